What follows belongs to an exercise in optimizing a design on an open flow for small area; a production flow would make more cautious choices. Only simulation tests tie the RTL to the original design; equivalence was not proved. Runs are listed by start time; runs that overlapped did not see each other's results, and the first one shown may already differ from the original design. The series may have gaps, and a smaller design here may also do less where the tests do not look.

==> flow/design.v <==
`timescale 1ns / 1ps
module thermo2binary_core #(
    parameter SERIAL_INPUT_LENGTH = 33,   
	parameter T2B_OUT_WIDTH = 6			 
)(
    input wire clk,           
    input wire reset,            
	input wire clear_data,     
	input wire capture_sign,   
    input wire add_enable,    	   
	input wire latch_data,     
    input wire serial_in,             
	output reg signed [T2B_OUT_WIDTH - 1:0] signed_result_out  
);
	localparam SUM_WIDTH = T2B_OUT_WIDTH - 1;   
    reg [SUM_WIDTH-1:0] sum_magnitude;  
	reg sign_bit_reg;
	always @(posedge clk) begin
        if (reset) begin
            sum_magnitude <= 0;
			sign_bit_reg <= 0;
			signed_result_out <= 0;		
        end 
		else if (clear_data) begin 
				sum_magnitude <= 0;
				sign_bit_reg <= 0;
        end else begin 
			if (capture_sign) begin
				sign_bit_reg <= !serial_in;  
			end
			if (add_enable) begin
				sum_magnitude <= sum_magnitude + serial_in;   
			end		
			if (latch_data) begin
				signed_result_out <= {sign_bit_reg, sum_magnitude};  
			end	
		end 
    end
endmodule
`timescale 1ns / 1ps
module thermo2binary_array_wrapper #(
    parameter SERIAL_INPUT_LENGTH = 33,
	parameter T2B_OUT_WIDTH = 6,
	parameter NUM_COLUMNS = 8
)(
    input wire clk,           
    input wire reset,         
    input wire start,		  
    input wire [NUM_COLUMNS-1:0] serial_in_array, 	
    output wire signed [NUM_COLUMNS-1:0][T2B_OUT_WIDTH - 1:0] signed_result_out_array,	
	output wire valid_out   
);
	reg valid_out_reg;  
	assign valid_out = valid_out_reg;    
    localparam IDLE = 2'b00;
    localparam START = 2'b01;   
    localparam ADDING = 2'b10;
    localparam DONE = 2'b11;
	localparam COUNT_WIDTH = $clog2(SERIAL_INPUT_LENGTH);	
	localparam LAST_BIT_COUNT = SERIAL_INPUT_LENGTH - 1;   
    reg [1:0] state, next_state;   
    reg [COUNT_WIDTH:0] bit_counter;   
	reg clear_data;
	reg capture_sign;
    reg add_enable; 
    reg latch_data;
    wire processing_complete;
    assign processing_complete = (bit_counter == LAST_BIT_COUNT);
	genvar i;
	generate 
		for (i = 0; i < NUM_COLUMNS; i = i + 1) begin : gen_thermo2binary_core_inst
			thermo2binary_core #(
				.SERIAL_INPUT_LENGTH(SERIAL_INPUT_LENGTH),
				.T2B_OUT_WIDTH(T2B_OUT_WIDTH)
			) t2b_dut (
				.clk(clk),
				.reset(reset),		
				.clear_data(clear_data),
				.capture_sign(capture_sign),
				.add_enable(add_enable),
				.latch_data(latch_data),		
				.serial_in(serial_in_array[i]),
				.signed_result_out(signed_result_out_array[i])		
			);
		end
	endgenerate
    always @(posedge clk) begin
        if (reset) begin
            state <= IDLE;
            bit_counter <= 0;
			valid_out_reg <= 0;
        end else begin
            state <= next_state;
            case (state)
                IDLE: begin
                    bit_counter <= 0;  
					valid_out_reg <= 0;
                end
                START: begin
                    bit_counter <= 1;  
					valid_out_reg <= 0;
                end
                ADDING: begin
                    bit_counter <= bit_counter + 1;  
					valid_out_reg <= 0;
                end
                DONE: begin
					valid_out_reg <= 1;
                end
                default: begin
                    bit_counter <= 0;
					valid_out_reg <= 0;
                end
            endcase
        end
    end
    always @(*) begin
        next_state = state;
        case (state)
            IDLE    : next_state = start ? START : IDLE;
            START   : next_state = ADDING;
            ADDING  : next_state = processing_complete ? DONE : ADDING;
            DONE    : next_state = IDLE;
            default : next_state = IDLE;   
        endcase
    end
    always @(*) begin
        clear_data = 0;
        capture_sign = 0;		
        add_enable = 0;
        latch_data = 0;
        case (state)
            IDLE: begin
				if (start) begin 
					clear_data = 1;  
				end 
            end
            START: begin
                capture_sign = 1;  
            end
            ADDING: begin
                add_enable = 1;  
            end
            DONE: begin
                latch_data = 1;  
            end
        endcase
    end
endmodule
`timescale 1ns / 1ps
module column_adder #(
    parameter INPUT_WIDTH = 6,
    parameter NUM_SEQ_INPUTS = 8,
	parameter COLUMN_SUM_WIDTH = 15
)(
    input clk,
    input clear,
    input signed [INPUT_WIDTH-1:0] sequential_sum_in,     
	input load_input,
    input enable_accumulation,
    output reg signed [COLUMN_SUM_WIDTH - 1:0] column_sum    
);
    localparam SUM_WIDTH = INPUT_WIDTH + 1 + NUM_SEQ_INPUTS;   
    localparam EXT_IN_WIDTH = INPUT_WIDTH + 1;   
	reg signed [INPUT_WIDTH-1:0] input_reg;   
    wire signed [EXT_IN_WIDTH-1:0] extended_input;
	wire signed [EXT_IN_WIDTH-1:0] sum_higher_bits;   
	wire signed [SUM_WIDTH-EXT_IN_WIDTH-1:0] sum_lower_bits;   
	wire signed [EXT_IN_WIDTH-1:0] updated_sum_higher_bits;   
	wire signed [SUM_WIDTH-1:0] updated_sum;   
	wire signed [SUM_WIDTH-1:0] shifted_sum;   
	assign extended_input = {input_reg[INPUT_WIDTH-1], input_reg};  	 
	assign sum_higher_bits = column_sum[SUM_WIDTH-1 -: EXT_IN_WIDTH];   
	assign sum_lower_bits = column_sum[SUM_WIDTH-EXT_IN_WIDTH-1:0];	    
	assign updated_sum_higher_bits = sum_higher_bits + extended_input;
	assign updated_sum = {updated_sum_higher_bits, sum_lower_bits}; 	 
	assign shifted_sum = updated_sum >>> 1; 							 
	always @(posedge clk) begin
		if (clear) begin  
			input_reg <= 0;
			column_sum <= 0;			
		end 
		else begin 
			if (load_input) begin 
				input_reg <= sequential_sum_in;
			end 
			if (enable_accumulation) begin 
				column_sum <= shifted_sum;   
			end 
		end 		
	end 
endmodule 
`timescale 1ns / 1ps
module column_adder_array #(
    parameter INPUT_WIDTH = 6,
    parameter NUM_SEQ_INPUTS = 8,
    parameter NUM_COLUMNS = 8,
	parameter COLUMN_SUM_WIDTH = 15,
	parameter FINAL_VECTOR_SUM_WIDTH = 24
)(
    input wire clk,
    input wire clear,
    input wire input_valid,
    input wire signed [NUM_COLUMNS-1:0][INPUT_WIDTH-1:0] data_in,
    output wire signed [NUM_COLUMNS-1:0][COLUMN_SUM_WIDTH - 1:0] column_sum,
    output wire out_column_sum_ready,   
	output wire signed [FINAL_VECTOR_SUM_WIDTH - 1:0] Final_Vector_Sum,
    output reg array_processing_complete	
);
	localparam IDLE  		= 2'b00,
			   ADD   		= 2'b01,
			   DONE 		= 2'b10,
			   HOLD 		= 2'b11;
    reg [1:0] state, next_state;
	localparam COUNTER_WIDTH = $clog2(NUM_SEQ_INPUTS+1);
	reg [COUNTER_WIDTH-1:0] iteration_count;   
	reg column_sum_ready;
	assign out_column_sum_ready = column_sum_ready;
	reg load_input;
	reg enable_accumulation; 
	reg first_accumulation; 
	wire w_load_input;
	assign w_load_input = ((state == IDLE || state == ADD)  && input_valid);	
	wire w_last_iteration;
	assign w_last_iteration = (state == ADD && (iteration_count == NUM_SEQ_INPUTS)); 
    genvar i;
    generate
        for (i = 0; i < NUM_COLUMNS; i = i + 1) begin : gen_column_adders
            column_adder #(
                .INPUT_WIDTH(INPUT_WIDTH),
                .NUM_SEQ_INPUTS(NUM_SEQ_INPUTS),
				.COLUMN_SUM_WIDTH(COLUMN_SUM_WIDTH)
            ) column_adder_inst (
                .clk(clk),
                .clear(clear),
                .sequential_sum_in(data_in[i]),
				.load_input(load_input),
                .enable_accumulation(enable_accumulation),
                .column_sum(column_sum[i])
            );
        end
    endgenerate
	always @(posedge clk) begin 
		if (clear) begin  
			state <= IDLE; 
			iteration_count <= 0;
			column_sum_ready <= 0;	
			array_processing_complete <= 0;
			enable_accumulation <= 0;
			first_accumulation <= 0;
		end else begin 
			state <= next_state;  
			case (state) 
				IDLE: begin 
					column_sum_ready <= 0;
					iteration_count <= 0;
					enable_accumulation <= 0;
					first_accumulation <= 0;
				end
				ADD: begin 
					if (load_input) begin  
						iteration_count <= iteration_count + 1;
						enable_accumulation <= 1;
					end else begin 
						enable_accumulation <= 0;
					end 
					if (!first_accumulation && (iteration_count == 0)) begin 
						enable_accumulation <= 1;
						first_accumulation <= 1;
						iteration_count <= iteration_count + 1;
					end else begin 
						first_accumulation <= 0;
					end 
					column_sum_ready <= 0;
				end 
				DONE: begin
					if (!column_sum_ready) begin 					
						column_sum_ready <= 1;	
						array_processing_complete <= 1;
					end
				end 
				HOLD: begin 
					column_sum_ready <= 1;
					array_processing_complete <= 1;
				end 
				default: begin 
					column_sum_ready <= 0;
					iteration_count <= 0;
					array_processing_complete <= 0;
					enable_accumulation <= 0;
				end 
			endcase 
		end 
	end 
	always @(*) begin 
		next_state = state; 
		case (state) 
			IDLE: begin 
				next_state = (input_valid) ? ADD : IDLE;
				if (input_valid) begin
					load_input = 1;
				end else begin 
					load_input = 0;
				end 
			end 
			ADD: begin 
				next_state = (w_last_iteration) ? DONE : ADD;
				if (input_valid) begin
					load_input = 1;
				end else begin 
					load_input = 0;
				end 
			end 
			DONE: begin 
				next_state = (column_sum_ready)? HOLD : DONE;  
				load_input = 0;
			end 
			HOLD: begin 
				next_state = HOLD;   
				load_input = 0;
			end 
			default: begin 
				next_state = IDLE;
				load_input = 0;
			end 
		endcase 
	end 
    localparam SUM_WIDTH = INPUT_WIDTH + 1 + NUM_SEQ_INPUTS;	
	localparam SIGN_EXT_SHIFTED_SUM_WIDTH = SUM_WIDTH + 1 + NUM_COLUMNS;   
	wire signed [NUM_COLUMNS-1:0][SIGN_EXT_SHIFTED_SUM_WIDTH - 1:0] Sign_Ext_and_Shifted_Col_Sum;   
	genvar j;
	generate
		for (j = 0; j < NUM_COLUMNS; j = j + 1) begin : gen_sign_ext_shift
			if (j == 0) begin
				assign Sign_Ext_and_Shifted_Col_Sum[0] = {
					{(NUM_COLUMNS + 1){column_sum[0][SUM_WIDTH-1]}},   
					column_sum[0]                                      
				};
			end else begin 
				assign Sign_Ext_and_Shifted_Col_Sum[j] = {
					{(NUM_COLUMNS + 1 - j){column_sum[j][SUM_WIDTH-1]}},   
					column_sum[j],                                          
					{j{1'b0}}                                              
				};
			end 
		end
	endgenerate
	wire signed [FINAL_VECTOR_SUM_WIDTH - 1:0] w_partial_sum [NUM_COLUMNS-1:0];
	genvar k, l, m;
	generate
		for (k = 0; k < NUM_COLUMNS/2; k = k + 1) begin : gen_accumulate_stage1
			assign w_partial_sum[k] = Sign_Ext_and_Shifted_Col_Sum[2*k] + Sign_Ext_and_Shifted_Col_Sum[2*k + 1];
		end 
		for (l = NUM_COLUMNS/2; l < NUM_COLUMNS - 1; l = l + 1) begin : gen_accumulate_stage2 
			assign w_partial_sum[l] = w_partial_sum[2*(l - NUM_COLUMNS/2)] + w_partial_sum[2*(l - NUM_COLUMNS/2) + 1];
		end 
		assign Final_Vector_Sum = w_partial_sum[NUM_COLUMNS - 2];   
	endgenerate
    generate
        if ((NUM_COLUMNS <= 0) || ((NUM_COLUMNS & (NUM_COLUMNS - 1)) != 0)) begin : gen_invalid_columns
			initial begin
                $fatal(1, "NUM_COLUMNS = %0d must be a positive power of 2. Valid values: 1, 2, 4, 8, 16, 32, ...", NUM_COLUMNS);
				$finish;
			end 
		end else begin : gen_valid_columns
		end
	endgenerate
endmodule
`timescale 1ns / 1ps
module column_processing_unit_top #(
	parameter NUM_UNITS = 16,
    parameter SERIAL_INPUT_LENGTH = 33,
    parameter T2B_OUT_WIDTH = 6,
    parameter NUM_COLUMNS = 8,
    parameter NUM_SEQ_INPUTS = 8,
	parameter COLUMN_SUM_WIDTH = 15,   
    parameter FINAL_VECTOR_SUM_WIDTH = 24
)(
    input wire clk,
    input wire reset,
    input wire clear,
	input wire global_accumulation_enable,   
	input wire start_conversion,  
    input wire [NUM_UNITS-1: 0][NUM_COLUMNS-1:0] serial_thermo_in,
    output wire signed [NUM_UNITS-1: 0][NUM_COLUMNS-1:0][COLUMN_SUM_WIDTH - 1:0] column_sum,
    output wire signed [NUM_UNITS-1: 0][FINAL_VECTOR_SUM_WIDTH - 1:0] final_vector_sum,
    output wire [NUM_UNITS-1: 0] conversion_valid,   
    output wire [NUM_UNITS-1: 0] column_sum_ready,
    output wire [NUM_UNITS-1: 0] processing_complete
); 
	wire w_start_conversion_top;  
	assign w_start_conversion_top = global_accumulation_enable && start_conversion;   
	genvar i; 
	generate 
		for (i = 0; i < NUM_UNITS; i = i + 1) begin: gen_col_proc_units 
			column_processing_unit #(
				.SERIAL_INPUT_LENGTH(SERIAL_INPUT_LENGTH),
				.T2B_OUT_WIDTH(T2B_OUT_WIDTH),
				.NUM_COLUMNS(NUM_COLUMNS),
				.NUM_SEQ_INPUTS(NUM_SEQ_INPUTS),
				.COLUMN_SUM_WIDTH(COLUMN_SUM_WIDTH),
				.FINAL_VECTOR_SUM_WIDTH(FINAL_VECTOR_SUM_WIDTH)
			) column_processing_unit_inst (
				.clk(clk),
				.reset(reset),
				.clear(clear),
				.start_conversion(w_start_conversion_top),   
				.serial_thermo_in(serial_thermo_in[i]),
				.column_sum(column_sum[i]),
				.final_vector_sum(final_vector_sum[i]),
				.conversion_valid(conversion_valid[i]),
				.column_sum_ready(column_sum_ready[i]),
				.processing_complete(processing_complete[i])
			);
		end 
	endgenerate 
endmodule
module column_processing_unit #(
    parameter SERIAL_INPUT_LENGTH = 33,
    parameter T2B_OUT_WIDTH = 6,
    parameter NUM_COLUMNS = 8,
    parameter NUM_SEQ_INPUTS = 8,
	parameter COLUMN_SUM_WIDTH = 15,
    parameter FINAL_VECTOR_SUM_WIDTH = 24
)(
    input wire clk,
    input wire reset,
    input wire clear,
	input wire start_conversion,  
    input wire [NUM_COLUMNS-1:0] serial_thermo_in,
    output wire signed [NUM_COLUMNS-1:0][COLUMN_SUM_WIDTH - 1:0] column_sum,
    output wire signed [FINAL_VECTOR_SUM_WIDTH - 1:0] final_vector_sum,
    output wire conversion_valid,   
    output wire column_sum_ready,
    output wire processing_complete
); 
    wire signed [NUM_COLUMNS-1:0][T2B_OUT_WIDTH - 1:0] t2b_results;
    wire t2b_valid;
    assign conversion_valid = t2b_valid;
    thermo2binary_array_wrapper #(
        .SERIAL_INPUT_LENGTH(SERIAL_INPUT_LENGTH),
        .T2B_OUT_WIDTH(T2B_OUT_WIDTH),
        .NUM_COLUMNS(NUM_COLUMNS)
    ) thermo2binary_wrapper_inst (
        .clk(clk),
        .reset(reset),
        .start(start_conversion),
        .serial_in_array(serial_thermo_in),
        .signed_result_out_array(t2b_results),
        .valid_out(t2b_valid)
    );
    column_adder_array #(
        .INPUT_WIDTH(T2B_OUT_WIDTH),
        .NUM_SEQ_INPUTS(NUM_SEQ_INPUTS),
        .NUM_COLUMNS(NUM_COLUMNS),
		.COLUMN_SUM_WIDTH(COLUMN_SUM_WIDTH),
        .FINAL_VECTOR_SUM_WIDTH(FINAL_VECTOR_SUM_WIDTH)
    ) column_adder_array_inst (
        .clk(clk),
        .clear(clear),
        .input_valid(t2b_valid),
        .data_in(t2b_results),
        .column_sum(column_sum),
        .out_column_sum_ready(column_sum_ready),
        .Final_Vector_Sum(final_vector_sum),
        .array_processing_complete(processing_complete)
    );
endmodule
==> flow/run.sh <==
#!/bin/bash
# synth_recipe.tcl (not shown) runs the flow's synth.tcl, then flattens the netlist and writes it again
# the make line also repeats each setting of config.mk as NAME=value (left out here)
make -C /OpenROAD-flow-scripts/flow DESIGN_CONFIG=/design/flow/config.mk WORK_HOME=/design/flow/orfs CLKGATE_MAP_FILE= SYNTH_SCRIPT=/design/flow/synth_recipe.tcl finish
==> flow/config.mk <==
export PLATFORM = sky130hd
export DESIGN_NAME = column_processing_unit_top
export DESIGN_NICKNAME = column_processing_unit_top
export VERILOG_FILES = /design/flow/design.v
export SDC_FILE = /design/flow/constraint.sdc
export NUM_CORES = 4
export LEC_CHECK = 0
export CAP_MARGIN = 20
export CORE_AREA = 10 10 890 890
export DIE_AREA = 0 0 900 900
export SLEW_MARGIN = 20
==> flow/constraint.sdc <==
create_clock -name core_clock -period 10.0 [get_ports {clk}]
set_input_delay 2.0000 -clock core_clock [delete_from_list [all_inputs] [get_ports {clk}]]
set_output_delay 2.0000 -clock core_clock [all_outputs]
set_load 0.01 [all_outputs]
==> summary.txt, run 1 <==
register area=88460 µm²; HP Class=reg2reg; Synth Flop Type=dfxtp_1; Seq/Total Area, Yosys=0.3571; Critical Path AT=7.53 ns; WL final=917500 µm; share of post-route cells with drive strength above 1=0.04233; Synthesized Nets=29870; CTS clk-pin slew, worst paths=0.06 ns; Root Buffer=clkbuf_16; hold_ws=0.3986 ns; Design Area, Final=293100 µm²; fin nets=30840; setup repair bufs after CTS=0; # DRC=0; CTS tree=built; WL/cell=24.00 µm; post-route setup slack=0.4735 ns; final setup fails=0; chip height=900 µm; Initial Utilization=0.3204; Final Hold Fails=0; Required @ worst endpoint=8.00 ns; I/O pin cnt=2485; status=complete, no violations; Max Clock Skew=0.09039 ns; number of DRC markers in iteration 0=11850; CTS Buf Count=532; vias in the first global route=181200; Placement Cell Area=274700 µm²; hold_buf cts=0; xor and xnor area share after synthesis=0.04192; Post-Synth Simple-Gate Area=0.1147; syn avg cell area=9.330 µm²; Worst-Margin Slew=1.326 ns; Relative slew margins=0.1098; commonest cells after routing, fill and taps aside=dfxtp_1, nor2_1, inv_1; overall routing resource usage=0.2182; ANT nets after route=0; largest net degree at the start of global routing=201; Die Area=810000 µm²; Mapped Area=247600 µm²; Final period util=0.9526; first-pass GRT wire length=1312000 µm; CTS max path bufs=4; Compound-Gate Fraction of Synth Area=0.07508; Crit Path Class=reg2out; worst-path maximum fanout=4; adder-cell area share of the yosys netlist=0.2093; Clock Sinks=4416; Core Area=772700 µm²; Hold Path Cell Cnt=2; multiplexer area fraction after synthesis=0.1042; combinational family with the most area after synthesis=adder cells; CP Launch Type=flop; R2R depth=4; Post-synth EDFFs=0; IO buf count=2484; Max Fclk=0.1050 GHz; Final Critical Period=9.526 ns; #FFs+latches synth=4416; area of the multi-input gates=135400 µm²; Post-Synthesis Cells=26530; most common cell after layout, fill and taps aside=dfxtp_1; Layout area overhead=18.39%; # resized after CTS=0; die width=900 µm; post-place setup slack=1.639 ns; max-slew violation count=0; hpwl dp=740400 µm; routed vias/inst=4.767; distinct cell type count after synthesis=73; crit end category=primary output; Pre-antenna DRT Iters=6; fillers=77060; routability cong.=0.9486; unrepaired setup endpoints after global routing=no; asr flop ratio synth=0; Ys Warns=4; initial antenna violation count=122; setup TNS=0 ns; CTS HTree Levels=6; worst skew pair latency=1.11 ns; Rows=323; aggregate global routing overflow=0; vias=182200; MaxCap Viol Count=0
worst max-delay path, cell delays in order, from the launching register on:
cell	delay [ns]
dfxtp_1	0.38
inv_1	0.11
fa_1	0.51
inv_1	0.09
fa_1	0.52
fa_1	0.54
inv_1	0.05
fa_1	0.53
inv_1	0.04
ha_1	0.33
o21ai_0	0.12
nand2b_1	0.08
a21oi_1	0.09
o31ai_1	0.61
nor3b_1	0.43
nor4_1	0.10
nor3_1	0.33
xor2_2	0.84
clkdlybuf4s50_1	0.72
logic make-up after synthesis:
logic type,count (synthesis)
adders and majority gates,3200
muxes,2578
AOI/OAI and AO/OA,2993
DFF,4416
xor gates and xnor gates,1185
buffers and inverters,5352
and+or+nand+nor,6810
per-layer routing:
| metal | wire length (µm) | track usage | up-vias |
|---|---|---|---|
| li1 | - | - | 86670 |
| met1 | 368200 | 0.2599 | 89940 |
| met2 | 428000 | 0.3644 | 4284 |
| met3 | 58800 | 0.04878 | 1287 |
| met4 | 62100 | 0.1192 | 54 |
| met5 | 374 | 0 | - |
path summary, 6_finish.rpt:
kind,start,to,slack (ns)
setup / recovery,flop,final_vector_sum[212],0.47
hold / removal,flop,flop,0.40
setup reg to reg,flop,flop,7.16
hold reg to reg,flop,flop,0.40
synth_stat cells (all sizes together), types with 24 or more instances:
master | number | area [µm²]
mux2i | 2576 | 25780
a211oi | 363 | 2730
o21bai | 61 | 457.9
nor2 | 3785 | 14210
a2111oi | 87 | 762.0
nand2 | 1868 | 7012
o21a | 28 | 210.2
nand3 | 96 | 480.5
a21oi | 1375 | 6885
xor2 | 737 | 6455
inv | 3134 | 11760
nand2b | 256 | 1602
clkbuf | 990 | 3716
a21o | 545 | 4091
dfxtp | 4416 | 88400
fa | 1568 | 31390
nor3b | 24 | 180.2
ha | 1632 | 20420
or2 | 24 | 150.1
buf | 1228 | 8706
nor3 | 81 | 405.4
a311oi | 49 | 429.2
nand4 | 303 | 1896
xnor2 | 448 | 3924
nor2b | 264 | 1652
a31oi | 42 | 262.8
and3 | 24 | 150.1
o21ai | 286 | 1431
area by class of cell:
cell class                      instances  share of cell area
Timing Repair Buffer                 2656             0.08978
Multi-Input combinational cell      16770              0.4618
Antenna cell                           69           0.0005891
Inverter                             3134             0.04014
Sequential cell                      4416              0.3018
Tap cell                            10240             0.04370
Clock inverter                        212             0.01044
Clock buffer                          739             0.05171
stage by stage:
stage | util | instances
2_1_floorplan | - | 26530
3_3_place_gp | 0.3554 | 37210
3_5_place_dp | 0.3554 | 37210
4_1_cts | 0.3790 | 38160
5_1_grt | 0.3792 | 38200
6_report | 0.3793 | 38230
Power of run 1 is not shown: the default activity estimate is doubtful for this run.
==> run 2: changes to the inputs <==
==> flow/design.v (replaced) <==
`timescale 1ns / 1ps
module thermo2binary_core (
    input  wire       clk,
    input  wire       ph_sign,
    input  wire       serial_in,
    output reg  [4:0] count,
    output reg        sign
);
    wire [4:0] c;
    wire [4:0] inc;
    assign c[0] = serial_in;
    genvar i;
    generate
        for (i = 0; i < 5; i = i + 1) begin : gen_inc
            assign inc[i] = count[i] ^ c[i];
            if (i < 4) begin : gen_c
                assign c[i+1] = count[i] & c[i];
            end
        end
    endgenerate
    always @(posedge clk) begin
        count <= ph_sign ? 5'd0 : inc;
        if (ph_sign) sign <= !serial_in;   
    end
endmodule
`timescale 1ns / 1ps
module thermo2binary_array_wrapper (
    input  wire clk,
    input  wire reset,
    input  wire clear,
    input  wire start,
    output wire ph_sign,
    output wire xfer,
    output wire first,
    output reg  valid,
    output reg  ready
);
    reg [5:0] ph;
    wire last = (ph == 6'd34);
    assign ph_sign = (ph == 6'd1);
    always @(posedge clk) begin
        if (reset)
            ph <= 6'd0;
        else if (ph == 6'd0)
            ph <= start ? 6'd1 : 6'd0;
        else if (last)
            ph <= 6'd0;
        else
            ph <= ph + 6'd1;
        valid <= !reset && last;
    end
    reg [3:0] cnt;
    reg       full_d;
    wire      full = cnt[3];
    always @(posedge clk) begin
        if (clear)
            cnt <= 4'd0;
        else if (valid && !full)
            cnt <= cnt + 4'd1;
        full_d <= !clear && full;
        ready  <= !clear && full_d;
    end
    assign first = clear || (cnt == 4'd0);
    assign xfer  = last && !reset && (clear || !full);
endmodule
`timescale 1ns / 1ps
module column_adder (
    input  wire        clk,
    input  wire        xfer,
    input  wire        first,
    input  wire [4:0]  count,
    input  wire        sign,
    output wire [14:0] column_sum
);
    reg  [13:0] A;
    wire [5:0]  a = first ? 6'd0 : A[13:8];    
    wire [6:0] h;
    wire [6:0] b = {sign, sign, count};
    wire [6:0] aa = {a[5], a};
    wire [7:0] cy;
    assign cy[0] = 1'b0;
    genvar i;
    generate
        for (i = 0; i < 7; i = i + 1) begin : gen_add
            assign h[i] = aa[i] ^ b[i] ^ cy[i];
            assign cy[i+1] = (aa[i] & b[i]) | (cy[i] & (aa[i] ^ b[i]));
        end
    endgenerate
    always @(posedge clk) begin
        if (xfer) A <= {h, A[7:1]};
    end
    assign column_sum = {A[13], A};
endmodule
`timescale 1ns / 1ps
module column_adder_array (
    input  wire                clk,
    input  wire                ph_sign,     
    input  wire                xfer,        
    input  wire                first,       
    input  wire [7:0]          serial_in,
    output wire [7:0][14:0]    column_sum,
    output wire [23:0]         final_vector_sum
);
    wire [4:0] n0, n1, n2, n3, n4, n5, n6, n7;
    wire [7:0] s;
    wire [7:0][4:0] n;
    assign {n7, n6, n5, n4, n3, n2, n1, n0} = n;
    genvar c;
    generate
        for (c = 0; c < 8; c = c + 1) begin : gen_lane
            thermo2binary_core conv (
                .clk(clk), .ph_sign(ph_sign), .serial_in(serial_in[c]),
                .count(n[c]), .sign(s[c])
            );
            column_adder acc (
                .clk(clk), .xfer(xfer), .first(first),
                .count(n[c]), .sign(s[c]), .column_sum(column_sum[c])
            );
        end
    endgenerate
    reg  [21:0] F;
    wire [13:0] ft = first ? 14'd0 : F[21:8];
    wire [14:0] hF;
  wire ts1;
  wire tc2;
  assign ts1 = ft[1] ^ n0[1] ^ n1[0];
  assign tc2 = (ft[1] & n0[1]) | (ft[1] & n1[0]) | (n0[1] & n1[0]);
  wire ts3;
  wire tc4;
  assign ts3 = ft[2] ^ n0[2] ^ n1[1];
  assign tc4 = (ft[2] & n0[2]) | (ft[2] & n1[1]) | (n0[2] & n1[1]);
  wire ts5;
  wire tc6;
  assign ts5 = ft[3] ^ n0[3] ^ n1[2];
  assign tc6 = (ft[3] & n0[3]) | (ft[3] & n1[2]) | (n0[3] & n1[2]);
  wire ts7;
  wire tc8;
  assign ts7 = ft[4] ^ n0[4] ^ n1[3];
  assign tc8 = (ft[4] & n0[4]) | (ft[4] & n1[3]) | (n0[4] & n1[3]);
  wire ts9;
  wire tc10;
  assign ts9 = n2[2] ^ n3[1] ^ n4[0];
  assign tc10 = (n2[2] & n3[1]) | (n2[2] & n4[0]) | (n3[1] & n4[0]);
  wire ts11;
  wire tc12;
  assign ts11 = ft[5] ^ ~s[0] ^ n1[4];
  assign tc12 = (ft[5] & ~s[0]) | (ft[5] & n1[4]) | (~s[0] & n1[4]);
  wire ts13;
  wire tc14;
  assign ts13 = n2[3] ^ n3[2] ^ n4[1];
  assign tc14 = (n2[3] & n3[2]) | (n2[3] & n4[1]) | (n3[2] & n4[1]);
  wire ts15;
  wire tc16;
  assign ts15 = ft[6] ^ ~s[1] ^ n2[4];
  assign tc16 = (ft[6] & ~s[1]) | (ft[6] & n2[4]) | (~s[1] & n2[4]);
  wire ts17;
  wire tc18;
  assign ts17 = n3[3] ^ n4[2] ^ n5[1];
  assign tc18 = (n3[3] & n4[2]) | (n3[3] & n5[1]) | (n4[2] & n5[1]);
  wire ts19;
  wire tc20;
  assign ts19 = ft[7] ^ ~s[2] ^ n3[4];
  assign tc20 = (ft[7] & ~s[2]) | (ft[7] & n3[4]) | (~s[2] & n3[4]);
  wire ts21;
  wire tc22;
  assign ts21 = n4[3] ^ n5[2] ^ n6[1];
  assign tc22 = (n4[3] & n5[2]) | (n4[3] & n6[1]) | (n5[2] & n6[1]);
  wire ts23;
  wire tc24;
  assign ts23 = ft[8] ^ ~s[3] ^ n4[4];
  assign tc24 = (ft[8] & ~s[3]) | (ft[8] & n4[4]) | (~s[3] & n4[4]);
  wire ts25;
  wire tc26;
  assign ts25 = n5[3] ^ n6[2] ^ n7[1];
  assign tc26 = (n5[3] & n6[2]) | (n5[3] & n7[1]) | (n6[2] & n7[1]);
  wire ts27;
  wire tc28;
  assign ts27 = ft[9] ^ ~s[4] ^ n5[4];
  assign tc28 = (ft[9] & ~s[4]) | (ft[9] & n5[4]) | (~s[4] & n5[4]);
  wire ts29;
  wire tc30;
  assign ts29 = ft[10] ^ ~s[5] ^ n6[4];
  assign tc30 = (ft[10] & ~s[5]) | (ft[10] & n6[4]) | (~s[5] & n6[4]);
  wire ts31;
  wire tc32;
  assign ts31 = ft[11] ^ ~s[6] ^ n7[4];
  assign tc32 = (ft[11] & ~s[6]) | (ft[11] & n7[4]) | (~s[6] & n7[4]);
  wire ts33;
  wire tc34;
  assign ts33 = tc2 ^ ts3 ^ n2[0];
  assign tc34 = (tc2 & ts3) | (tc2 & n2[0]) | (ts3 & n2[0]);
  wire ts35;
  wire tc36;
  assign ts35 = tc4 ^ ts5 ^ n2[1];
  assign tc36 = (tc4 & ts5) | (tc4 & n2[1]) | (ts5 & n2[1]);
  wire ts37;
  wire tc38;
  assign ts37 = tc6 ^ ts7 ^ ts9;
  assign tc38 = (tc6 & ts7) | (tc6 & ts9) | (ts7 & ts9);
  wire ts39;
  wire tc40;
  assign ts39 = tc8 ^ tc10 ^ ts11;
  assign tc40 = (tc8 & tc10) | (tc8 & ts11) | (tc10 & ts11);
  wire ts41;
  wire tc42;
  assign ts41 = ts13 ^ n5[0] ^ 1'b1;
  assign tc42 = (ts13 & n5[0]) | (ts13 & 1'b1) | (n5[0] & 1'b1);
  wire ts43;
  wire tc44;
  assign ts43 = tc12 ^ tc14 ^ ts15;
  assign tc44 = (tc12 & tc14) | (tc12 & ts15) | (tc14 & ts15);
  wire ts45;
  wire tc46;
  assign ts45 = tc16 ^ tc18 ^ ts19;
  assign tc46 = (tc16 & tc18) | (tc16 & ts19) | (tc18 & ts19);
  wire ts47;
  wire tc48;
  assign ts47 = tc20 ^ tc22 ^ ts23;
  assign tc48 = (tc20 & tc22) | (tc20 & ts23) | (tc22 & ts23);
  wire ts49;
  wire tc50;
  assign ts49 = tc24 ^ tc26 ^ ts27;
  assign tc50 = (tc24 & tc26) | (tc24 & ts27) | (tc26 & ts27);
  wire ts51;
  wire tc52;
  assign ts51 = tc28 ^ ts29 ^ n7[3];
  assign tc52 = (tc28 & ts29) | (tc28 & n7[3]) | (ts29 & n7[3]);
  wire ts53;
  wire tc54;
  assign ts53 = tc32 ^ ft[12] ^ ~s[7];
  assign tc54 = (tc32 & ft[12]) | (tc32 & ~s[7]) | (ft[12] & ~s[7]);
  wire ts55;
  wire tc56;
  assign ts55 = tc34 ^ ts35 ^ n3[0];
  assign tc56 = (tc34 & ts35) | (tc34 & n3[0]) | (ts35 & n3[0]);
  wire ts57;
  wire tc58;
  assign ts57 = tc38 ^ ts39 ^ ts41;
  assign tc58 = (tc38 & ts39) | (tc38 & ts41) | (ts39 & ts41);
  wire ts59;
  wire tc60;
  assign ts59 = tc40 ^ tc42 ^ ts43;
  assign tc60 = (tc40 & tc42) | (tc40 & ts43) | (tc42 & ts43);
  wire ts61;
  wire tc62;
  assign ts61 = tc44 ^ ts45 ^ ts21;
  assign tc62 = (tc44 & ts45) | (tc44 & ts21) | (ts45 & ts21);
  wire ts63;
  wire tc64;
  assign ts63 = tc46 ^ ts47 ^ ts25;
  assign tc64 = (tc46 & ts47) | (tc46 & ts25) | (ts47 & ts25);
  wire ts65;
  wire tc66;
  assign ts65 = tc48 ^ ts49 ^ n6[3];
  assign tc66 = (tc48 & ts49) | (tc48 & n6[3]) | (ts49 & n6[3]);
  wire ts67;
  wire tc68;
  assign ts67 = tc52 ^ tc30 ^ ts31;
  assign tc68 = (tc52 & tc30) | (tc52 & ts31) | (tc30 & ts31);
  wire ts69;
  wire tc70;
  assign ts69 = tc56 ^ tc36 ^ ts37;
  assign tc70 = (tc56 & tc36) | (tc56 & ts37) | (tc36 & ts37);
  wire ts71;
  wire tc72;
  assign ts71 = tc58 ^ ts59 ^ ts17;
  assign tc72 = (tc58 & ts59) | (tc58 & ts17) | (ts59 & ts17);
  wire ts73;
  wire tc74;
  assign ts73 = tc60 ^ ts61 ^ n7[0];
  assign tc74 = (tc60 & ts61) | (tc60 & n7[0]) | (ts61 & n7[0]);
  wire ts75;
  wire tc76;
  assign ts75 = tc64 ^ ts65 ^ n7[2];
  assign tc76 = (tc64 & ts65) | (tc64 & n7[2]) | (ts65 & n7[2]);
  wire ts77;
  wire tc78;
  assign ts77 = tc66 ^ tc50 ^ ts51;
  assign tc78 = (tc66 & tc50) | (tc66 & ts51) | (tc50 & ts51);
  wire ts79;
  wire tc80;
  assign ts79 = tc74 ^ tc62 ^ ts63;
  assign tc80 = (tc74 & tc62) | (tc74 & ts63) | (tc62 & ts63);
  wire ts81;
  wire tc82;
  assign ts81 = ft[0] ^ n0[0];
  assign tc82 = ft[0] & n0[0];
  wire ts83;
  wire tc84;
  assign ts83 = ts1 ^ tc82;
  assign tc84 = ts1 & tc82;
  wire ts85;
  wire tc86;
  assign ts85 = ts33 ^ tc84;
  assign tc86 = ts33 & tc84;
  wire ts87;
  wire tc88;
  assign ts87 = ts55 ^ tc86;
  assign tc88 = ts55 & tc86;
  wire ts89;
  wire tc90;
  assign ts89 = ts69 ^ tc88;
  assign tc90 = ts69 & tc88;
  wire ts91;
  wire tc92;
  assign ts91 = tc70 ^ ts57 ^ tc90;
  assign tc92 = (tc70 & ts57) | (tc70 & tc90) | (ts57 & tc90);
  wire ts93;
  wire tc94;
  assign ts93 = ts71 ^ n6[0] ^ tc92;
  assign tc94 = (ts71 & n6[0]) | (ts71 & tc92) | (n6[0] & tc92);
  wire ts95;
  wire tc96;
  assign ts95 = tc72 ^ ts73 ^ tc94;
  assign tc96 = (tc72 & ts73) | (tc72 & tc94) | (ts73 & tc94);
  wire ts97;
  wire tc98;
  assign ts97 = ts79 ^ tc96;
  assign tc98 = ts79 & tc96;
  wire ts99;
  wire tc100;
  assign ts99 = tc80 ^ ts75 ^ tc98;
  assign tc100 = (tc80 & ts75) | (tc80 & tc98) | (ts75 & tc98);
  wire ts101;
  wire tc102;
  assign ts101 = tc76 ^ ts77 ^ tc100;
  assign tc102 = (tc76 & ts77) | (tc76 & tc100) | (ts77 & tc100);
  wire ts103;
  wire tc104;
  assign ts103 = tc78 ^ ts67 ^ tc102;
  assign tc104 = (tc78 & ts67) | (tc78 & tc102) | (ts67 & tc102);
  wire ts105;
  wire tc106;
  assign ts105 = tc68 ^ ts53 ^ tc104;
  assign tc106 = (tc68 & ts53) | (tc68 & tc104) | (ts53 & tc104);
  wire ts107;
  wire tc108;
  assign ts107 = tc54 ^ ~ft[13] ^ tc106;
  assign tc108 = (tc54 & ~ft[13]) | (tc54 & tc106) | (~ft[13] & tc106);
  wire ts109;
  assign ts109 = 1'b1 ^ tc108;
  assign hF[0] = ts81;
  assign hF[1] = ts83;
  assign hF[2] = ts85;
  assign hF[3] = ts87;
  assign hF[4] = ts89;
  assign hF[5] = ts91;
  assign hF[6] = ts93;
  assign hF[7] = ts95;
  assign hF[8] = ts97;
  assign hF[9] = ts99;
  assign hF[10] = ts101;
  assign hF[11] = ts103;
  assign hF[12] = ts105;
  assign hF[13] = ts107;
  assign hF[14] = ts109;
    always @(posedge clk) begin
        if (xfer) F <= {hF, F[7:1]};
    end
    assign final_vector_sum = {F[21], F[21], F};
endmodule
`timescale 1ns / 1ps
module column_processing_unit_top #(
    parameter NUM_UNITS = 16,
    parameter NUM_COLUMNS = 8,
    parameter COLUMN_SUM_WIDTH = 15,
    parameter FINAL_VECTOR_SUM_WIDTH = 24
)(
    input  wire clk,
    input  wire reset,
    input  wire clear,
    input  wire global_accumulation_enable,
    input  wire start_conversion,
    input  wire [NUM_UNITS-1:0][NUM_COLUMNS-1:0] serial_thermo_in,
    output wire signed [NUM_UNITS-1:0][NUM_COLUMNS-1:0][COLUMN_SUM_WIDTH-1:0] column_sum,
    output wire signed [NUM_UNITS-1:0][FINAL_VECTOR_SUM_WIDTH-1:0] final_vector_sum,
    output wire [NUM_UNITS-1:0] conversion_valid,
    output wire [NUM_UNITS-1:0] column_sum_ready,
    output wire [NUM_UNITS-1:0] processing_complete
);
    wire ph_sign, xfer, first, valid, ready;
    thermo2binary_array_wrapper ctrl (
        .clk(clk), .reset(reset), .clear(clear),
        .start(global_accumulation_enable && start_conversion),
        .ph_sign(ph_sign), .xfer(xfer), .first(first),
        .valid(valid), .ready(ready)
    );
    assign conversion_valid    = {NUM_UNITS{valid}};
    assign column_sum_ready    = {NUM_UNITS{ready}};
    assign processing_complete = {NUM_UNITS{ready}};
    genvar u;
    generate
        for (u = 0; u < NUM_UNITS; u = u + 1) begin : gen_unit
            column_adder_array unit (
                .clk(clk), .ph_sign(ph_sign), .xfer(xfer), .first(first),
                .serial_in(serial_thermo_in[u]),
                .column_sum(column_sum[u]),
                .final_vector_sum(final_vector_sum[u])
            );
        end
    endgenerate
endmodule
==> run 2 against run 1 <==
Against the previous run: the layout now fails its checks (antenna rules); routed wire length down 36%; via count down 56%; final cell count down 41%; area after synthesis down 43%; sequential share of layout area up 13 points; register-to-register slack worse by 4.5 ns; design area down 35%; clock-buffer cell count down 276; critical path type is now in2reg; critical endpoint is now gen_unit[9].unit.F[20]$_DFFE_PP_; largest cell class is now flip-flops and latches.
==> summary.txt, run 2 <==
R2R depth=24 (was 4); CTS tree=built (unchanged); Core Area=772700 µm² (unchanged); fillers=80420 (was 77060); overall routing resource usage=0.1392 (was 0.2182); number of DRC markers in iteration 0=6657 (was 11850); HP Class=reg2reg (unchanged); CP Cell Sequence=clkdlybuf4s50_1 -> a21oi_4 -> buf_12 -> buf_4 -> and2_1 -> fa_1 -> fa_1 -> fa_1 -> inv_1 -> fa_1 -> inv_1 -> ha_1 -> inv_1 -> fa_1 -> fa_1 -> inv_1 -> fa_1 -> ha_1 -> fa_1 -> fa_1 -> fa_1 -> fa_1 -> fa_1 (was inv_1 -> fa_1 -> inv_1 -> fa_1 -> fa_1 -> inv_1 -> fa_1 -> inv_1 -> ha_1 -> o21ai_0 -> nand2b_1 -> a21oi_1 -> o31ai_1 -> nor3b_1 -> nor4_1 -> nor3_1 -> xor2_2 -> clkdlybuf4s50_1); Critical Path AT=9.08 ns (was 7.53 ns); Required @ worst endpoint=10.69 ns (was 8.00 ns); CTS max path bufs=4 (unchanged); worst-path maximum fanout=24 (was 4); #FFs+latches synth=2925 (was 4416); count leader, synth=edfxtp_1 (was dfxtp_1); hold_buf cts=0 (unchanged); # resized after CTS=0 (unchanged); Max Clock Skew=0.06587 ns (was 0.09039 ns); post-place setup slack=0.5248 ns (was 1.639 ns); Worst-Margin Slew=1.116 ns (was 1.326 ns); biggest regs=gen_unit.unit.gen_lane.acc.A: 1792 flops, gen_unit.unit.gen_lane.conv.count: 640 flops, gen_unit.unit.F: 352 flops; share of post-route cells with drive strength above 1=0.05106 (was 0.04233); vias=79610 (was 182200); I/O pin cnt=2485 (unchanged); post-route setup slack=1.609 ns (was 0.4735 ns); Critical Path Most Common Cell=fa_1; SO Viols=antenna rules; Final Critical Period=8.391 ns (was 9.526 ns); most common cell after layout, fill and taps aside=clkdlybuf4s50_1 (was dfxtp_1); Post-Synth Simple-Gate Area=0.06966 (was 0.1147); xor and xnor area share after synthesis=0.008216 (was 0.04192); Post-synth EDFFs=2272 (was 0); top post-synthesis cells by area=edfxtp_1, fa_1, dfxtp_1 (was dfxtp_1, fa_1, mux2i_1); initial antenna violation count=111 (was 122); Root Buffer=clkbuf_16 (unchanged); combinational family with the most area after synthesis=adder cells (unchanged); hpwl dp=493500 µm (was 740400 µm); adder-cell area share of the yosys netlist=0.2815 (was 0.2093); WL/cell=25.94 µm (was 24.00 µm); crit end category=flop (was primary output); routed vias/inst=3.542 (was 4.767); Synthesized Nets=11790 (was 29870); area share of the largest cell type after synthesis=0.4812 (was 0.3571); multiplexer area fraction after synthesis=0.0001412 (was 0.1042); max-slew violation count=0 (unchanged); Final Hold Fails=0 (unchanged); ANT nets after route=1 (was 0); CTS Buf Count=345 (was 532); WL final=583200 µm (was 917500 µm); Clock Sinks=2925 (was 4416); status=failed layout checks (was complete, no violations); first-pass GRT wire length=774300 µm (was 1312000 µm); vias in the first global route=84080 (was 181200); MaxCap Viol Count=0 (unchanged); chip height=900 µm (unchanged); Post-Synthesis Cells=9378 (was 26530); CTS clk-pin slew, worst paths=0.06 ns (about the same); Ys Warns=4 (unchanged); Hold Path Cell Cnt=0 (was 2); Pre-antenna DRT Iters=7 (was 6); Rows=323 (unchanged); Layout area overhead=33.73% (was 18.39%); cell taking the most area after synthesis=edfxtp_1 (was dfxtp_1); Compound-Gate Fraction of Synth Area=0.0002824 (was 0.07508); Synth Flop Type=edfxtp_1 (was dfxtp_1); max reg flops=1792; # DRC=0 (unchanged); CP max-delay cell=clkdlybuf4s50_1 (was xor2_2); worst skew pair latency=0.99 ns (was 1.11 ns); Relative slew margins=0.2536 (was 0.1098); Most flops, register=gen_unit.unit.gen_lane.acc.A; unrepaired setup endpoints after global routing=no (unchanged); final setup fails=0 (unchanged); syn avg cell area=15.12 µm² (was 9.330 µm²); distinct cell type count after synthesis=33 (was 73); Final period util=0.8391 (was 0.9526); IO buf count=2484 (unchanged); setup repair bufs after CTS=0 (unchanged); CTS HTree Levels=5 (was 6); largest net degree at the start of global routing=147 (was 201); die width=900 µm (unchanged); top cells by count, synth=edfxtp_1, inv_1, fa_1, and2_1, ha_1 (was dfxtp_1, nor2_1, inv_1, mux2i_1, nand2_1); Die Area=810000 µm² (unchanged); Seq/Total Area, Yosys=0.5734 (was 0.3571); setup TNS=0 ns (unchanged); slowest stage delay, CP=0.60 ns (was 0.84 ns); Crit Path Class=in2reg (was reg2out); Mapped Area=141800 µm² (was 247600 µm²); routability cong.=0.8854 (was 0.9486); commonest cells after routing, fill and taps aside=clkdlybuf4s50_1, edfxtp_1, inv_1 (was dfxtp_1, nor2_1, inv_1); Initial Utilization=0.1835 (was 0.3204); fin nets=14300 (was 30840); CP Launch Type=primary input (was flop); aggregate global routing overflow=0 (unchanged); asr flop ratio synth=0 (unchanged); Max Fclk=0.1192 GHz (was 0.1050 GHz)
## run 2: final timing paths
path	slack, ns	end	from
worst max-delay path	1.61	gen_unit[9].unit.F[20]$_DFFE_PP_	clear
worst min-delay path	0.41	gen_unit[3].unit.gen_lane[1].acc.A[2]$_DFFE_PP_	gen_unit[3].unit.gen_lane[1].acc.A[3]$_DFFE_PP_
worst max register to register	2.65	gen_unit[9].unit.F[20]$_DFFE_PP_	ctrl.cnt[0]$_SDFFE_PP0P_
worst min register to register	0.41	gen_unit[3].unit.gen_lane[1].acc.A[2]$_DFFE_PP_	gen_unit[3].unit.gen_lane[1].acc.A[3]$_DFFE_PP_
## run 2: through the flow
stage / instances / utilization / cell area, µm² / hold slack, ns
CTS: 22420 / 0.2452 / 189500 / 0.4059
global placement: 21780 / 0.2300 / 177800 / 0.4222
finish: 22480 / 0.2454 / 189600 / 0.4129
floorplan: 9378 / - / 141800 / 0.4138
detailed placement: 21780 / 0.2300 / 177800 / 0.4307
global route: 22450 / 0.2453 / 189500 / 0.4191
## run 2: final cells by class
cell class              count  area, µm²  share of cell area
clock inverters           180       2059             0.01086
well taps               10240      12810             0.06755
multi-input cells        4204      51050              0.2693
diodes                     61      152.6           0.0008051
repair buffers           2563      25640              0.1352
flip-flops and latches   2925      81300              0.4288
clock buffers             463       9654             0.05092
inverters                1846       6937             0.03658
## run 2: per-layer routing
| layer | track usage | up-vias | part of all wire |
|---|---|---|---|
| li1 | - | 34330 | - |
| met5 | 0 | - | 0.00049 |
| met4 | 0.04016 | 44 | 0.033 |
| met2 | 0.2330 | 2930 | 0.48 |
| met3 | 0.05649 | 597 | 0.10 |
| met1 | 0.1635 | 41710 | 0.38 |
## run 2: worst max-delay path: cells and delay by family
family / cells / cell delay [ns]
AOI/OAI and AO/OA: 1 / 0.30
adders and majority gates: 14 / 5.23
buffers and inverters: 7 / 1.29
and+or+nand+nor: 1 / 0.18
## run 2: cells by family after synthesis
kind of cell	count (synthesis)
DFF	2925
adders and majority gates	2278
buffers and inverters	2249
and+or+nand+nor	1785
xor gates and xnor gates	133
AOI/OAI and AO/OA	6
muxes	2
Power of run 2 is not shown: the default activity estimate is doubtful for this run.
==> run 3: changes to the inputs <==
--- a/flow/design.v
+++ b/flow/design.v
@@ -4,7 +4,7 @@
     input  wire       ph_sign,
     input  wire       serial_in,
     output reg  [4:0] count,
-    output reg        sign
+    output reg        sign_n    
 );
     wire [4:0] c;
     wire [4:0] inc;
@@ -20,7 +20,7 @@
     endgenerate
     always @(posedge clk) begin
         count <= ph_sign ? 5'd0 : inc;
-        if (ph_sign) sign <= !serial_in;   
+        if (ph_sign) sign_n <= serial_in;   
     end
 endmodule
 `timescale 1ns / 1ps
@@ -69,23 +69,24 @@
     input  wire        xfer,
     input  wire        first,
     input  wire [4:0]  count,
-    input  wire        sign,
+    input  wire        sign_n,    
     output wire [14:0] column_sum
 );
     reg  [13:0] A;
     wire [5:0]  a = first ? 6'd0 : A[13:8];    
+    wire [5:0] cy;
     wire [6:0] h;
-    wire [6:0] b = {sign, sign, count};
-    wire [6:0] aa = {a[5], a};
-    wire [7:0] cy;
+    wire       a5n = ~a[5];
     assign cy[0] = 1'b0;
     genvar i;
     generate
-        for (i = 0; i < 7; i = i + 1) begin : gen_add
-            assign h[i] = aa[i] ^ b[i] ^ cy[i];
-            assign cy[i+1] = (aa[i] & b[i]) | (cy[i] & (aa[i] ^ b[i]));
+        for (i = 0; i < 5; i = i + 1) begin : gen_add
+            assign h[i] = a[i] ^ count[i] ^ cy[i];
+            assign cy[i+1] = (a[i] & count[i]) | (cy[i] & (a[i] ^ count[i]));
         end
     endgenerate
+    assign h[5] = a5n ^ sign_n ^ cy[5];
+    assign h[6] = ~((a5n & sign_n) | (cy[5] & (a5n ^ sign_n)));
     always @(posedge clk) begin
         if (xfer) A <= {h, A[7:1]};
     end
@@ -102,7 +103,7 @@
     output wire [23:0]         final_vector_sum
 );
     wire [4:0] n0, n1, n2, n3, n4, n5, n6, n7;
-    wire [7:0] s;
+    wire [7:0] s;    
     wire [7:0][4:0] n;
     assign {n7, n6, n5, n4, n3, n2, n1, n0} = n;
     genvar c;
@@ -110,11 +111,11 @@
         for (c = 0; c < 8; c = c + 1) begin : gen_lane
             thermo2binary_core conv (
                 .clk(clk), .ph_sign(ph_sign), .serial_in(serial_in[c]),
-                .count(n[c]), .sign(s[c])
+                .count(n[c]), .sign_n(s[c])
             );
             column_adder acc (
                 .clk(clk), .xfer(xfer), .first(first),
-                .count(n[c]), .sign(s[c]), .column_sum(column_sum[c])
+                .count(n[c]), .sign_n(s[c]), .column_sum(column_sum[c])
             );
         end
     endgenerate
@@ -143,48 +144,48 @@
   assign tc10 = (n2[2] & n3[1]) | (n2[2] & n4[0]) | (n3[1] & n4[0]);
   wire ts11;
   wire tc12;
-  assign ts11 = ft[5] ^ ~s[0] ^ n1[4];
-  assign tc12 = (ft[5] & ~s[0]) | (ft[5] & n1[4]) | (~s[0] & n1[4]);
+  assign ts11 = ft[5] ^ s[0] ^ n1[4];
+  assign tc12 = (ft[5] & s[0]) | (ft[5] & n1[4]) | (s[0] & n1[4]);
   wire ts13;
   wire tc14;
   assign ts13 = n2[3] ^ n3[2] ^ n4[1];
   assign tc14 = (n2[3] & n3[2]) | (n2[3] & n4[1]) | (n3[2] & n4[1]);
   wire ts15;
   wire tc16;
-  assign ts15 = ft[6] ^ ~s[1] ^ n2[4];
-  assign tc16 = (ft[6] & ~s[1]) | (ft[6] & n2[4]) | (~s[1] & n2[4]);
+  assign ts15 = ft[6] ^ s[1] ^ n2[4];
+  assign tc16 = (ft[6] & s[1]) | (ft[6] & n2[4]) | (s[1] & n2[4]);
   wire ts17;
   wire tc18;
   assign ts17 = n3[3] ^ n4[2] ^ n5[1];
   assign tc18 = (n3[3] & n4[2]) | (n3[3] & n5[1]) | (n4[2] & n5[1]);
   wire ts19;
   wire tc20;
-  assign ts19 = ft[7] ^ ~s[2] ^ n3[4];
-  assign tc20 = (ft[7] & ~s[2]) | (ft[7] & n3[4]) | (~s[2] & n3[4]);
+  assign ts19 = ft[7] ^ s[2] ^ n3[4];
+  assign tc20 = (ft[7] & s[2]) | (ft[7] & n3[4]) | (s[2] & n3[4]);
   wire ts21;
   wire tc22;
   assign ts21 = n4[3] ^ n5[2] ^ n6[1];
   assign tc22 = (n4[3] & n5[2]) | (n4[3] & n6[1]) | (n5[2] & n6[1]);
   wire ts23;
   wire tc24;
-  assign ts23 = ft[8] ^ ~s[3] ^ n4[4];
-  assign tc24 = (ft[8] & ~s[3]) | (ft[8] & n4[4]) | (~s[3] & n4[4]);
+  assign ts23 = ft[8] ^ s[3] ^ n4[4];
+  assign tc24 = (ft[8] & s[3]) | (ft[8] & n4[4]) | (s[3] & n4[4]);
   wire ts25;
   wire tc26;
   assign ts25 = n5[3] ^ n6[2] ^ n7[1];
   assign tc26 = (n5[3] & n6[2]) | (n5[3] & n7[1]) | (n6[2] & n7[1]);
   wire ts27;
   wire tc28;
-  assign ts27 = ft[9] ^ ~s[4] ^ n5[4];
-  assign tc28 = (ft[9] & ~s[4]) | (ft[9] & n5[4]) | (~s[4] & n5[4]);
+  assign ts27 = ft[9] ^ s[4] ^ n5[4];
+  assign tc28 = (ft[9] & s[4]) | (ft[9] & n5[4]) | (s[4] & n5[4]);
   wire ts29;
   wire tc30;
-  assign ts29 = ft[10] ^ ~s[5] ^ n6[4];
-  assign tc30 = (ft[10] & ~s[5]) | (ft[10] & n6[4]) | (~s[5] & n6[4]);
+  assign ts29 = ft[10] ^ s[5] ^ n6[4];
+  assign tc30 = (ft[10] & s[5]) | (ft[10] & n6[4]) | (s[5] & n6[4]);
   wire ts31;
   wire tc32;
-  assign ts31 = ft[11] ^ ~s[6] ^ n7[4];
-  assign tc32 = (ft[11] & ~s[6]) | (ft[11] & n7[4]) | (~s[6] & n7[4]);
+  assign ts31 = ft[11] ^ s[6] ^ n7[4];
+  assign tc32 = (ft[11] & s[6]) | (ft[11] & n7[4]) | (s[6] & n7[4]);
   wire ts33;
   wire tc34;
   assign ts33 = tc2 ^ ts3 ^ n2[0];
@@ -227,8 +228,8 @@
   assign tc52 = (tc28 & ts29) | (tc28 & n7[3]) | (ts29 & n7[3]);
   wire ts53;
   wire tc54;
-  assign ts53 = tc32 ^ ft[12] ^ ~s[7];
-  assign tc54 = (tc32 & ft[12]) | (tc32 & ~s[7]) | (ft[12] & ~s[7]);
+  assign ts53 = tc32 ^ ft[12] ^ s[7];
+  assign tc54 = (tc32 & ft[12]) | (tc32 & s[7]) | (ft[12] & s[7]);
   wire ts55;
   wire tc56;
   assign ts55 = tc34 ^ ts35 ^ n3[0];
==> flow/flow/run.sh (new file) <==
#!/bin/bash
# Own layout flow: the standard ORFS flow (standard.sh) with
#  - the smallest buffer (buf_1) on every input and output port,
#  - CTS without dummy loads.
# Every tool's output goes to a log file in the work folder.
set -euo pipefail
cat > my_config.mk <<EOM
include $PWD/config.mk
export BUFFER_PORTS_ARGS = -buffer_cell sky130_fd_sc_hd__buf_1
EOM
sed "s#DESIGN_CONFIG=[^ ]*#DESIGN_CONFIG=$PWD/my_config.mk#" standard.sh > my_standard.sh
bash my_standard.sh finish > flow_make.log 2>&1
test -f out/final.def
==> flow/standard.sh (new file) <==
#!/bin/bash
# synth_recipe.tcl (not shown) runs the flow's synth.tcl, then flattens the netlist and writes it again
# the make line also repeats each setting of config.mk as NAME=value (left out here)
make -C /OpenROAD-flow-scripts/flow DESIGN_CONFIG=/design/flow/config.mk WORK_HOME=/design/flow/orfs CLKGATE_MAP_FILE= SYNTH_SCRIPT=/design/flow/synth_recipe.tcl "${@:-finish}"
--- a/flow/config.mk
+++ b/flow/config.mk
@@ -6,6 +6,6 @@
 export NUM_CORES = 4
 export LEC_CHECK = 0
 export CAP_MARGIN = 20
-export CORE_AREA = 10 10 890 890
-export DIE_AREA = 0 0 900 900
+export CORE_AREA = 10 10 550 550
+export DIE_AREA = 0 0 560 560
 export SLEW_MARGIN = 20
removed: flow/run.sh
==> run 3 against run 2 <==
Against the previous run: the flow now stops in I/O pin placement; synthesized cell count shrank 3.1%; area after synthesis shrank 2.2%.
==> summary.txt, run 3 <==
status=did not finish (was failed layout checks); Stop stage=I/O pin placement; tool error=[ERROR PPL-0024] Number of IO pins (2485) exceeds maximum number of available positions (2030). Increase the die perimeter from 2240.00um to 3379.60um.; area share of the largest cell type after synthesis=0.4922 (was 0.4812); Seq/Total Area, Yosys=0.5865 (was 0.5734); count leader, synth=edfxtp_1 (unchanged); top cells by count, synth=edfxtp_1, inv_1, fa_1, and2_1, ha_1 (unchanged); Initial Utilization=0.4770 (was 0.1835); Ys Warns=4 (unchanged); distinct cell type count after synthesis=31 (was 33); syn avg cell area=15.25 µm² (was 15.12 µm²); Synth Flop Type=edfxtp_1 (unchanged); chip height=560 µm (was 900 µm); Post-Synthesis Cells=9091 (was 9378); #FFs+latches synth=2925 (unchanged); cell taking the most area after synthesis=edfxtp_1 (unchanged); asr flop ratio synth=0 (unchanged); Rows=198 (was 323); Post-synth EDFFs=2272 (unchanged); Synthesized Nets=11370 (was 11790); Mapped Area=138600 µm² (was 141800 µm²); die width=560 µm (was 900 µm); top post-synthesis cells by area=edfxtp_1, fa_1, dfxtp_1 (unchanged)
==> run 3: cell types whose count changed after synthesis, sizes merged <==
cell	change
nand2	-145
inv	-17
clkbuf	+6
and2	+17
fa	-128
buf	-20
==> run 3: logic make-up after synthesis <==
family	after synthesis	synth area share
DFF	2925	0.5865
xor gates and xnor gates	133	0.008404
and+or+nand+nor	1657	0.06806
adders and majority gates	2150	0.2695
muxes	2	0.0001444
buffers and inverters	2218	0.06717
AOI/OAI and AO/OA	6	0.0002618
==> run 4: changes to the inputs <==
==> flow/run.sh (new file) <==
#!/bin/bash
# synth_recipe.tcl (not shown) runs the flow's synth.tcl, then flattens the netlist and writes it again
# the make line also repeats each setting of config.mk as NAME=value (left out here)
make -C /OpenROAD-flow-scripts/flow DESIGN_CONFIG=/design/flow/config.mk WORK_HOME=/design/flow/orfs CLKGATE_MAP_FILE= SYNTH_SCRIPT=/design/flow/synth_recipe.tcl finish
--- a/flow/config.mk
+++ b/flow/config.mk
@@ -6,6 +6,6 @@
 export NUM_CORES = 4
 export LEC_CHECK = 0
 export CAP_MARGIN = 20
-export CORE_AREA = 10 10 550 550
-export DIE_AREA = 0 0 560 560
+export CORE_AREA = 10 10 850 850
+export DIE_AREA = 0 0 860 860
 export SLEW_MARGIN = 20
removed: flow/flow/run.sh
removed: flow/standard.sh
==> run 4 against run 3 <==
Against the previous run: the run now finishes clean; area after synthesis unchanged; synthesized cell count unchanged.
==> summary.txt, run 4 <==
Rows=308 (was 198); initial antenna violation count=90; asr flop ratio synth=0 (unchanged); vias=77670; Synth Flop Type=edfxtp_1 (unchanged); setup TNS=0 ns; overall routing resource usage=0.1483; CTS Buf Count=351; Compound-Gate Fraction of Synth Area=0.0002618 (unchanged); post-place setup slack=0.6834 ns; Required @ worst endpoint=10.71 ns; crit-path leading delay family=adder cells; Initial Utilization=0.1971 (was 0.4770); # DRC=0; syn avg cell area=15.25 µm² (unchanged); HP Class=reg2reg; ANT nets after route=0; CP Launch Type=primary input; Reg2Reg Launch Point=ctrl.cnt[0]$_SDFFE_PP0P_; count leader, synth=edfxtp_1 (unchanged); max-slew violation count=0; die width=860 µm (was 560 µm); chip height=860 µm (was 560 µm); post-route setup slack=1.782 ns; # resized after CTS=0; CP Cell Sequence=clkdlybuf4s50_1 -> a21oi_4 -> buf_12 -> buf_12 -> and2_1 -> fa_1 -> fa_1 -> fa_1 -> inv_1 -> fa_1 -> inv_1 -> ha_1 -> inv_1 -> fa_1 -> fa_1 -> inv_1 -> fa_1 -> ha_1 -> fa_1 -> fa_1 -> fa_1 -> fa_1 -> fa_1; CTS tree=built; WL/cell=26.74 µm; fillers=72190; Core Area=703300 µm²; R2R depth=24; Seq/Total Area, Yosys=0.5865 (unchanged); Most flops, register=gen_unit.unit.gen_lane.acc.A; Critical Path Most Common Cell=fa_1; cell taking the most area after synthesis=edfxtp_1 (unchanged); top cells by count, synth=edfxtp_1, inv_1, fa_1, and2_1, ha_1 (unchanged); Post-Synth Simple-Gate Area=0.06806 (unchanged); CTS clk-pin slew, worst paths=0.06 ns; top post-synthesis cells by area=edfxtp_1, fa_1, dfxtp_1 (unchanged); hold_ws=0.3758 ns; WP buf/inv=7; Design Area, Final=185500 µm²; area share of the largest cell type after synthesis=0.4922 (unchanged); routability cong.=0.8951; Critical R2R Capture=gen_unit[2].unit.F[20]$_DFFE_PP_; Root Buffer=clkbuf_16; Max Clock Skew=0.1231 ns; status=complete, no violations (was did not finish); fin nets=13910; CP max-delay cell=clkdlybuf4s50_1; adder-cell area share of the yosys netlist=0.2695 (unchanged); setup repair bufs after CTS=0; crit path from=clear; commonest cells after routing, fill and taps aside=clkdlybuf4s50_1, edfxtp_1, inv_1; first-pass GRT wire length=755000 µm; CTS max path bufs=4; largest net degree at the start of global routing=187; vias in the first global route=82910; Crit Path Class=in2reg; Final Hold Fails=0; worst skew pair latency=1.03 ns; hold_buf cts=0; combinational family with the most area after synthesis=adder cells (unchanged); CTS HTree Levels=5; final setup fails=0; Synthesized Nets=11370 (unchanged); multiplexer area fraction after synthesis=0.0001444 (unchanged); WL final=567900 µm; unrepaired setup endpoints after global routing=no; Placement Cell Area=173600 µm²; I/O pin cnt=2485; Worst-Margin Slew=1.168 ns; number of DRC markers in iteration 0=5928; max reg flops=1792; biggest regs=gen_unit.unit.gen_lane.acc.A: 1792 flops, gen_unit.unit.gen_lane.conv.count: 640 flops, gen_unit.unit.F: 352 flops; Ys Warns=4 (unchanged); #FFs+latches synth=2925 (unchanged); Post-synth EDFFs=2272 (unchanged); Pre-antenna DRT Iters=5; Final period util=0.8218; Critical Path AT=8.93 ns; slowest stage delay, CP=0.61 ns; Final Critical Period=8.218 ns; flop2flop setup slack=2.82 ns; distinct cell type count after synthesis=31 (unchanged); worst-path maximum fanout=77; Relative slew margins=0.2211; aggregate global routing overflow=0; Critical Path Sink=gen_unit[2].unit.F[20]$_DFFE_PP_; Layout area overhead=33.85%; CP Depth=23; routed vias/inst=3.658; xor and xnor area share after synthesis=0.008404 (unchanged); MaxCap Viol Count=0; Clock Sinks=2925; Die Area=739600 µm²; crit end category=flop; Max Fclk=0.1217 GHz; hpwl dp=476300 µm; most common cell after layout, fill and taps aside=clkdlybuf4s50_1; IO buf count=2484; Post-Synthesis Cells=9091 (unchanged); share of post-route cells with drive strength above 1=0.05411; Mapped Area=138600 µm² (unchanged)
-- run 4: cell counts after synthesis --
No cell type changed its count.
-- run 4: kinds of logic after synthesis --
logic type	count (synthesis)
buffers and inverters	2218
and+or+nand+nor	1657
DFF	2925
muxes	2
AOI/OAI and AO/OA	6
adders and majority gates	2150
xor gates and xnor gates	133
-- run 4: worst reg2reg max path, delay by kind of cell, from the launching register on --
family | cells | cell delay (ns)
adders and majority gates | 15 | 5.04
buffers and inverters | 7 | 0.99
DFF | 1 | 0.39
and+or+nand+nor | 1 | 0.33
AOI/OAI and AO/OA | 1 | 0.20
-- run 4: cell type report --
| class | count | area [µm²] | area share |
|---|---|---|---|
| diodes | 14 | 35.03 | 0.0001888 |
| clock buffers | 467 | 9772 | 0.05267 |
| clock inverters | 183 | 2068 | 0.01115 |
| inverters | 1829 | 6873 | 0.03704 |
| multi-input cells | 3948 | 48050 | 0.2590 |
| flip-flops and latches | 2925 | 81300 | 0.4382 |
| well taps | 9300 | 11640 | 0.06272 |
| repair buffers | 2569 | 25800 | 0.1390 |
-- run 4: worst min path at each step --
| stage | start | to | slack (ns) | cells after the start |
|---|---|---|---|---|
| 4_1_cts | gen_unit[8].unit.gen_lane[7].acc.A[2]$_DFFE_PP_ | gen_unit[8].unit.gen_lane[7].acc.A[1]$_DFFE_PP_ | 0.36 | 0 |
| 3_3_place_gp | gen_unit[13].unit.gen_lane[1].acc.A[1]$_DFFE_PP_ | gen_unit[13].unit.gen_lane[1].acc.A[0]$_DFFE_PP_ | 0.43 | 0 |
| 5_1_grt | gen_unit[8].unit.gen_lane[7].acc.A[2]$_DFFE_PP_ | gen_unit[8].unit.gen_lane[7].acc.A[1]$_DFFE_PP_ | 0.39 | 0 |
| 6_report | gen_unit[8].unit.gen_lane[7].acc.A[2]$_DFFE_PP_ | gen_unit[8].unit.gen_lane[7].acc.A[1]$_DFFE_PP_ | 0.38 | 0 |
| 2_1_floorplan | ctrl.full_d$_DFF_P_ | ctrl.ready$_DFF_P_ | 0.41 | 1 |
| 3_5_place_dp | ctrl.full_d$_DFF_P_ | ctrl.ready$_DFF_P_ | 0.43 | 1 |
-- run 4: metrics by stage --
step / utilization / std cells
global placement: 0.2468 / 20570
floorplan: - / 9091
detailed placement: 0.2469 / 20570
global route: 0.2638 / 21230
CTS: 0.2637 / 21220
finish: 0.2638 / 21240
-- run 4: per-layer routing --
layer  up-vias  global-route usage  routed length, µm
met1     40660              0.1714             214600
li1      33770                   -                  -
met5         -                   0                217
met4        34             0.03359              14750
met3       600             0.05150              51870
met2      2610              0.2627             286400
Power of run 4 is not shown: the default activity estimate is doubtful for this run.
==> run 5: changes to the inputs <==
==> flow/flow/run.sh (new file) <==
#!/bin/bash
# Own layout flow: the standard ORFS flow (standard.sh) with
#  - the smallest buffer (buf_1) on every input and output port,
#  - CTS without dummy loads.
# Every tool's output goes to a log file in the work folder.
set -euo pipefail
cat > my_config.mk <<EOM
include $PWD/config.mk
export BUFFER_PORTS_ARGS = -buffer_cell sky130_fd_sc_hd__buf_1
export PLACE_PINS_ARGS = -min_distance 1 -min_distance_in_tracks
EOM
sed "s#DESIGN_CONFIG=[^ ]*#DESIGN_CONFIG=$PWD/my_config.mk#" standard.sh > my_standard.sh
bash my_standard.sh finish > flow_make.log 2>&1
test -f out/final.def
==> flow/standard.sh (new file) <==
#!/bin/bash
# synth_recipe.tcl (not shown) runs the flow's synth.tcl, then flattens the netlist and writes it again
# the make line also repeats each setting of config.mk as NAME=value (left out here)
make -C /OpenROAD-flow-scripts/flow DESIGN_CONFIG=/design/flow/config.mk WORK_HOME=/design/flow/orfs CLKGATE_MAP_FILE= SYNTH_SCRIPT=/design/flow/synth_recipe.tcl "${@:-finish}"
--- a/flow/config.mk
+++ b/flow/config.mk
@@ -6,6 +6,6 @@
 export NUM_CORES = 4
 export LEC_CHECK = 0
 export CAP_MARGIN = 20
-export CORE_AREA = 10 10 850 850
-export DIE_AREA = 0 0 860 860
+export CORE_AREA = 10 10 630 630
+export DIE_AREA = 0 0 640 640
 export SLEW_MARGIN = 20
removed: flow/run.sh
==> run 5 against run 4 <==
Against the previous run: still clean; global-route usage grew 5.4 points; clock skew is 0.048 ns lower; first-iteration DRC count decreased by 5.3%; largest cell class unchanged.
==> summary.txt, run 5 <==
Rows=227 (was 308); initial antenna violation count=58 (was 90); unrepaired setup endpoints after global routing=no (unchanged); Final Hold Fails=0 (unchanged); aggregate global routing overflow=0 (unchanged); Initial Utilization=0.3623 (was 0.1971); Max Clock Skew=0.07475 ns (was 0.1231 ns); worst hold path startpoint=gen_unit[8].unit.gen_lane[2].acc.A[4]$_DFFE_PP_ (was gen_unit[8].unit.gen_lane[7].acc.A[2]$_DFFE_PP_); Hold Path Cell Cnt=0 (unchanged); #FFs+latches synth=2925 (unchanged); Post-synth EDFFs=2272 (unchanged); CP Launch Type=primary input (unchanged); worst skew pair latency=0.95 ns (was 1.03 ns); WL final=427300 µm (was 567900 µm); ANT nets after route=0 (unchanged); Core Area=382600 µm² (was 703300 µm²); CP max-delay cell=a21oi_4 (was clkdlybuf4s50_1); max reg flops=1792 (unchanged); Most flops, register=gen_unit.unit.gen_lane.acc.A (unchanged); crit end category=flop (unchanged); Crit Path Class=in2reg (unchanged); top cells by count, synth=edfxtp_1, inv_1, fa_1, and2_1, ha_1 (unchanged); share of post-route cells with drive strength above 1=0.04932 (was 0.05411); syn avg cell area=15.25 µm² (unchanged); count leader, synth=edfxtp_1 (unchanged); biggest regs=gen_unit.unit.gen_lane.acc.A: 1792 flops, gen_unit.unit.gen_lane.conv.count: 640 flops, gen_unit.unit.F: 352 flops (unchanged); CP Depth=22 (was 23); area share of the largest cell type after synthesis=0.4922 (unchanged); first-pass GRT wire length=602200 µm (was 755000 µm); Final Critical Period=8.355 ns (was 8.218 ns); WL/cell=25.21 µm (was 26.74 µm); Mapped Area=138600 µm² (unchanged); routability cong.=0.9211 (was 0.8951); Clock Sinks=2925 (unchanged); crit-path leading delay family=adder cells (unchanged); CTS HTree Levels=5 (unchanged); status=complete, no violations (unchanged); distinct cell type count after synthesis=31 (unchanged); CP Cell Sequence=buf_1 -> a21oi_4 -> buf_12 -> and2_1 -> fa_1 -> fa_1 -> fa_1 -> inv_1 -> fa_1 -> inv_1 -> ha_1 -> inv_1 -> fa_1 -> fa_1 -> inv_1 -> fa_1 -> ha_1 -> fa_1 -> fa_1 -> fa_1 -> fa_1 -> fa_1 (was clkdlybuf4s50_1 -> a21oi_4 -> buf_12 -> buf_12 -> and2_1 -> fa_1 -> fa_1 -> fa_1 -> inv_1 -> fa_1 -> inv_1 -> ha_1 -> inv_1 -> fa_1 -> fa_1 -> inv_1 -> fa_1 -> ha_1 -> fa_1 -> fa_1 -> fa_1 -> fa_1 -> fa_1); Worst-Margin Slew=1.092 ns (was 1.168 ns); R2R depth=23 (was 24); overall routing resource usage=0.2026 (was 0.1483); HP Class=reg2reg (unchanged); max-slew violation count=0 (unchanged); Final period util=0.8355 (was 0.8218); asr flop ratio synth=0 (unchanged); flop2flop setup slack=2.35 ns (was 2.82 ns); Layout area overhead=18.14% (was 33.85%); setup TNS=0 ns (unchanged); Min-Delay Endpoint=gen_unit[8].unit.gen_lane[2].acc.A[3]$_DFFE_PP_ (was gen_unit[8].unit.gen_lane[7].acc.A[1]$_DFFE_PP_); Die Area=409600 µm² (was 739600 µm²); die width=640 µm (was 860 µm); hpwl dp=345300 µm (was 476300 µm); final setup fails=0 (unchanged); Required @ worst endpoint=10.65 ns (was 10.71 ns); CTS tree=built (unchanged); # resized after CTS=0 (unchanged); dpl cells=16300 (was 20570); worst-path maximum fanout=32 (was 77); Max Fclk=0.1197 GHz (was 0.1217 GHz); CTS Buf Count=333 (was 351); chip height=640 µm (was 860 µm); commonest cells after routing, fill and taps aside=buf_1, edfxtp_1, inv_1 (was clkdlybuf4s50_1, edfxtp_1, inv_1); vias=77430 (was 77670); cell taking the most area after synthesis=edfxtp_1 (unchanged); Synthesized Nets=11370 (unchanged); most common cell after layout, fill and taps aside=buf_1 (was clkdlybuf4s50_1); fin nets=13880 (was 13910); # DRC=0 (unchanged); Synth Flop Type=edfxtp_1 (unchanged); Post-Synthesis Cells=9091 (unchanged); routed vias/inst=4.568 (was 3.658); MaxCap Viol Count=0 (unchanged); Reg2Reg Launch Point=ctrl.cnt[0]$_SDFFE_PP0P_ (unchanged); WP buf/inv=6 (was 7); Relative slew margins=0.2722 (was 0.2211); CTS max path bufs=4 (unchanged); setup repair bufs after CTS=0 (unchanged); slowest stage delay, CP=0.83 ns (was 0.61 ns); Seq/Total Area, Yosys=0.5865 (unchanged); IO buf count=2484 (unchanged); hold_buf cts=0 (unchanged); Ys Warns=4 (unchanged); largest net degree at the start of global routing=182 (was 187); vias in the first global route=81400 (was 82910); Root Buffer=clkbuf_16 (unchanged); Final Non-Filler Cells=16950 (was 21240); I/O pin cnt=2485 (unchanged); number of DRC markers in iteration 0=5614 (was 5928); Pre-antenna DRT Iters=7 (was 5); CTS clk-pin slew, worst paths=0.06 ns (about the same); Critical Path AT=9.00 ns (was 8.93 ns); Critical R2R Capture=gen_unit[0].unit.F[20]$_DFFE_PP_ (was gen_unit[2].unit.F[20]$_DFFE_PP_); Critical Path Most Common Cell=fa_1 (unchanged); top post-synthesis cells by area=edfxtp_1, fa_1, dfxtp_1 (unchanged)
run 5: cells by family (layout without fill, tap and decap cells):
family / after synthesis / in the layout / synth area share
AOI/OAI and AO/OA: 6 / 6 / 0.0002618
xor gates and xnor gates: 133 / 133 / 0.008404
adders and majority gates: 2150 / 2150 / 0.2695
buffers and inverters: 2218 / 5008 / 0.06717
DFF: 2925 / 2925 / 0.5865
muxes: 2 / 2 / 0.0001444
other: 0 / 33 / 0
and+or+nand+nor: 1657 / 1657 / 0.06806
run 5: area by class of cell:
cell class                      instances  area, µm²
Antenna cell                           33      82.58
Clock buffer                          436       9016
Clock inverter                        182       1977
Fill cell                           35260     218800
Inverter                             1829       6873
Multi-Input combinational cell       3948      48050
Sequential cell                      2925      81300
Tap cell                             5038       6304
Timing Repair Buffer                 2561      10150
run 5: worst reg2reg max path: stages (launching register included):
cell,delay (ns)
dfxtp_1,0.38
inv_1,0.06
ha_1,0.22
a21oi_4,0.80
buf_12,0.34
and2_1,0.20
fa_1,0.43
fa_1,0.55
fa_1,0.17
inv_1,0.05
fa_1,0.47
inv_1,0.04
ha_1,0.17
inv_1,0.08
fa_1,0.20
fa_1,0.18
inv_1,0.06
fa_1,0.42
ha_1,0.25
fa_1,0.46
fa_1,0.47
fa_1,0.46
fa_1,0.46
fa_1,0.49
run 5: how the worst max path moves through the flow:
stage / start / to / slack [ns]
after CTS: clear / gen_unit[0].unit.F[20]$_DFFE_PP_ / 1.64
after global placement: clear / gen_unit[0].unit.F[20]$_DFFE_PP_ / 0.66
final: clear / gen_unit[0].unit.F[20]$_DFFE_PP_ / 1.64
after floorplan: clear / gen_unit[0].unit.F[0]$_DFFE_PP_ / -59.87
after global routing: clear / gen_unit[0].unit.F[20]$_DFFE_PP_ / 1.34
after detailed placement: clear / gen_unit[0].unit.F[20]$_DFFE_PP_ / 0.59
run 5: routing by layer:
layer  up-vias  global-route usage  part of all wire
met5         -            0.007749            0.0012
met4        14              0.1303             0.079
met3      1062             0.05505             0.085
met2      3230              0.3243              0.46
met1     39430              0.2411              0.37
li1      33700                   -                 -
run 5: per-stage QoR:
stage | utilization | hold slack (ns) | worst slack, ns | instance area [µm²]
6_report | 0.4280 | 0.4110 | 1.645 | 163800
2_1_floorplan | - | 0.4138 | -59.87 | 138600
4_1_cts | 0.4278 | 0.4043 | 1.635 | 163700
5_1_grt | 0.4280 | 0.4301 | 1.344 | 163700
3_5_place_dp | 0.3991 | 0.4294 | 0.5920 | 152700
3_3_place_gp | 0.3991 | 0.4256 | 0.6564 | 152700
Power of run 5 is not shown: the default activity estimate is doubtful for this run.
==> run 6: changes to the inputs <==
--- a/flow/design.v
+++ b/flow/design.v
@@ -119,7 +119,7 @@
             );
         end
     endgenerate
-    reg  [21:0] F;
+    reg  [21:2] F;
     wire [13:0] ft = first ? 14'd0 : F[21:8];
     wire [14:0] hF;
   wire ts1;
@@ -356,9 +356,10 @@
   assign hF[13] = ts107;
   assign hF[14] = ts109;
     always @(posedge clk) begin
-        if (xfer) F <= {hF, F[7:1]};
+        if (xfer) F[21:2] <= {hF, F[7:3]};
     end
-    assign final_vector_sum = {F[21], F[21], F};
+    assign final_vector_sum = {F[21], F[21], F[21:2],
+                               column_sum[0][1] ^ column_sum[1][0], column_sum[0][0]};
 endmodule
 `timescale 1ns / 1ps
 module column_processing_unit_top #(
==> flow/flow/run.sh (replaced) <==
#!/bin/bash
# Own layout flow: the standard ORFS flow (standard.sh) with
#  - the standard synthesis, followed by an inverter clean-up around the
#    full adders (polarity.py; registers and their cells are untouched),
#  - the smallest buffer (buf_1) on every input and output port,
#  - IO pins one track apart, so a smaller die fits all 2485 pins.
# Every tool's output goes to a log file in the work folder.
set -euo pipefail
RES=$PWD/orfs/results/sky130hd/column_processing_unit_top/base
cat > my_config.mk <<EOM
include $PWD/config.mk
export BUFFER_PORTS_ARGS = -buffer_cell sky130_fd_sc_hd__buf_1
export PLACE_PINS_ARGS = -min_distance 1 -min_distance_in_tracks
EOM
sed "s#DESIGN_CONFIG=[^ ]*#DESIGN_CONFIG=$PWD/my_config.mk#" standard.sh > my_standard.sh
bash my_standard.sh $RES/1_2_yosys.v > flow_synth.log 2>&1
cp $RES/1_2_yosys.v 1_2_yosys_standard.v
python3 flow/polarity.py 1_2_yosys_standard.v $RES/1_2_yosys.v > flow_polarity.log 2>&1
bash my_standard.sh finish > flow_make.log 2>&1
test -f out/final.def
==> flow/flow/polarity.py (new file) <==
#!/usr/bin/env python3
"""Inverter clean-up for a flat Yosys gate netlist (sky130hd).

Yosys's extract_fa often builds a full adder on inverted inputs and then adds
inverters around it.  Since FA(~a,~b,~c) = (~SUM, ~COUT), a full adder may be
"flipped": all its inputs and both outputs change polarity.  This script picks
the flips that need the fewest inverters (greedy local search), then rewrites
the netlist.  Only inv_1 cells and fa_1 cells are touched; registers and every
other cell keep their names, types and connections (up to signal polarity
handled by inverters), so the logic is unchanged.

usage: polarity.py in.v out.v
"""
import re, sys
from collections import defaultdict

src = open(sys.argv[1]).read()
m = re.search(r'\bmodule\s+(\w+)', src)
mod_start = m.start()
endm = src.rindex('endmodule')
body = src[mod_start:endm]

# statements
stmts = []
for st in re.finditer(r'[^;]*;', body, re.S):
    stmts.append(st.group(0))

cell_re = re.compile(r'\s*(sky130_fd_sc_hd__\w+)\s+(\S+)\s*\((.*)\)\s*;\s*$', re.S)
pin_re = re.compile(r'\.(\w+)\(\s*([^()]*?)\s*\)')
OUTS = {'X', 'Y', 'Q', 'Q_N', 'SUM', 'COUT', 'HI', 'LO'}

cells = []     # (idx, type, name, [(pin, net)])
other = []
ports = set()
for i, s in enumerate(stmts):
    cm = cell_re.match(s)
    if cm:
        typ, name, pins = cm.groups()
        cells.append([i, typ, name, pin_re.findall(pins)])
    else:
        pm = re.match(r'\s*(input|output|inout)\s*(\[[^\]]*\])?\s*([^;]*);', s)
        if pm:
            rng = pm.group(2)
            for n in pm.group(3).split(','):
                n = n.strip()
                if rng:
                    hi, lo = map(int, rng[1:-1].split(':'))
                    for k in range(min(hi, lo), max(hi, lo) + 1):
                        ports.add('%s[%d]' % (n, k))
                else:
                    ports.add(n)
        if re.match(r'\s*assign\b', s):
            # nets in assigns are treated as fixed (ports-like)
            for n in re.findall(r'[\\\w][^\s=;,{}]*(?:\s*\[\d+\])?', s.split('assign', 1)[1]):
                ports.add(n.replace(' ', ''))

def norm(n):
    return n.replace(' ', '')

def is_inv(t):
    return re.match(r'sky130_fd_sc_hd__inv_1$', t) is not None

# drivers
driver = {}
for c in cells:
    for p, n in c[3]:
        if p in OUTS:
            driver[norm(n)] = (c, p)

# inverter classes: root(net) -> (root, parity)
inv_cells = [c for c in cells if is_inv(c[1])]
inv_in = {}
for c in inv_cells:
    d = dict(c[3])
    inv_in[norm(d['Y'])] = norm(d['A'])

def root(n):
    par = 0
    seen = 0
    while n in inv_in and seen < 100:
        n = inv_in[n]; par ^= 1; seen += 1
    return n, par

fa_cells = [c for c in cells if c[1] == 'sky130_fd_sc_hd__fa_1']
fa_id = {id(c): k for k, c in enumerate(fa_cells)}
flip = [0] * len(fa_cells)

# requirement list per root: (kind, ref, parity) kind 'fix' or ('fa', k)
req = defaultdict(list)
names_of = defaultdict(lambda: [set(), set()])   # root -> [names with parity 0, parity 1]
for c in cells:
    if is_inv(c[1]):
        continue
    for p, n in c[3]:
        if p in OUTS:
            continue
        n = norm(n)
        if n.startswith("1'b") or n.startswith("1'h"):
            continue
        r, par = root(n)
        names_of[r][par].add(n)
        if c[1] == 'sky130_fd_sc_hd__fa_1':
            req[r].append((fa_id[id(c)], par))
        else:
            req[r].append((None, par))
for n in ports:
    if n in inv_in or n in driver:
        r, par = root(n)
        names_of[r][par].add(n)
        req[r].append((None, par))
for y in inv_in:
    r, par = root(y)
    names_of[r][par].add(y)

# root provider: FA output or fixed
prov = {}
for r in list(req.keys()):
    d = driver.get(r)
    if d and d[0][1] == 'sky130_fd_sc_hd__fa_1':
        prov[r] = fa_id[id(d[0])]
    else:
        prov[r] = None

fa_roots = defaultdict(set)
for r, lst in req.items():
    for k, par in lst:
        if k is not None:
            fa_roots[k].add(r)
    if prov[r] is not None:
        fa_roots[prov[r]].add(r)

def cost(r):
    has = prov[r]
    provided = flip[has] if has is not None else 0
    need = set()
    for k, par in req[r]:
        need.add(par ^ (flip[k] if k is not None else 0))
    return len(need - {provided})

before = sum(cost(r) for r in req)
improved = True
it = 0
while improved and it < 50:
    improved = False; it += 1
    for k in range(len(fa_cells)):
        rs = fa_roots[k]
        c0 = sum(cost(r) for r in rs)
        flip[k] ^= 1
        c1 = sum(cost(r) for r in rs)
        if c1 < c0:
            improved = True
        else:
            flip[k] ^= 1
after = sum(cost(r) for r in req)
sys.stderr.write("polarity: inverters %d -> %d (%d flips, %d inv cells before)\n" %
                 (before, after, sum(flip), len(inv_cells)))

# rewrite
new_inv = []
cnt = [0]
def netname(r, par):
    s = sorted(names_of[r][par])
    for n in s:
        if n in ports:
            return n
    if s:
        return s[0]
    if par == 0:
        return r
    cnt[0] += 1
    n = '_pol%d_' % cnt[0]
    names_of[r][par].add(n)
    return n

decl = []
conn = {}   # (root, par) -> physical net name
for r in req:
    has = prov[r]
    provided = flip[has] if has is not None else 0
    need = set()
    for k, par in req[r]:
        need.add(par ^ (flip[k] if k is not None else 0))
    # port names must exist with their polarity
    for par in (0, 1):
        if any(n in ports for n in names_of[r][par]):
            need.add(par)
    pn = netname(r, provided)
    conn[(r, provided)] = pn
    for par in need - {provided}:
        on = netname(r, par)
        conn[(r, par)] = on
        new_inv.append((pn, on))
    # extra names of the same polarity that are ports must be aliased
    for par in (0, 1):
        if (r, par) in conn:
            for n in names_of[r][par]:
                if n in ports and n != conn[(r, par)]:
                    new_inv.append(('ALIAS', conn[(r, par)], n))

def fmt(n):
    return n if n.startswith('\\') is False else n + ' '

out_stmts = list(stmts)
drop = set(c[0] for c in inv_cells)
for c in cells:
    if is_inv(c[1]):
        continue
    isfa = c[1] == 'sky130_fd_sc_hd__fa_1'
    f = flip[fa_id[id(c)]] if isfa else 0
    newpins = []
    for p, n in c[3]:
        n0 = norm(n)
        if n0.startswith("1'b") or n0.startswith("1'h"):
            newpins.append((p, n)); continue
        if p in OUTS:
            if n0 in req:
                newpins.append((p, conn[(n0, f)] if isfa else conn.get((n0, 0), n0)))
            else:
                newpins.append((p, n0))
        else:
            r, par = root(n0)
            newpins.append((p, conn[(r, par ^ f)]))
    txt = '  %s %s (\n%s\n  );' % (c[1], c[2], ',\n'.join('    .%s(%s)' % (p, fmt(n)) for p, n in newpins))
    out_stmts[c[0]] = txt
for i in drop:
    out_stmts[i] = ''
extra = []
declared = set(re.findall(r'wire\s+(?:\[[^\]]*\]\s*)?([^;\s]+(?: )?)\s*;', body))
k = 0
for item in new_inv:
    if item[0] == 'ALIAS':
        extra.append('  sky130_fd_sc_hd__buf_1 _polbuf%d_ (\n    .A(%s),\n    .X(%s)\n  );' % (k, fmt(item[1]), fmt(item[2])))
    else:
        a, y = item
        extra.append('  sky130_fd_sc_hd__inv_1 _polinv%d_ (\n    .A(%s),\n    .Y(%s)\n  );' % (k, fmt(a), fmt(y)))
    k += 1
for par_names in names_of.values():
    for s in par_names:
        for n in s:
            if n.startswith('_pol'):
                extra.insert(0, '  wire %s;' % n)
res = src[:mod_start] + ''.join(out_stmts) + '\n' + '\n'.join(extra) + '\n' + src[endm:]
open(sys.argv[2], 'w').write(res)
--- a/flow/config.mk
+++ b/flow/config.mk
@@ -7,5 +7,6 @@
 export LEC_CHECK = 0
 export CAP_MARGIN = 20
 export CORE_AREA = 10 10 630 630
+export CTS_BUF_LIST = sky130_fd_sc_hd__clkbuf_8
 export DIE_AREA = 0 0 640 640
 export SLEW_MARGIN = 20
==> run 6 against run 5 <==
Against the previous run: the flow now stops in global routing; area after synthesis decreased by 3.9%; synthesized cell count is 14% lower.
==> summary.txt, run 6 <==
status=did not finish (was complete, no violations); Stop stage=global routing; tool error=[ERROR GRT-0116] Global routing finished with congestion. Check the congestion regions in the DRC Viewer.; hold_buf cts=0 (unchanged); chip height=640 µm (unchanged); IO buf count=2484 (unchanged); setup repair bufs after CTS=0 (unchanged); Mapped Area=133200 µm² (was 138600 µm²); Initial Utilization=0.3481 (was 0.3623); syn avg cell area=17.01 µm² (was 15.25 µm²); aggregate global routing overflow=10; Ys Warns=4 (unchanged); largest net degree at the start of global routing=193; CTS Buf Count=524 (was 333); routability cong.=0.9286 (was 0.9211); Rows=227 (unchanged); Post-Synthesis Cells=7827 (was 9091); I/O pin cnt=2485 (unchanged); overall routing resource usage=0.2105; die width=640 µm (unchanged); CTS HTree Levels=6 (was 5); Synthesized Nets=10110 (was 11370); hpwl dp=348600 µm (was 345300 µm); Root Buffer=clkbuf_8 (was clkbuf_16); vias in the first global route=86670; first-pass GRT wire length=619500 µm; CTS max path bufs=4 (unchanged); # resized after CTS=0 (unchanged); Placement Cell Area=147000 µm² (was 152700 µm²); dpl cells=15010 (was 16300)
[run 6: how the worst max path moves through the flow]
stage / startpoint / cells past startpoint / to / slack, ns
2_1_floorplan: clear / 2 / gen_unit[0].unit.F[10]$_DFFE_PP_ / -58.86
3_3_place_gp: clear / 19 / gen_unit[10].unit.F[20]$_DFFE_PP_ / 0.54
3_5_place_dp: clear / 19 / gen_unit[10].unit.F[20]$_DFFE_PP_ / 0.45
4_1_cts: clear / 19 / gen_unit[10].unit.F[20]$_DFFE_PP_ / 1.77
[run 6: layer usage]
metal	overflow	track usage
met1	0	0.2421
met2	8	0.3252
met3	0	0.07176
met4	2	0.1581
met5	0	0.004858
[run 6: through the flow]
step                setup slack [ns]  hold WS (ns)
detailed placement            0.4493        0.4301
floorplan                     -58.86        0.4138
global placement              0.5405        0.4266
CTS                            1.773        0.3799
==> run 7: changes to the inputs <==
==> flow/flow/run.sh (replaced) <==
#!/bin/bash
# Own layout flow: the standard ORFS flow (standard.sh) with
#  - the standard synthesis, followed by an inverter clean-up around the
#    full adders (polarity.py; registers and their cells are untouched),
#  - the smallest buffer (buf_1) on every input and output port,
#  - IO pins one track apart, so a smaller die fits all 2485 pins.
# If an attempt fails (routing congestion) or leaves antenna violations,
# the layout is redone from the floorplan on a larger die.
# Every tool's output goes to a log file in the work folder.
set -uo pipefail
RES=$PWD/orfs/results/sky130hd/column_processing_unit_top/base
cat > my_config.mk <<EOM
include $PWD/config.mk
export BUFFER_PORTS_ARGS = -buffer_cell sky130_fd_sc_hd__buf_1
export PLACE_PINS_ARGS = -min_distance 1 -min_distance_in_tracks
EOM
sed "s#DESIGN_CONFIG=[^ ]*#DESIGN_CONFIG=$PWD/my_config.mk#" standard.sh > my_standard.sh
bash my_standard.sh $RES/1_2_yosys.v > flow_synth.log 2>&1 || exit 1
cp $RES/1_2_yosys.v 1_2_yosys_standard.v
python3 flow/polarity.py 1_2_yosys_standard.v $RES/1_2_yosys.v > flow_polarity.log 2>&1 || exit 1

cat > check_ant.tcl <<EOM
read_db $RES/6_final.odb
set n [check_antennas]
puts "ANTENNA_COUNT \$n"
EOM

k=0
for die in 760 860 960; do
  k=$((k+1))
  rm -f $RES/2_* $RES/3_* $RES/4_* $RES/5_* $RES/6_* out/final.def
  c=$((die-10))
  sed -e "s#'CORE_AREA=[^']*'#'CORE_AREA=10 10 $c $c'#" -e "s#'DIE_AREA=[^']*'#'DIE_AREA=0 0 $die $die'#" \
      my_standard.sh > my_standard_$k.sh
  if bash my_standard_$k.sh finish > flow_make_$k.log 2>&1 && [[ -f out/final.def ]]; then
    openroad -no_init -exit check_ant.tcl > flow_antenna_$k.log 2>&1
    n=$(sed -n 's/.*ANTENNA_COUNT \([0-9]*\).*/\1/p' flow_antenna_$k.log | tail -1)
    if [[ "$n" == "0" ]]; then
      exit 0
    fi
  fi
done
exit 1
--- a/flow/config.mk
+++ b/flow/config.mk
@@ -6,7 +6,7 @@
 export NUM_CORES = 4
 export LEC_CHECK = 0
 export CAP_MARGIN = 20
-export CORE_AREA = 10 10 630 630
+export CORE_AREA = 10 10 750 750
 export CTS_BUF_LIST = sky130_fd_sc_hd__clkbuf_8
-export DIE_AREA = 0 0 640 640
+export DIE_AREA = 0 0 760 760
 export SLEW_MARGIN = 20
==> run 7 against run 6 <==
Against the previous run: the run now finishes clean; synthesized cell count unchanged; area after synthesis unchanged.
==> summary.txt, run 7 <==
Ys Warns=4 (unchanged); vias in the first global route=79850; first-pass GRT wire length=633200 µm; CTS Buf Count=527 (was 524); MaxCap Viol Count=0; I/O pin cnt=2485 (unchanged); commonest cells after routing, fill and taps aside=buf_1, edfxtp_1, fa_1; fillers=54890; setup repair bufs after CTS=0 (unchanged); Max Clock Skew=0.07227 ns; Pre-antenna DRT Iters=6; overall routing resource usage=0.1524; max-slew violation count=0; Post-Synthesis Cells=7827 (unchanged); Clock Sinks=2893; Root Buffer=clkbuf_8 (unchanged); CTS tree=built; Required @ worst endpoint=10.87 ns; Mapped Area=133200 µm² (unchanged); # DRC=0; crit end category=flop; max reg flops=1792; Relative slew margins=0.2231; die width=760 µm (was 640 µm); # resized after CTS=0 (unchanged); fin nets=12780; Critical Path AT=9.05 ns; CTS HTree Levels=6 (unchanged); CTS clk-pin slew, worst paths=0.06 ns; biggest regs=gen_unit.unit.gen_lane.acc.A: 1792 flops, gen_unit.unit.gen_lane.conv.count: 640 flops, gen_unit.unit.F: 320 flops; share of post-route cells with drive strength above 1=0.07130; number of DRC markers in iteration 0=5449; Worst-Margin Slew=1.165 ns; chip height=760 µm (was 640 µm); routability cong.=0.8938 (was 0.9286); Max Fclk=0.1224 GHz; ANT nets after route=0; Crit Path Class=in2reg; IO buf count=2484 (unchanged); final setup fails=0; unrepaired setup endpoints after global routing=no; setup TNS=0 ns; Final period util=0.8172; CP Launch Type=primary input; aggregate global routing overflow=0; hpwl dp=368800 µm (was 348600 µm); Rows=271 (was 227); largest net degree at the start of global routing=185; worst skew pair latency=1.21 ns; HP Class=reg2reg; Synthesized Nets=10110 (unchanged); hold_buf cts=0 (unchanged); status=complete, no violations (was did not finish); Core Area=545200 µm²; Final Hold Fails=0; routed vias/inst=4.074; most common cell after layout, fill and taps aside=buf_1; initial antenna violation count=74; worst-path maximum fanout=30; Initial Utilization=0.2442 (was 0.3481); syn avg cell area=17.01 µm² (unchanged); CTS max path bufs=4 (unchanged); Final Critical Period=8.172 ns; vias=74200; Layout area overhead=20.48%; WL/cell=24.97 µm; Die Area=577600 µm²; Most flops, register=gen_unit.unit.gen_lane.acc.A; WL final=454700 µm
## run 7: area by class of cell
cell class / instances / area [µm²] / area share
multi-input combinational: 3964 / 48190 / 0.3004
inverter: 565 / 2128 / 0.01326
timing repair buffer: 2543 / 10050 / 0.06265
tap: 7234 / 9051 / 0.05641
sequential: 2893 / 80340 / 0.5007
clock inverter: 383 / 2613 / 0.01628
antenna: 53 / 132.6 / 0.0008266
clock buffer: 577 / 7941 / 0.04949
## run 7: path summary, 6_finish.rpt
path | from | to | slack [ns] | cells after the start
worst min-delay path | gen_unit[14].unit.F[4]$_DFFE_PP_ | gen_unit[14].unit.F[3]$_DFFE_PP_ | 0.40 | 0
worst min register to register | gen_unit[14].unit.F[4]$_DFFE_PP_ | gen_unit[14].unit.F[3]$_DFFE_PP_ | 0.40 | 0
worst max register to register | ctrl.cnt[0]$_SDFFE_PP0P_ | gen_unit[11].unit.F[20]$_DFFE_PP_ | 2.22 | 20
worst max-delay path | clear | gen_unit[11].unit.F[20]$_DFFE_PP_ | 1.83 | 18
## run 7: metal layers
layer  vias up  track usage  part of all wire
met5         -    0.0002457           0.00018
met4        14       0.1149             0.087
met3      1152      0.04860             0.086
met2      3483       0.2380              0.45
met1     37980       0.1745              0.37
li1      31570            -                 -
## run 7: worst max-delay path, cell delays in order
cell and delay [ns]:
buf_1 0.33, a21oi_4 0.10, buf_12 0.18, and2_1 0.29, fa_1 0.48, fa_1 0.51
fa_1 0.42, fa_1 0.44, ha_1 0.21, fa_1 0.45, fa_1 0.43, fa_1 0.43
ha_1 0.23, fa_1 0.48, fa_1 0.47, fa_1 0.46, fa_1 0.47, fa_1 0.48
## run 7: through the flow
| step | hold slack, ns | instance area (µm²) | util | setup slack, ns | cells |
|---|---|---|---|---|---|
| floorplan | 0.4138 | 133200 | - | -58.86 | 7827 |
| global placement | 0.4255 | 149800 | 0.2747 | 0.7387 | 17200 |
| detailed placement | 0.4296 | 149800 | 0.2747 | 0.6400 | 17200 |
| CTS | 0.3899 | 160300 | 0.2940 | 2.049 | 18160 |
| global route | 0.4146 | 160400 | 0.2942 | 1.733 | 18200 |
| finish | 0.3972 | 160400 | 0.2943 | 1.828 | 18210 |
Power of run 7 is not shown: the default activity estimate is doubtful for this run.
==> run 8: changes to the inputs <==
--- a/flow/flow/run.sh
+++ b/flow/flow/run.sh
@@ -1,7 +1,8 @@
 #!/bin/bash
 # Own layout flow: the standard ORFS flow (standard.sh) with
 #  - the standard synthesis, followed by an inverter clean-up around the
-#    full adders (polarity.py; registers and their cells are untouched),
+#    full adders (polarity.py) and a new ABC mapping of the plain gates
+#    around them (reabc.ys); registers and their cells are untouched,
 #  - the smallest buffer (buf_1) on every input and output port,
 #  - IO pins one track apart, so a smaller die fits all 2485 pins.
 # If an attempt fails (routing congestion) or leaves antenna violations,
@@ -17,7 +18,14 @@
 sed "s#DESIGN_CONFIG=[^ ]*#DESIGN_CONFIG=$PWD/my_config.mk#" standard.sh > my_standard.sh
 bash my_standard.sh $RES/1_2_yosys.v > flow_synth.log 2>&1 || exit 1
 cp $RES/1_2_yosys.v 1_2_yosys_standard.v
-python3 flow/polarity.py 1_2_yosys_standard.v $RES/1_2_yosys.v > flow_polarity.log 2>&1 || exit 1
+python3 flow/polarity.py 1_2_yosys_standard.v 1_2_yosys_polarity.v > flow_polarity.log 2>&1 || exit 1
+YOSYS=$FLOW_HOME/../tools/install/yosys/bin/yosys
+[[ -x $YOSYS ]] || YOSYS=yosys
+LIB=$FLOW_HOME/platforms/sky130hd/lib/sky130_fd_sc_hd__tt_025C_1v80.lib
+sed -e "s#@LIB@#$LIB#g" -e "s#@IN@#$PWD/1_2_yosys_polarity.v#" -e "s#@OUT@#$PWD/1_2_yosys_reabc.v#" \
+    -e "s#@TOP@#$FLOW_TOP#g" -e "s#@FLOW@#$FLOW_HOME#g" flow/reabc.ys > reabc_run.ys
+$YOSYS -q -l flow_reabc.log reabc_run.ys > /dev/null 2>&1 || exit 1
+cp 1_2_yosys_reabc.v $RES/1_2_yosys.v
 
 cat > check_ant.tcl <<EOM
 read_db $RES/6_final.odb
--- a/flow/flow/polarity.py
+++ b/flow/flow/polarity.py
@@ -11,7 +11,7 @@
 
 usage: polarity.py in.v out.v
 """
-import re, sys
+import os, re, sys
 from collections import defaultdict
 
 src = open(sys.argv[1]).read()
@@ -114,12 +114,17 @@
 
 # root provider: FA output or fixed
 prov = {}
+SOFT = os.environ.get('POLARITY_SOFT', '0') == '1'
+soft = set()
 for r in list(req.keys()):
     d = driver.get(r)
     if d and d[0][1] == 'sky130_fd_sc_hd__fa_1':
         prov[r] = fa_id[id(d[0])]
     else:
         prov[r] = None
+        # a plain single-output gate can be remapped to give either polarity
+        if SOFT and d and r not in ports and not re.search(r'(fa|ha|df|edf|sdf|dl|conb)', d[0][1].replace('sky130_fd_sc_hd__', '')) and d[1] in ('X', 'Y'):
+            soft.add(r)
 
 fa_roots = defaultdict(set)
 for r, lst in req.items():
@@ -130,6 +135,11 @@
         fa_roots[prov[r]].add(r)
 
 def cost(r):
+    if r in soft:
+        need = set()
+        for k, par in req[r]:
+            need.add(par ^ (flip[k] if k is not None else 0))
+        return max(0, len(need) - 1)
     has = prov[r]
     provided = flip[has] if has is not None else 0
     need = set()
==> flow/flow/reabc.ys (new file) <==
# Re-map the plain gates of the netlist after polarity.py. Full and half
# adders and flip-flops are kept as they are (black boxes); everything else
# is flattened to gates and mapped again by ABC with ORFS's speed script.
read_liberty -ignore_miss_func @LIB@
read_verilog @IN@
hierarchy -top @TOP@
blackbox sky130_fd_sc_hd__fa_1 sky130_fd_sc_hd__ha_1 sky130_fd_sc_hd__edfxtp_1 sky130_fd_sc_hd__dfxtp_1 sky130_fd_sc_hd__conb_1
flatten
rename -hide w:_*_.*
opt_clean -purge
abc -script @FLOW@/scripts/abc_speed.script -liberty @LIB@ -dont_use sky130_fd_sc_hd__probe_p_8 -dont_use sky130_fd_sc_hd__probec_p_8 -dont_use sky130_fd_sc_hd__lpflow_bleeder_1 -dont_use sky130_fd_sc_hd__lpflow_clkbufkapwr_1 -dont_use sky130_fd_sc_hd__lpflow_clkbufkapwr_16 -dont_use sky130_fd_sc_hd__lpflow_clkbufkapwr_2 -dont_use sky130_fd_sc_hd__lpflow_clkbufkapwr_4 -dont_use sky130_fd_sc_hd__lpflow_clkbufkapwr_8 -dont_use sky130_fd_sc_hd__lpflow_clkinvkapwr_1 -dont_use sky130_fd_sc_hd__lpflow_clkinvkapwr_16 -dont_use sky130_fd_sc_hd__lpflow_clkinvkapwr_2 -dont_use sky130_fd_sc_hd__lpflow_clkinvkapwr_4 -dont_use sky130_fd_sc_hd__lpflow_clkinvkapwr_8 -dont_use sky130_fd_sc_hd__lpflow_decapkapwr_12 -dont_use sky130_fd_sc_hd__lpflow_decapkapwr_3 -dont_use sky130_fd_sc_hd__lpflow_decapkapwr_4 -dont_use sky130_fd_sc_hd__lpflow_decapkapwr_6 -dont_use sky130_fd_sc_hd__lpflow_decapkapwr_8 -dont_use sky130_fd_sc_hd__lpflow_inputiso0n_1 -dont_use sky130_fd_sc_hd__lpflow_inputiso0p_1 -dont_use sky130_fd_sc_hd__lpflow_inputiso1n_1 -dont_use sky130_fd_sc_hd__lpflow_inputiso1p_1 -dont_use sky130_fd_sc_hd__lpflow_inputisolatch_1 -dont_use sky130_fd_sc_hd__lpflow_isobufsrc_1 -dont_use sky130_fd_sc_hd__lpflow_isobufsrc_16 -dont_use sky130_fd_sc_hd__lpflow_isobufsrc_2 -dont_use sky130_fd_sc_hd__lpflow_isobufsrc_4 -dont_use sky130_fd_sc_hd__lpflow_isobufsrc_8 -dont_use sky130_fd_sc_hd__lpflow_isobufsrckapwr_16 -dont_use sky130_fd_sc_hd__lpflow_lsbuf_lh_hl_isowell_tap_1 -dont_use sky130_fd_sc_hd__lpflow_lsbuf_lh_hl_isowell_tap_2 
opt_clean -purge
setundef -zero
splitnets
insbuf -buf sky130_fd_sc_hd__buf_4 A X
hilomap -singleton -hicell sky130_fd_sc_hd__conb_1 HI -locell sky130_fd_sc_hd__conb_1 LO
opt_clean -purge
stat -top @TOP@ -liberty @LIB@
write_verilog -noattr -noexpr -selected @OUT@
==> run 8 against run 7 <==
Against the previous run: still clean; core utilization down 0.22 points; critical path depth up 1; clock-buffer cell count up 3; fmax up 1.1%; non-clock buffer count up 16; synthesized cell count down 4.5%; via count down 1.9%; first-iteration DRC count down 7.3%; area after synthesis down 0.50%; critical path type unchanged.
==> summary.txt, run 8 <==
status=complete, no violations (unchanged); Required @ worst endpoint=10.90 ns (was 10.87 ns); routability cong.=0.8867 (was 0.8938); final setup fails=0 (unchanged); worst-path maximum fanout=21 (was 30); Critical Path Sink=gen_unit[11].unit.F[20]$_DFFE_PP_ (unchanged); max-slew violation count=0 (unchanged); share of post-route cells with drive strength above 1=0.07369 (was 0.07130); GR Util met3=0.04948 (was 0.04860); vias in the first global route=78710 (was 79850); Rows=271 (unchanged); WL/cell=25.61 µm (was 24.97 µm); Reg2Reg Launch Point=ctrl.cnt[0]$_SDFFE_PP0P_ (unchanged); flop2flop setup slack=2.22 ns (about the same); setup TNS=0 ns (unchanged); fin nets=12440 (was 12780); max reg flops=1792 (unchanged); routed vias/inst=4.074 (about the same); Core Area=545200 µm² (unchanged); number of DRC markers in iteration 0=5053 (was 5449); WL final=457700 µm (was 454700 µm); CP Launch Type=primary input (unchanged); busiest grt layer=met2 (unchanged); hold_buf cts=0 (unchanged); crit end category=flop (unchanged); most common cell after layout, fill and taps aside=buf_1 (unchanged); Mapped Area=132500 µm² (was 133200 µm²); grt met2 use=0.2424 (was 0.2380); unrepaired setup endpoints after global routing=no (unchanged); largest net degree at the start of global routing=191 (was 185); fillers=54960 (was 54890); CTS tree=built (unchanged); Hold Path Cell Cnt=0 (unchanged); Relative slew margins=0.2150 (was 0.2231); HP Class=reg2reg (unchanged); Final Hold Fails=0 (unchanged); # DRC=0 (unchanged); Final Critical Period=8.080 ns (was 8.172 ns); overall routing resource usage=0.1535 (was 0.1524); Worst-Margin Slew=1.178 ns (was 1.165 ns); setup repair bufs after CTS=0 (unchanged); commonest cells after routing, fill and taps aside=buf_1, edfxtp_1, fa_1 (unchanged); vias=72810 (was 74200); MaxCap Viol Count=0 (unchanged); Clock Sinks=2893 (unchanged); Max Clock Skew=0.06418 ns (was 0.07227 ns); R2R depth=20 (unchanged); Synthesized Nets=9759 (was 10110); worst skew pair latency=1.17 ns (was 1.21 ns); die width=760 µm (unchanged); Ys Warns=4 (unchanged); Pre-antenna DRT Iters=5 (was 6); Critical Path AT=8.98 ns (was 9.05 ns); initial antenna violation count=77 (was 74); CTS Buf Count=525 (was 527); hpwl dp=371600 µm (was 368800 µm); # resized after CTS=0 (unchanged); IO buf count=2484 (unchanged); crit path from=clear (unchanged); Initial Utilization=0.2430 (was 0.2442); grt met1 use=0.1760 (was 0.1745); I/O pin cnt=2485 (unchanged); Layout area overhead=20.20% (was 20.48%); area of the multi-input gates=48440 µm² (was 48190 µm²); register area=80340 µm² (unchanged); Die Area=577600 µm² (unchanged); syn avg cell area=17.72 µm² (was 17.01 µm²); Root Buffer=clkbuf_8 (unchanged); chip height=760 µm (unchanged); biggest regs=gen_unit.unit.gen_lane.acc.A: 1792 flops, gen_unit.unit.gen_lane.conv.count: 640 flops, gen_unit.unit.F: 320 flops (unchanged); Critical R2R Capture=gen_unit[11].unit.F[20]$_DFFE_PP_ (unchanged); Crit Path Class=in2reg (unchanged); Max Fclk=0.1238 GHz (was 0.1224 GHz); Most flops, register=gen_unit.unit.gen_lane.acc.A (unchanged); CTS max path bufs=4 (unchanged); first-pass GRT wire length=633300 µm (was 633200 µm); ANT nets after route=0 (unchanged); aggregate global routing overflow=0 (unchanged); CTS clk-pin slew, worst paths=0.06 ns (about the same); Final period util=0.8080 (was 0.8172); CTS HTree Levels=6 (unchanged); Post-Synthesis Cells=7476 (was 7827)
run 8: worst min path at each step:
stage | end | startpoint | slack [ns]
floorplan | ctrl.ready$_DFF_P_ | ctrl.full_d$_DFF_P_ | 0.41
detailed placement | gen_unit[5].unit.gen_lane[5].acc.A[4]$_DFFE_PP_ | gen_unit[5].unit.gen_lane[5].acc.A[5]$_DFFE_PP_ | 0.43
global route | gen_unit[10].unit.F[3]$_DFFE_PP_ | gen_unit[10].unit.F[4]$_DFFE_PP_ | 0.40
CTS | gen_unit[11].unit.gen_lane[7].acc.A[3]$_DFFE_PP_ | gen_unit[11].unit.gen_lane[7].acc.A[4]$_DFFE_PP_ | 0.38
finish | gen_unit[11].unit.gen_lane[7].acc.A[3]$_DFFE_PP_ | gen_unit[11].unit.gen_lane[7].acc.A[4]$_DFFE_PP_ | 0.39
global placement | ctrl.ready$_DFF_P_ | ctrl.full_d$_DFF_P_ | 0.42
run 8: layer usage:
layer	routed length [µm]	up-vias
met4	37410	14
li1	-	30910
met5	219	-
met3	38770	1139
met1	171300	37330
met2	210000	3414
run 8: worst max-delay path, stage by stage:
cell and delay [ns]:
buf_1 0.12, a21oi_4 0.24, buf_12 0.22, buf_4 0.19, and2_0 0.15, fa_1 0.45, fa_1 0.49, fa_1 0.42
fa_1 0.44, ha_1 0.22, fa_1 0.45, fa_1 0.44, fa_1 0.44, ha_1 0.24, fa_1 0.47, fa_1 0.47
fa_1 0.46, fa_1 0.46, fa_1 0.49
run 8: area by class of cell:
type / instances / share of cell area
Sequential cell: 2893 / 0.5044
Multi-Input combinational cell: 3966 / 0.3041
Timing Repair Buffer: 2559 / 0.06330
Tap cell: 7234 / 0.05683
Clock buffer: 580 / 0.05012
Clock inverter: 374 / 0.01532
Inverter: 213 / 0.005067
Antenna cell: 54 / 0.0008484
run 8: metrics by stage:
step	worst slack (ns)	hold slack [ns]	instances	util	cell area, µm²
2_1_floorplan	-58.88	0.4138	7476	-	132500
3_3_place_gp	0.7150	0.4191	16870	0.2728	148700
3_5_place_dp	0.6634	0.4302	16870	0.2728	148700
4_1_cts	2.058	0.3838	17820	0.2919	159100
5_1_grt	1.754	0.3962	17870	0.2921	159300
6_report	1.920	0.3935	17870	0.2921	159300
Power of run 8 is not shown: the default activity estimate is doubtful for this run.
==> run 9: changes to the inputs <==
--- a/flow/flow/run.sh
+++ b/flow/flow/run.sh
@@ -4,7 +4,8 @@
 #    full adders (polarity.py) and a new ABC mapping of the plain gates
 #    around them (reabc.ys); registers and their cells are untouched,
 #  - the smallest buffer (buf_1) on every input and output port,
-#  - IO pins one track apart, so a smaller die fits all 2485 pins.
+#  - IO pins one track apart, so a smaller die fits all 2485 pins,
+#  - clock tree: larger sink clusters and no dummy loads.
 # If an attempt fails (routing congestion) or leaves antenna violations,
 # the layout is redone from the floorplan on a larger die.
 # Every tool's output goes to a log file in the work folder.
@@ -14,6 +15,7 @@
 include $PWD/config.mk
 export BUFFER_PORTS_ARGS = -buffer_cell sky130_fd_sc_hd__buf_1
 export PLACE_PINS_ARGS = -min_distance 1 -min_distance_in_tracks
+export CTS_ARGS = -sink_clustering_enable -repair_clock_nets -buf_list sky130_fd_sc_hd__clkbuf_16 -sink_clustering_size 30 -sink_clustering_max_diameter 100 -dont_use_dummy_load
 EOM
 sed "s#DESIGN_CONFIG=[^ ]*#DESIGN_CONFIG=$PWD/my_config.mk#" standard.sh > my_standard.sh
 bash my_standard.sh $RES/1_2_yosys.v > flow_synth.log 2>&1 || exit 1
--- a/flow/config.mk
+++ b/flow/config.mk
@@ -7,6 +7,5 @@
 export LEC_CHECK = 0
 export CAP_MARGIN = 20
 export CORE_AREA = 10 10 750 750
-export CTS_BUF_LIST = sky130_fd_sc_hd__clkbuf_8
 export DIE_AREA = 0 0 760 760
 export SLEW_MARGIN = 20
==> run 9 against run 8 <==
Against the previous run: critical path depth unchanged; non-clock buffer count stayed put; design area is 4.3% lower; clock skew up 0.039 ns; via count fell by 4.1%; global-route usage decreased by 0.32 points; area after synthesis stayed put; core utilization is 1.2 points lower; worst hold slack improved by 0.017 ns; fmax down 3.4%.
==> summary.txt, run 9 <==
syn avg cell area=17.72 µm² (unchanged); max-slew violation count=0 (unchanged); Clock Sinks=2893 (unchanged); Pre-antenna DRT Iters=6 (was 5); Required @ worst endpoint=10.60 ns (was 10.90 ns); Initial Utilization=0.2430 (unchanged); final setup fails=0 (unchanged); Worst-Margin Slew=1.300 ns (was 1.178 ns); # resized after CTS=0 (unchanged); Layout area overhead=15.07% (was 20.20%); # DRC=0 (unchanged); CTS tree=built (unchanged); Post-Synthesis Cells=7476 (unchanged); R2R depth=20 (unchanged); Final Hold Fails=0 (unchanged); Synthesized Nets=9759 (unchanged); routability cong.=0.8867 (unchanged); Root Buffer=clkbuf_16 (was clkbuf_8); Relative slew margins=0.1333 (was 0.2150); ANT nets after route=0 (unchanged); Max Clock Skew=0.1034 ns (was 0.06418 ns); Die Area=577600 µm² (unchanged); CP Launch Type=primary input (unchanged); crit end category=flop (unchanged); HP Class=reg2reg (unchanged); fillers=55310 (was 54960); Rows=271 (unchanged); commonest cells after routing, fill and taps aside=buf_1, edfxtp_1, fa_1 (unchanged); fin nets=12060 (was 12440); number of DRC markers in iteration 0=5045 (was 5053); status=complete, no violations (unchanged); Critical Path Sink=gen_unit[11].unit.F[20]$_DFFE_PP_ (unchanged); vias=69850 (was 72810); WL final=447900 µm (was 457700 µm); Core Area=545200 µm² (unchanged); die width=760 µm (unchanged); flop2flop setup slack=2.26 ns (was 2.22 ns); unrepaired setup endpoints after global routing=no (unchanged); crit path from=clear (unchanged); overall routing resource usage=0.1504 (was 0.1535); first-pass GRT wire length=618700 µm (was 633300 µm); Most flops, register=gen_unit.unit.gen_lane.acc.A (unchanged); largest net degree at the start of global routing=191 (unchanged); hpwl dp=371600 µm (unchanged); setup repair bufs after CTS=0 (unchanged); Ys Warns=4 (unchanged); biggest regs=gen_unit.unit.gen_lane.acc.A: 1792 flops, gen_unit.unit.gen_lane.conv.count: 640 flops, gen_unit.unit.F: 320 flops (unchanged); worst skew pair latency=0.90 ns (was 1.17 ns); Reg2Reg Launch Point=ctrl.cnt[0]$_SDFFE_PP0P_ (unchanged); Critical Path AT=8.97 ns (was 8.98 ns); vias in the first global route=74680 (was 78710); Critical R2R Capture=gen_unit[11].unit.F[20]$_DFFE_PP_ (unchanged); Crit Path Class=in2reg (unchanged); setup TNS=0 ns (unchanged); routed vias/inst=4.094 (was 4.074); most common cell after layout, fill and taps aside=buf_1 (unchanged); aggregate global routing overflow=0 (unchanged); worst-path maximum fanout=21 (unchanged); hold_buf cts=0 (unchanged); IO buf count=2484 (unchanged); max reg flops=1792 (unchanged); share of post-route cells with drive strength above 1=0.02342 (was 0.07369); CTS clk-pin slew, worst paths=0.11 ns (was 0.06 ns); Final period util=0.8362 (was 0.8080); MaxCap Viol Count=0 (unchanged); initial antenna violation count=71 (was 77); Max Fclk=0.1196 GHz (was 0.1238 GHz); I/O pin cnt=2485 (unchanged); chip height=760 µm (unchanged); CTS HTree Levels=4 (was 6); CTS Buf Count=145 (was 525); CTS max path bufs=4 (unchanged); Final Critical Period=8.362 ns (was 8.080 ns); WL/cell=26.25 µm (was 25.61 µm); Mapped Area=132500 µm² (unchanged)
-- run 9: cell types whose count changed in the layout (fill, tap and decap cells not counted), sizes merged --
cell      change
clkinvlp      -8
clkbuf      -435
bufinv       -15
clkinv      -114
inv         -237
diode         -3
-- run 9: worst min-delay path by stage --
| stage | start | slack [ns] | depth (start not counted) | endpoint |
|---|---|---|---|---|
| global placement | ctrl.full_d$_DFF_P_ | 0.42 | 1 | ctrl.ready$_DFF_P_ |
| detailed placement | gen_unit[5].unit.gen_lane[5].acc.A[5]$_DFFE_PP_ | 0.43 | 0 | gen_unit[5].unit.gen_lane[5].acc.A[4]$_DFFE_PP_ |
| CTS | gen_unit[3].unit.gen_lane[4].acc.A[4]$_DFFE_PP_ | 0.41 | 0 | gen_unit[3].unit.gen_lane[4].acc.A[3]$_DFFE_PP_ |
| global route | gen_unit[3].unit.gen_lane[4].acc.A[4]$_DFFE_PP_ | 0.41 | 0 | gen_unit[3].unit.gen_lane[4].acc.A[3]$_DFFE_PP_ |
| floorplan | ctrl.full_d$_DFF_P_ | 0.41 | 1 | ctrl.ready$_DFF_P_ |
| finish | gen_unit[3].unit.gen_lane[4].acc.A[4]$_DFFE_PP_ | 0.41 | 0 | gen_unit[3].unit.gen_lane[4].acc.A[3]$_DFFE_PP_ |
-- run 9: cell type report --
cell class | count | area [µm²] | area share
clock buffers | 145 | 3628 | 0.02380
diodes | 51 | 127.6 | 0.0008370
inverters | 213 | 807.0 | 0.005293
repair buffers | 2559 | 10080 | 0.06612
flip-flops and latches | 2893 | 80340 | 0.5269
well taps | 7234 | 9051 | 0.05936
multi-input cells | 3966 | 48440 | 0.3177
-- run 9: routing by layer --
layer | part of all wire | global-route usage | vias to the layer above | wire length (µm)
met4 | 0.080 | 0.1016 | 16 | 36050
met5 | 0.00056 | 0.002375 | - | 253
met2 | 0.46 | 0.2403 | 2918 | 207600
met3 | 0.079 | 0.04346 | 946 | 35170
li1 | - | - | 29700 | -
met1 | 0.38 | 0.1748 | 36270 | 168800
-- run 9: per-stage QoR --
step	setup WS [ns]	instances	util	cell area [µm²]	hold slack [ns]
2_1_floorplan	-58.88	7476	-	132500	0.4138
3_3_place_gp	0.7150	16870	0.2728	148700	0.4191
3_5_place_dp	0.6634	16870	0.2728	148700	0.4302
4_1_cts	1.659	17010	0.2794	152300	0.4143
5_1_grt	1.395	17050	0.2796	152400	0.4083
6_report	1.638	17060	0.2796	152500	0.4110
-- run 9: worst max-delay path, stage by stage --
cell and delay [ns]:
buf_1 0.12, a21oi_4 0.24, buf_12 0.23, buf_4 0.18, and2_0 0.15, fa_1 0.45
fa_1 0.49, fa_1 0.42, fa_1 0.44, ha_1 0.22, fa_1 0.45, fa_1 0.44
fa_1 0.44, ha_1 0.24, fa_1 0.47, fa_1 0.47, fa_1 0.46, fa_1 0.46
fa_1 0.49
Power of run 9 is not shown: the default activity estimate is doubtful for this run.
==> run 10: changes to the inputs <==
--- a/flow/design.v
+++ b/flow/design.v
@@ -3,12 +3,13 @@
     input  wire       clk,
     input  wire       ph_sign,
     input  wire       serial_in,
+    input  wire       count_en,
     output reg  [4:0] count,
     output reg        sign_n    
 );
     wire [4:0] c;
     wire [4:0] inc;
-    assign c[0] = serial_in;
+    assign c[0] = serial_in & count_en;
     genvar i;
     generate
         for (i = 0; i < 5; i = i + 1) begin : gen_inc
@@ -30,13 +31,16 @@
     input  wire clear,
     input  wire start,
     output wire ph_sign,
-    output wire xfer,
-    output wire first,
+    output wire last,       
+    output wire xfer_a,
+    output wire first_a,
+    output wire xfer_b,
+    output wire first_b,
     output reg  valid,
     output reg  ready
 );
     reg [5:0] ph;
-    wire last = (ph == 6'd34);
+    assign last = (ph == 6'd34);
     assign ph_sign = (ph == 6'd1);
     always @(posedge clk) begin
         if (reset)
@@ -60,8 +64,10 @@
         full_d <= !clear && full;
         ready  <= !clear && full_d;
     end
-    assign first = clear || (cnt == 4'd0);
-    assign xfer  = last && !reset && (clear || !full);
+    assign first_a = clear || (cnt == 4'd0);
+    assign xfer_a  = last && !reset && (clear || !full);
+    assign first_b = (cnt == 4'd0);
+    assign xfer_b  = valid && !clear && !full;
 endmodule
 `timescale 1ns / 1ps
 module column_adder (
@@ -96,31 +102,50 @@
 module column_adder_array (
     input  wire                clk,
     input  wire                ph_sign,     
-    input  wire                xfer,        
-    input  wire                first,       
-    input  wire [7:0]          serial_in,
-    output wire [7:0][14:0]    column_sum,
-    output wire [23:0]         final_vector_sum
+    input  wire                hold_b,      
+    input  wire                sel,         
+    input  wire                xfer_a,
+    input  wire                first_a,
+    input  wire                xfer_b,
+    input  wire                first_b,
+    input  wire [7:0]          serial_in_a,
+    input  wire [7:0]          serial_in_b,
+    output wire [7:0][14:0]    column_sum_a,
+    output wire [7:0][14:0]    column_sum_b,
+    output wire [23:0]         final_vector_sum_a,
+    output wire [23:0]         final_vector_sum_b
 );
-    wire [4:0] n0, n1, n2, n3, n4, n5, n6, n7;
-    wire [7:0] s;    
-    wire [7:0][4:0] n;
-    assign {n7, n6, n5, n4, n3, n2, n1, n0} = n;
+    wire [7:0][4:0] na, nb;
+    wire [7:0]      sa, sb;    
     genvar c;
     generate
         for (c = 0; c < 8; c = c + 1) begin : gen_lane
-            thermo2binary_core conv (
-                .clk(clk), .ph_sign(ph_sign), .serial_in(serial_in[c]),
-                .count(n[c]), .sign_n(s[c])
+            thermo2binary_core conv_a (
+                .clk(clk), .ph_sign(ph_sign), .serial_in(serial_in_a[c]), .count_en(1'b1),
+                .count(na[c]), .sign_n(sa[c])
             );
-            column_adder acc (
-                .clk(clk), .xfer(xfer), .first(first),
-                .count(n[c]), .sign_n(s[c]), .column_sum(column_sum[c])
+            column_adder acc_a (
+                .clk(clk), .xfer(xfer_a), .first(first_a),
+                .count(na[c]), .sign_n(sa[c]), .column_sum(column_sum_a[c])
+            );
+            thermo2binary_core conv_b (
+                .clk(clk), .ph_sign(ph_sign), .serial_in(serial_in_b[c]), .count_en(!hold_b),
+                .count(nb[c]), .sign_n(sb[c])
+            );
+            column_adder acc_b (
+                .clk(clk), .xfer(xfer_b), .first(first_b),
+                .count(nb[c]), .sign_n(sb[c]), .column_sum(column_sum_b[c])
             );
         end
     endgenerate
-    reg  [21:2] F;
-    wire [13:0] ft = first ? 14'd0 : F[21:8];
+    reg  [21:2] Fa, Fb;
+    wire [13:0] fta = first_a ? 14'd0 : Fa[21:8];
+    wire [13:0] ftb = first_b ? 14'd0 : Fb[21:8];
+    wire [13:0] ft = sel ? ftb : fta;
+    wire [7:0][4:0] n = sel ? nb : na;
+    wire [7:0]      s = sel ? sb : sa;
+    wire [4:0] n0 = n[0], n1 = n[1], n2 = n[2], n3 = n[3];
+    wire [4:0] n4 = n[4], n5 = n[5], n6 = n[6], n7 = n[7];
     wire [14:0] hF;
   wire ts1;
   wire tc2;
@@ -356,10 +381,13 @@
   assign hF[13] = ts107;
   assign hF[14] = ts109;
     always @(posedge clk) begin
-        if (xfer) F[21:2] <= {hF, F[7:3]};
+        if (xfer_a) Fa <= {hF, Fa[7:3]};
+        if (xfer_b) Fb <= {hF, Fb[7:3]};
     end
-    assign final_vector_sum = {F[21], F[21], F[21:2],
-                               column_sum[0][1] ^ column_sum[1][0], column_sum[0][0]};
+    assign final_vector_sum_a = {Fa[21], Fa[21], Fa,
+                                 column_sum_a[0][1] ^ column_sum_a[1][0], column_sum_a[0][0]};
+    assign final_vector_sum_b = {Fb[21], Fb[21], Fb,
+                                 column_sum_b[0][1] ^ column_sum_b[1][0], column_sum_b[0][0]};
 endmodule
 `timescale 1ns / 1ps
 module column_processing_unit_top #(
@@ -380,11 +408,12 @@
     output wire [NUM_UNITS-1:0] column_sum_ready,
     output wire [NUM_UNITS-1:0] processing_complete
 );
-    wire ph_sign, xfer, first, valid, ready;
+    wire ph_sign, last, xfer_a, first_a, xfer_b, first_b, valid, ready;
     thermo2binary_array_wrapper ctrl (
         .clk(clk), .reset(reset), .clear(clear),
         .start(global_accumulation_enable && start_conversion),
-        .ph_sign(ph_sign), .xfer(xfer), .first(first),
+        .ph_sign(ph_sign), .last(last),
+        .xfer_a(xfer_a), .first_a(first_a), .xfer_b(xfer_b), .first_b(first_b),
         .valid(valid), .ready(ready)
     );
     assign conversion_valid    = {NUM_UNITS{valid}};
@@ -392,12 +421,16 @@
     assign processing_complete = {NUM_UNITS{ready}};
     genvar u;
     generate
-        for (u = 0; u < NUM_UNITS; u = u + 1) begin : gen_unit
-            column_adder_array unit (
-                .clk(clk), .ph_sign(ph_sign), .xfer(xfer), .first(first),
-                .serial_in(serial_thermo_in[u]),
-                .column_sum(column_sum[u]),
-                .final_vector_sum(final_vector_sum[u])
+        for (u = 0; u < NUM_UNITS/2; u = u + 1) begin : gen_pair
+            column_adder_array pair (
+                .clk(clk), .ph_sign(ph_sign), .hold_b(last), .sel(valid),
+                .xfer_a(xfer_a), .first_a(first_a), .xfer_b(xfer_b), .first_b(first_b),
+                .serial_in_a(serial_thermo_in[u]),
+                .serial_in_b(serial_thermo_in[u + NUM_UNITS/2]),
+                .column_sum_a(column_sum[u]),
+                .column_sum_b(column_sum[u + NUM_UNITS/2]),
+                .final_vector_sum_a(final_vector_sum[u]),
+                .final_vector_sum_b(final_vector_sum[u + NUM_UNITS/2])
             );
         end
     endgenerate
==> run 10 against run 9 <==
Against the previous run: non-clock buffer count rose by 18; via count rose by 3.8%; sequential share of layout area rose by 1.0 points; worst hold slack worse by 0.020 ns; first-iteration DRC count grew 24%; critical path depth is 2 higher; clock-buffer cell count is 1 higher; global-route usage rose by 1.1 points; highest routed layer unchanged; largest cell class unchanged; register-to-register slack got worse by 0.22 ns.
==> summary.txt, run 10 <==
slowest stage delay, CP=0.59 ns (was 0.49 ns); CTS max path bufs=4 (unchanged); WL final=485000 µm (was 447900 µm); Reg2Reg Launch Point=ctrl.valid$_DFF_P_ (was ctrl.cnt[0]$_SDFFE_PP0P_); MaxCap Viol Count=0 (unchanged); commonest cells after routing, fill and taps aside=buf_1, edfxtp_1, fa_1 (unchanged); Worst-Margin Slew=1.243 ns (was 1.300 ns); grt met1 use=0.1926 (was 0.1748); largest net degree at the start of global routing=160 (was 191); Max Clock Skew=0.1823 ns (was 0.1034 ns); Critical Path AT=9.02 ns (was 8.97 ns); biggest regs=gen_pair.pair.gen_lane.acc_a.A: 896 flops, gen_pair.pair.gen_lane.acc_b.A: 896 flops (was gen_unit.unit.gen_lane.acc.A: 1792 flops, gen_unit.unit.gen_lane.conv.count: 640 flops, gen_unit.unit.F: 320 flops); Ys Warns=4 (unchanged); overall routing resource usage=0.1618 (was 0.1504); crit-path leading delay family=adder cells (unchanged); initial antenna violation count=84 (was 71); Pre-antenna DRT Iters=5 (was 6); WP buf/inv=4 (was 3); setup repair bufs after CTS=0 (unchanged); Initial Utilization=0.2370 (was 0.2430); max-slew violation count=0 (unchanged); Required @ worst endpoint=10.53 ns (was 10.60 ns); CTS HTree Levels=4 (unchanged); Critical R2R Capture=gen_pair[7].pair.Fa[20]$_DFFE_PP_ (was gen_unit[11].unit.F[20]$_DFFE_PP_); aggregate global routing overflow=0 (unchanged); routability cong.=0.9166 (was 0.8867); chip height=760 µm (unchanged); status=complete, no violations (unchanged); Placement Cell Area=145800 µm² (was 148700 µm²); Post-Synthesis Cells=7643 (was 7476); ANT nets after route=0 (unchanged); post-route setup slack=1.515 ns (was 1.638 ns); GR Util met3=0.04536 (was 0.04346); # resized after CTS=0 (unchanged); Design Area, Final=149600 µm² (was 152500 µm²); most common cell after layout, fill and taps aside=buf_1 (unchanged); setup TNS=0 ns (unchanged); fin nets=11810 (was 12060); Max Fclk=0.1179 GHz (was 0.1196 GHz); Synthesized Nets=9494 (was 9759); CP Depth=21 (was 19); routed vias/inst=4.206 (was 4.094); crit path from=clear (unchanged); number of DRC markers in iteration 0=6240 (was 5045); worst hold path startpoint=gen_pair[2].pair.gen_lane[1].acc_b.A[4]$_DFFE_PP_ (was gen_unit[3].unit.gen_lane[4].acc.A[4]$_DFFE_PP_); share of post-route cells with drive strength above 1=0.03675 (was 0.02342); Final Critical Period=8.485 ns (was 8.362 ns); post-place setup slack=0.5455 ns (was 0.6634 ns); Crit Path Class=in2reg (unchanged); Root Buffer=clkbuf_16 (unchanged); die width=760 µm (unchanged); CP Launch Type=primary input (unchanged); I/O pin cnt=2485 (unchanged); vias=72520 (was 69850); vias in the first global route=76020 (was 74680); hold_buf cts=0 (unchanged); worst-path maximum fanout=6 (was 21); R2R depth=18 (was 20); Die Area=577600 µm² (unchanged); Final Hold Fails=0 (unchanged); crit end category=flop (unchanged); first-pass GRT wire length=658600 µm (was 618700 µm); Critical Path Sink=gen_pair[4].pair.Fa[20]$_DFFE_PP_ (was gen_unit[11].unit.F[20]$_DFFE_PP_); CP Cell Sequence=buf_1 -> nor2_4 -> buf_4 -> buf_4 -> a22o_1 -> nand2_1 -> fa_1 -> fa_1 -> fa_1 -> fa_1 -> inv_1 -> ha_1 -> fa_1 -> fa_1 -> fa_1 -> ha_1 -> fa_1 -> fa_1 -> fa_1 -> fa_1 -> fa_1 (was buf_1 -> a21oi_4 -> buf_12 -> buf_4 -> and2_0 -> fa_1 -> fa_1 -> fa_1 -> fa_1 -> ha_1 -> fa_1 -> fa_1 -> fa_1 -> ha_1 -> fa_1 -> fa_1 -> fa_1 -> fa_1 -> fa_1); final setup fails=0 (unchanged); Rows=271 (unchanged); busiest grt layer=met2 (unchanged); worst skew pair latency=0.95 ns (was 0.90 ns); CTS Buf Count=146 (was 145); hpwl dp=394400 µm (was 371600 µm); Core Area=545200 µm² (unchanged); Mapped Area=129200 µm² (was 132500 µm²); WL/cell=28.13 µm (was 26.25 µm); Critical Path Most Common Cell=fa_1 (unchanged); CTS clk-pin slew, worst paths=0.11 ns (about the same); HP Class=reg2reg (unchanged); CP max-delay cell=fa_1 (unchanged); Relative slew margins=0.1710 (was 0.1333); CTS tree=built (unchanged); Clock Sinks=2893 (unchanged); fillers=55750 (was 55310); grt met2 use=0.2432 (was 0.2403); Layout area overhead=15.74% (was 15.07%); flop2flop setup slack=2.04 ns (was 2.26 ns); IO buf count=2484 (unchanged); Final period util=0.8485 (was 0.8362); hold_ws=0.3912 ns (was 0.4110 ns); unrepaired setup endpoints after global routing=no (unchanged); # DRC=0 (unchanged); syn avg cell area=16.91 µm² (was 17.72 µm²)
-- run 10: changes by cell type in the layout (fill, tap and decap cells not counted), moves of 16 or more --
cell     change
a22o_1      +96
mux2_2     +112
nor2_1      +17
nand2_1     +79
nor2b_1    +385
and2_0     -520
inv_1      +136
fa_1       -376
ha_1        -56
a22oi_1     +16
mux2i_1    +265
-- run 10: per-stage QoR --
step                cells  utilization
finish              17240       0.2743
global route        17230       0.2743
CTS                 17190       0.2741
detailed placement  17050       0.2674
global placement    17040       0.2673
floorplan            7643            -
-- run 10: layout make-up --
type,instances,area (µm²),share of cell area
antenna,50,125.1,0.0008365
clock buffer,146,3654,0.02443
inverter,349,1318,0.008808
multi-input combinational,3993,44690,0.2988
sequential,2893,80340,0.5371
tap,7234,9051,0.06051
timing repair buffer,2577,10400,0.06955
-- run 10: worst min-delay path by stage --
stage | to | slack [ns] | depth (start not counted)
detailed placement | gen_pair[1].pair.gen_lane[7].acc_b.A[0]$_DFFE_PP_ | 0.43 | 0
global route | gen_pair[2].pair.gen_lane[1].acc_b.A[3]$_DFFE_PP_ | 0.39 | 0
floorplan | ctrl.ready$_DFF_P_ | 0.41 | 1
global placement | gen_pair[3].pair.gen_lane[1].acc_b.A[0]$_DFFE_PP_ | 0.43 | 0
finish | gen_pair[2].pair.gen_lane[1].acc_b.A[3]$_DFFE_PP_ | 0.39 | 0
CTS | gen_pair[2].pair.gen_lane[1].acc_b.A[3]$_DFFE_PP_ | 0.38 | 0
-- run 10: per-layer routing --
metal  part of all wire  wire length [µm]  vias to the layer above
li1                   -                 -                    30650
met3              0.080             38950                     1124
met2               0.44            211700                     3370
met5            0.00074               357                        -
met1               0.38            186000                    37350
met4              0.099             48010                       22
Power of run 10 is not shown: the default activity estimate is doubtful for this run.
==> run 11: changes to the inputs <==
--- a/flow/flow/run.sh
+++ b/flow/flow/run.sh
@@ -15,7 +15,7 @@
 include $PWD/config.mk
 export BUFFER_PORTS_ARGS = -buffer_cell sky130_fd_sc_hd__buf_1
 export PLACE_PINS_ARGS = -min_distance 1 -min_distance_in_tracks
-export CTS_ARGS = -sink_clustering_enable -repair_clock_nets -buf_list sky130_fd_sc_hd__clkbuf_16 -sink_clustering_size 30 -sink_clustering_max_diameter 100 -dont_use_dummy_load
+export CTS_ARGS = -sink_clustering_enable -repair_clock_nets -buf_list sky130_fd_sc_hd__clkbuf_16 -sink_clustering_size 22 -sink_clustering_max_diameter 80 -dont_use_dummy_load
 EOM
 sed "s#DESIGN_CONFIG=[^ ]*#DESIGN_CONFIG=$PWD/my_config.mk#" standard.sh > my_standard.sh
 bash my_standard.sh $RES/1_2_yosys.v > flow_synth.log 2>&1 || exit 1
==> run 11 against run 10 <==
Against the previous run: critical path depth unchanged; die area is the same; fmax up 0.50%; area after synthesis unchanged.
==> summary.txt, run 11 <==
CP Depth=21 (unchanged); setup TNS=0 ns (unchanged); WL final=486200 µm (was 485000 µm); hold_buf cts=0 (unchanged); aggregate global routing overflow=0 (unchanged); Layout area overhead=16.76% (was 15.74%); area of the multi-input gates=44690 µm² (unchanged); Die Area=577600 µm² (unchanged); IO buf count=2484 (unchanged); Final period util=0.8442 (was 0.8485); # DRC=0 (unchanged); Worst-Margin Slew=1.212 ns (was 1.243 ns); Max Fclk=0.1185 GHz (was 0.1179 GHz); CP max-delay cell=fa_1 (unchanged); Crit Path Class=in2reg (unchanged); die width=760 µm (unchanged); most common cell after layout, fill and taps aside=buf_1 (unchanged); Placement Cell Area=145800 µm² (unchanged); WP buf/inv=4 (unchanged); register area=80340 µm² (unchanged); initial antenna violation count=88 (was 84); CP Cell Sequence=buf_1 -> nor2_4 -> buf_4 -> buf_4 -> a22o_1 -> nand2_1 -> fa_1 -> fa_1 -> fa_1 -> fa_1 -> inv_1 -> ha_1 -> fa_1 -> fa_1 -> fa_1 -> ha_1 -> fa_1 -> fa_1 -> fa_1 -> fa_1 -> fa_1 (unchanged); first-pass GRT wire length=660400 µm (was 658600 µm); Pre-antenna DRT Iters=8 (was 5); share of post-route cells with drive strength above 1=0.04185 (was 0.03675); Final Critical Period=8.442 ns (was 8.485 ns); Core Area=545200 µm² (unchanged); flop2flop setup slack=2.08 ns (was 2.04 ns); fin nets=11860 (was 11810); Critical R2R Capture=gen_pair[7].pair.Fa[20]$_DFFE_PP_ (unchanged); setup repair bufs after CTS=0 (unchanged); routability cong.=0.9166 (unchanged); R2R depth=18 (unchanged); unrepaired setup endpoints after global routing=no (unchanged); I/O pin cnt=2485 (unchanged); CTS tree=built (unchanged); Clock Sinks=2893 (unchanged); Critical Path Sink=gen_pair[4].pair.Fa[20]$_DFFE_PP_ (unchanged); vias in the first global route=76420 (was 76020); largest net degree at the start of global routing=160 (unchanged); final setup fails=0 (unchanged); WL/cell=28.12 µm (was 28.13 µm); CTS HTree Levels=4 (unchanged); Synthesized Nets=9494 (unchanged); CTS Buf Count=199 (was 146); Critical Path Most Common Cell=fa_1 (unchanged); fillers=55610 (was 55750); chip height=760 µm (unchanged); routed vias/inst=4.213 (was 4.206); # resized after CTS=0 (unchanged); syn avg cell area=16.91 µm² (unchanged); Ys Warns=4 (unchanged); Initial Utilization=0.2370 (unchanged); crit end category=flop (unchanged); Mapped Area=129200 µm² (unchanged); dpl cells=17050 (unchanged); Critical Path AT=8.99 ns (was 9.02 ns); Final Hold Fails=0 (unchanged); biggest regs=gen_pair.pair.gen_lane.acc_a.A: 896 flops, gen_pair.pair.gen_lane.acc_b.A: 896 flops (unchanged); status=complete, no violations (unchanged); MaxCap Viol Count=0 (unchanged); max-slew violation count=0 (unchanged); slowest stage delay, CP=0.59 ns (about the same); Relative slew margins=0.1917 (was 0.1710); Post-Synthesis Cells=7643 (unchanged); worst skew pair latency=0.96 ns (was 0.95 ns); ANT nets after route=0 (unchanged); Root Buffer=clkbuf_16 (unchanged); worst-path maximum fanout=6 (unchanged); crit path from=clear (unchanged); Max Clock Skew=0.1836 ns (was 0.1823 ns); commonest cells after routing, fill and taps aside=buf_1, edfxtp_1, fa_1 (unchanged); hpwl dp=394400 µm (unchanged); HP Class=reg2reg (unchanged); overall routing resource usage=0.1622 (was 0.1618); hold_ws=0.3472 ns (was 0.3912 ns); Design Area, Final=150900 µm² (was 149600 µm²); Required @ worst endpoint=10.55 ns (was 10.53 ns); CTS clk-pin slew, worst paths=0.09 ns (was 0.11 ns); number of DRC markers in iteration 0=6310 (was 6240); Rows=271 (unchanged); CP Launch Type=primary input (unchanged); CTS max path bufs=4 (unchanged); vias=72850 (was 72520); crit-path leading delay family=adder cells (unchanged); Final Non-Filler Cells=17290 (was 17240); Reg2Reg Launch Point=ctrl.valid$_DFF_P_ (unchanged)
-- run 11: cell types whose count changed in the layout (fill, tap and decap cells not counted) --
cell / previous run / this run
clkbuf_16: 146 / 199
diode_2: 50 / 48
-- run 11: how the worst min path moves through the flow --
stage	start	to	slack [ns]	cells past startpoint
3_5_place_dp	gen_pair[1].pair.gen_lane[7].acc_b.A[1]$_DFFE_PP_	gen_pair[1].pair.gen_lane[7].acc_b.A[0]$_DFFE_PP_	0.43	0
4_1_cts	gen_pair[6].pair.gen_lane[3].acc_b.A[5]$_DFFE_PP_	gen_pair[6].pair.gen_lane[3].acc_b.A[4]$_DFFE_PP_	0.34	0
2_1_floorplan	ctrl.full_d$_DFF_P_	ctrl.ready$_DFF_P_	0.41	1
3_3_place_gp	gen_pair[3].pair.gen_lane[1].acc_b.A[1]$_DFFE_PP_	gen_pair[3].pair.gen_lane[1].acc_b.A[0]$_DFFE_PP_	0.43	0
5_1_grt	gen_pair[6].pair.gen_lane[3].acc_b.A[5]$_DFFE_PP_	gen_pair[6].pair.gen_lane[3].acc_b.A[4]$_DFFE_PP_	0.36	0
6_report	gen_pair[6].pair.gen_lane[3].acc_b.A[5]$_DFFE_PP_	gen_pair[6].pair.gen_lane[3].acc_b.A[4]$_DFFE_PP_	0.35	0
-- run 11: layer usage --
layer | track usage | wire (µm)
met4 | 0.1321 | 47670
met1 | 0.1929 | 185900
met3 | 0.04598 | 39990
met5 | 0.001884 | 303
met2 | 0.2440 | 212300
-- run 11: area by class of cell --
class / instances / area share
Timing Repair Buffer: 2577 / 0.06894
Multi-Input combinational cell: 3993 / 0.2961
Tap cell: 7234 / 0.05998
Antenna cell: 48 / 0.0007960
Inverter: 349 / 0.008731
Clock buffer: 199 / 0.03300
Sequential cell: 2893 / 0.5324
-- run 11: metrics by stage --
stage | util | worst slack [ns]
final | 0.2768 | 1.558
after global routing | 0.2767 | 1.414
after CTS | 0.2765 | 1.560
after detailed placement | 0.2674 | 0.5455
after global placement | 0.2673 | 0.6013
after floorplan | - | -25.70
Power of run 11 is not shown: the default activity estimate is doubtful for this run.
==> run 12: changes to the inputs <==
--- a/flow/design.v
+++ b/flow/design.v
@@ -72,14 +72,18 @@
 `timescale 1ns / 1ps
 module column_adder (
     input  wire        clk,
-    input  wire        xfer,
-    input  wire        first,
+    input  wire        sel,
+    input  wire        xfer_a,
+    input  wire        first_a,
+    input  wire        xfer_b,
+    input  wire        first_b,
     input  wire [4:0]  count,
     input  wire        sign_n,    
-    output wire [14:0] column_sum
+    output wire [14:0] column_sum_a,
+    output wire [14:0] column_sum_b
 );
-    reg  [13:0] A;
-    wire [5:0]  a = first ? 6'd0 : A[13:8];    
+    reg  [13:0] Aa, Ab;
+    wire [5:0]  a = sel ? (first_b ? 6'd0 : Ab[13:8]) : (first_a ? 6'd0 : Aa[13:8]);
     wire [5:0] cy;
     wire [6:0] h;
     wire       a5n = ~a[5];
@@ -94,9 +98,11 @@
     assign h[5] = a5n ^ sign_n ^ cy[5];
     assign h[6] = ~((a5n & sign_n) | (cy[5] & (a5n ^ sign_n)));
     always @(posedge clk) begin
-        if (xfer) A <= {h, A[7:1]};
+        if (xfer_a) Aa <= {h, Aa[7:1]};
+        if (xfer_b) Ab <= {h, Ab[7:1]};
     end
-    assign column_sum = {A[13], A};
+    assign column_sum_a = {Aa[13], Aa};
+    assign column_sum_b = {Ab[13], Ab};
 endmodule
 `timescale 1ns / 1ps
 module column_adder_array (
@@ -117,6 +123,8 @@
 );
     wire [7:0][4:0] na, nb;
     wire [7:0]      sa, sb;    
+    wire [7:0][4:0] n = sel ? nb : na;
+    wire [7:0]      s = sel ? sb : sa;
     genvar c;
     generate
         for (c = 0; c < 8; c = c + 1) begin : gen_lane
@@ -124,17 +132,15 @@
                 .clk(clk), .ph_sign(ph_sign), .serial_in(serial_in_a[c]), .count_en(1'b1),
                 .count(na[c]), .sign_n(sa[c])
             );
-            column_adder acc_a (
-                .clk(clk), .xfer(xfer_a), .first(first_a),
-                .count(na[c]), .sign_n(sa[c]), .column_sum(column_sum_a[c])
-            );
             thermo2binary_core conv_b (
                 .clk(clk), .ph_sign(ph_sign), .serial_in(serial_in_b[c]), .count_en(!hold_b),
                 .count(nb[c]), .sign_n(sb[c])
             );
-            column_adder acc_b (
-                .clk(clk), .xfer(xfer_b), .first(first_b),
-                .count(nb[c]), .sign_n(sb[c]), .column_sum(column_sum_b[c])
+            column_adder acc (
+                .clk(clk), .sel(sel),
+                .xfer_a(xfer_a), .first_a(first_a), .xfer_b(xfer_b), .first_b(first_b),
+                .count(n[c]), .sign_n(s[c]),
+                .column_sum_a(column_sum_a[c]), .column_sum_b(column_sum_b[c])
             );
         end
     endgenerate
@@ -142,8 +148,6 @@
     wire [13:0] fta = first_a ? 14'd0 : Fa[21:8];
     wire [13:0] ftb = first_b ? 14'd0 : Fb[21:8];
     wire [13:0] ft = sel ? ftb : fta;
-    wire [7:0][4:0] n = sel ? nb : na;
-    wire [7:0]      s = sel ? sb : sa;
     wire [4:0] n0 = n[0], n1 = n[1], n2 = n[2], n3 = n[3];
     wire [4:0] n4 = n[4], n5 = n[5], n6 = n[6], n7 = n[7];
     wire [14:0] hF;
==> run 12 against run 11 <==
Against the previous run: still clean on timing, DRC and antenna; clock skew is 0.0081 ns higher; design area is 5.5% lower; routed wire length shrank 7.2%; core utilization shrank 1.5 points; fmax grew 1.3%; sequential cell count did not move; area after synthesis down 6.7%; clock-buffer cell count decreased by 7; via count is 6.1% lower; global-route usage is 1.3 points lower.
==> summary.txt, run 12 <==
CP Cell Sequence=buf_1 -> nor3_4 -> buf_12 -> buf_12 -> a22o_1 -> fa_1 -> fa_1 -> fa_1 -> fa_1 -> ha_1 -> fa_1 -> fa_1 -> fa_1 -> ha_1 -> fa_1 -> fa_1 -> fa_1 -> fa_1 -> fa_1 (was buf_1 -> nor2_4 -> buf_4 -> buf_4 -> a22o_1 -> nand2_1 -> fa_1 -> fa_1 -> fa_1 -> fa_1 -> inv_1 -> ha_1 -> fa_1 -> fa_1 -> fa_1 -> ha_1 -> fa_1 -> fa_1 -> fa_1 -> fa_1 -> fa_1); HP Class=reg2reg (unchanged); Rows=271 (unchanged); status=complete, no violations (unchanged); initial antenna violation count=116 (was 88); Ys Warns=4 (unchanged); worst skew pair latency=1.00 ns (was 0.96 ns); dpl cells=16310 (was 17050); die width=760 µm (unchanged); IO buf count=2484 (unchanged); WL final=451000 µm (was 486200 µm); CTS clk-pin slew, worst paths=0.10 ns (was 0.09 ns); routed vias/inst=4.121 (was 4.213); Crit Path Class=in2reg (unchanged); crit-path leading delay family=adder cells (unchanged); Mapped Area=120600 µm² (was 129200 µm²); Initial Utilization=0.2212 (was 0.2370); CP Launch Type=primary input (unchanged); final setup fails=0 (unchanged); setup repair bufs after CTS=0 (unchanged); Relative slew margins=0.2208 (was 0.1917); Pre-antenna DRT Iters=6 (was 8); fin util=0.2614 (was 0.2768); Clock Sinks=2893 (unchanged); aggregate global routing overflow=0 (unchanged); hpwl dp=365400 µm (was 394400 µm); # DRC=0 (unchanged); Root Buffer=clkbuf_16 (unchanged); Final Non-Filler Cells=16610 (was 17290); first-pass GRT wire length=606600 µm (was 660400 µm); hold_buf cts=0 (unchanged); slowest stage delay, CP=0.51 ns (was 0.59 ns); register area=80340 µm² (unchanged); CTS HTree Levels=4 (unchanged); vias in the first global route=71330 (was 76420); routability cong.=0.9019 (was 0.9166); Max Fclk=0.1200 GHz (was 0.1185 GHz); fillers=56050 (was 55610); max-slew violation count=0 (unchanged); biggest regs=gen_pair.pair.gen_lane.acc.Aa: 896 flops, gen_pair.pair.gen_lane.acc.Ab: 896 flops (was gen_pair.pair.gen_lane.acc_a.A: 896 flops, gen_pair.pair.gen_lane.acc_b.A: 896 flops); CTS max path bufs=4 (unchanged); WL/cell=27.16 µm (was 28.12 µm); hold_ws=0.3699 ns (was 0.3472 ns); Critical Path Most Common Cell=fa_1 (unchanged); share of post-route cells with drive strength above 1=0.06085 (was 0.04185); CTS tree=built (unchanged); Final Critical Period=8.334 ns (was 8.442 ns); most common cell after layout, fill and taps aside=buf_1 (unchanged); Worst-Margin Slew=1.136 ns (was 1.212 ns); I/O pin cnt=2485 (unchanged); Post-Synthesis Cells=6900 (was 7643); number of DRC markers in iteration 0=5495 (was 6310); Layout area overhead=18.15% (was 16.76%); WP buf/inv=3 (was 4); Required @ worst endpoint=10.63 ns (was 10.55 ns); CP max-delay cell=fa_1 (unchanged); crit end category=flop (unchanged); # resized after CTS=0 (unchanged); Final Hold Fails=0 (unchanged); overall routing resource usage=0.1490 (was 0.1622); fin nets=10740 (was 11860); largest net degree at the start of global routing=147 (was 160); ANT nets after route=0 (unchanged); setup TNS=0 ns (unchanged); vias=68430 (was 72850); worst-path maximum fanout=28 (was 6); chip height=760 µm (unchanged); Max Clock Skew=0.1917 ns (was 0.1836 ns); Die Area=577600 µm² (unchanged); area of the multi-input gates=35880 µm² (was 44690 µm²); commonest cells after routing, fill and taps aside=buf_1, edfxtp_1, fa_1 (unchanged); Synthesized Nets=8367 (was 9494); syn avg cell area=17.48 µm² (was 16.91 µm²); CTS Buf Count=192 (was 199); unrepaired setup endpoints after global routing=no (unchanged); Final period util=0.8334 (was 0.8442); Critical Path AT=8.96 ns (was 8.99 ns); MaxCap Viol Count=0 (unchanged); Core Area=545200 µm² (unchanged)
run 12: path summary, 6_finish.rpt:
path	from	endpoint	slack [ns]	depth (start not counted)
worst max-delay path	clear	gen_pair[2].pair.Fb[20]$_DFFE_PP_	1.67	19
worst min-delay path	gen_pair[1].pair.gen_lane[4].acc.Aa[2]$_DFFE_PP_	gen_pair[1].pair.gen_lane[4].acc.Aa[1]$_DFFE_PP_	0.37	0
worst max register to register	ctrl.cnt[0]$_SDFFE_PP0P_	gen_pair[5].pair.Fb[20]$_DFFE_PP_	1.74	21
worst min register to register	gen_pair[1].pair.gen_lane[4].acc.Aa[2]$_DFFE_PP_	gen_pair[1].pair.gen_lane[4].acc.Aa[1]$_DFFE_PP_	0.37	0
run 12: stage by stage:
step,area (µm²),setup slack (ns)
final,142500,1.666
after global routing,142500,1.418
after CTS,142300,1.687
after detailed placement,137500,0.6501
after global placement,137500,0.7308
after floorplan,120700,-17.37
run 12: layer usage:
layer,track usage,vias up,share of wire
li1,-,29110,-
met1,0.1618,34630,0.35
met2,0.2372,3513,0.46
met3,0.04620,1144,0.087
met4,0.1255,28,0.098
met5,0.004177,-,0.0011
run 12: layout make-up:
cell class / count / area share
flip-flops and latches: 2893 / 0.5637
multi-input cells: 3102 / 0.2517
repair buffers: 2588 / 0.07253
diodes: 103 / 0.001808
inverters: 494 / 0.01306
clock buffers: 192 / 0.03371
well taps: 7234 / 0.06350
run 12: worst register-to-register path, delay by kind of cell, from the launching register on:
kind / cells / cell delay (ns)
AOI/OAI and AO/OA: 1 / 0.26
adders and majority gates: 15 / 5.80
buffers and inverters: 3 / 0.89
DFF: 1 / 0.41
and+or+nand+nor: 2 / 0.68
Power of run 12 is not shown: the default activity estimate is doubtful for this run.
==> run 13: changes to the inputs <==
--- a/flow/design.v
+++ b/flow/design.v
@@ -26,21 +26,20 @@
 endmodule
 `timescale 1ns / 1ps
 module thermo2binary_array_wrapper (
-    input  wire clk,
-    input  wire reset,
-    input  wire clear,
-    input  wire start,
-    output wire ph_sign,
-    output wire last,       
-    output wire xfer_a,
-    output wire first_a,
-    output wire xfer_b,
-    output wire first_b,
-    output reg  valid,
-    output reg  ready
+    input  wire       clk,
+    input  wire       reset,
+    input  wire       clear,
+    input  wire       start,
+    output wire       ph_sign,
+    output wire [2:0] cnt_en,
+    output wire [2:0] sel,
+    output wire [2:0] keep,
+    output wire [2:0] xfer,
+    output reg        valid,
+    output reg        ready
 );
     reg [5:0] ph;
-    assign last = (ph == 6'd34);
+    wire last = (ph == 6'd34);
     assign ph_sign = (ph == 6'd1);
     always @(posedge clk) begin
         if (reset)
@@ -55,35 +54,45 @@
     end
     reg [3:0] cnt;
     reg       full_d;
+    reg       valid_d, acc_d, keep_d;
     wire      full = cnt[3];
+    wire      none = (cnt == 4'd0);
+    wire      acc  = valid && !clear && !full;
     always @(posedge clk) begin
         if (clear)
             cnt <= 4'd0;
         else if (valid && !full)
             cnt <= cnt + 4'd1;
-        full_d <= !clear && full;
-        ready  <= !clear && full_d;
+        full_d  <= !clear && full;
+        ready   <= !clear && full_d;
+        valid_d <= valid;
+        acc_d   <= acc;
+        keep_d  <= !none;
     end
-    assign first_a = clear || (cnt == 4'd0);
-    assign xfer_a  = last && !reset && (clear || !full);
-    assign first_b = (cnt == 4'd0);
-    assign xfer_b  = valid && !clear && !full;
+    assign sel    = {valid_d, valid, !(valid || valid_d)};
+    assign xfer   = {acc_d, acc, last && !reset && (clear || !full)};
+    assign keep   = {valid_d && keep_d, valid && !none, !(valid || valid_d) && !clear && !none};
+    assign cnt_en = {!(last || valid), !last, 1'b1};
 endmodule
 `timescale 1ns / 1ps
-module column_adder (
-    input  wire        clk,
-    input  wire        sel,
-    input  wire        xfer_a,
-    input  wire        first_a,
-    input  wire        xfer_b,
-    input  wire        first_b,
-    input  wire [4:0]  count,
-    input  wire        sign_n,    
-    output wire [14:0] column_sum_a,
-    output wire [14:0] column_sum_b
+module column_adder #(
+    parameter NU = 3
+)(
+    input  wire                 clk,
+    input  wire [NU-1:0]        keep,
+    input  wire [NU-1:0]        xfer,
+    input  wire [4:0]           count,
+    input  wire                 sign_n,    
+    output wire [NU-1:0][14:0]  column_sum
 );
-    reg  [13:0] Aa, Ab;
-    wire [5:0]  a = sel ? (first_b ? 6'd0 : Ab[13:8]) : (first_a ? 6'd0 : Aa[13:8]);
+    wire [NU-1:0][5:0] top;    
+    reg  [5:0] a;
+    integer k;
+    always @(*) begin
+        a = 6'd0;
+        for (k = 0; k < NU; k = k + 1)
+            a = a | (top[k] & {6{keep[k]}});
+    end
     wire [5:0] cy;
     wire [6:0] h;
     wire       a5n = ~a[5];
@@ -94,60 +103,71 @@
             assign h[i] = a[i] ^ count[i] ^ cy[i];
             assign cy[i+1] = (a[i] & count[i]) | (cy[i] & (a[i] ^ count[i]));
         end
+        for (i = 0; i < NU; i = i + 1) begin : gen_reg
+            reg [13:0] A;
+            always @(posedge clk) begin
+                if (xfer[i]) A <= {h, A[7:1]};
+            end
+            assign top[i] = A[13:8];
+            assign column_sum[i] = {A[13], A};
+        end
     endgenerate
     assign h[5] = a5n ^ sign_n ^ cy[5];
     assign h[6] = ~((a5n & sign_n) | (cy[5] & (a5n ^ sign_n)));
-    always @(posedge clk) begin
-        if (xfer_a) Aa <= {h, Aa[7:1]};
-        if (xfer_b) Ab <= {h, Ab[7:1]};
-    end
-    assign column_sum_a = {Aa[13], Aa};
-    assign column_sum_b = {Ab[13], Ab};
 endmodule
 `timescale 1ns / 1ps
-module column_adder_array (
-    input  wire                clk,
-    input  wire                ph_sign,     
-    input  wire                hold_b,      
-    input  wire                sel,         
-    input  wire                xfer_a,
-    input  wire                first_a,
-    input  wire                xfer_b,
-    input  wire                first_b,
-    input  wire [7:0]          serial_in_a,
-    input  wire [7:0]          serial_in_b,
-    output wire [7:0][14:0]    column_sum_a,
-    output wire [7:0][14:0]    column_sum_b,
-    output wire [23:0]         final_vector_sum_a,
-    output wire [23:0]         final_vector_sum_b
+module column_adder_array #(
+    parameter NU = 3
+)(
+    input  wire                     clk,
+    input  wire                     ph_sign,    
+    input  wire [NU-1:0]            cnt_en,     
+    input  wire [NU-1:0]            sel,        
+    input  wire [NU-1:0]            keep,       
+    input  wire [NU-1:0]            xfer,       
+    input  wire [NU-1:0][7:0]       serial_in,
+    output wire [NU-1:0][7:0][14:0] column_sum,
+    output wire [NU-1:0][23:0]      final_vector_sum
 );
-    wire [7:0][4:0] na, nb;
-    wire [7:0]      sa, sb;    
-    wire [7:0][4:0] n = sel ? nb : na;
-    wire [7:0]      s = sel ? sb : sa;
-    genvar c;
+    wire [NU-1:0][7:0][4:0] nu;
+    wire [NU-1:0][7:0]      su;    
+    reg [7:0][4:0] n;
+    reg [7:0]      s;
+    integer k;
+    always @(*) begin
+        n = 40'd0;
+        s = 8'd0;
+        for (k = 0; k < NU; k = k + 1) begin
+            n = n | (nu[k] & {40{sel[k]}});
+            s = s | (su[k] & {8{sel[k]}});
+        end
+    end
+    wire [7:0][NU-1:0][14:0] cs;    
+    genvar c, u;
     generate
         for (c = 0; c < 8; c = c + 1) begin : gen_lane
-            thermo2binary_core conv_a (
-                .clk(clk), .ph_sign(ph_sign), .serial_in(serial_in_a[c]), .count_en(1'b1),
-                .count(na[c]), .sign_n(sa[c])
-            );
-            thermo2binary_core conv_b (
-                .clk(clk), .ph_sign(ph_sign), .serial_in(serial_in_b[c]), .count_en(!hold_b),
-                .count(nb[c]), .sign_n(sb[c])
-            );
-            column_adder acc (
-                .clk(clk), .sel(sel),
-                .xfer_a(xfer_a), .first_a(first_a), .xfer_b(xfer_b), .first_b(first_b),
-                .count(n[c]), .sign_n(s[c]),
-                .column_sum_a(column_sum_a[c]), .column_sum_b(column_sum_b[c])
+            for (u = 0; u < NU; u = u + 1) begin : gen_conv
+                thermo2binary_core conv (
+                    .clk(clk), .ph_sign(ph_sign), .serial_in(serial_in[u][c]),
+                    .count_en(cnt_en[u]), .count(nu[u][c]), .sign_n(su[u][c])
+                );
+            end
+            column_adder #(.NU(NU)) acc (
+                .clk(clk), .keep(keep), .xfer(xfer),
+                .count(n[c]), .sign_n(s[c]), .column_sum(cs[c])
             );
+            for (u = 0; u < NU; u = u + 1) begin : gen_cs
+                assign column_sum[u][c] = cs[c][u];
+            end
         end
     endgenerate
-    reg  [21:2] Fa, Fb;
-    wire [13:0] fta = first_a ? 14'd0 : Fa[21:8];
-    wire [13:0] ftb = first_b ? 14'd0 : Fb[21:8];
-    wire [13:0] ft = sel ? ftb : fta;
+    wire [NU-1:0][13:0] ftop;    
+    reg  [13:0] ft;
+    always @(*) begin
+        ft = 14'd0;
+        for (k = 0; k < NU; k = k + 1)
+            ft = ft | (ftop[k] & {14{keep[k]}});
+    end
     wire [4:0] n0 = n[0], n1 = n[1], n2 = n[2], n3 = n[3];
     wire [4:0] n4 = n[4], n5 = n[5], n6 = n[6], n7 = n[7];
     wire [14:0] hF;
@@ -384,14 +404,18 @@
   assign hF[12] = ts105;
   assign hF[13] = ts107;
   assign hF[14] = ts109;
-    always @(posedge clk) begin
-        if (xfer_a) Fa <= {hF, Fa[7:3]};
-        if (xfer_b) Fb <= {hF, Fb[7:3]};
-    end
-    assign final_vector_sum_a = {Fa[21], Fa[21], Fa,
-                                 column_sum_a[0][1] ^ column_sum_a[1][0], column_sum_a[0][0]};
-    assign final_vector_sum_b = {Fb[21], Fb[21], Fb,
-                                 column_sum_b[0][1] ^ column_sum_b[1][0], column_sum_b[0][0]};
+    generate
+        for (u = 0; u < NU; u = u + 1) begin : gen_f
+            reg [21:2] F;
+            always @(posedge clk) begin
+                if (xfer[u]) F <= {hF, F[7:3]};
+            end
+            assign ftop[u] = F[21:8];
+            assign final_vector_sum[u] = {F[21], F[21], F,
+                                          column_sum[u][0][1] ^ column_sum[u][1][0],
+                                          column_sum[u][0][0]};
+        end
+    endgenerate
 endmodule
 `timescale 1ns / 1ps
 module column_processing_unit_top #(
@@ -412,29 +436,35 @@
     output wire [NUM_UNITS-1:0] column_sum_ready,
     output wire [NUM_UNITS-1:0] processing_complete
 );
-    wire ph_sign, last, xfer_a, first_a, xfer_b, first_b, valid, ready;
+    wire ph_sign, valid, ready;
+    wire [2:0] cnt_en, sel, keep, xfer;
     thermo2binary_array_wrapper ctrl (
         .clk(clk), .reset(reset), .clear(clear),
         .start(global_accumulation_enable && start_conversion),
-        .ph_sign(ph_sign), .last(last),
-        .xfer_a(xfer_a), .first_a(first_a), .xfer_b(xfer_b), .first_b(first_b),
+        .ph_sign(ph_sign), .cnt_en(cnt_en), .sel(sel), .keep(keep), .xfer(xfer),
         .valid(valid), .ready(ready)
     );
     assign conversion_valid    = {NUM_UNITS{valid}};
     assign column_sum_ready    = {NUM_UNITS{ready}};
     assign processing_complete = {NUM_UNITS{ready}};
-    genvar u;
+    genvar g;
     generate
-        for (u = 0; u < NUM_UNITS/2; u = u + 1) begin : gen_pair
-            column_adder_array pair (
-                .clk(clk), .ph_sign(ph_sign), .hold_b(last), .sel(valid),
-                .xfer_a(xfer_a), .first_a(first_a), .xfer_b(xfer_b), .first_b(first_b),
-                .serial_in_a(serial_thermo_in[u]),
-                .serial_in_b(serial_thermo_in[u + NUM_UNITS/2]),
-                .column_sum_a(column_sum[u]),
-                .column_sum_b(column_sum[u + NUM_UNITS/2]),
-                .final_vector_sum_a(final_vector_sum[u]),
-                .final_vector_sum_b(final_vector_sum[u + NUM_UNITS/2])
+        for (g = 0; g < 4; g = g + 1) begin : gen_trio
+            column_adder_array #(.NU(3)) grp (
+                .clk(clk), .ph_sign(ph_sign),
+                .cnt_en(cnt_en), .sel(sel), .keep(keep), .xfer(xfer),
+                .serial_in(serial_thermo_in[3*g+2 : 3*g]),
+                .column_sum(column_sum[3*g+2 : 3*g]),
+                .final_vector_sum(final_vector_sum[3*g+2 : 3*g])
+            );
+        end
+        for (g = 0; g < 2; g = g + 1) begin : gen_pair
+            column_adder_array #(.NU(2)) grp (
+                .clk(clk), .ph_sign(ph_sign),
+                .cnt_en(cnt_en[1:0]), .sel(sel[1:0]), .keep(keep[1:0]), .xfer(xfer[1:0]),
+                .serial_in(serial_thermo_in[12+2*g+1 : 12+2*g]),
+                .column_sum(column_sum[12+2*g+1 : 12+2*g]),
+                .final_vector_sum(final_vector_sum[12+2*g+1 : 12+2*g])
             );
         end
     endgenerate
==> run 13 against run 12 <==
Against the previous run: first-iteration DRC count up 23%; core utilization shrank 0.59 points; worst hold slack better by 0.037 ns; register-to-register slack improved by 0.10 ns; area after synthesis shrank 2.7%; critical path depth unchanged; global-route usage rose by 1.3 points; clock skew is 0.034 ns lower; critical endpoint is now gen_pair[0].grp.gen_f[1].F[20]$_DFFE_PP_; highest routed layer unchanged.
==> summary.txt, run 13 <==
status=complete, no violations (unchanged); slowest stage delay, CP=0.57 ns (was 0.51 ns); Core Area=545200 µm² (unchanged); first-pass GRT wire length=649200 µm (was 606600 µm); Critical Path AT=9.08 ns (was 8.96 ns); routability cong.=0.9215 (was 0.9019); HP Class=reg2reg (unchanged); Max Clock Skew=0.1582 ns (was 0.1917 ns); Max Fclk=0.1191 GHz (was 0.1200 GHz); chip height=760 µm (unchanged); overall routing resource usage=0.1619 (was 0.1490); Post-Synthesis Cells=7046 (was 6900); number of DRC markers in iteration 0=6773 (was 5495); max reg flops=1344; Crit Path Class=in2reg (unchanged); routed vias/inst=4.275 (was 4.121); CTS Buf Count=195 (was 192); unrepaired setup endpoints after global routing=no (unchanged); WL/cell=29.41 µm (was 27.16 µm); Most flops, register=gen_trio.grp.gen_lane.acc.gen.A; Final period util=0.8399 (was 0.8334); Relative slew margins=0.2210 (was 0.2208); CTS max path bufs=4 (unchanged); most common cell after layout, fill and taps aside=buf_1 (unchanged); Die Area=577600 µm² (unchanged); die width=760 µm (unchanged); Initial Utilization=0.2153 (was 0.2212); largest net degree at the start of global routing=161 (was 147); final setup fails=0 (unchanged); aggregate global routing overflow=0 (unchanged); Mapped Area=117400 µm² (was 120600 µm²); Clock Sinks=2896 (was 2893); CP max-delay cell=fa_1 (unchanged); vias=71370 (was 68430); ANT nets after route=0 (unchanged); MaxCap Viol Count=0 (unchanged); crit end category=flop (unchanged); max-slew violation count=0 (unchanged); worst-path maximum fanout=20 (was 28); WP buf/inv=3 (unchanged); setup TNS=0 ns (unchanged); setup repair bufs after CTS=0 (unchanged); CP Cell Sequence=buf_1 -> nor4_4 -> buf_12 -> a22oi_1 -> fa_1 -> fa_1 -> fa_1 -> fa_1 -> inv_1 -> ha_1 -> fa_1 -> fa_1 -> fa_1 -> ha_1 -> fa_1 -> fa_1 -> fa_1 -> fa_1 -> fa_1 (was buf_1 -> nor3_4 -> buf_12 -> buf_12 -> a22o_1 -> fa_1 -> fa_1 -> fa_1 -> fa_1 -> ha_1 -> fa_1 -> fa_1 -> fa_1 -> ha_1 -> fa_1 -> fa_1 -> fa_1 -> fa_1 -> fa_1); Pre-antenna DRT Iters=5 (was 6); Layout area overhead=18.72% (was 18.15%); vias in the first global route=72630 (was 71330); CTS HTree Levels=4 (unchanged); # DRC=0 (unchanged); biggest regs=gen_trio.grp.gen_lane.acc.gen.A: 1344 flops, gen_trio.grp.gen_lane.gen_conv.conv.count: 480 flops, gen_pair.grp.gen_lane.acc.gen.A: 448 flops (was gen_pair.pair.gen_lane.acc.Aa: 896 flops, gen_pair.pair.gen_lane.acc.Ab: 896 flops); I/O pin cnt=2485 (unchanged); Worst-Margin Slew=1.168 ns (was 1.136 ns); Final Hold Fails=0 (unchanged); Synthesized Nets=8309 (was 8367); crit-path leading delay family=adder cells (unchanged); commonest cells after routing, fill and taps aside=buf_1, edfxtp_1, and2_0 (was buf_1, edfxtp_1, fa_1); initial antenna violation count=107 (was 116); WL final=491000 µm (was 451000 µm); Final Critical Period=8.399 ns (was 8.334 ns); worst skew pair latency=0.94 ns (was 1.00 ns); hold_buf cts=0 (unchanged); Rows=271 (unchanged); Critical Path Most Common Cell=fa_1 (unchanged); CTS clk-pin slew, worst paths=0.09 ns (was 0.10 ns); Root Buffer=clkbuf_16 (unchanged); share of post-route cells with drive strength above 1=0.03286 (was 0.06085); Required @ worst endpoint=10.68 ns (was 10.63 ns); syn avg cell area=16.66 µm² (was 17.48 µm²); hpwl dp=389900 µm (was 365400 µm); IO buf count=2484 (unchanged); CP Launch Type=primary input (unchanged); # resized after CTS=0 (unchanged); CTS tree=built (unchanged); fin nets=10670 (was 10740); Ys Warns=6 (was 4)
==> run 13: cell types whose count changed in the layout (fill, tap and decap cells not counted), moves of 174 or more <==
cell and delta:
and3_1 +248, fa_1 -174, mux2_2 -248, a221o_1 +204
nand2_1 +348, inv_1 -216
==> run 13: worst paths after layout <==
kind	start	to	slack (ns)	cells past startpoint
max	clear	gen_pair[0].grp.gen_f[1].F[20]$_DFFE_PP_	1.60	19
min	gen_trio[0].grp.gen_lane[3].acc.gen_reg[0].A[6]$_DFFE_PP_	gen_trio[0].grp.gen_lane[3].acc.gen_reg[0].A[5]$_DFFE_PP_	0.41	0
max reg2reg	ctrl.cnt[0]$_SDFFE_PP0P_	gen_pair[0].grp.gen_f[1].F[20]$_DFFE_PP_	1.84	20
min reg2reg	gen_trio[0].grp.gen_lane[3].acc.gen_reg[0].A[6]$_DFFE_PP_	gen_trio[0].grp.gen_lane[3].acc.gen_reg[0].A[5]$_DFFE_PP_	0.41	0
==> run 13: per-layer routing <==
layer / global-route usage / routed length (µm)
met5: 0.003522 / 299
met4: 0.1205 / 44030
met3: 0.05270 / 47460
met2: 0.2409 / 210300
met1: 0.1949 / 188900
==> run 13: area by class of cell <==
| class | count | area (µm²) |
|---|---|---|
| fill | 56310 | 405900 |
| sequential | 2896 | 80410 |
| multi-input combinational | 3457 | 33450 |
| timing repair buffer | 2578 | 10350 |
| tap | 7234 | 9051 |
| clock buffer | 195 | 4880 |
| inverter | 278 | 1051 |
| antenna | 56 | 140.1 |
==> run 13: stage by stage <==
stage / std cells / hold WS, ns / utilization / area, µm² / setup slack (ns)
2_1_floorplan: 7046 / 0.4138 / - / 117400 / -12.32
3_3_place_gp: 16440 / 0.4257 / 0.2463 / 134300 / 0.6445
3_5_place_dp: 16440 / 0.4296 / 0.2463 / 134300 / 0.6036
4_1_cts: 16640 / 0.4134 / 0.2553 / 139200 / 1.695
5_1_grt: 16660 / 0.4175 / 0.2554 / 139200 / 1.407
6_report: 16690 / 0.4069 / 0.2556 / 139300 / 1.601
Power of run 13 is not shown: the default activity estimate is doubtful for this run.
==> run 14: changes to the inputs <==
--- a/flow/flow/run.sh
+++ b/flow/flow/run.sh
@@ -15,7 +15,7 @@
 include $PWD/config.mk
 export BUFFER_PORTS_ARGS = -buffer_cell sky130_fd_sc_hd__buf_1
 export PLACE_PINS_ARGS = -min_distance 1 -min_distance_in_tracks
-export CTS_ARGS = -sink_clustering_enable -repair_clock_nets -buf_list sky130_fd_sc_hd__clkbuf_16 -sink_clustering_size 22 -sink_clustering_max_diameter 80 -dont_use_dummy_load
+export CTS_ARGS = -sink_clustering_enable -repair_clock_nets -buf_list sky130_fd_sc_hd__clkbuf_16 -sink_clustering_size 26 -sink_clustering_max_diameter 90 -dont_use_dummy_load
 EOM
 sed "s#DESIGN_CONFIG=[^ ]*#DESIGN_CONFIG=$PWD/my_config.mk#" standard.sh > my_standard.sh
 bash my_standard.sh $RES/1_2_yosys.v > flow_synth.log 2>&1 || exit 1
==> run 14 against run 13 <==
Against the previous run: still clean; global-route usage is essentially flat; critical path depth is the same; fmax grew 0.15%; critical endpoint unchanged; largest cell class unchanged.
==> summary.txt, run 14 <==
status=complete, no violations (unchanged); Design Area, Final=138500 µm² (was 139300 µm²); HP Class=reg2reg (unchanged); grt met2 use=0.2401 (was 0.2409); CP Cell Sequence=buf_1 -> nor4_4 -> buf_12 -> a22oi_1 -> fa_1 -> fa_1 -> fa_1 -> fa_1 -> inv_1 -> ha_1 -> fa_1 -> fa_1 -> fa_1 -> ha_1 -> fa_1 -> fa_1 -> fa_1 -> fa_1 -> fa_1 (unchanged); WL/cell=29.45 µm (was 29.41 µm); Final period util=0.8387 (was 0.8399); unrepaired setup endpoints after global routing=no (unchanged); overall routing resource usage=0.1617 (was 0.1619); Rows=271 (unchanged); ANT nets after route=0 (unchanged); largest net degree at the start of global routing=161 (unchanged); Clock Sinks=2896 (unchanged); # resized after CTS=0 (unchanged); grt met1 use=0.1952 (was 0.1949); Post-Synthesis Cells=7046 (unchanged); # DRC=0 (unchanged); share of post-route cells with drive strength above 1=0.02925 (was 0.03286); biggest regs=gen_trio.grp.gen_lane.acc.gen.A: 1344 flops, gen_trio.grp.gen_lane.gen_conv.conv.count: 480 flops, gen_pair.grp.gen_lane.acc.gen.A: 448 flops (unchanged); R2R depth=22 (was 20); Root Buffer=clkbuf_16 (unchanged); I/O pin cnt=2485 (unchanged); commonest cells after routing, fill and taps aside=buf_1, edfxtp_1, and2_0 (unchanged); Crit Path Class=in2reg (unchanged); number of DRC markers in iteration 0=7253 (was 6773); WL final=490400 µm (was 491000 µm); max reg flops=1344 (unchanged); worst-path maximum fanout=20 (unchanged); die width=760 µm (unchanged); CP Launch Type=primary input (unchanged); Most flops, register=gen_trio.grp.gen_lane.acc.gen.A (unchanged); final setup fails=0 (unchanged); Core Area=545200 µm² (unchanged); Min-Delay Endpoint=gen_trio[1].grp.gen_lane[3].acc.gen_reg[2].A[5]$_DFFE_PP_ (was gen_trio[0].grp.gen_lane[3].acc.gen_reg[0].A[5]$_DFFE_PP_); Critical R2R Capture=gen_trio[0].grp.gen_f[1].F[20]$_DFFE_PP_ (was gen_pair[0].grp.gen_f[1].F[20]$_DFFE_PP_); Final Critical Period=8.387 ns (was 8.399 ns); Relative slew margins=0.2710 (was 0.2210); hpwl dp=389900 µm (unchanged); Max Fclk=0.1192 GHz (was 0.1191 GHz); most common cell after layout, fill and taps aside=buf_1 (unchanged); IO buf count=2484 (unchanged); CTS tree=built (unchanged); Final Hold Fails=0 (unchanged); Layout area overhead=17.97% (was 18.72%); Critical Path Most Common Cell=fa_1 (unchanged); Final Non-Filler Cells=16650 (was 16690); Required @ worst endpoint=10.69 ns (was 10.68 ns); CTS max path bufs=4 (unchanged); flop2flop setup slack=1.71 ns (was 1.84 ns); worst hold path startpoint=gen_trio[1].grp.gen_lane[3].acc.gen_reg[2].A[6]$_DFFE_PP_ (was gen_trio[0].grp.gen_lane[3].acc.gen_reg[0].A[6]$_DFFE_PP_); aggregate global routing overflow=0 (unchanged); Die Area=577600 µm² (unchanged); Reg2Reg Launch Point=ctrl.valid$_DFF_P_ (was ctrl.cnt[0]$_SDFFE_PP0P_); GR Util met3=0.05117 (was 0.05270); dpl cells=16440 (unchanged); first-pass GRT wire length=647700 µm (was 649200 µm); Ys Warns=6 (unchanged); vias=71380 (was 71370); Hold Path Cell Cnt=0 (unchanged); crit end category=flop (unchanged); Synthesized Nets=8309 (unchanged); Max Clock Skew=0.1802 ns (was 0.1582 ns); CTS Buf Count=161 (was 195); hold_buf cts=0 (unchanged); fin util=0.2539 (was 0.2556); Critical Path AT=9.08 ns (about the same); worst skew pair latency=0.94 ns (about the same); busiest grt layer=met2 (unchanged); slowest stage delay, CP=0.57 ns (about the same); setup repair bufs after CTS=0 (unchanged); Placement Cell Area=134300 µm² (unchanged); Pre-antenna DRT Iters=6 (was 5); routed vias/inst=4.287 (was 4.275); CTS clk-pin slew, worst paths=0.11 ns (was 0.09 ns); vias in the first global route=72320 (was 72630); routability cong.=0.9215 (unchanged); chip height=760 µm (unchanged); initial antenna violation count=107 (unchanged); MaxCap Viol Count=0 (unchanged); Mapped Area=117400 µm² (unchanged); CP max-delay cell=fa_1 (unchanged); syn avg cell area=16.66 µm² (unchanged); CTS HTree Levels=4 (unchanged); Worst-Margin Slew=1.093 ns (was 1.168 ns); setup TNS=0 ns (unchanged); Initial Utilization=0.2153 (unchanged); fin nets=10630 (was 10670); max-slew violation count=0 (unchanged)
## run 14: worst max path at each step
stage	startpoint	endpoint	cells past startpoint
floorplan	clear	gen_pair[0].grp.gen_f[0].F[10]$_DFFE_PP_	2
CTS	ctrl.valid$_DFF_P_	gen_trio[0].grp.gen_f[1].F[20]$_DFFE_PP_	22
finish	clear	gen_pair[0].grp.gen_f[1].F[20]$_DFFE_PP_	19
global route	ctrl.valid$_DFF_P_	gen_trio[0].grp.gen_f[2].F[20]$_DFFE_PP_	22
detailed placement	clear	gen_pair[0].grp.gen_f[0].F[20]$_DFFE_PP_	19
global placement	clear	gen_pair[0].grp.gen_f[0].F[20]$_DFFE_PP_	19
## run 14: final cells by class
| type | instances | area, µm² |
|---|---|---|
| Antenna cell | 49 | 122.6 |
| Clock buffer | 161 | 4029 |
| Fill cell | 56410 | 406800 |
| Inverter | 278 | 1051 |
| Multi-Input combinational cell | 3457 | 33450 |
| Sequential cell | 2896 | 80410 |
| Tap cell | 7234 | 9051 |
| Timing Repair Buffer | 2577 | 10340 |
## run 14: layer usage
| layer | wire [µm] | part of all wire |
|---|---|---|
| met5 | 347 | 0.00071 |
| met2 | 209200 | 0.43 |
| met3 | 47020 | 0.096 |
| met4 | 44620 | 0.091 |
| met1 | 189200 | 0.39 |
## run 14: critical path, delay by kind of cell
| kind | cells | cell delay (ns) |
|---|---|---|
| AOI/OAI and AO/OA | 1 | 0.12 |
| adders and majority gates | 14 | 6.16 |
| buffers and inverters | 3 | 0.40 |
| and+or+nand+nor | 1 | 0.36 |
## run 14: through the flow
| step | setup WS, ns | hold WS [ns] |
|---|---|---|
| final | 1.613 | 0.3760 |
| after global routing | 1.327 | 0.3916 |
| after CTS | 1.611 | 0.3748 |
| after detailed placement | 0.6036 | 0.4296 |
| after global placement | 0.6445 | 0.4257 |
| after floorplan | -12.32 | 0.4138 |
Power of run 14 is not shown: the default activity estimate is doubtful for this run.
==> run 15: changes to the inputs <==
--- a/flow/flow/run.sh
+++ b/flow/flow/run.sh
@@ -15,7 +15,7 @@
 include $PWD/config.mk
 export BUFFER_PORTS_ARGS = -buffer_cell sky130_fd_sc_hd__buf_1
 export PLACE_PINS_ARGS = -min_distance 1 -min_distance_in_tracks
-export CTS_ARGS = -sink_clustering_enable -repair_clock_nets -buf_list sky130_fd_sc_hd__clkbuf_16 -sink_clustering_size 26 -sink_clustering_max_diameter 90 -dont_use_dummy_load
+export CTS_ARGS = -sink_clustering_enable -repair_clock_nets -buf_list {sky130_fd_sc_hd__clkbuf_8 sky130_fd_sc_hd__clkbuf_16} -sink_clustering_size 22 -sink_clustering_max_diameter 80 -dont_use_dummy_load
 EOM
 sed "s#DESIGN_CONFIG=[^ ]*#DESIGN_CONFIG=$PWD/my_config.mk#" standard.sh > my_standard.sh
 bash my_standard.sh $RES/1_2_yosys.v > flow_synth.log 2>&1 || exit 1
==> run 15 against run 14 <==
Against the previous run: still clean on timing, DRC and antenna; design area rose by 0.63%; setup slack got worse by 0.012 ns; sequential share of layout area fell by 0.36 points; die area did not move; sequential cell count did not move; via count barely moved; register-to-register slack improved by 0.13 ns; routed wire length rose by 0.12%; final cell count rose by 0.25%; clock skew fell by 0.022 ns; worst hold slack improved by 0.031 ns; critical path type unchanged; highest routed layer unchanged.
==> summary.txt, run 15 <==
largest net degree at the start of global routing=161 (unchanged); ANT nets after route=0 (unchanged); # resized after CTS=0 (unchanged); Worst-Margin Slew=1.168 ns (was 1.093 ns); Critical Path AT=9.08 ns (about the same); fillers=56310 (was 56410); Reg2Reg Launch Point=ctrl.cnt[0]$_SDFFE_PP0P_ (was ctrl.valid$_DFF_P_); hpwl dp=389900 µm (unchanged); number of DRC markers in iteration 0=6773 (was 7253); status=complete, no violations (unchanged); commonest cells after routing, fill and taps aside=buf_1, edfxtp_1, and2_0 (unchanged); Final Hold Fails=0 (unchanged); Hold Path Cell Cnt=0 (unchanged); unrepaired setup endpoints after global routing=no (unchanged); biggest regs=gen_trio.grp.gen_lane.acc.gen.A: 1344 flops, gen_trio.grp.gen_lane.gen_conv.conv.count: 480 flops, gen_pair.grp.gen_lane.acc.gen.A: 448 flops (unchanged); max reg flops=1344 (unchanged); I/O pin cnt=2485 (unchanged); share of post-route cells with drive strength above 1=0.03286 (was 0.02925); worst-path maximum fanout=20 (unchanged); max-slew violation count=0 (unchanged); metal2 WL=210300 µm (was 209200 µm); hold_ws=0.4069 ns (was 0.3760 ns); Clock Sinks=2896 (unchanged); aggregate global routing overflow=0 (unchanged); HP Class=reg2reg (unchanged); Final Critical Period=8.399 ns (was 8.387 ns); Pre-antenna DRT Iters=5 (was 6); Max Clock Skew=0.1582 ns (was 0.1802 ns); Core Area=545200 µm² (unchanged); routed vias/inst=4.275 (was 4.287); overall routing resource usage=0.1619 (was 0.1617); worst skew pair latency=0.94 ns (about the same); crit end category=flop (unchanged); Most flops, register=gen_trio.grp.gen_lane.acc.gen.A (unchanged); setup TNS=0 ns (unchanged); Crit Path Class=in2reg (unchanged); CTS HTree Levels=4 (unchanged); CTS Buf Count=195 (was 161); Relative slew margins=0.2210 (was 0.2710); post-route setup slack=1.601 ns (was 1.613 ns); die width=760 µm (unchanged); Final period util=0.8399 (was 0.8387); Ys Warns=6 (unchanged); WL/cell=29.41 µm (was 29.45 µm); Synthesized Nets=8309 (unchanged); fin nets=10670 (was 10630); chip height=760 µm (unchanged); CTS max path bufs=4 (unchanged); Required @ worst endpoint=10.68 ns (was 10.69 ns); Post-Synthesis Cells=7046 (unchanged); fin util=0.2556 (was 0.2539); Layout area overhead=18.72% (was 17.97%); crit path from=clear (unchanged); post-place setup slack=0.6036 ns (unchanged); # DRC=0 (unchanged); Rows=271 (unchanged); vias in the first global route=72630 (was 72320); routability cong.=0.9215 (unchanged); setup repair bufs after CTS=0 (unchanged); Die Area=577600 µm² (unchanged); first-pass GRT wire length=649200 µm (was 647700 µm); register area=80410 µm² (unchanged); IO buf count=2484 (unchanged); Max Fclk=0.1191 GHz (was 0.1192 GHz); initial antenna violation count=107 (unchanged); met3 wire length=47460 µm (was 47020 µm); CP Launch Type=primary input (unchanged); worst hold path startpoint=gen_trio[0].grp.gen_lane[3].acc.gen_reg[0].A[6]$_DFFE_PP_ (was gen_trio[1].grp.gen_lane[3].acc.gen_reg[2].A[6]$_DFFE_PP_); R2R depth=20 (was 22); Root Buffer=clkbuf_16 (unchanged); Mapped Area=117400 µm² (unchanged); vias=71370 (was 71380); met1 WL=188900 µm (was 189200 µm); most common cell after layout, fill and taps aside=buf_1 (unchanged); CTS tree=built (unchanged); uppermost layer routed=met5 (unchanged); final setup fails=0 (unchanged); WL final=491000 µm (was 490400 µm); hold_buf cts=0 (unchanged); MaxCap Viol Count=0 (unchanged); area of the multi-input gates=33450 µm² (unchanged); Initial Utilization=0.2153 (unchanged); CTS clk-pin slew, worst paths=0.09 ns (was 0.11 ns); syn avg cell area=16.66 µm² (unchanged)
run 15: cell count changes in the layout (fill, tap and decap cells not counted), sizes merged:
cell and change:
buf +1, diode +7, clkbuf +34
run 15: path summary, 6_finish.rpt:
| kind | endpoint | slack [ns] |
|---|---|---|
| hold / removal | gen_trio[0].grp.gen_lane[3].acc.gen_reg[0].A[5]$_DFFE_PP_ | 0.41 |
| setup reg to reg | gen_pair[0].grp.gen_f[1].F[20]$_DFFE_PP_ | 1.84 |
| setup / recovery | gen_pair[0].grp.gen_f[1].F[20]$_DFFE_PP_ | 1.60 |
| hold reg to reg | gen_trio[0].grp.gen_lane[3].acc.gen_reg[0].A[5]$_DFFE_PP_ | 0.41 |
run 15: cell type report:
class                      count  share of cell area
inverter                     278            0.007543
clock buffer                 195             0.03502
timing repair buffer        2578             0.07426
tap                         7234             0.06496
antenna                       56            0.001006
sequential                  2896              0.5771
multi-input combinational   3457              0.2401
run 15: metal layers:
| metal | up-vias | track usage |
|---|---|---|
| met3 | 1278 | 0.05270 |
| met5 | - | 0.003522 |
| li1 | 30170 | - |
| met4 | 30 | 0.1205 |
| met1 | 35980 | 0.1949 |
| met2 | 3911 | 0.2409 |
run 15: worst max-delay path, stage by stage:
cell and delay, ns:
buf_1 0.13, nor4_4 0.37, buf_12 0.23, a22oi_1 0.12, fa_1 0.57, fa_1 0.44
fa_1 0.42, fa_1 0.49, inv_1 0.04, ha_1 0.19, fa_1 0.48, fa_1 0.47
fa_1 0.45, ha_1 0.24, fa_1 0.46, fa_1 0.50, fa_1 0.48, fa_1 0.46
fa_1 0.50
run 15: metrics by stage:
step	std cells	instance area, µm²
after global routing	16660	139200
after CTS	16640	139200
final	16690	139300
after floorplan	7046	117400
after global placement	16440	134300
after detailed placement	16440	134300
Power of run 15 is not shown: the default activity estimate is doubtful for this run.

-- what the ideal ports hide --
The results above use ideal ports. As a check the final layouts listed here were re-extracted and re-timed, cells and wires unchanged. Step 1, drivers: a clkbuf_16 drives clk and a buf_2 each remaining input, both assumed. Step 2 adds t to the input delays and takes it off the output delays; t is the mean of the earliest and latest rising clock arrival at the registers after step 1. Input paths then give back, and output paths get back, about the clock's delay inside the block. a / b / c = ideal / step 1 / step 2; a / b = the first two.
run | shift t [ns] | setup WS [ns] | hold slack, ns | worst data-port slew with drivers (ns) | cell pins on the clock port's net
run 1 | 1.208 | 0.474 / 0.332 / 1.540 | 0.399 / 0.399 / 0.399 | 0.55 | 1
run 2 | 1.093 | 1.609 / 1.663 / 0.570 | 0.413 / 0.413 / 0.413 | 0.76 | 1
run 4 | 1.077 | 1.782 / 1.817 / 0.739 | 0.376 / 0.376 / 0.376 | 0.52 | 1
run 5 | 1.010 | 1.645 / 1.687 / 0.677 | 0.411 / 0.411 / 0.411 | 0.34 | 1
run 7 | 1.272 | 1.828 / 1.806 / 0.535 | 0.397 / 0.397 / 0.397 | 0.36 | 1
run 8 | 1.248 | 1.920 / 1.927 / 0.679 | 0.394 / 0.394 / 0.394 | 0.44 | 1
run 9 | 0.960 | 1.638 / 1.655 / 0.695 | 0.411 / 0.411 / 0.411 | 0.35 | 1
run 10 | 0.956 | 1.515 / 1.590 / 0.634 | 0.391 / 0.391 / 0.391 | 0.50 | 1
run 11 | 0.981 | 1.558 / 1.639 / 0.658 | 0.347 / 0.347 / 0.347 | 0.48 | 1
run 12 | 0.999 | 1.666 / 1.623 / 0.624 | 0.370 / 0.370 / 0.370 | 0.44 | 1
run 13 | 0.957 | 1.601 / 1.572 / 0.615 | 0.407 / 0.407 / 0.407 | 0.37 | 1
run 14 | 0.948 | 1.613 / 1.590 / 0.642 | 0.376 / 0.376 / 0.376 | 0.38 | 1
run 15 | 0.957 | 1.601 / 1.572 / 0.615 | 0.407 / 0.407 / 0.407 | 0.37 | 1
The setup slack of run 7, which loses most, moves by -0.022 ns with the drivers and by -1.293 ns with both steps.
